What follows belongs to an exercise in optimizing a design on an open flow for small area and a short achievable clock period; a production flow would make more cautious choices.
RTL that was checked went through simulation tests only; none was proved equivalent to the original.
Order is by start time. A run may have started before the one above it ended, and the first run may already hold edits.
Some runs may be left out. An edit can pass the tests and still lose a function that they never use.
The RTL of runs 1 to 5, 9 and 10 was laid out without a check of its function.

<file path="flow/design.v">
package PSL_pkg;
    localparam j_bit_width = 6;  
    localparam h_bit_width = 6;  
    localparam i_bit_width = 6;  
    localparam j_bram_addr_bit_width = 17;  
    localparam h_bram_addr_bit_width = 15;  
    localparam s_bram_addr_bit_width = 20;  
    localparam RNG_bit_width = 32;  
    localparam num_pbits = 50653;  
    localparam length_J_array = 26734;
    localparam length_h_array = 8442;
    localparam available_clocks = 3;
    localparam W_R_clk_ratio = 3;  
    localparam DATA_WIDTH_FMC = 30;  
    localparam DATA_WIDTH_FMCPLUS = 54;  
    localparam actual_num_pbits_sending_2_3 = 1369;  
    localparam TOTAL_NUM_PBITS_SENDING_2_3 = ((actual_num_pbits_sending_2_3 + DATA_WIDTH_FMC - 1) / DATA_WIDTH_FMC) * DATA_WIDTH_FMC;  
    localparam actual_num_pbits_receiving_3_2 = 1369;  
    localparam TOTAL_NUM_PBITS_RECEIVING_3_2 = ((actual_num_pbits_receiving_3_2 + DATA_WIDTH_FMC - 1) / DATA_WIDTH_FMC) * DATA_WIDTH_FMC;  
    localparam actual_num_pbits_sending_3_2 = 1369;  
    localparam TOTAL_NUM_PBITS_SENDING_3_2 = ((actual_num_pbits_sending_3_2 + DATA_WIDTH_FMC - 1) / DATA_WIDTH_FMC) * DATA_WIDTH_FMC;  
    localparam actual_num_pbits_receiving_2_3 = 1369;  
    localparam TOTAL_NUM_PBITS_RECEIVING_2_3 = ((actual_num_pbits_receiving_2_3 + DATA_WIDTH_FMC - 1) / DATA_WIDTH_FMC) * DATA_WIDTH_FMC;  
    localparam actual_num_pbits_sending_3_4 = 1369;  
    localparam TOTAL_NUM_PBITS_SENDING_3_4 = ((actual_num_pbits_sending_3_4 + DATA_WIDTH_FMCPLUS - 1) / DATA_WIDTH_FMCPLUS) * DATA_WIDTH_FMCPLUS;  
    localparam actual_num_pbits_receiving_4_3 = 1369;  
    localparam TOTAL_NUM_PBITS_RECEIVING_4_3 = ((actual_num_pbits_receiving_4_3 + DATA_WIDTH_FMCPLUS - 1) / DATA_WIDTH_FMCPLUS) * DATA_WIDTH_FMCPLUS;  
    localparam actual_num_pbits_sending_4_3 = 1369;  
    localparam TOTAL_NUM_PBITS_SENDING_4_3 = ((actual_num_pbits_sending_4_3 + DATA_WIDTH_FMCPLUS - 1) / DATA_WIDTH_FMCPLUS) * DATA_WIDTH_FMCPLUS;  
    localparam actual_num_pbits_receiving_3_4 = 1369;  
    localparam TOTAL_NUM_PBITS_RECEIVING_3_4 = ((actual_num_pbits_receiving_3_4 + DATA_WIDTH_FMCPLUS - 1) / DATA_WIDTH_FMCPLUS) * DATA_WIDTH_FMCPLUS;  
endpackage : PSL_pkg
`timescale 1ns / 1ps
module LFSR_n (clk, rst, en, seed_mix, LFSR_out);
  parameter RNG_bit_width=2; 
  parameter [RNG_bit_width-1:0] seed = 32'b00100001101100001100011110000001;
  input clk;
  input rst;  
  input en;   
  input [RNG_bit_width-1:0] seed_mix;  
  output [RNG_bit_width-1:0] LFSR_out;
  reg [RNG_bit_width:1] r_LFSR;
  reg  feedback;
 always @(*)
    begin
      case (RNG_bit_width)
        3: begin
          feedback = r_LFSR[3] ^~ r_LFSR[2];
        end
        4: begin
          feedback = r_LFSR[4] ^~ r_LFSR[3];
        end
        5: begin
          feedback = r_LFSR[5] ^~ r_LFSR[3];
        end
        6: begin
          feedback = r_LFSR[6] ^~ r_LFSR[5];
        end
        7: begin
          feedback = r_LFSR[7] ^~ r_LFSR[6];
        end
        8: begin
          feedback = r_LFSR[8] ^~ r_LFSR[6] ^~ r_LFSR[5] ^~ r_LFSR[4];
        end
        9: begin
          feedback = r_LFSR[9] ^~ r_LFSR[5];
        end
        10: begin
          feedback = r_LFSR[10] ^~ r_LFSR[7];
        end
        11: begin
          feedback = r_LFSR[11] ^~ r_LFSR[9];
        end
        12: begin
          feedback = r_LFSR[12] ^~ r_LFSR[6] ^~ r_LFSR[4] ^~ r_LFSR[1];
        end
        13: begin
          feedback = r_LFSR[13] ^~ r_LFSR[4] ^~ r_LFSR[3] ^~ r_LFSR[1];
        end
        14: begin
          feedback = r_LFSR[14] ^~ r_LFSR[5] ^~ r_LFSR[3] ^~ r_LFSR[1];
        end
        15: begin
          feedback = r_LFSR[15] ^~ r_LFSR[14];
        end
        16: begin
          feedback = r_LFSR[16] ^~ r_LFSR[15] ^~ r_LFSR[13] ^~ r_LFSR[4];
          end
        17: begin
          feedback = r_LFSR[17] ^~ r_LFSR[14];
        end
        18: begin
          feedback = r_LFSR[18] ^~ r_LFSR[11];
        end
        19: begin
          feedback = r_LFSR[19] ^~ r_LFSR[6] ^~ r_LFSR[2] ^~ r_LFSR[1];
        end
        20: begin
          feedback = r_LFSR[20] ^~ r_LFSR[17];
        end
        21: begin
          feedback = r_LFSR[21] ^~ r_LFSR[19];
        end
        22: begin
          feedback = r_LFSR[22] ^~ r_LFSR[21];
        end
        23: begin
          feedback = r_LFSR[23] ^~ r_LFSR[18];
        end
        24: begin
          feedback = r_LFSR[24] ^~ r_LFSR[23] ^~ r_LFSR[22] ^~ r_LFSR[17];
        end
        25: begin
          feedback = r_LFSR[25] ^~ r_LFSR[22];
        end
        26: begin
          feedback = r_LFSR[26] ^~ r_LFSR[6] ^~ r_LFSR[2] ^~ r_LFSR[1];
        end
        27: begin
          feedback = r_LFSR[27] ^~ r_LFSR[5] ^~ r_LFSR[2] ^~ r_LFSR[1];
        end
        28: begin
          feedback = r_LFSR[28] ^~ r_LFSR[25];
        end
        29: begin
          feedback = r_LFSR[29] ^~ r_LFSR[27];
        end
        30: begin
          feedback = r_LFSR[30] ^~ r_LFSR[6] ^~ r_LFSR[4] ^~ r_LFSR[1];
        end
        31: begin
          feedback = r_LFSR[31] ^~ r_LFSR[28];
        end
        32: begin
          feedback = r_LFSR[32] ^~ r_LFSR[22] ^~ r_LFSR[2] ^~ r_LFSR[1];
        end
      endcase  
    end  
    always @(posedge clk)
    begin
      if (rst) r_LFSR <= seed ^ seed_mix;
      else if (en) r_LFSR <= {r_LFSR[RNG_bit_width-1:1], feedback};
    end
  assign LFSR_out = r_LFSR[RNG_bit_width:1];
endmodule  
`timescale 1ns / 1ps
import PSL_pkg :: *;
module LUT_bias ( Iin, Out);
input  [i_bit_width-2:0] Iin;
output reg [RNG_bit_width-1:0] Out;
always @ * 
begin 
case (Iin)
5'b00000 : Out =32'b10000000000000000000000000000000;
5'b00001 : Out =32'b10111011001001101010011110101111;
5'b00010 : Out =32'b11100001011110111110101011010100;
5'b00011 : Out =32'b11110011110110111110010111100010;
5'b00100 : Out =32'b11111011011001010100000101111000;
5'b00101 : Out =32'b11111110010010010110000010011000;
5'b00110 : Out =32'b11111111010111011111010001000100;
5'b00111 : Out =32'b11111111110001000100101100011001;
5'b01000 : Out =32'b11111111111010100000010111000010;
5'b01001 : Out =32'b11111111111101111110100111001000;
5'b01010 : Out =32'b11111111111111010000011001011010;
5'b01011 : Out =32'b11111111111111101110011111001100;
5'b01100 : Out =32'b11111111111111111001100011101011;
5'b01101 : Out =32'b11111111111111111101101000010100;
5'b01110 : Out =32'b11111111111111111111001000001101;
5'b01111 : Out =32'b11111111111111111111101011011110;
5'b10000 : Out =32'b11111111111111111111111000011101;
5'b10001 : Out =32'b11111111111111111111111101001110;
5'b10010 : Out =32'b11111111111111111111111110111111;
5'b10011 : Out =32'b11111111111111111111111111101000;
5'b10100 : Out =32'b11111111111111111111111111110111;
5'b10101 : Out =32'b11111111111111111111111111111101;
5'b10110 : Out =32'b11111111111111111111111111111111;
5'b10111 : Out =32'b11111111111111111111111111111111;
5'b11000 : Out =32'b11111111111111111111111111111111;
5'b11001 : Out =32'b11111111111111111111111111111111;
5'b11010 : Out =32'b11111111111111111111111111111111;
5'b11011 : Out =32'b11111111111111111111111111111111;
5'b11100 : Out =32'b11111111111111111111111111111111;
5'b11101 : Out =32'b11111111111111111111111111111111;
5'b11110 : Out =32'b11111111111111111111111111111111;
5'b11111 : Out =32'b11111111111111111111111111111111;
endcase
end
endmodule
`timescale 1ns / 1ps
import PSL_pkg :: *;
(* use_dsp = "yes" *) module weight (s_in0, s_in1, s_in2, s_in3, s_in4, s_in5, h_n, J_n0, J_n1, J_n2, J_n3, J_n4, J_n5, Iin);
output reg[i_bit_width-1:0] Iin;
input [j_bit_width-1:0] J_n0, J_n1, J_n2, J_n3, J_n4, J_n5;
input [h_bit_width-1:0] h_n;
input s_in0, s_in1, s_in2, s_in3, s_in4, s_in5;
wire [j_bit_width-1+3:0] J_n0_temp, J_n1_temp, J_n2_temp, J_n3_temp, J_n4_temp, J_n5_temp;
wire [h_bit_width-1+3:0] h_temp;
assign J_n0_temp = {{3{J_n0[j_bit_width-1]}},J_n0};
assign J_n1_temp = {{3{J_n1[j_bit_width-1]}},J_n1};
assign J_n2_temp = {{3{J_n2[j_bit_width-1]}},J_n2};
assign J_n3_temp = {{3{J_n3[j_bit_width-1]}},J_n3};
assign J_n4_temp = {{3{J_n4[j_bit_width-1]}},J_n4};
assign J_n5_temp = {{3{J_n5[j_bit_width-1]}},J_n5};
assign h_temp =    {{3{h_n[h_bit_width-1]}},h_n};
reg  [h_bit_width-1+3:0] Iin_temp;
reg  [h_bit_width-1+3:0] nmin = 9'b111100001;  
reg  [h_bit_width-1+3:0] pmax = 9'b000011111;  
always @*  begin
Iin_temp = (s_in0 ? J_n0_temp : -J_n0_temp) + (s_in1 ? J_n1_temp : -J_n1_temp) + (s_in2 ? J_n2_temp : -J_n2_temp) + (s_in3 ? J_n3_temp : -J_n3_temp) + (s_in4 ? J_n4_temp : -J_n4_temp) + (s_in5 ? J_n5_temp : -J_n5_temp) + h_temp;
    if ($signed(Iin_temp) > $signed(pmax))
        Iin <= 6'b011111;  
    else if ($signed(Iin_temp) < $signed(nmin))
        Iin <= 6'b100001;  
    else
        Iin <= Iin_temp[i_bit_width-1:0];
end
endmodule
`timescale 1ns / 1ps
import PSL_pkg :: *;
module pbit (GE, rst, seed_mix, phase_en, clk, h_n, J_n0, J_n1, J_n2, J_n3, J_n4, J_n5, s_in0, s_in1, s_in2, s_in3, s_in4, s_in5, s_out);
parameter [RNG_bit_width-1:0] seed = 32'b00100001101100001100011110000011;
input GE;
input rst;
input [RNG_bit_width-1:0] seed_mix;  
input phase_en;  
input clk;
input [j_bit_width-1:0] J_n0, J_n1, J_n2, J_n3, J_n4, J_n5;
input [h_bit_width-1:0] h_n;
input s_in0, s_in1, s_in2, s_in3, s_in4, s_in5;
output reg s_out; 
logic [i_bit_width-1:0] Iin;
logic [i_bit_width-1:0] Iin_LUT;
logic [RNG_bit_width-1:0] LUT_out;
logic [RNG_bit_width-1:0] LFSR_out;
weight weight_i (.s_in0(s_in0), .s_in1(s_in1), .s_in2(s_in2), .s_in3(s_in3), .s_in4(s_in4), .s_in5(s_in5), .h_n(h_n), .J_n0(J_n0), .J_n1(J_n1), .J_n2(J_n2), .J_n3(J_n3), .J_n4(J_n4), .J_n5(J_n5), .Iin(Iin));
LFSR_n  #(.seed(seed), .RNG_bit_width(RNG_bit_width)) LFSR_i(.clk(clk), .rst(rst), .en(phase_en), .seed_mix(seed_mix), .LFSR_out(LFSR_out));
LUT_bias Lut_i (.Iin(Iin_LUT[i_bit_width-2:0]), .Out(LUT_out));
always @ (posedge clk) begin
    if (rst) s_out = 1'b0;
    else if (phase_en == 1'b1 && GE == 1'b1) begin
         if (Iin[i_bit_width-1]==0) begin  
               if (LUT_out == LFSR_out) s_out = 1'b0;  
               else s_out = (LUT_out > LFSR_out) ? 1'b1 : 1'b0 ;
         end
         else if (Iin[i_bit_width-1]==1) begin  
               if (LUT_out == LFSR_out) s_out = 1'b0;  
               else s_out = (LUT_out > LFSR_out) ? 1'b0 : 1'b1 ;
         end
    end
end
always@* begin
    if(Iin[i_bit_width-1]==1) Iin_LUT = -Iin;  
    else Iin_LUT = Iin;
end
endmodule
`timescale 1ns / 1ps
import PSL_pkg :: *;
module pbit_lattice (
    input  wire        clk,
    input  wire        rst,         
    input  wire        run,         
    input  wire [31:0] seed_mix,    
    input  wire        cfg_we,      
    input  wire [6:0]  cfg_addr,    
    input  wire [5:0]  cfg_wdata,   
    output wire [26:0] s            
);
localparam L = 3;
localparam N = L*L*L;
localparam [N*RNG_bit_width-1:0] SEEDS = {
        32'h55724a8a,
        32'hafa2d07c,
        32'h1121a14d,
        32'h8fde5639,
        32'h132a29cf,
        32'h27cd95a0,
        32'h26af91d1,
        32'ha71dba49,
        32'h5552da89,
        32'hdab4fcb8,
        32'h093f36eb,
        32'h8eca7365,
        32'h7965c0fe,
        32'h4d317c68,
        32'h022dd18d,
        32'h3c7ba9e3,
        32'h8be9794d,
        32'h3c95ad20,
        32'h819ed6b6,
        32'he7158a80,
        32'h21f64544,
        32'he06c85af,
        32'hbaec4ef7,
        32'h02ff349d,
        32'h4f876aa3,
        32'h9c2b9d9f,
        32'h2ae75e2e
};
reg [j_bit_width-1:0] J [0:3*N-1];
reg [h_bit_width-1:0] h [0:N-1];
reg [1:0] phase;
integer k;
always @(posedge clk) begin
    if (rst) begin
        for (k = 0; k < 3*N; k = k + 1) J[k] <= {j_bit_width{1'b0}};
        for (k = 0; k < N; k = k + 1) h[k] <= {h_bit_width{1'b0}};
    end else if (cfg_we) begin
        if (cfg_addr < 3*N) J[cfg_addr] <= cfg_wdata;
        else if (cfg_addr < 4*N) h[cfg_addr - 3*N] <= cfg_wdata;
    end
end
always @(posedge clk) begin
    if (rst) phase <= 2'd0;
    else phase <= (phase == 2'd2) ? 2'd0 : phase + 2'd1;
end
genvar x, y, z;
generate
for (z = 0; z < L; z = z + 1) begin : gz
  for (y = 0; y < L; y = y + 1) begin : gy
    for (x = 0; x < L; x = x + 1) begin : gx
      localparam integer I  = x + L*y + L*L*z;
      localparam integer XP = (x+1)%L + L*y + L*L*z;
      localparam integer XM = (x+L-1)%L + L*y + L*L*z;
      localparam integer YP = x + L*((y+1)%L) + L*L*z;
      localparam integer YM = x + L*((y+L-1)%L) + L*L*z;
      localparam integer ZP = x + L*y + L*L*((z+1)%L);
      localparam integer ZM = x + L*y + L*L*((z+L-1)%L);
      localparam integer C  = (x+y+z)%3;
      pbit #(.seed(SEEDS[I*RNG_bit_width +: RNG_bit_width])) bit_i (
          .GE(run), .rst(rst), .seed_mix(seed_mix), .phase_en(phase == C), .clk(clk), .h_n(h[I]),
          .J_n0(J[3*I+0]),  .J_n1(J[3*XM+0]),
          .J_n2(J[3*I+1]),  .J_n3(J[3*YM+1]),
          .J_n4(J[3*I+2]),  .J_n5(J[3*ZM+2]),
          .s_in0(s[XP]), .s_in1(s[XM]), .s_in2(s[YP]), .s_in3(s[YM]), .s_in4(s[ZP]), .s_in5(s[ZM]),
          .s_out(s[I]));
    end
  end
end
endgenerate
endmodule
</file>
<file path="flow/run.sh">
#!/bin/bash
# synth_recipe.tcl (not shown) runs the flow's synth.tcl, then flattens the netlist and writes it again
# the make line also repeats each setting of config.mk as NAME=value (left out here)
make -C /OpenROAD-flow-scripts/flow DESIGN_CONFIG=/design/flow/config.mk WORK_HOME=/design/flow/orfs CLKGATE_MAP_FILE= SYNTH_SCRIPT=/design/flow/synth_recipe.tcl finish
</file>
<file path="flow/config.mk">
export PLATFORM = sky130hd
export DESIGN_NAME = pbit_lattice
export DESIGN_NICKNAME = pbit_lattice
export VERILOG_FILES = /design/flow/design.v
export SDC_FILE = /design/flow/constraint.sdc
export NUM_CORES = 4
export LEC_CHECK = 0
export CAP_MARGIN = 20
export CORE_MARGIN = 2
export CORE_UTILIZATION = 40
export SLEW_MARGIN = 20
</file>
<file path="flow/constraint.sdc">
create_clock -name core_clock -period 10.0 [get_ports {clk}]
set_input_delay 2.0000 -clock core_clock [delete_from_list [all_inputs] [get_ports {clk}]]
set_output_delay 2.0000 -clock core_clock [all_outputs]
set_load 0.01 [all_outputs]
</file>
==> results of run 1 <==
-- routing by layer --
metal | vias to the layer above | routed length, um | GRT usage (%)
met2 | 6617 | 259000 | 44.1
met3 | 1029 | 69100 | 5.76
met4 | 6 | 33400 | 14.4
met1 | 65200 | 250000 | 41.7
li1 | 61000 | - | -
met5 | - | 40 | 0
-- Yosys cell counts (34+ instances only) --
| library cell | instances |
|---|---|
| o311ai_0 | 37 |
| a22oi_1 | 51 |
| nor3_1 | 500 |
| mux2i_1 | 123 |
| nand4_1 | 200 |
| nor2b_1 | 178 |
| buf_1 | 91 |
| o21a_1 | 244 |
| fa_1 | 999 |
| mux2_2 | 204 |
| xnor2_1 | 386 |
| or3_1 | 78 |
| o221ai_1 | 43 |
| nor3b_1 | 64 |
| nor4b_1 | 56 |
| a21o_1 | 366 |
| inv_1 | 2078 |
| nand3b_1 | 37 |
| or2_2 | 155 |
| nand3_1 | 161 |
| o211ai_1 | 162 |
| clkbuf_1 | 689 |
| a21oi_1 | 918 |
| o21ai_0 | 1656 |
| nor2_1 | 1258 |
| a22o_1 | 50 |
| a31oi_1 | 63 |
| ha_1 | 1407 |
| buf_2 | 70 |
| and3_1 | 83 |
| xor2_1 | 526 |
| a21boi_0 | 34 |
| a211oi_1 | 102 |
| and2_1 | 719 |
| nand2b_1 | 299 |
| o22ai_1 | 80 |
| nand2_1 | 982 |
| edfxtp_1 | 1512 |
| xnor3_1 | 57 |
-- kinds of logic after synthesis --
group | count (synthesis) | synth area share, %
adder cells (fa/ha/maj) | 2406 | 23.8
buffers and inverters | 2966 | 7.17
multiplexers | 329 | 2.25
AND/OR/NAND/NOR | 4881 | 15.5
XOR/XNOR | 984 | 6.07
AO/OA/AOI/OAI | 4204 | 16.2
flip-flops | 1541 | 29.1
-- flip-flops by register name, indices dropped and copies added (netlist names) --
name	cells
gz.gy.gx.bit_i.LFSR_i.r_LFSR	864
J	486
h	162
phase	2
gz.gy.gx.bit_i.s_out	27
-- per-stage QoR --
stage | hold slack, ps | worst slack, ps | std cells
global route | 510 | -163 | 23200
finish | 455 | 285 | 23300
floorplan | 417 | 133 | 17300
CTS | 453 | 0.433 | 23100
detailed placement | 442 | -271 | 22700
global placement | 431 | -253 | 22700
-- timing repair --
action / in CTS / in global routing
endpoints found under the setup margin: 5 / 27
gates resized for setup: 7 / 326
pin swaps: 0 / 33
gates cloned: 0 / 1
buffers inserted: 0 / 76
-- worst reg2reg max path, delay by kind of cell, from the launching register on --
kind | cells | cell delay [ps]
buffers and inverters | 8 | 1220
xor gates and xnor gates | 3 | 800
adders and majority gates | 7 | 3010
DFF | 1 | 560
AOI/OAI and AO/OA | 18 | 2950
and+or+nand+nor | 4 | 1030
-- cell type report --
class / instances / area (um2)
clock inverters: 127 / 1360
fillers: 38000 / 214000
inverters: 2083 / 7820
flip-flops and latches: 1541 / 46100
well taps: 5220 / 6530
multi-input cells: 12800 / 103000
diodes: 111 / 278
repair buffers: 1174 / 9630
clock buffers: 228 / 5030
-- worst paths after layout --
kind              slack (ps)                                       start  cells after the start                                         end
hold reg to reg          460                         phase[0]$_SDFF_PP0_                      1                         phase[0]$_SDFF_PP0_
setup reg to reg         290  gz[2].gy[0].gx[0].bit_i.s_out$_SDFFE_PP0P_                     40  gz[2].gy[0].gx[1].bit_i.s_out$_SDFFE_PP0P_
setup / recovery         290  gz[2].gy[0].gx[0].bit_i.s_out$_SDFFE_PP0P_                     40  gz[2].gy[0].gx[1].bit_i.s_out$_SDFFE_PP0P_
hold / removal           460                         phase[0]$_SDFF_PP0_                      1                         phase[0]$_SDFF_PP0_
==> run_results.csv, run 1 <==
group,metric,value,unit
outcome,outcome,"timing/DRC/antenna clean",
routing,drt-total-wl,612000,um
sta,skew,69.9,ps
floorplan,fp.coreArea,393000,um2
sta,tns,0,ps
floorplan,die_h,633,um
sta,fmax,103,MHz
cells_and_area,final_core_util,45.7,%
clocking,cts.sinks,1541,
placement,portBuffers,75,
critical_path,worstPathArrival,10500,ps
synthesis,yosys.area.top_type,"edfxtp_1",
placement,dp_hpwl,474000,um
synthesis,synth_warnings,57,
clocking,cts_buffers,194,
cells_and_area,nNetsFinal,20300,
critical_path,start_kind,"register",
synthesis,synthFlopType,"edfxtp_1",
clocking,clk_pin_slew,70,ps
routing,antenna_left,0,
critical_path,cp_slowest_stage_delay,690,ps
global_route,grt_overflow,0,
routing,wire_per_inst,26.3,um
sta,timing_hold_violations_final,0,
critical_path,cp_max_fo,24,
routing,vias,134000,
global_route,grt_max_degree,136,
cells_and_area,drive_gt1_share,12.1,%
sta,slew-limit-headroom,17.0,%
clocking,insertion_delay,930,ps
critical_path,crit_slowest_cell,"or4b_2",
floorplan,io_pins,76,
cells_and_area,fin_area,180000,um2
synthesis,synth_top_area_share,28.7,%
sta,setup_violations,0,
floorplan,die_w,633,um
synthesis,synthArstFlopShare,0,%
floorplan,num_rows,230,
critical_path,cp_common_cell,"a21o_1",
clocking,cts_hold_buf,0,
global_route,grt_usage,29.8,%
critical_path,cp-end-kind,"register",
clocking,clock_path_buffers,4,
cells_and_area,layout.cells.most_common,"inv_1",
synthesis,synth.avg_cell_area,9.14,um2
sta,worstMarginPinSlew,1250,ps
sta,slew_violations,0,
synthesis,synthCells,17300,
routing,vias_per_cell,5.75,
floorplan,initial_core_util,40.3,%
sta,period_share,97.1,%
critical_path,critical_path_class,"register to register",
placement,place_area,171000,um2
cells_and_area,final_cell_mix,"inv_1, o21ai_0, edfxtp_1, ha_1, nor2_1",
clocking,cts_tree,"yes",
routing,drc_errors,0,
synthesis,yosysUniqueCellTypes,111,
synthesis,syn_area,158000,um2
floorplan,dieArea,401000,um2
global_route,grt_pass1_wl,870000,um
clocking,clock-root-buffer,"clkbuf_16",
synthesis,ys_ff_latch,1541,
global_route,grt_pass1_vias,124000,
routing,firstDrtPassIters,6,
placement,gp_congestion,1.05,
run,drv_cap,0,
critical_path,required,10790,ps
critical_path,critPathTopFamily,"adder cells",
hold_path,min_path_type,"register to register",
synthesis,synthTopCellsByArea,"edfxtp_1, fa_1, ha_1",
sta,period_minus_slack,9710,ps
critical_path,path_buf_inv,8,
routing,drtIter0Drc,17600,
cells_and_area,area_growth,13.4,%
clocking,h-tree-depth,4,
synthesis,synth_edf_count,1512,
global_route,antenna_found_initial,88,
synthesis,ys_seq_area_share,29.1,%
Power of run 1 is not shown: default switching activity piles up to over one toggle a cycle in this logic, so the estimate is an artifact.
==> run 2: changes to the inputs <==
==> flow/design.v (replaced) <==
package PSL_pkg;
    localparam j_bit_width   = 6;   
    localparam h_bit_width   = 6;   
    localparam i_bit_width   = 6;   
    localparam RNG_bit_width = 32;  
endpackage : PSL_pkg
import PSL_pkg :: *;
module LFSR_n (r, r_next);
  input  [RNG_bit_width-1:0] r;
  output [RNG_bit_width-1:0] r_next;
  assign r_next = {r[RNG_bit_width-2:0], ~(r[31] ^ r[21] ^ r[1] ^ r[0])};
endmodule
`timescale 1ns / 1ps
import PSL_pkg :: *;
module LUT_bias ( Iin, Out);
input  [i_bit_width-2:0] Iin;
output reg [RNG_bit_width-1:0] Out;
always @ * 
begin 
case (Iin)
5'b00000 : Out =32'b10000000000000000000000000000000;
5'b00001 : Out =32'b10111011001001101010011110101111;
5'b00010 : Out =32'b11100001011110111110101011010100;
5'b00011 : Out =32'b11110011110110111110010111100010;
5'b00100 : Out =32'b11111011011001010100000101111000;
5'b00101 : Out =32'b11111110010010010110000010011000;
5'b00110 : Out =32'b11111111010111011111010001000100;
5'b00111 : Out =32'b11111111110001000100101100011001;
5'b01000 : Out =32'b11111111111010100000010111000010;
5'b01001 : Out =32'b11111111111101111110100111001000;
5'b01010 : Out =32'b11111111111111010000011001011010;
5'b01011 : Out =32'b11111111111111101110011111001100;
5'b01100 : Out =32'b11111111111111111001100011101011;
5'b01101 : Out =32'b11111111111111111101101000010100;
5'b01110 : Out =32'b11111111111111111111001000001101;
5'b01111 : Out =32'b11111111111111111111101011011110;
5'b10000 : Out =32'b11111111111111111111111000011101;
5'b10001 : Out =32'b11111111111111111111111101001110;
5'b10010 : Out =32'b11111111111111111111111110111111;
5'b10011 : Out =32'b11111111111111111111111111101000;
5'b10100 : Out =32'b11111111111111111111111111110111;
5'b10101 : Out =32'b11111111111111111111111111111101;
5'b10110 : Out =32'b11111111111111111111111111111111;
5'b10111 : Out =32'b11111111111111111111111111111111;
5'b11000 : Out =32'b11111111111111111111111111111111;
5'b11001 : Out =32'b11111111111111111111111111111111;
5'b11010 : Out =32'b11111111111111111111111111111111;
5'b11011 : Out =32'b11111111111111111111111111111111;
5'b11100 : Out =32'b11111111111111111111111111111111;
5'b11101 : Out =32'b11111111111111111111111111111111;
5'b11110 : Out =32'b11111111111111111111111111111111;
5'b11111 : Out =32'b11111111111111111111111111111111;
endcase
end
endmodule
`timescale 1ns / 1ps
import PSL_pkg :: *;
module weight (s_in0, s_in1, s_in2, s_in3, s_in4, s_in5, h_n, J_n0, J_n1, J_n2, J_n3, J_n4, J_n5, Iin);
output [i_bit_width-1:0] Iin;
input [j_bit_width-1:0] J_n0, J_n1, J_n2, J_n3, J_n4, J_n5;
input [h_bit_width-1:0] h_n;
input s_in0, s_in1, s_in2, s_in3, s_in4, s_in5;
wire signed [8:0] t0 = $signed({{3{J_n0[5]}}, J_n0} ^ {9{~s_in0}});
wire signed [8:0] t1 = $signed({{3{J_n1[5]}}, J_n1} ^ {9{~s_in1}});
wire signed [8:0] t2 = $signed({{3{J_n2[5]}}, J_n2} ^ {9{~s_in2}});
wire signed [8:0] t3 = $signed({{3{J_n3[5]}}, J_n3} ^ {9{~s_in3}});
wire signed [8:0] t4 = $signed({{3{J_n4[5]}}, J_n4} ^ {9{~s_in4}});
wire signed [8:0] t5 = $signed({{3{J_n5[5]}}, J_n5} ^ {9{~s_in5}});
wire signed [8:0] th = $signed({{3{h_n[5]}}, h_n});
wire [2:0] nneg = {2'b0, ~s_in0} + {2'b0, ~s_in1} + {2'b0, ~s_in2} + {2'b0, ~s_in3} + {2'b0, ~s_in4} + {2'b0, ~s_in5};
wire signed [8:0] I = t0 + t1 + t2 + t3 + t4 + t5 + th + $signed({6'b0, nneg});
assign Iin = (I > 9'sd31) ? 6'sd31 : (I < -9'sd31) ? -6'sd31 : I[5:0];
endmodule
`timescale 1ns / 1ps
import PSL_pkg :: *;
module pbit (h_n, J_n0, J_n1, J_n2, J_n3, J_n4, J_n5, s_in0, s_in1, s_in2, s_in3, s_in4, s_in5, r, s_new);
input [j_bit_width-1:0] J_n0, J_n1, J_n2, J_n3, J_n4, J_n5;
input [h_bit_width-1:0] h_n;
input s_in0, s_in1, s_in2, s_in3, s_in4, s_in5;
input [RNG_bit_width-1:0] r;
output s_new;
wire [i_bit_width-1:0] Iin;
wire [i_bit_width-1:0] Iin_LUT = Iin[i_bit_width-1] ? -Iin : Iin;
wire [RNG_bit_width-1:0] LUT_out;
weight weight_i (.s_in0(s_in0), .s_in1(s_in1), .s_in2(s_in2), .s_in3(s_in3), .s_in4(s_in4), .s_in5(s_in5), .h_n(h_n), .J_n0(J_n0), .J_n1(J_n1), .J_n2(J_n2), .J_n3(J_n3), .J_n4(J_n4), .J_n5(J_n5), .Iin(Iin));
LUT_bias Lut_i (.Iin(Iin_LUT[i_bit_width-2:0]), .Out(LUT_out));
assign s_new = (LUT_out == r) ? 1'b0 : (Iin[i_bit_width-1] ? (LUT_out < r) : (LUT_out > r));
endmodule
`timescale 1ns / 1ps
import PSL_pkg :: *;
module pbit_lattice (
    input  wire        clk,
    input  wire        rst,         
    input  wire        run,         
    input  wire [31:0] seed_mix,    
    input  wire        cfg_we,      
    input  wire [6:0]  cfg_addr,    
    input  wire [5:0]  cfg_wdata,   
    output wire [26:0] s            
);
localparam L = 3;
localparam N = L*L*L;
localparam [N*RNG_bit_width-1:0] SEEDS = {
        32'h55724a8a,
        32'hafa2d07c,
        32'h1121a14d,
        32'h8fde5639,
        32'h132a29cf,
        32'h27cd95a0,
        32'h26af91d1,
        32'ha71dba49,
        32'h5552da89,
        32'hdab4fcb8,
        32'h093f36eb,
        32'h8eca7365,
        32'h7965c0fe,
        32'h4d317c68,
        32'h022dd18d,
        32'h3c7ba9e3,
        32'h8be9794d,
        32'h3c95ad20,
        32'h819ed6b6,
        32'he7158a80,
        32'h21f64544,
        32'he06c85af,
        32'hbaec4ef7,
        32'h02ff349d,
        32'h4f876aa3,
        32'h9c2b9d9f,
        32'h2ae75e2e
};
reg [2:0] ph;
always @(posedge clk) begin
    if (rst) ph <= 3'b001;
    else ph <= {ph[1:0], ph[2]};
end
reg [j_bit_width-1:0]   Js [0:3*N-1];    
reg [h_bit_width-1:0]   hs [0:N-1];
reg [RNG_bit_width-1:0] rs [0:N-1];
reg [N-1:0]             ss;
wire [4*N-1:0] dec;
genvar a;
generate
for (a = 0; a < 4*N; a = a + 1) begin : gdec
    assign dec[a] = cfg_we && (cfg_addr == a);
end
endgenerate
wire [5:0] wd = rst ? 6'd0 : cfg_wdata;
genvar x, y, z, d;
generate
for (z = 0; z < L; z = z + 1) begin : gz
  for (y = 0; y < L; y = y + 1) begin : gy
    localparam integer UA  = (L - (y+z)%L) % L;
    localparam integer A   = UA + L*y + L*L*z;
    localparam integer XP  = (UA+1)%L + L*y + L*L*z;
    localparam integer XM  = (UA+L-1)%L + L*y + L*L*z;
    localparam integer YP  = UA + L*((y+1)%L) + L*L*z;
    localparam integer YM  = UA + L*((y+L-1)%L) + L*L*z;
    localparam integer ZP  = UA + L*y + L*L*((z+1)%L);
    localparam integer ZM  = UA + L*y + L*L*((z+L-1)%L);
    wire s_new;
    wire [RNG_bit_width-1:0] r_next;
    pbit unit (
        .h_n(hs[A]),
        .J_n0(Js[3*A+0]),  .J_n1(Js[3*XM+0]),
        .J_n2(Js[3*A+1]),  .J_n3(Js[3*YM+1]),
        .J_n4(Js[3*A+2]),  .J_n5(Js[3*ZM+2]),
        .s_in0(ss[XP]), .s_in1(ss[XM]), .s_in2(ss[YP]), .s_in3(ss[YM]), .s_in4(ss[ZP]), .s_in5(ss[ZM]),
        .r(rs[A]), .s_new(s_new));
    LFSR_n step (.r(rs[A]), .r_next(r_next));
    for (x = 0; x < L; x = x + 1) begin : gu
      localparam integer U   = x;
      localparam integer S   = U + L*y + L*L*z;
      localparam integer SRC = (U+1)%L + L*y + L*L*z;
      localparam integer X0  = (U+1)%L, X1 = (U+2)%L, X2 = U;
      localparam integer I0  = X0 + L*y + L*L*z, I1 = X1 + L*y + L*L*z, I2 = X2 + L*y + L*L*z;
      always @(posedge clk) begin
          if (rst) rs[S] <= SEEDS[S*RNG_bit_width +: RNG_bit_width] ^ seed_mix;
          else if (SRC == A) rs[S] <= r_next;
          else rs[S] <= rs[SRC];
      end
      always @(posedge clk) begin
          if (rst) ss[S] <= 1'b0;
          else if (SRC == A) ss[S] <= run ? s_new : ss[SRC];
          else ss[S] <= ss[SRC];
      end
      wire hld = rst | (ph[0] & dec[3*N+I0]) | (ph[1] & dec[3*N+I1]) | (ph[2] & dec[3*N+I2]);
      always @(posedge clk) hs[S] <= hld ? wd : hs[SRC];
      for (d = 0; d < 3; d = d + 1) begin : gd
        wire jld = rst | (ph[0] & dec[3*I0+d]) | (ph[1] & dec[3*I1+d]) | (ph[2] & dec[3*I2+d]);
        always @(posedge clk) Js[3*S+d] <= jld ? wd : Js[3*SRC+d];
      end
      localparam integer Q0 = x + L*y + L*L*z;
      localparam integer Q1 = (x+L-1)%L + L*y + L*L*z;
      localparam integer Q2 = (x+L-2)%L + L*y + L*L*z;
      assign s[S] = (ph[0] & ss[Q0]) | (ph[1] & ss[Q1]) | (ph[2] & ss[Q2]);
    end
  end
end
endgenerate
endmodule
==> run_results.csv, run 2 <==
group,metric,value,unit
outcome,outcome,"timing/DRC/antenna clean",
critical_path,crit_slowest_cell,"or4_1",
global_route,grt_pass1_wl,386000,um
floorplan,num_rows,162,
routing,drtIter0Drc,5883,
global_route,grt_overflow,0,
critical_path,cp_slowest_stage_delay,610,ps
critical_path,cp-end-kind,"register",
global_route,grt_max_degree,191,
clocking,cts_buffers,163,
routing,drc_errors,0,
synthesis,synthFlopType,"dfxtp_1",
synthesis,synth.avg_cell_area,8.77,um2
clocking,cts.sinks,1542,
cells_and_area,final_cell_mix,"dfxtp_1, o21ai_0, inv_1, nand2_1, ha_1",
floorplan,fp.coreArea,195000,um2
sta,slew-limit-headroom,23.6,%
global_route,grt_usage,25.8,%
floorplan,io_pins,76,
critical_path,required,10680,ps
routing,vias_per_cell,5.32,
critical_path,critPathTopFamily,"adder cells",
clocking,h-tree-depth,4,
synthesis,ys_ff_latch,1542,
synthesis,syn_area,78600,um2
cells_and_area,fillers,19000,
cells_and_area,largest_reg_flops,864,
synthesis,synth_commonest_cells,"dfxtp_1, o21ai_0, inv_1",
routing,drt-total-wl,262000,um
synthesis,yosys.area.top_type,"dfxtp_1",
clocking,clk_pin_slew,60,ps
clocking,cts_tree,"yes",
synthesis,yosysUniqueCellTypes,101,
critical_path,cp_max_fo,22,
routing,vias,62000,
routing,firstDrtPassIters,9,
synthesis,ys_seq_area_share,39.3,%
sta,skew,62.3,ps
sta,worstMarginPinSlew,1150,ps
critical_path,start_kind,"register",
routing,wl_met2,118000,um
routing,route.top_layer_used,"met5",
routing,antenna_left,0,
clocking,clock-root-buffer,"clkbuf_16",
floorplan,dieArea,200000,um2
routing,wire_per_inst,22.5,um
critical_path,path_buf_inv,6,
run,drv_cap,0,
global_route,antenna_found_initial,16,
critical_path,cp_common_cell,"fa_1",
sta,fmax,104,MHz
cells_and_area,drive_gt1_share,8.90,%
floorplan,die_w,447,um
floorplan,initial_core_util,40.3,%
clocking,clock_path_buffers,3,
synthesis,synthCells,8966,
synthesis,synth_edf_count,0,
sta,hold_slack,393,ps
routing,drt-met1-wl,116000,um
cells_and_area,layout.cells.most_common,"dfxtp_1",
sta,setup_violations,0,
synthesis,synthArstFlopShare,0,%
cells_and_area,top_regs,"rs (864), Js (486), hs (162)",
synthesis,synth_most_common_cell,"dfxtp_1",
global_route,grt_pass1_vias,59200,
sta,period_minus_slack,9640,ps
placement,dp_hpwl,195000,um
routing,wl_met3,17300,um
floorplan,die_h,447,um
synthesis,synthTopCellsByArea,"dfxtp_1, o21ai_0, fa_1",
critical_path,critical_path_class,"register to register",
placement,gp_congestion,0.989,
hold_path,min_path_type,"register to register",
clocking,insertion_delay,850,ps
sta,timing_hold_violations_final,0,
critical_path,worstPathArrival,10320,ps
cells_and_area,regMostFlops,"rs",
sta,period_share,96.4,%
synthesis,synth_top_area_share,39.3,%
cells_and_area,nNetsFinal,9749,
synthesis,synth_warnings,8,
cells_and_area,area_growth,12.5,%
placement,portBuffers,75,
clocking,cts_hold_buf,0,
sta,slew_violations,0,
==> run 2: cell types whose count changed after synthesis, sizes merged, moves of 406 or more <==
cell / change
edfxtp: -1512
and2: -709
dfxtp: +1513
inv: -771
nor3: -406
fa: -657
a21oi: -657
ha: -930
nor2: -932
==> run 2: cell type report <==
type / instances / area, um2 / area share, %
Inverter: 1312 / 4930 / 5.57
Timing Repair Buffer: 305 / 2540 / 2.87
Antenna cell: 6 / 15.0 / 0.0170
Tap cell: 2624 / 3280 / 3.71
Sequential cell: 1542 / 30900 / 34.9
Clock buffer: 226 / 4680 / 5.29
Multi-Input combinational cell: 5557 / 41000 / 46.3
Clock inverter: 70 / 1120 / 1.27
==> run 2: per-stage QoR <==
stage                     setup WS [ps]  cells  area [um2]  utilization (%)  TNS (ps)
after floorplan                     524   8966       78600                -         0
after global routing              -36.0  11600       88400             45.3     -68.4
after detailed placement           -150  11300       82300             42.2      -150
after CTS                          15.6  11600       88100             45.1         0
after global placement             -137  11300       82300             42.2      -167
final                               359  11600       88400             45.3         0
==> run 2: routing by layer <==
metal	track usage [%]	vias up
li1	-	29300
met1	35.5	30200
met2	40.9	2061
met3	3.64	411
met4	10.1	6
met5	0	-
==> run 2: kinds of logic (layout without fill, tap and decap cells) <==
family	count (synthesis)	after routing	synth area share [%]
and+or+nand+nor	1714	1714	9.96
buffers and inverters	1867	1913	9.09
adders and majority gates	819	819	16.3
other	0	6	0
xor gates and xnor gates	422	422	4.74
DFF	1542	1542	39.3
muxes	232	232	3.23
AOI/OAI and AO/OA	2370	2370	17.4
==> run 2: worst paths after layout <==
path,from,endpoint,slack (ps),depth (start not counted)
setup / recovery,ss[8]$_SDFF_PP0_,ss[6]$_SDFF_PP0_,360,35
hold / removal,Js[61][2]$_DFF_P_,Js[58][2]$_DFF_P_,390,2
hold reg to reg,Js[61][2]$_DFF_P_,Js[58][2]$_DFF_P_,390,2
setup reg to reg,ss[8]$_SDFF_PP0_,ss[6]$_SDFF_PP0_,360,35
==> run 2: repair_timing <==
item	4_1_cts	5_1_grt
pin swaps	0	5
buffers inserted	0	2
cloned	0	0
gates resized for setup	5	58
setup endpoints to repair	3	9
hold endpoints to repair	0	0
==> run 2: worst reg2reg max path: cells and delay by family (launching register included) <==
kind / cells / cell delay [ps]
AOI/OAI and AO/OA: 5 / 780
xor gates and xnor gates: 1 / 200
adders and majority gates: 11 / 4150
buffers and inverters: 6 / 530
DFF: 1 / 340
and+or+nand+nor: 12 / 3510
Power of run 2 is left out for the same reason.
==> run 3: changes to the inputs <==
==> flow/design.v (replaced) <==
package PSL_pkg;
    localparam j_bit_width   = 6;   
    localparam h_bit_width   = 6;   
    localparam i_bit_width   = 6;   
    localparam RNG_bit_width = 32;  
endpackage : PSL_pkg
import PSL_pkg :: *;
module LFSR_n (r, r_next);
  input  [RNG_bit_width-1:0] r;
  output [RNG_bit_width-1:0] r_next;
  assign r_next = {r[RNG_bit_width-2:0], ~(r[31] ^ r[21] ^ r[1] ^ r[0])};
endmodule
`timescale 1ns / 1ps
module LUT_bias (r, tp, tinf, tn, nok);
input  [31:0] r;
output [4:0]  tp;
output        tinf;
output [4:0]  tn;
output        nok;
wire [31:0] th;
assign th[0] = r[31];
assign th[1] = th[0] & r[30];
assign th[2] = th[1] & r[29];
assign th[3] = th[2] & r[28];
assign th[4] = th[3] & r[27];
assign th[5] = th[4] & r[26];
assign th[6] = th[5] & r[25];
assign th[7] = th[6] & r[24];
assign th[8] = th[7] & r[23];
assign th[9] = th[8] & r[22];
assign th[10] = th[9] & r[21];
assign th[11] = th[10] & r[20];
assign th[12] = th[11] & r[19];
assign th[13] = th[12] & r[18];
assign th[14] = th[13] & r[17];
assign th[15] = th[14] & r[16];
assign th[16] = th[15] & r[15];
assign th[17] = th[16] & r[14];
assign th[18] = th[17] & r[13];
assign th[19] = th[18] & r[12];
assign th[20] = th[19] & r[11];
assign th[21] = th[20] & r[10];
assign th[22] = th[21] & r[9];
assign th[23] = th[22] & r[8];
assign th[24] = th[23] & r[7];
assign th[25] = th[24] & r[6];
assign th[26] = th[25] & r[5];
assign th[27] = th[26] & r[4];
assign th[28] = th[27] & r[3];
assign th[29] = th[28] & r[2];
assign th[30] = th[29] & r[1];
assign th[31] = th[30] & r[0];
wire [32:0] oh;
assign oh[0] = ~r[31];
assign oh[1] = th[0] & ~r[30];
assign oh[2] = th[1] & ~r[29];
assign oh[3] = th[2] & ~r[28];
assign oh[4] = th[3] & ~r[27];
assign oh[5] = th[4] & ~r[26];
assign oh[6] = th[5] & ~r[25];
assign oh[7] = th[6] & ~r[24];
assign oh[8] = th[7] & ~r[23];
assign oh[9] = th[8] & ~r[22];
assign oh[10] = th[9] & ~r[21];
assign oh[11] = th[10] & ~r[20];
assign oh[12] = th[11] & ~r[19];
assign oh[13] = th[12] & ~r[18];
assign oh[14] = th[13] & ~r[17];
assign oh[15] = th[14] & ~r[16];
assign oh[16] = th[15] & ~r[15];
assign oh[17] = th[16] & ~r[14];
assign oh[18] = th[17] & ~r[13];
assign oh[19] = th[18] & ~r[12];
assign oh[20] = th[19] & ~r[11];
assign oh[21] = th[20] & ~r[10];
assign oh[22] = th[21] & ~r[9];
assign oh[23] = th[22] & ~r[8];
assign oh[24] = th[23] & ~r[7];
assign oh[25] = th[24] & ~r[6];
assign oh[26] = th[25] & ~r[5];
assign oh[27] = th[26] & ~r[4];
assign oh[28] = th[27] & ~r[3];
assign oh[29] = th[28] & ~r[2];
assign oh[30] = th[29] & ~r[1];
assign oh[31] = th[30] & ~r[0];
assign oh[32] = th[31];
wire [31:0] lsel;
assign lsel[0] = oh[1] | oh[10] | oh[17] | oh[20] | oh[23] | oh[25] | oh[28] | oh[30] | th[31];
assign lsel[1] = oh[1] | oh[4] | oh[11] | oh[14] | oh[17] | oh[21] | oh[24] | oh[25] | oh[28] | th[30];
assign lsel[2] = oh[1] | oh[3] | oh[8] | oh[15] | oh[18] | oh[20] | oh[21] | oh[23] | oh[24] | oh[25] | oh[28] | th[29];
assign lsel[3] = oh[1] | oh[5] | oh[7] | oh[10] | oh[12] | oh[14] | oh[15] | oh[17] | oh[20] | oh[21] | oh[23] | oh[24] | oh[25] | oh[27] | th[28];
assign lsel[4] = oh[3] | oh[5] | oh[7] | oh[10] | oh[14] | oh[18] | oh[21] | oh[23] | oh[25] | th[27];
assign lsel[5] = oh[1] | oh[4] | oh[5] | oh[17] | oh[25] | th[26];
assign lsel[6] = oh[3] | oh[4] | oh[5] | oh[8] | oh[11] | oh[12] | oh[14] | oh[15] | oh[17] | oh[21] | oh[24] | th[25];
assign lsel[7] = oh[1] | oh[3] | oh[4] | oh[7] | oh[11] | oh[12] | oh[15] | oh[17] | oh[21] | th[24];
assign lsel[8] = oh[1] | oh[4] | oh[5] | oh[10] | oh[11] | oh[12] | oh[15] | th[23];
assign lsel[9] = oh[1] | oh[3] | oh[10] | oh[14] | oh[15] | oh[18] | oh[20] | oh[21] | th[22];
assign lsel[10] = oh[1] | oh[4] | oh[8] | oh[11] | oh[14] | oh[15] | th[21];
assign lsel[11] = oh[3] | oh[10] | oh[12] | oh[17] | oh[18] | th[20];
assign lsel[12] = oh[8] | oh[17] | oh[18] | th[19];
assign lsel[13] = oh[1] | oh[3] | oh[4] | oh[7] | oh[8] | oh[12] | oh[15] | th[18];
assign lsel[14] = oh[3] | oh[4] | oh[5] | oh[7] | oh[8] | oh[10] | oh[12] | oh[15] | th[17];
assign lsel[15] = oh[1] | oh[3] | oh[4] | oh[8] | oh[12] | oh[15] | th[16];
assign lsel[16] = oh[3] | oh[4] | oh[5] | oh[7] | oh[8] | oh[12] | oh[14] | th[15];
assign lsel[17] = oh[1] | oh[3] | oh[4] | oh[11] | oh[12] | th[14];
assign lsel[18] = oh[1] | oh[5] | oh[8] | oh[10] | oh[12] | th[13];
assign lsel[19] = oh[3] | oh[4] | oh[7] | oh[8] | oh[11] | th[12];
assign lsel[20] = oh[3] | oh[4] | oh[8] | th[11];
assign lsel[21] = oh[1] | oh[3] | oh[5] | th[10];
assign lsel[22] = oh[3] | oh[4] | oh[5] | oh[7] | oh[8] | th[9];
assign lsel[23] = oh[4] | th[8];
assign lsel[24] = oh[1] | oh[3] | oh[4] | oh[5] | th[7];
assign lsel[25] = oh[1] | oh[4] | oh[5] | th[6];
assign lsel[26] = th[5];
assign lsel[27] = oh[1] | th[4];
assign lsel[28] = oh[1] | th[3];
assign lsel[29] = oh[1] | th[2];
assign lsel[30] = th[1];
assign lsel[31] = th[0];
wire [31:0] cg0 = lsel & ~r;
wire [31:0] cl0 = ~lsel & r;
wire cg1_0 = cg0[1] | (~cl0[1] & cg0[0]);
wire cl1_0 = cl0[1] | (~cg0[1] & cl0[0]);
wire cg1_1 = cg0[3] | (~cl0[3] & cg0[2]);
wire cl1_1 = cl0[3] | (~cg0[3] & cl0[2]);
wire cg1_2 = cg0[5] | (~cl0[5] & cg0[4]);
wire cl1_2 = cl0[5] | (~cg0[5] & cl0[4]);
wire cg1_3 = cg0[7] | (~cl0[7] & cg0[6]);
wire cl1_3 = cl0[7] | (~cg0[7] & cl0[6]);
wire cg1_4 = cg0[9] | (~cl0[9] & cg0[8]);
wire cl1_4 = cl0[9] | (~cg0[9] & cl0[8]);
wire cg1_5 = cg0[11] | (~cl0[11] & cg0[10]);
wire cl1_5 = cl0[11] | (~cg0[11] & cl0[10]);
wire cg1_6 = cg0[13] | (~cl0[13] & cg0[12]);
wire cl1_6 = cl0[13] | (~cg0[13] & cl0[12]);
wire cg1_7 = cg0[15] | (~cl0[15] & cg0[14]);
wire cl1_7 = cl0[15] | (~cg0[15] & cl0[14]);
wire cg1_8 = cg0[17] | (~cl0[17] & cg0[16]);
wire cl1_8 = cl0[17] | (~cg0[17] & cl0[16]);
wire cg1_9 = cg0[19] | (~cl0[19] & cg0[18]);
wire cl1_9 = cl0[19] | (~cg0[19] & cl0[18]);
wire cg1_10 = cg0[21] | (~cl0[21] & cg0[20]);
wire cl1_10 = cl0[21] | (~cg0[21] & cl0[20]);
wire cg1_11 = cg0[23] | (~cl0[23] & cg0[22]);
wire cl1_11 = cl0[23] | (~cg0[23] & cl0[22]);
wire cg1_12 = cg0[25] | (~cl0[25] & cg0[24]);
wire cl1_12 = cl0[25] | (~cg0[25] & cl0[24]);
wire cg1_13 = cg0[27] | (~cl0[27] & cg0[26]);
wire cl1_13 = cl0[27] | (~cg0[27] & cl0[26]);
wire cg1_14 = cg0[29] | (~cl0[29] & cg0[28]);
wire cl1_14 = cl0[29] | (~cg0[29] & cl0[28]);
wire cg1_15 = cg0[31] | (~cl0[31] & cg0[30]);
wire cl1_15 = cl0[31] | (~cg0[31] & cl0[30]);
wire cg2_0 = cg1_1 | (~cl1_1 & cg1_0);
wire cl2_0 = cl1_1 | (~cg1_1 & cl1_0);
wire cg2_1 = cg1_3 | (~cl1_3 & cg1_2);
wire cl2_1 = cl1_3 | (~cg1_3 & cl1_2);
wire cg2_2 = cg1_5 | (~cl1_5 & cg1_4);
wire cl2_2 = cl1_5 | (~cg1_5 & cl1_4);
wire cg2_3 = cg1_7 | (~cl1_7 & cg1_6);
wire cl2_3 = cl1_7 | (~cg1_7 & cl1_6);
wire cg2_4 = cg1_9 | (~cl1_9 & cg1_8);
wire cl2_4 = cl1_9 | (~cg1_9 & cl1_8);
wire cg2_5 = cg1_11 | (~cl1_11 & cg1_10);
wire cl2_5 = cl1_11 | (~cg1_11 & cl1_10);
wire cg2_6 = cg1_13 | (~cl1_13 & cg1_12);
wire cl2_6 = cl1_13 | (~cg1_13 & cl1_12);
wire cg2_7 = cg1_15 | (~cl1_15 & cg1_14);
wire cl2_7 = cl1_15 | (~cg1_15 & cl1_14);
wire cg3_0 = cg2_1 | (~cl2_1 & cg2_0);
wire cl3_0 = cl2_1 | (~cg2_1 & cl2_0);
wire cg3_1 = cg2_3 | (~cl2_3 & cg2_2);
wire cl3_1 = cl2_3 | (~cg2_3 & cl2_2);
wire cg3_2 = cg2_5 | (~cl2_5 & cg2_4);
wire cl3_2 = cl2_5 | (~cg2_5 & cl2_4);
wire cg3_3 = cg2_7 | (~cl2_7 & cg2_6);
wire cl3_3 = cl2_7 | (~cg2_7 & cl2_6);
wire cg4_0 = cg3_1 | (~cl3_1 & cg3_0);
wire cl4_0 = cl3_1 | (~cg3_1 & cl3_0);
wire cg4_1 = cg3_3 | (~cl3_3 & cg3_2);
wire cl4_1 = cl3_3 | (~cg3_3 & cl3_2);
wire cg5_0 = cg4_1 | (~cl4_1 & cg4_0);
wire cl5_0 = cl4_1 | (~cg4_1 & cl4_0);
wire gt = cg5_0;
wire ltc = cl5_0;
wire le = ~gt;
wire lt = ltc;
wire [5:0] mb;
assign mb[0] = oh[1] | oh[3] | oh[5] | oh[7] | oh[9] | oh[11] | oh[13] | oh[15] | oh[17] | oh[19] | oh[21] | oh[23] | oh[25] | oh[27] | oh[29] | oh[31];
assign mb[1] = oh[2] | oh[3] | oh[6] | oh[7] | oh[10] | oh[11] | oh[14] | oh[15] | oh[18] | oh[19] | oh[22] | oh[23] | oh[26] | oh[27] | oh[30] | oh[31];
assign mb[2] = oh[4] | oh[5] | oh[6] | oh[7] | oh[12] | oh[13] | oh[14] | oh[15] | oh[20] | oh[21] | oh[22] | oh[23] | oh[28] | oh[29] | oh[30] | oh[31];
assign mb[3] = oh[8] | oh[9] | oh[10] | oh[11] | oh[12] | oh[13] | oh[14] | oh[15] | oh[24] | oh[25] | oh[26] | oh[27] | oh[28] | oh[29] | oh[30] | oh[31];
assign mb[4] = oh[16] | oh[17] | oh[18] | oh[19] | oh[20] | oh[21] | oh[22] | oh[23] | oh[24] | oh[25] | oh[26] | oh[27] | oh[28] | oh[29] | oh[30] | oh[31];
assign mb[5] = oh[32];
reg [4:0] tpa, tpb, tna, tnb;
reg nka, nkb;
always @* begin
  case (mb)
    6'd0: begin tpa = 5'd0; tpb = 5'd0; tna = 5'd1; tnb = 5'd1; nka = 1'b0; nkb = 1'b0; end
    6'd1: begin tpa = 5'd2; tpb = 5'd1; tna = 5'd31; tnb = 5'd0; nka = 1'b1; nkb = 1'b0; end
    6'd2: begin tpa = 5'd2; tpb = 5'd2; tna = 5'd31; tnb = 5'd31; nka = 1'b1; nkb = 1'b1; end
    6'd3: begin tpa = 5'd3; tpb = 5'd2; tna = 5'd30; tnb = 5'd31; nka = 1'b1; nkb = 1'b1; end
    6'd4: begin tpa = 5'd4; tpb = 5'd3; tna = 5'd29; tnb = 5'd30; nka = 1'b1; nkb = 1'b1; end
    6'd5: begin tpa = 5'd5; tpb = 5'd4; tna = 5'd28; tnb = 5'd29; nka = 1'b1; nkb = 1'b1; end
    6'd6: begin tpa = 5'd5; tpb = 5'd5; tna = 5'd28; tnb = 5'd28; nka = 1'b1; nkb = 1'b1; end
    6'd7: begin tpa = 5'd6; tpb = 5'd5; tna = 5'd27; tnb = 5'd28; nka = 1'b1; nkb = 1'b1; end
    6'd8: begin tpa = 5'd7; tpb = 5'd6; tna = 5'd26; tnb = 5'd27; nka = 1'b1; nkb = 1'b1; end
    6'd9: begin tpa = 5'd7; tpb = 5'd7; tna = 5'd26; tnb = 5'd26; nka = 1'b1; nkb = 1'b1; end
    6'd10: begin tpa = 5'd8; tpb = 5'd7; tna = 5'd25; tnb = 5'd26; nka = 1'b1; nkb = 1'b1; end
    6'd11: begin tpa = 5'd9; tpb = 5'd8; tna = 5'd24; tnb = 5'd25; nka = 1'b1; nkb = 1'b1; end
    6'd12: begin tpa = 5'd10; tpb = 5'd9; tna = 5'd23; tnb = 5'd24; nka = 1'b1; nkb = 1'b1; end
    6'd13: begin tpa = 5'd10; tpb = 5'd10; tna = 5'd23; tnb = 5'd23; nka = 1'b1; nkb = 1'b1; end
    6'd14: begin tpa = 5'd11; tpb = 5'd10; tna = 5'd22; tnb = 5'd23; nka = 1'b1; nkb = 1'b1; end
    6'd15: begin tpa = 5'd12; tpb = 5'd11; tna = 5'd21; tnb = 5'd22; nka = 1'b1; nkb = 1'b1; end
    6'd16: begin tpa = 5'd12; tpb = 5'd12; tna = 5'd21; tnb = 5'd21; nka = 1'b1; nkb = 1'b1; end
    6'd17: begin tpa = 5'd13; tpb = 5'd12; tna = 5'd20; tnb = 5'd21; nka = 1'b1; nkb = 1'b1; end
    6'd18: begin tpa = 5'd14; tpb = 5'd13; tna = 5'd19; tnb = 5'd20; nka = 1'b1; nkb = 1'b1; end
    6'd19: begin tpa = 5'd14; tpb = 5'd14; tna = 5'd19; tnb = 5'd19; nka = 1'b1; nkb = 1'b1; end
    6'd20: begin tpa = 5'd15; tpb = 5'd14; tna = 5'd18; tnb = 5'd19; nka = 1'b1; nkb = 1'b1; end
    6'd21: begin tpa = 5'd16; tpb = 5'd15; tna = 5'd17; tnb = 5'd18; nka = 1'b1; nkb = 1'b1; end
    6'd22: begin tpa = 5'd16; tpb = 5'd16; tna = 5'd17; tnb = 5'd17; nka = 1'b1; nkb = 1'b1; end
    6'd23: begin tpa = 5'd17; tpb = 5'd16; tna = 5'd16; tnb = 5'd17; nka = 1'b1; nkb = 1'b1; end
    6'd24: begin tpa = 5'd18; tpb = 5'd17; tna = 5'd15; tnb = 5'd16; nka = 1'b1; nkb = 1'b1; end
    6'd25: begin tpa = 5'd19; tpb = 5'd18; tna = 5'd14; tnb = 5'd15; nka = 1'b1; nkb = 1'b1; end
    6'd26: begin tpa = 5'd19; tpb = 5'd19; tna = 5'd14; tnb = 5'd14; nka = 1'b1; nkb = 1'b1; end
    6'd27: begin tpa = 5'd20; tpb = 5'd19; tna = 5'd13; tnb = 5'd14; nka = 1'b1; nkb = 1'b1; end
    6'd28: begin tpa = 5'd21; tpb = 5'd20; tna = 5'd12; tnb = 5'd13; nka = 1'b1; nkb = 1'b1; end
    6'd29: begin tpa = 5'd21; tpb = 5'd21; tna = 5'd12; tnb = 5'd12; nka = 1'b1; nkb = 1'b1; end
    6'd30: begin tpa = 5'd22; tpb = 5'd21; tna = 5'd11; tnb = 5'd12; nka = 1'b1; nkb = 1'b1; end
    6'd31: begin tpa = 5'd22; tpb = 5'd22; tna = 5'd11; tnb = 5'd11; nka = 1'b1; nkb = 1'b1; end
    6'd32: begin tpa = 5'd0; tpb = 5'd0; tna = 5'd11; tnb = 5'd11; nka = 1'b1; nkb = 1'b1; end
    default: begin tpa = 5'd0; tpb = 5'd0; tna = 5'd0; tnb = 5'd0; nka = 1'b0; nkb = 1'b0; end
  endcase
end
assign tp = le ? tpa : tpb;
assign tinf = oh[32];
assign tn = lt ? tna : tnb;
assign nok = lt ? nka : nkb;
endmodule
`timescale 1ns / 1ps
module weight (s_in, h_n, J_n, U);
input  [5:0]  s_in;        
input  [5:0]  h_n;         
input  [35:0] J_n;         
output [8:0]  U;
wire t0_1 = ~(J_n[1] ^ s_in[0]);
wire t0_2 = ~(J_n[2] ^ s_in[0]);
wire t0_3 = ~(J_n[3] ^ s_in[0]);
wire t0_4 = ~(J_n[4] ^ s_in[0]);
wire t0_5 = J_n[5] ^ s_in[0];
wire c0 = ~(J_n[0] | s_in[0]);
wire t1_1 = ~(J_n[7] ^ s_in[1]);
wire t1_2 = ~(J_n[8] ^ s_in[1]);
wire t1_3 = ~(J_n[9] ^ s_in[1]);
wire t1_4 = ~(J_n[10] ^ s_in[1]);
wire t1_5 = J_n[11] ^ s_in[1];
wire c1 = ~(J_n[6] | s_in[1]);
wire t2_1 = ~(J_n[13] ^ s_in[2]);
wire t2_2 = ~(J_n[14] ^ s_in[2]);
wire t2_3 = ~(J_n[15] ^ s_in[2]);
wire t2_4 = ~(J_n[16] ^ s_in[2]);
wire t2_5 = J_n[17] ^ s_in[2];
wire c2 = ~(J_n[12] | s_in[2]);
wire t3_1 = ~(J_n[19] ^ s_in[3]);
wire t3_2 = ~(J_n[20] ^ s_in[3]);
wire t3_3 = ~(J_n[21] ^ s_in[3]);
wire t3_4 = ~(J_n[22] ^ s_in[3]);
wire t3_5 = J_n[23] ^ s_in[3];
wire c3 = ~(J_n[18] | s_in[3]);
wire t4_1 = ~(J_n[25] ^ s_in[4]);
wire t4_2 = ~(J_n[26] ^ s_in[4]);
wire t4_3 = ~(J_n[27] ^ s_in[4]);
wire t4_4 = ~(J_n[28] ^ s_in[4]);
wire t4_5 = J_n[29] ^ s_in[4];
wire c4 = ~(J_n[24] | s_in[4]);
wire t5_1 = ~(J_n[31] ^ s_in[5]);
wire t5_2 = ~(J_n[32] ^ s_in[5]);
wire t5_3 = ~(J_n[33] ^ s_in[5]);
wire t5_4 = ~(J_n[34] ^ s_in[5]);
wire t5_5 = J_n[35] ^ s_in[5];
wire c5 = ~(J_n[30] | s_in[5]);
wire hb5 = ~h_n[5];
wire fs1, fc1;
assign fs1 = h_n[1] ^ c0 ^ c1;
assign fc1 = (h_n[1] & c0) | (h_n[1] & c1) | (c0 & c1);
wire fs2, fc2;
assign fs2 = c2 ^ c3 ^ c4;
assign fc2 = (c2 & c3) | (c2 & c4) | (c3 & c4);
wire hs3, hc3;
assign hs3 = J_n[0] ^ J_n[6];
assign hc3 = J_n[0] & J_n[6];
wire fs4, fc4;
assign fs4 = c5 ^ t0_1 ^ t1_1;
assign fc4 = (c5 & t0_1) | (c5 & t1_1) | (t0_1 & t1_1);
wire fs5, fc5;
assign fs5 = t2_1 ^ t3_1 ^ t4_1;
assign fc5 = (t2_1 & t3_1) | (t2_1 & t4_1) | (t3_1 & t4_1);
wire fs6, fc6;
assign fs6 = h_n[2] ^ t0_2 ^ t1_2;
assign fc6 = (h_n[2] & t0_2) | (h_n[2] & t1_2) | (t0_2 & t1_2);
wire fs7, fc7;
assign fs7 = t2_2 ^ t3_2 ^ t4_2;
assign fc7 = (t2_2 & t3_2) | (t2_2 & t4_2) | (t3_2 & t4_2);
wire hs8, hc8;
assign hs8 = t5_2 ^ fc1;
assign hc8 = t5_2 & fc1;
wire fs9, fc9;
assign fs9 = h_n[3] ^ t0_3 ^ t1_3;
assign fc9 = (h_n[3] & t0_3) | (h_n[3] & t1_3) | (t0_3 & t1_3);
wire fs10, fc10;
assign fs10 = t2_3 ^ t3_3 ^ t4_3;
assign fc10 = (t2_3 & t3_3) | (t2_3 & t4_3) | (t3_3 & t4_3);
wire fs11, fc11;
assign fs11 = h_n[4] ^ t0_4 ^ t1_4;
assign fc11 = (h_n[4] & t0_4) | (h_n[4] & t1_4) | (t0_4 & t1_4);
wire hs12, hc12;
assign hs12 = t2_4 ^ t3_4;
assign hc12 = t2_4 & t3_4;
wire fs13, fc13;
assign fs13 = hb5 ^ t0_5 ^ t1_5;
assign fc13 = (hb5 & t0_5) | (hb5 & t1_5) | (t0_5 & t1_5);
wire hs14, hc14;
assign hs14 = t2_5 ^ t3_5;
assign hc14 = t2_5 & t3_5;
wire fs15, fc15;
assign fs15 = J_n[12] ^ J_n[18] ^ J_n[24];
assign fc15 = (J_n[12] & J_n[18]) | (J_n[12] & J_n[24]) | (J_n[18] & J_n[24]);
wire fs16, fc16;
assign fs16 = t5_1 ^ hc3 ^ fs1;
assign fc16 = (t5_1 & hc3) | (t5_1 & fs1) | (hc3 & fs1);
wire hs17, hc17;
assign hs17 = fs2 ^ fs4;
assign hc17 = fs2 & fs4;
wire fs18, fc18;
assign fs18 = fc2 ^ fc4 ^ fc5;
assign fc18 = (fc2 & fc4) | (fc2 & fc5) | (fc4 & fc5);
wire fs19, fc19;
assign fs19 = fs6 ^ fs7 ^ hs8;
assign fc19 = (fs6 & fs7) | (fs6 & hs8) | (fs7 & hs8);
wire fs20, fc20;
assign fs20 = t5_3 ^ fc6 ^ fc7;
assign fc20 = (t5_3 & fc6) | (t5_3 & fc7) | (fc6 & fc7);
wire fs21, fc21;
assign fs21 = fs9 ^ fs10 ^ hc8;
assign fc21 = (fs9 & fs10) | (fs9 & hc8) | (fs10 & hc8);
wire fs22, fc22;
assign fs22 = t4_4 ^ t5_4 ^ hs12;
assign fc22 = (t4_4 & t5_4) | (t4_4 & hs12) | (t5_4 & hs12);
wire fs23, fc23;
assign fs23 = fc9 ^ fc10 ^ fs11;
assign fc23 = (fc9 & fc10) | (fc9 & fs11) | (fc10 & fs11);
wire fs24, fc24;
assign fs24 = t4_5 ^ t5_5 ^ hc12;
assign fc24 = (t4_5 & t5_5) | (t4_5 & hc12) | (t5_5 & hc12);
wire fs25, fc25;
assign fs25 = hs14 ^ fc11 ^ fs13;
assign fc25 = (hs14 & fc11) | (hs14 & fs13) | (fc11 & fs13);
wire hs26, hc26;
assign hs26 = J_n[30] ^ h_n[0];
assign hc26 = J_n[30] & h_n[0];
wire fs27, fc27;
assign fs27 = fc15 ^ fs5 ^ hs17;
assign fc27 = (fc15 & fs5) | (fc15 & hs17) | (fs5 & hs17);
wire fs28, fc28;
assign fs28 = hc17 ^ fc16 ^ fs18;
assign fc28 = (hc17 & fc16) | (hc17 & fs18) | (fc16 & fs18);
wire fs29, fc29;
assign fs29 = fc18 ^ fs20 ^ fc19;
assign fc29 = (fc18 & fs20) | (fc18 & fc19) | (fs20 & fc19);
wire fs30, fc30;
assign fs30 = fs22 ^ fc20 ^ fs23;
assign fc30 = (fs22 & fc20) | (fs22 & fs23) | (fc20 & fs23);
wire fs31, fc31;
assign fs31 = fc22 ^ fs24 ^ fc23;
assign fc31 = (fc22 & fs24) | (fc22 & fc23) | (fs24 & fc23);
wire fs32, fc32;
assign fs32 = hc14 ^ fc13 ^ fc24;
assign fc32 = (hc14 & fc13) | (hc14 & fc24) | (fc13 & fc24);
wire hs33, hc33;
assign hs33 = hs26 ^ hs3;
assign hc33 = hs26 & hs3;
wire fs34, fc34;
assign fs34 = hc26 ^ fs16 ^ fs27;
assign fc34 = (hc26 & fs16) | (hc26 & fs27) | (fs16 & fs27);
wire fs35, fc35;
assign fs35 = fs19 ^ fc27 ^ fs28;
assign fc35 = (fs19 & fc27) | (fs19 & fs28) | (fc27 & fs28);
wire fs36, fc36;
assign fs36 = fs21 ^ fc28 ^ fs29;
assign fc36 = (fs21 & fc28) | (fs21 & fs29) | (fc28 & fs29);
wire fs37, fc37;
assign fs37 = fc21 ^ fs30 ^ fc29;
assign fc37 = (fc21 & fs30) | (fc21 & fc29) | (fs30 & fc29);
wire fs38, fc38;
assign fs38 = fs25 ^ fc30 ^ fs31;
assign fc38 = (fs25 & fc30) | (fs25 & fs31) | (fc30 & fs31);
wire fs39, fc39;
assign fs39 = fc25 ^ fs32 ^ fc31;
assign fc39 = (fc25 & fs32) | (fc25 & fc31) | (fs32 & fc31);
wire [8:0] ra = {1'b0, fc39, fc38, fc37, fc36, fc35, fc34, hc33, hs33};
wire [8:0] rb = {1'b0, fc32, fs39, fs38, fs37, fs36, fs35, fs34, fs15};
wire [8:0] g0 = ra & rb;
wire [8:0] x0 = ra ^ rb;
wire [8:0] p0 = x0;
wire g1_1 = g0[1] | (p0[1] & g0[0]);
wire p1_1 = p0[1] & p0[0];
wire g1_2 = g0[2] | (p0[2] & g0[1]);
wire p1_2 = p0[2] & p0[1];
wire g1_3 = g0[3] | (p0[3] & g0[2]);
wire p1_3 = p0[3] & p0[2];
wire g1_4 = g0[4] | (p0[4] & g0[3]);
wire p1_4 = p0[4] & p0[3];
wire g1_5 = g0[5] | (p0[5] & g0[4]);
wire p1_5 = p0[5] & p0[4];
wire g1_6 = g0[6] | (p0[6] & g0[5]);
wire p1_6 = p0[6] & p0[5];
wire g1_7 = g0[7] | (p0[7] & g0[6]);
wire p1_7 = p0[7] & p0[6];
wire g1_8 = g0[8] | (p0[8] & g0[7]);
wire p1_8 = p0[8] & p0[7];
wire g2_2 = g1_2 | (p1_2 & g0[0]);
wire p2_2 = p1_2 & p0[0];
wire g2_3 = g1_3 | (p1_3 & g1_1);
wire p2_3 = p1_3 & p1_1;
wire g2_4 = g1_4 | (p1_4 & g1_2);
wire p2_4 = p1_4 & p1_2;
wire g2_5 = g1_5 | (p1_5 & g1_3);
wire p2_5 = p1_5 & p1_3;
wire g2_6 = g1_6 | (p1_6 & g1_4);
wire p2_6 = p1_6 & p1_4;
wire g2_7 = g1_7 | (p1_7 & g1_5);
wire p2_7 = p1_7 & p1_5;
wire g2_8 = g1_8 | (p1_8 & g1_6);
wire p2_8 = p1_8 & p1_6;
wire g3_4 = g2_4 | (p2_4 & g0[0]);
wire p3_4 = p2_4 & p0[0];
wire g3_5 = g2_5 | (p2_5 & g1_1);
wire p3_5 = p2_5 & p1_1;
wire g3_6 = g2_6 | (p2_6 & g2_2);
wire p3_6 = p2_6 & p2_2;
wire g3_7 = g2_7 | (p2_7 & g2_3);
wire p3_7 = p2_7 & p2_3;
wire g3_8 = g2_8 | (p2_8 & g2_4);
wire p3_8 = p2_8 & p2_4;
wire g4_8 = g3_8 | (p3_8 & g0[0]);
wire p4_8 = p3_8 & p0[0];
assign U[0] = x0[0];
assign U[1] = x0[1] ^ g0[0];
assign U[2] = x0[2] ^ g1_1;
assign U[3] = x0[3] ^ g2_2;
assign U[4] = x0[4] ^ g2_3;
assign U[5] = x0[5] ^ g3_4;
assign U[6] = x0[6] ^ g3_5;
assign U[7] = x0[7] ^ g3_6;
assign U[8] = x0[8] ^ g3_7;
endmodule
`timescale 1ns / 1ps
module pbit (s_in, h_n, J_n, r, s_new);
input  [5:0]  s_in;
input  [5:0]  h_n;
input  [35:0] J_n;
input  [31:0] r;
output        s_new;
wire [8:0] U;
wire [4:0] tp, tn;
wire tinf, nok;
weight   w_i (.s_in(s_in), .h_n(h_n), .J_n(J_n), .U(U));
LUT_bias l_i (.r(r), .tp(tp), .tinf(tinf), .tn(tn), .nok(nok));
function automatic ge5(input [4:0] a, input [4:0] b);
    reg [4:0] g, e;
    reg g1, e1, g2, e2;
    begin
        g = a & ~b; e = ~a & b;    
        g1 = g[4] | (~e[4] & g[3]); e1 = e[4] | (~g[4] & e[3]);
        g2 = g[2] | (~e[2] & (g[1] | (~e[1] & g[0])));
        e2 = e[2] | (~g[2] & (e[1] | (~g[1] & e[0])));
        ge5 = g1 | (~e1 & ~e2);
    end
endfunction
wire pos = ~tinf & (U[8] | (U[7] & U[6] & U[5] & ge5(U[4:0], tp)));
wire neg = nok & ~U[8] & U[7] & U[6] & ~U[5] & ge5(U[4:0], tn);
assign s_new = pos | neg;
endmodule
`timescale 1ns / 1ps
import PSL_pkg :: *;
module pbit_lattice (
    input  wire        clk,
    input  wire        rst,         
    input  wire        run,         
    input  wire [31:0] seed_mix,    
    input  wire        cfg_we,      
    input  wire [6:0]  cfg_addr,    
    input  wire [5:0]  cfg_wdata,   
    output wire [26:0] s            
);
localparam L = 3;
localparam N = L*L*L;
localparam [N*RNG_bit_width-1:0] SEEDS = {
        32'h55724a8a,
        32'hafa2d07c,
        32'h1121a14d,
        32'h8fde5639,
        32'h132a29cf,
        32'h27cd95a0,
        32'h26af91d1,
        32'ha71dba49,
        32'h5552da89,
        32'hdab4fcb8,
        32'h093f36eb,
        32'h8eca7365,
        32'h7965c0fe,
        32'h4d317c68,
        32'h022dd18d,
        32'h3c7ba9e3,
        32'h8be9794d,
        32'h3c95ad20,
        32'h819ed6b6,
        32'he7158a80,
        32'h21f64544,
        32'he06c85af,
        32'hbaec4ef7,
        32'h02ff349d,
        32'h4f876aa3,
        32'h9c2b9d9f,
        32'h2ae75e2e
};
reg [2:0] ph;
always @(posedge clk) begin
    if (rst) ph <= 3'b001;
    else ph <= {ph[1:0], ph[2]};
end
reg [j_bit_width-1:0]   Js [0:3*N-1];    
reg [h_bit_width-1:0]   hs [0:N-1];
reg [RNG_bit_width-1:0] rs [0:N-1];
reg [N-1:0]             ss;
wire [4*N-1:0] dec;
genvar a;
generate
for (a = 0; a < 4*N; a = a + 1) begin : gdec
    assign dec[a] = cfg_we && (cfg_addr == a);
end
endgenerate
wire [5:0] wd = rst ? 6'd0 : cfg_wdata;
genvar x, y, z, d;
generate
for (z = 0; z < L; z = z + 1) begin : gz
  for (y = 0; y < L; y = y + 1) begin : gy
    localparam integer UA  = (L - (y+z)%L) % L;
    localparam integer A   = UA + L*y + L*L*z;
    localparam integer XP  = (UA+1)%L + L*y + L*L*z;
    localparam integer XM  = (UA+L-1)%L + L*y + L*L*z;
    localparam integer YP  = UA + L*((y+1)%L) + L*L*z;
    localparam integer YM  = UA + L*((y+L-1)%L) + L*L*z;
    localparam integer ZP  = UA + L*y + L*L*((z+1)%L);
    localparam integer ZM  = UA + L*y + L*L*((z+L-1)%L);
    wire s_new;
    wire [RNG_bit_width-1:0] r_next;
    pbit unit (
        .s_in({ss[ZM], ss[ZP], ss[YM], ss[YP], ss[XM], ss[XP]}),
        .h_n(hs[A]),
        .J_n({Js[3*ZM+2], Js[3*A+2], Js[3*YM+1], Js[3*A+1], Js[3*XM+0], Js[3*A+0]}),
        .r(rs[A]), .s_new(s_new));
    LFSR_n step (.r(rs[A]), .r_next(r_next));
    for (x = 0; x < L; x = x + 1) begin : gu
      localparam integer U   = x;
      localparam integer S   = U + L*y + L*L*z;
      localparam integer SRC = (U+1)%L + L*y + L*L*z;
      localparam integer X0  = (U+1)%L, X1 = (U+2)%L, X2 = U;
      localparam integer I0  = X0 + L*y + L*L*z, I1 = X1 + L*y + L*L*z, I2 = X2 + L*y + L*L*z;
      always @(posedge clk) begin
          if (rst) rs[S] <= SEEDS[S*RNG_bit_width +: RNG_bit_width] ^ seed_mix;
          else if (SRC == A) rs[S] <= r_next;
          else rs[S] <= rs[SRC];
      end
      always @(posedge clk) begin
          if (rst) ss[S] <= 1'b0;
          else if (SRC == A) ss[S] <= run ? s_new : ss[SRC];
          else ss[S] <= ss[SRC];
      end
      wire hld = rst | (ph[0] & dec[3*N+I0]) | (ph[1] & dec[3*N+I1]) | (ph[2] & dec[3*N+I2]);
      always @(posedge clk) hs[S] <= hld ? wd : hs[SRC];
      for (d = 0; d < 3; d = d + 1) begin : gd
        wire jld = rst | (ph[0] & dec[3*I0+d]) | (ph[1] & dec[3*I1+d]) | (ph[2] & dec[3*I2+d]);
        always @(posedge clk) Js[3*S+d] <= jld ? wd : Js[3*SRC+d];
      end
      localparam integer Q0 = x + L*y + L*L*z;
      localparam integer Q1 = (x+L-1)%L + L*y + L*L*z;
      localparam integer Q2 = (x+L-2)%L + L*y + L*L*z;
      assign s[S] = (ph[0] & ss[Q0]) | (ph[1] & ss[Q1]) | (ph[2] & ss[Q2]);
    end
  end
end
endgenerate
endmodule
--- a/flow/config.mk
+++ b/flow/config.mk
@@ -7,5 +7,7 @@
 export LEC_CHECK = 0
+export ABC_CLOCK_PERIOD_IN_PS = 3000
 export CAP_MARGIN = 20
 export CORE_MARGIN = 2
-export CORE_UTILIZATION = 40
+export CORE_UTILIZATION = 55
+export SETUP_SLACK_MARGIN = 5
 export SLEW_MARGIN = 20
==> run_results.csv, run 3 <==
group,metric,value,unit
outcome,outcome,"timing/DRC/antenna clean",
sta,period_minus_slack,5330,ps
sta,rsz0062_at_grt,"true",
floorplan,io_pins,76,
critical_path,r2r_start,"ss[6]$_SDFF_PP0_",
sta,slew-limit-headroom,15.3,%
placement,gp_congestion,1.05,
clocking,h-tree-depth,4,
synthesis,synthCells,10900,
sta,setup_violations,0,
clocking,clk_pin_slew,60,ps
critical_path,cp_max_fo,10,
synthesis,synthAdderAreaFrac,9.99,%
critical_path,critical_path_class,"register to register",
synthesis,synth_xor_area_share,3.40,%
critical_path,startpoint,"ss[6]$_SDFF_PP0_",
global_route,grt_pass1_wl,502000,um
cells_and_area,largest_reg_flops,864,
routing,wire_per_inst,26.1,um
floorplan,initial_core_util,55.5,%
cells_and_area,layout.cells.most_common,"o21ai_0",
synthesis,synth_top_area_share,34.5,%
routing,drc_errors,0,
synthesis,synth_commonest_cells,"o21ai_0, dfxtp_1, inv_1",
synthesis,synth-compound-area-share,24.0,%
clocking,clock-root-buffer,"clkbuf_16",
cells_and_area,final_cell_mix,"o21ai_0, dfxtp_1, inv_1, nand2_1, nor2_1",
clocking,clock_path_buffers,3,
synthesis,synth_edf_count,0,
placement,portBuffers,75,
routing,drt-total-wl,342000,um
hold_path,min_path_type,"register to register",
cells_and_area,regMostFlops,"rs",
synthesis,synth_top_family_by_area,"compound AO/OA/AOI/OAI gates",
global_route,grt_max_degree,289,
floorplan,num_rows,147,
cells_and_area,drive_gt1_share,13.4,%
floorplan,die_h,407,um
run,drv_cap,0,
routing,firstDrtPassIters,10,
synthesis,synthTopCellsByArea,"dfxtp_1, o21ai_0, fa_1",
sta,skew,53.9,ps
synthesis,yosys.area.top_type,"dfxtp_1",
clocking,insertion_delay,850,ps
global_route,antenna_found_initial,19,
synthesis,ys_seq_area_share,34.5,%
synthesis,yosysUniqueCellTypes,125,
sta,period_share,53.3,%
global_route,grt_usage,39.4,%
clocking,cts_tree,"yes",
synthesis,syn_area,89400,um2
synthesis,synth_warnings,9,
synthesis,synth.avg_cell_area,8.17,um2
sta,fmax,188,MHz
floorplan,dieArea,166000,um2
placement,dp_hpwl,240000,um
critical_path,cp-end-kind,"register",
global_route,grt_pass1_vias,78500,
routing,vias,85000,
routing,drtIter0Drc,11000,
placement,place_ws,3420,ps
critical_path,worstPathArrival,6030,ps
floorplan,fp.coreArea,161000,um2
sta,slew_violations,0,
synthesis,yosys.area_share.simple,15.5,%
sta,worstMarginPinSlew,1270,ps
critical_path,start_kind,"register",
clocking,cts_hold_buf,0,
routing,antenna_left,0,
cells_and_area,top_regs,"rs (864), Js (486), hs (162)",
clocking,cts_buffers,162,
cells_and_area,nNetsFinal,11300,
synthesis,synthFlopType,"dfxtp_1",
synthesis,ys_ff_latch,1542,
clocking,cts.sinks,1542,
synthesis,synthArstFlopShare,0,%
critical_path,required,10700,ps
sta,hold_slack,393,ps
cells_and_area,area_growth,12.4,%
sta,finalWorstSetupSlack,4670,ps
sta,tns,0,ps
sta,timing_hold_violations_final,0,
synthesis,synth_most_common_cell,"o21ai_0",
synthesis,synthMuxAreaShare,4.50,%
floorplan,die_w,407,um
routing,vias_per_cell,6.49,
hold_path,hold_path.startpoint,"rs[9][21]$_DFF_P_",
global_route,grt_overflow,0,
[run 3: cell types whose count changed after synthesis, sizes merged, moves of 108 or more]
cell	before	now
a21oi	264	477
a31oi	34	146
clkbuf	431	539
ha	477	198
inv	1308	1164
mux2	161	301
nand2	818	1001
nand3	76	265
nor2	327	523
[run 3: what timing repair did]
action,4_1_cts,5_1_grt
hold endpoints to repair,0,0
cloned,10,0
resized for setup,311,238
buffers inserted,125,30
pin swaps,132,121
setup endpoints to repair,21,13
[run 3: routing by layer]
| metal | vias up | share of wire, % | global-route usage, % |
|---|---|---|---|
| met5 | - | 0.013 | 0 |
| met4 | 8 | 7.2 | 24.9 |
| met3 | 1066 | 9.5 | 6.95 |
| met2 | 4922 | 43 | 59.5 |
| met1 | 41000 | 40 | 52.2 |
| li1 | 38000 | - | - |
[run 3: cell type report]
class / count / area [um2]
sequential: 1542 / 31000
fill: 13800 / 60400
multi-input combinational: 7539 / 53100
timing repair buffer: 379 / 3690
antenna: 9 / 22.5
inverter: 1164 / 4370
clock buffer: 223 / 4550
clock inverter: 73 / 987
tap: 2160 / 2700
[run 3: logic make-up after synthesis]
| kind of cell | Yosys count |
|---|---|
| AOI/OAI and AO/OA | 3460 |
| xor gates and xnor gates | 347 |
| adders and majority gates | 544 |
| buffers and inverters | 1860 |
| DFF | 1542 |
| muxes | 364 |
| and+or+nand+nor | 2824 |
[run 3: worst max-delay path: stages (launching register included)]
cell and delay (ps):
dfxtp_4 380, buf_12 160, nor2_1 280, fa_1 520, ha_4 290, inv_1 40
fa_1 490, inv_2 40, fa_1 510, ha_1 290, a21o_1 120, a21oi_2 70
xnor2_1 820, a22oi_1 230, a311oi_1 380, maj3_1 290, a31oi_2 130, o31ai_4 130
[run 3: final timing paths]
kind,slack [ps],cells past startpoint,end
min,390,2,rs[11][21]$_DFF_P_
max reg2reg,4670,17,ss[17]$_SDFF_PP0_
min reg2reg,390,2,rs[11][21]$_DFF_P_
max,4670,17,ss[17]$_SDFF_PP0_
[run 3: metrics by stage]
| step | util, % | area (um2) | instances |
|---|---|---|---|
| 6_report | 62.5 | 101000 | 13100 |
| 3_3_place_gp | 56.7 | 91300 | 12600 |
| 5_1_grt | 62.4 | 100000 | 13100 |
| 3_5_place_dp | 56.7 | 91300 | 12600 |
| 4_1_cts | 61.7 | 99400 | 13100 |
| 2_1_floorplan | - | 89500 | 10900 |
Power of run 3 is not shown: the default activity estimate is doubtful for this run.
==> run 4: changes to the inputs <==
==> flow/design.v (replaced) <==
package PSL_pkg;
    localparam j_bit_width   = 6;   
    localparam h_bit_width   = 6;   
    localparam i_bit_width   = 6;   
    localparam RNG_bit_width = 32;  
endpackage : PSL_pkg
`timescale 1ns / 1ps
module lfsr_bit_n (rst, q, c, d);
input rst, q, c;
output d;
assign d = ~((rst | q) & c);
endmodule
module lfsr_bit_p (nrst, q, b, d);
input nrst, q, b;
output d;
assign d = (nrst & q) | b;
endmodule
module wbit_n (ld, ldn, w, q, d);
input ld, ldn, w, q;
output d;
assign d = ~((ld | q) & (ldn | w));
endmodule
module wbit_p (ld, ldn, w, q, d);
input ld, ldn, w, q;
output d;
assign d = (ld | q) & (ldn | w);
endmodule
`timescale 1ns / 1ps
module LUT_bias (rn, base, q, hk, le, lt, tinf);
input  [31:0] rn;
output [4:0]  base;
output [5:0]  q;
output        hk, le, lt, tinf;
wire [31:0] r = ~rn;
wire [31:0] th;
assign th[0] = r[31];
assign th[1] = th[0] & r[30];
assign th[2] = th[1] & r[29];
assign th[3] = th[2] & r[28];
assign th[4] = th[3] & r[27];
assign th[5] = th[4] & r[26];
assign th[6] = th[5] & r[25];
assign th[7] = th[6] & r[24];
assign th[8] = th[7] & r[23];
assign th[9] = th[8] & r[22];
assign th[10] = th[9] & r[21];
assign th[11] = th[10] & r[20];
assign th[12] = th[11] & r[19];
assign th[13] = th[12] & r[18];
assign th[14] = th[13] & r[17];
assign th[15] = th[14] & r[16];
assign th[16] = th[15] & r[15];
assign th[17] = th[16] & r[14];
assign th[18] = th[17] & r[13];
assign th[19] = th[18] & r[12];
assign th[20] = th[19] & r[11];
assign th[21] = th[20] & r[10];
assign th[22] = th[21] & r[9];
assign th[23] = th[22] & r[8];
assign th[24] = th[23] & r[7];
assign th[25] = th[24] & r[6];
assign th[26] = th[25] & r[5];
assign th[27] = th[26] & r[4];
assign th[28] = th[27] & r[3];
assign th[29] = th[28] & r[2];
assign th[30] = th[29] & r[1];
assign th[31] = th[30] & r[0];
wire [32:0] oh;
assign oh[0] = ~r[31];
assign oh[1] = th[0] & ~r[30];
assign oh[2] = th[1] & ~r[29];
assign oh[3] = th[2] & ~r[28];
assign oh[4] = th[3] & ~r[27];
assign oh[5] = th[4] & ~r[26];
assign oh[6] = th[5] & ~r[25];
assign oh[7] = th[6] & ~r[24];
assign oh[8] = th[7] & ~r[23];
assign oh[9] = th[8] & ~r[22];
assign oh[10] = th[9] & ~r[21];
assign oh[11] = th[10] & ~r[20];
assign oh[12] = th[11] & ~r[19];
assign oh[13] = th[12] & ~r[18];
assign oh[14] = th[13] & ~r[17];
assign oh[15] = th[14] & ~r[16];
assign oh[16] = th[15] & ~r[15];
assign oh[17] = th[16] & ~r[14];
assign oh[18] = th[17] & ~r[13];
assign oh[19] = th[18] & ~r[12];
assign oh[20] = th[19] & ~r[11];
assign oh[21] = th[20] & ~r[10];
assign oh[22] = th[21] & ~r[9];
assign oh[23] = th[22] & ~r[8];
assign oh[24] = th[23] & ~r[7];
assign oh[25] = th[24] & ~r[6];
assign oh[26] = th[25] & ~r[5];
assign oh[27] = th[26] & ~r[4];
assign oh[28] = th[27] & ~r[3];
assign oh[29] = th[28] & ~r[2];
assign oh[30] = th[29] & ~r[1];
assign oh[31] = th[30] & ~r[0];
assign oh[32] = th[31];
wire [31:0] lsel;
assign lsel[0] = oh[1] | oh[10] | oh[17] | oh[20] | oh[23] | oh[25] | oh[28] | oh[30] | th[31];
assign lsel[1] = oh[1] | oh[4] | oh[11] | oh[14] | oh[17] | oh[21] | oh[24] | oh[25] | oh[28] | th[30];
assign lsel[2] = oh[1] | oh[3] | oh[8] | oh[15] | oh[18] | oh[20] | oh[21] | oh[23] | oh[24] | oh[25] | oh[28] | th[29];
assign lsel[3] = oh[1] | oh[5] | oh[7] | oh[10] | oh[12] | oh[14] | oh[15] | oh[17] | oh[20] | oh[21] | oh[23] | oh[24] | oh[25] | oh[27] | th[28];
assign lsel[4] = oh[3] | oh[5] | oh[7] | oh[10] | oh[14] | oh[18] | oh[21] | oh[23] | oh[25] | th[27];
assign lsel[5] = oh[1] | oh[4] | oh[5] | oh[17] | oh[25] | th[26];
assign lsel[6] = oh[3] | oh[4] | oh[5] | oh[8] | oh[11] | oh[12] | oh[14] | oh[15] | oh[17] | oh[21] | oh[24] | th[25];
assign lsel[7] = oh[1] | oh[3] | oh[4] | oh[7] | oh[11] | oh[12] | oh[15] | oh[17] | oh[21] | th[24];
assign lsel[8] = oh[1] | oh[4] | oh[5] | oh[10] | oh[11] | oh[12] | oh[15] | th[23];
assign lsel[9] = oh[1] | oh[3] | oh[10] | oh[14] | oh[15] | oh[18] | oh[20] | oh[21] | th[22];
assign lsel[10] = oh[1] | oh[4] | oh[8] | oh[11] | oh[14] | oh[15] | th[21];
assign lsel[11] = oh[3] | oh[10] | oh[12] | oh[17] | oh[18] | th[20];
assign lsel[12] = oh[8] | oh[17] | oh[18] | th[19];
assign lsel[13] = oh[1] | oh[3] | oh[4] | oh[7] | oh[8] | oh[12] | oh[15] | th[18];
assign lsel[14] = oh[3] | oh[4] | oh[5] | oh[7] | oh[8] | oh[10] | oh[12] | oh[15] | th[17];
assign lsel[15] = oh[1] | oh[3] | oh[4] | oh[8] | oh[12] | oh[15] | th[16];
assign lsel[16] = oh[3] | oh[4] | oh[5] | oh[7] | oh[8] | oh[12] | oh[14] | th[15];
assign lsel[17] = oh[1] | oh[3] | oh[4] | oh[11] | oh[12] | th[14];
assign lsel[18] = oh[1] | oh[5] | oh[8] | oh[10] | oh[12] | th[13];
assign lsel[19] = oh[3] | oh[4] | oh[7] | oh[8] | oh[11] | th[12];
assign lsel[20] = oh[3] | oh[4] | oh[8] | th[11];
assign lsel[21] = oh[1] | oh[3] | oh[5] | th[10];
assign lsel[22] = oh[3] | oh[4] | oh[5] | oh[7] | oh[8] | th[9];
assign lsel[23] = oh[4] | th[8];
assign lsel[24] = oh[1] | oh[3] | oh[4] | oh[5] | th[7];
assign lsel[25] = oh[1] | oh[4] | oh[5] | th[6];
assign lsel[26] = th[5];
assign lsel[27] = oh[1] | th[4];
assign lsel[28] = oh[1] | th[3];
assign lsel[29] = oh[1] | th[2];
assign lsel[30] = th[1];
assign lsel[31] = th[0];
wire [31:0] cg0, ce0;
cmp_leaf cl0 (.a(lsel[0]), .bn(rn[0]), .g(cg0[0]), .e(ce0[0]));
cmp_leaf cl1 (.a(lsel[1]), .bn(rn[1]), .g(cg0[1]), .e(ce0[1]));
cmp_leaf cl2 (.a(lsel[2]), .bn(rn[2]), .g(cg0[2]), .e(ce0[2]));
cmp_leaf cl3 (.a(lsel[3]), .bn(rn[3]), .g(cg0[3]), .e(ce0[3]));
cmp_leaf cl4 (.a(lsel[4]), .bn(rn[4]), .g(cg0[4]), .e(ce0[4]));
cmp_leaf cl5 (.a(lsel[5]), .bn(rn[5]), .g(cg0[5]), .e(ce0[5]));
cmp_leaf cl6 (.a(lsel[6]), .bn(rn[6]), .g(cg0[6]), .e(ce0[6]));
cmp_leaf cl7 (.a(lsel[7]), .bn(rn[7]), .g(cg0[7]), .e(ce0[7]));
cmp_leaf cl8 (.a(lsel[8]), .bn(rn[8]), .g(cg0[8]), .e(ce0[8]));
cmp_leaf cl9 (.a(lsel[9]), .bn(rn[9]), .g(cg0[9]), .e(ce0[9]));
cmp_leaf cl10 (.a(lsel[10]), .bn(rn[10]), .g(cg0[10]), .e(ce0[10]));
cmp_leaf cl11 (.a(lsel[11]), .bn(rn[11]), .g(cg0[11]), .e(ce0[11]));
cmp_leaf cl12 (.a(lsel[12]), .bn(rn[12]), .g(cg0[12]), .e(ce0[12]));
cmp_leaf cl13 (.a(lsel[13]), .bn(rn[13]), .g(cg0[13]), .e(ce0[13]));
cmp_leaf cl14 (.a(lsel[14]), .bn(rn[14]), .g(cg0[14]), .e(ce0[14]));
cmp_leaf cl15 (.a(lsel[15]), .bn(rn[15]), .g(cg0[15]), .e(ce0[15]));
cmp_leaf cl16 (.a(lsel[16]), .bn(rn[16]), .g(cg0[16]), .e(ce0[16]));
cmp_leaf cl17 (.a(lsel[17]), .bn(rn[17]), .g(cg0[17]), .e(ce0[17]));
cmp_leaf cl18 (.a(lsel[18]), .bn(rn[18]), .g(cg0[18]), .e(ce0[18]));
cmp_leaf cl19 (.a(lsel[19]), .bn(rn[19]), .g(cg0[19]), .e(ce0[19]));
cmp_leaf cl20 (.a(lsel[20]), .bn(rn[20]), .g(cg0[20]), .e(ce0[20]));
cmp_leaf cl21 (.a(lsel[21]), .bn(rn[21]), .g(cg0[21]), .e(ce0[21]));
cmp_leaf cl22 (.a(lsel[22]), .bn(rn[22]), .g(cg0[22]), .e(ce0[22]));
cmp_leaf cl23 (.a(lsel[23]), .bn(rn[23]), .g(cg0[23]), .e(ce0[23]));
cmp_leaf cl24 (.a(lsel[24]), .bn(rn[24]), .g(cg0[24]), .e(ce0[24]));
cmp_leaf cl25 (.a(lsel[25]), .bn(rn[25]), .g(cg0[25]), .e(ce0[25]));
cmp_leaf cl26 (.a(lsel[26]), .bn(rn[26]), .g(cg0[26]), .e(ce0[26]));
cmp_leaf cl27 (.a(lsel[27]), .bn(rn[27]), .g(cg0[27]), .e(ce0[27]));
cmp_leaf cl28 (.a(lsel[28]), .bn(rn[28]), .g(cg0[28]), .e(ce0[28]));
cmp_leaf cl29 (.a(lsel[29]), .bn(rn[29]), .g(cg0[29]), .e(ce0[29]));
cmp_leaf cl30 (.a(lsel[30]), .bn(rn[30]), .g(cg0[30]), .e(ce0[30]));
cmp_leaf cl31 (.a(lsel[31]), .bn(rn[31]), .g(cg0[31]), .e(ce0[31]));
wire c1_0g, c1_0e;
cmp_node_p nc1_0 (.gh(cg0[1]), .eh(ce0[1]), .gl(cg0[0]), .el(ce0[0]), .g(c1_0g), .e(c1_0e));
wire c1_1g, c1_1e;
cmp_node_p nc1_1 (.gh(cg0[3]), .eh(ce0[3]), .gl(cg0[2]), .el(ce0[2]), .g(c1_1g), .e(c1_1e));
wire c1_2g, c1_2e;
cmp_node_p nc1_2 (.gh(cg0[5]), .eh(ce0[5]), .gl(cg0[4]), .el(ce0[4]), .g(c1_2g), .e(c1_2e));
wire c1_3g, c1_3e;
cmp_node_p nc1_3 (.gh(cg0[7]), .eh(ce0[7]), .gl(cg0[6]), .el(ce0[6]), .g(c1_3g), .e(c1_3e));
wire c1_4g, c1_4e;
cmp_node_p nc1_4 (.gh(cg0[9]), .eh(ce0[9]), .gl(cg0[8]), .el(ce0[8]), .g(c1_4g), .e(c1_4e));
wire c1_5g, c1_5e;
cmp_node_p nc1_5 (.gh(cg0[11]), .eh(ce0[11]), .gl(cg0[10]), .el(ce0[10]), .g(c1_5g), .e(c1_5e));
wire c1_6g, c1_6e;
cmp_node_p nc1_6 (.gh(cg0[13]), .eh(ce0[13]), .gl(cg0[12]), .el(ce0[12]), .g(c1_6g), .e(c1_6e));
wire c1_7g, c1_7e;
cmp_node_p nc1_7 (.gh(cg0[15]), .eh(ce0[15]), .gl(cg0[14]), .el(ce0[14]), .g(c1_7g), .e(c1_7e));
wire c1_8g, c1_8e;
cmp_node_p nc1_8 (.gh(cg0[17]), .eh(ce0[17]), .gl(cg0[16]), .el(ce0[16]), .g(c1_8g), .e(c1_8e));
wire c1_9g, c1_9e;
cmp_node_p nc1_9 (.gh(cg0[19]), .eh(ce0[19]), .gl(cg0[18]), .el(ce0[18]), .g(c1_9g), .e(c1_9e));
wire c1_10g, c1_10e;
cmp_node_p nc1_10 (.gh(cg0[21]), .eh(ce0[21]), .gl(cg0[20]), .el(ce0[20]), .g(c1_10g), .e(c1_10e));
wire c1_11g, c1_11e;
cmp_node_p nc1_11 (.gh(cg0[23]), .eh(ce0[23]), .gl(cg0[22]), .el(ce0[22]), .g(c1_11g), .e(c1_11e));
wire c1_12g, c1_12e;
cmp_node_p nc1_12 (.gh(cg0[25]), .eh(ce0[25]), .gl(cg0[24]), .el(ce0[24]), .g(c1_12g), .e(c1_12e));
wire c1_13g, c1_13e;
cmp_node_p nc1_13 (.gh(cg0[27]), .eh(ce0[27]), .gl(cg0[26]), .el(ce0[26]), .g(c1_13g), .e(c1_13e));
wire c1_14g, c1_14e;
cmp_node_p nc1_14 (.gh(cg0[29]), .eh(ce0[29]), .gl(cg0[28]), .el(ce0[28]), .g(c1_14g), .e(c1_14e));
wire c1_15g, c1_15e;
cmp_node_p nc1_15 (.gh(cg0[31]), .eh(ce0[31]), .gl(cg0[30]), .el(ce0[30]), .g(c1_15g), .e(c1_15e));
wire c2_0g, c2_0e;
cmp_node_n nc2_0 (.gh(c1_1g), .eh(c1_1e), .gl(c1_0g), .el(c1_0e), .g(c2_0g), .e(c2_0e));
wire c2_1g, c2_1e;
cmp_node_n nc2_1 (.gh(c1_3g), .eh(c1_3e), .gl(c1_2g), .el(c1_2e), .g(c2_1g), .e(c2_1e));
wire c2_2g, c2_2e;
cmp_node_n nc2_2 (.gh(c1_5g), .eh(c1_5e), .gl(c1_4g), .el(c1_4e), .g(c2_2g), .e(c2_2e));
wire c2_3g, c2_3e;
cmp_node_n nc2_3 (.gh(c1_7g), .eh(c1_7e), .gl(c1_6g), .el(c1_6e), .g(c2_3g), .e(c2_3e));
wire c2_4g, c2_4e;
cmp_node_n nc2_4 (.gh(c1_9g), .eh(c1_9e), .gl(c1_8g), .el(c1_8e), .g(c2_4g), .e(c2_4e));
wire c2_5g, c2_5e;
cmp_node_n nc2_5 (.gh(c1_11g), .eh(c1_11e), .gl(c1_10g), .el(c1_10e), .g(c2_5g), .e(c2_5e));
wire c2_6g, c2_6e;
cmp_node_n nc2_6 (.gh(c1_13g), .eh(c1_13e), .gl(c1_12g), .el(c1_12e), .g(c2_6g), .e(c2_6e));
wire c2_7g, c2_7e;
cmp_node_n nc2_7 (.gh(c1_15g), .eh(c1_15e), .gl(c1_14g), .el(c1_14e), .g(c2_7g), .e(c2_7e));
wire c3_0g, c3_0e;
cmp_node_p nc3_0 (.gh(c2_1g), .eh(c2_1e), .gl(c2_0g), .el(c2_0e), .g(c3_0g), .e(c3_0e));
wire c3_1g, c3_1e;
cmp_node_p nc3_1 (.gh(c2_3g), .eh(c2_3e), .gl(c2_2g), .el(c2_2e), .g(c3_1g), .e(c3_1e));
wire c3_2g, c3_2e;
cmp_node_p nc3_2 (.gh(c2_5g), .eh(c2_5e), .gl(c2_4g), .el(c2_4e), .g(c3_2g), .e(c3_2e));
wire c3_3g, c3_3e;
cmp_node_p nc3_3 (.gh(c2_7g), .eh(c2_7e), .gl(c2_6g), .el(c2_6e), .g(c3_3g), .e(c3_3e));
wire c4_0g, c4_0e;
cmp_node_n nc4_0 (.gh(c3_1g), .eh(c3_1e), .gl(c3_0g), .el(c3_0e), .g(c4_0g), .e(c4_0e));
wire c4_1g, c4_1e;
cmp_node_n nc4_1 (.gh(c3_3g), .eh(c3_3e), .gl(c3_2g), .el(c3_2e), .g(c4_1g), .e(c4_1e));
wire c5_0g, c5_0e;
cmp_node_p nc5_0 (.gh(c4_1g), .eh(c4_1e), .gl(c4_0g), .el(c4_0e), .g(c5_0g), .e(c5_0e));
assign le = c5_0g;
assign lt = c5_0g & c5_0e;
assign hk = oh[1] | oh[3] | oh[4] | oh[5] | oh[7] | oh[8] | oh[10] | oh[11] | oh[12] | oh[14] | oh[15] | oh[17] | oh[18] | oh[20] | oh[21] | oh[23] | oh[24] | oh[25] | oh[27] | oh[28] | oh[30];
assign tinf = oh[32];
wire [5:0] mb;
assign mb[0] = oh[1] | oh[3] | oh[5] | oh[7] | oh[9] | oh[11] | oh[13] | oh[15] | oh[17] | oh[19] | oh[21] | oh[23] | oh[25] | oh[27] | oh[29] | oh[31];
assign mb[1] = oh[2] | oh[3] | oh[6] | oh[7] | oh[10] | oh[11] | oh[14] | oh[15] | oh[18] | oh[19] | oh[22] | oh[23] | oh[26] | oh[27] | oh[30] | oh[31];
assign mb[2] = oh[4] | oh[5] | oh[6] | oh[7] | oh[12] | oh[13] | oh[14] | oh[15] | oh[20] | oh[21] | oh[22] | oh[23] | oh[28] | oh[29] | oh[30] | oh[31];
assign mb[3] = oh[8] | oh[9] | oh[10] | oh[11] | oh[12] | oh[13] | oh[14] | oh[15] | oh[24] | oh[25] | oh[26] | oh[27] | oh[28] | oh[29] | oh[30] | oh[31];
assign mb[4] = oh[16] | oh[17] | oh[18] | oh[19] | oh[20] | oh[21] | oh[22] | oh[23] | oh[24] | oh[25] | oh[26] | oh[27] | oh[28] | oh[29] | oh[30] | oh[31];
assign mb[5] = oh[32];
t_base tb (.mb(mb), .base(base), .q(q));
endmodule
module t_base (mb, base, q);
input [5:0] mb;
output reg [4:0] base;
output reg [5:0] q;
always @* begin
  case (mb)
    6'd0: begin base = 5'd0; q = 6'd32; end
    6'd1: begin base = 5'd1; q = 6'd31; end
    6'd2: begin base = 5'd2; q = 6'd30; end
    6'd3: begin base = 5'd2; q = 6'd30; end
    6'd4: begin base = 5'd3; q = 6'd29; end
    6'd5: begin base = 5'd4; q = 6'd28; end
    6'd6: begin base = 5'd5; q = 6'd27; end
    6'd7: begin base = 5'd5; q = 6'd27; end
    6'd8: begin base = 5'd6; q = 6'd26; end
    6'd9: begin base = 5'd7; q = 6'd25; end
    6'd10: begin base = 5'd7; q = 6'd25; end
    6'd11: begin base = 5'd8; q = 6'd24; end
    6'd12: begin base = 5'd9; q = 6'd23; end
    6'd13: begin base = 5'd10; q = 6'd22; end
    6'd14: begin base = 5'd10; q = 6'd22; end
    6'd15: begin base = 5'd11; q = 6'd21; end
    6'd16: begin base = 5'd12; q = 6'd20; end
    6'd17: begin base = 5'd12; q = 6'd20; end
    6'd18: begin base = 5'd13; q = 6'd19; end
    6'd19: begin base = 5'd14; q = 6'd18; end
    6'd20: begin base = 5'd14; q = 6'd18; end
    6'd21: begin base = 5'd15; q = 6'd17; end
    6'd22: begin base = 5'd16; q = 6'd16; end
    6'd23: begin base = 5'd16; q = 6'd16; end
    6'd24: begin base = 5'd17; q = 6'd15; end
    6'd25: begin base = 5'd18; q = 6'd14; end
    6'd26: begin base = 5'd19; q = 6'd13; end
    6'd27: begin base = 5'd19; q = 6'd13; end
    6'd28: begin base = 5'd20; q = 6'd12; end
    6'd29: begin base = 5'd21; q = 6'd11; end
    6'd30: begin base = 5'd21; q = 6'd11; end
    6'd31: begin base = 5'd22; q = 6'd10; end
    6'd32: begin base = 5'd22; q = 6'd10; end
    default: begin base = 5'd0; q = 6'd32; end
  endcase
end
endmodule
module cmp_leaf (a, bn, g, e);
input a, bn;
output g, e;
assign g = a & bn;
assign e = a ^ bn;
endmodule
module cmp_node_p (gh, eh, gl, el, g, e);
input gh, eh, gl, el;
output g, e;
assign g = ~(gh | (eh & gl));
assign e = ~(eh & el);
endmodule
module cmp_node_n (gh, eh, gl, el, g, e);
input gh, eh, gl, el;
output g, e;
assign g = ~(gh & (eh | gl));
assign e = ~(eh | el);
endmodule
`timescale 1ns / 1ps
module weight (s_in, h_n, J_n, U);
input  [5:0]  s_in;        
input  [5:0]  h_n;         
input  [35:0] J_n;         
output [8:0]  U;
wire t0_1 = ~(J_n[1] ^ s_in[0]);
wire t0_2 = ~(J_n[2] ^ s_in[0]);
wire t0_3 = ~(J_n[3] ^ s_in[0]);
wire t0_4 = ~(J_n[4] ^ s_in[0]);
wire t0_5 = J_n[5] ^ s_in[0];
wire c0 = ~(J_n[0] | s_in[0]);
wire t1_1 = ~(J_n[7] ^ s_in[1]);
wire t1_2 = ~(J_n[8] ^ s_in[1]);
wire t1_3 = ~(J_n[9] ^ s_in[1]);
wire t1_4 = ~(J_n[10] ^ s_in[1]);
wire t1_5 = J_n[11] ^ s_in[1];
wire c1 = ~(J_n[6] | s_in[1]);
wire t2_1 = ~(J_n[13] ^ s_in[2]);
wire t2_2 = ~(J_n[14] ^ s_in[2]);
wire t2_3 = ~(J_n[15] ^ s_in[2]);
wire t2_4 = ~(J_n[16] ^ s_in[2]);
wire t2_5 = J_n[17] ^ s_in[2];
wire c2 = ~(J_n[12] | s_in[2]);
wire t3_1 = ~(J_n[19] ^ s_in[3]);
wire t3_2 = ~(J_n[20] ^ s_in[3]);
wire t3_3 = ~(J_n[21] ^ s_in[3]);
wire t3_4 = ~(J_n[22] ^ s_in[3]);
wire t3_5 = J_n[23] ^ s_in[3];
wire c3 = ~(J_n[18] | s_in[3]);
wire t4_1 = ~(J_n[25] ^ s_in[4]);
wire t4_2 = ~(J_n[26] ^ s_in[4]);
wire t4_3 = ~(J_n[27] ^ s_in[4]);
wire t4_4 = ~(J_n[28] ^ s_in[4]);
wire t4_5 = J_n[29] ^ s_in[4];
wire c4 = ~(J_n[24] | s_in[4]);
wire t5_1 = ~(J_n[31] ^ s_in[5]);
wire t5_2 = ~(J_n[32] ^ s_in[5]);
wire t5_3 = ~(J_n[33] ^ s_in[5]);
wire t5_4 = ~(J_n[34] ^ s_in[5]);
wire t5_5 = J_n[35] ^ s_in[5];
wire c5 = ~(J_n[30] | s_in[5]);
wire hb5 = ~h_n[5];
wire fs1, fc1;
fadd fa1 (.a(h_n[1]), .b(c0), .c(c1), .s(fs1), .co(fc1));
wire fs2, fc2;
fadd fa2 (.a(c2), .b(c3), .c(c4), .s(fs2), .co(fc2));
wire hs3, hc3;
hadd ha3 (.a(J_n[0]), .b(J_n[6]), .s(hs3), .co(hc3));
wire fs4, fc4;
fadd fa4 (.a(c5), .b(t0_1), .c(t1_1), .s(fs4), .co(fc4));
wire fs5, fc5;
fadd fa5 (.a(t2_1), .b(t3_1), .c(t4_1), .s(fs5), .co(fc5));
wire fs6, fc6;
fadd fa6 (.a(h_n[2]), .b(t0_2), .c(t1_2), .s(fs6), .co(fc6));
wire fs7, fc7;
fadd fa7 (.a(t2_2), .b(t3_2), .c(t4_2), .s(fs7), .co(fc7));
wire hs8, hc8;
hadd ha8 (.a(t5_2), .b(fc1), .s(hs8), .co(hc8));
wire fs9, fc9;
fadd fa9 (.a(h_n[3]), .b(t0_3), .c(t1_3), .s(fs9), .co(fc9));
wire fs10, fc10;
fadd fa10 (.a(t2_3), .b(t3_3), .c(t4_3), .s(fs10), .co(fc10));
wire fs11, fc11;
fadd fa11 (.a(h_n[4]), .b(t0_4), .c(t1_4), .s(fs11), .co(fc11));
wire hs12, hc12;
hadd ha12 (.a(t2_4), .b(t3_4), .s(hs12), .co(hc12));
wire fs13, fc13;
fadd fa13 (.a(hb5), .b(t0_5), .c(t1_5), .s(fs13), .co(fc13));
wire hs14, hc14;
hadd ha14 (.a(t2_5), .b(t3_5), .s(hs14), .co(hc14));
wire fs15, fc15;
fadd fa15 (.a(J_n[12]), .b(J_n[18]), .c(J_n[24]), .s(fs15), .co(fc15));
wire fs16, fc16;
fadd fa16 (.a(t5_1), .b(hc3), .c(fs1), .s(fs16), .co(fc16));
wire hs17, hc17;
hadd ha17 (.a(fs2), .b(fs4), .s(hs17), .co(hc17));
wire fs18, fc18;
fadd fa18 (.a(fc2), .b(fc4), .c(fc5), .s(fs18), .co(fc18));
wire fs19, fc19;
fadd fa19 (.a(fs6), .b(fs7), .c(hs8), .s(fs19), .co(fc19));
wire fs20, fc20;
fadd fa20 (.a(t5_3), .b(fc6), .c(fc7), .s(fs20), .co(fc20));
wire fs21, fc21;
fadd fa21 (.a(fs9), .b(fs10), .c(hc8), .s(fs21), .co(fc21));
wire fs22, fc22;
fadd fa22 (.a(t4_4), .b(t5_4), .c(hs12), .s(fs22), .co(fc22));
wire fs23, fc23;
fadd fa23 (.a(fc9), .b(fc10), .c(fs11), .s(fs23), .co(fc23));
wire fs24, fc24;
fadd fa24 (.a(t4_5), .b(t5_5), .c(hc12), .s(fs24), .co(fc24));
wire fs25, fc25;
fadd fa25 (.a(hs14), .b(fc11), .c(fs13), .s(fs25), .co(fc25));
wire hs26, hc26;
hadd ha26 (.a(J_n[30]), .b(h_n[0]), .s(hs26), .co(hc26));
wire fs27, fc27;
fadd fa27 (.a(fc15), .b(fs5), .c(hs17), .s(fs27), .co(fc27));
wire fs28, fc28;
fadd fa28 (.a(hc17), .b(fc16), .c(fs18), .s(fs28), .co(fc28));
wire fs29, fc29;
fadd fa29 (.a(fc18), .b(fs20), .c(fc19), .s(fs29), .co(fc29));
wire fs30, fc30;
fadd fa30 (.a(fs22), .b(fc20), .c(fs23), .s(fs30), .co(fc30));
wire fs31, fc31;
fadd fa31 (.a(fc22), .b(fs24), .c(fc23), .s(fs31), .co(fc31));
wire fs32, fc32;
fadd fa32 (.a(hc14), .b(fc13), .c(fc24), .s(fs32), .co(fc32));
wire hs33, hc33;
hadd ha33 (.a(hs26), .b(hs3), .s(hs33), .co(hc33));
wire fs34, fc34;
fadd fa34 (.a(hc26), .b(fs16), .c(fs27), .s(fs34), .co(fc34));
wire fs35, fc35;
fadd fa35 (.a(fs19), .b(fc27), .c(fs28), .s(fs35), .co(fc35));
wire fs36, fc36;
fadd fa36 (.a(fs21), .b(fc28), .c(fs29), .s(fs36), .co(fc36));
wire fs37, fc37;
fadd fa37 (.a(fc21), .b(fs30), .c(fc29), .s(fs37), .co(fc37));
wire fs38, fc38;
fadd fa38 (.a(fs25), .b(fc30), .c(fs31), .s(fs38), .co(fc38));
wire fs39, fc39;
fadd fa39 (.a(fc25), .b(fs32), .c(fc31), .s(fs39), .co(fc39));
wire [8:0] ra = {1'b0, fc39, fc38, fc37, fc36, fc35, fc34, hc33, hs33};
wire [8:0] rb = {1'b0, fc32, fs39, fs38, fs37, fs36, fs35, fs34, fs15};
wire [8:0] g0 = ra & rb;
wire [8:0] x0 = ra ^ rb;
wire [8:0] p0 = x0;
wire g1_1 = g0[1] | (p0[1] & g0[0]);
wire p1_1 = p0[1] & p0[0];
wire g1_2 = g0[2] | (p0[2] & g0[1]);
wire p1_2 = p0[2] & p0[1];
wire g1_3 = g0[3] | (p0[3] & g0[2]);
wire p1_3 = p0[3] & p0[2];
wire g1_4 = g0[4] | (p0[4] & g0[3]);
wire p1_4 = p0[4] & p0[3];
wire g1_5 = g0[5] | (p0[5] & g0[4]);
wire p1_5 = p0[5] & p0[4];
wire g1_6 = g0[6] | (p0[6] & g0[5]);
wire p1_6 = p0[6] & p0[5];
wire g1_7 = g0[7] | (p0[7] & g0[6]);
wire p1_7 = p0[7] & p0[6];
wire g1_8 = g0[8] | (p0[8] & g0[7]);
wire p1_8 = p0[8] & p0[7];
wire g2_2 = g1_2 | (p1_2 & g0[0]);
wire p2_2 = p1_2 & p0[0];
wire g2_3 = g1_3 | (p1_3 & g1_1);
wire p2_3 = p1_3 & p1_1;
wire g2_4 = g1_4 | (p1_4 & g1_2);
wire p2_4 = p1_4 & p1_2;
wire g2_5 = g1_5 | (p1_5 & g1_3);
wire p2_5 = p1_5 & p1_3;
wire g2_6 = g1_6 | (p1_6 & g1_4);
wire p2_6 = p1_6 & p1_4;
wire g2_7 = g1_7 | (p1_7 & g1_5);
wire p2_7 = p1_7 & p1_5;
wire g2_8 = g1_8 | (p1_8 & g1_6);
wire p2_8 = p1_8 & p1_6;
wire g3_4 = g2_4 | (p2_4 & g0[0]);
wire p3_4 = p2_4 & p0[0];
wire g3_5 = g2_5 | (p2_5 & g1_1);
wire p3_5 = p2_5 & p1_1;
wire g3_6 = g2_6 | (p2_6 & g2_2);
wire p3_6 = p2_6 & p2_2;
wire g3_7 = g2_7 | (p2_7 & g2_3);
wire p3_7 = p2_7 & p2_3;
wire g3_8 = g2_8 | (p2_8 & g2_4);
wire p3_8 = p2_8 & p2_4;
wire g4_8 = g3_8 | (p3_8 & g0[0]);
wire p4_8 = p3_8 & p0[0];
assign U[0] = x0[0];
assign U[1] = x0[1] ^ g0[0];
assign U[2] = x0[2] ^ g1_1;
assign U[3] = x0[3] ^ g2_2;
assign U[4] = x0[4] ^ g2_3;
assign U[5] = x0[5] ^ g3_4;
assign U[6] = x0[6] ^ g3_5;
assign U[7] = x0[7] ^ g3_6;
assign U[8] = x0[8] ^ g3_7;
endmodule
module fadd (a, b, c, s, co);
input a, b, c;
output s, co;
assign s = a ^ b ^ c;
assign co = (a & b) | (a & c) | (b & c);
endmodule
module hadd (a, b, s, co);
input a, b;
output s, co;
assign s = a ^ b;
assign co = a & b;
endmodule
`timescale 1ns / 1ps
module pbit (s_in, h_n, J_n, rn, s_new);
input  [5:0]  s_in;
input  [5:0]  h_n;
input  [35:0] J_n;
input  [31:0] rn;     
output        s_new;
wire [8:0] U;
wire [4:0] base;
wire [5:0] q;
wire hk, le, lt, tinf;
weight   w_i (.s_in(s_in), .h_n(h_n), .J_n(J_n), .U(U));
LUT_bias l_i (.rn(rn), .base(base), .q(q), .hk(hk), .le(le), .lt(lt), .tinf(tinf));
wire [4:0] u5 = U[4:0];
wire gtb = u5 > base;
wire eqb = u5 == base;
wire gtq = ~q[5] & (u5 > q[4:0]);
wire eqq = ~q[5] & (u5 == q[4:0]);
wire pos = ~tinf & (U[8] | (U[7] & U[6] & U[5] & (gtb | (eqb & ~(hk & le)))));
wire neg = ~U[8] & U[7] & U[6] & ~U[5] & (gtq | (eqq & hk & lt));
assign s_new = pos | neg;
endmodule
`timescale 1ns / 1ps
import PSL_pkg :: *;
module pbit_lattice (
    input  wire        clk,
    input  wire        rst,         
    input  wire        run,         
    input  wire [31:0] seed_mix,    
    input  wire        cfg_we,      
    input  wire [6:0]  cfg_addr,    
    input  wire [5:0]  cfg_wdata,   
    output wire [26:0] s            
);
localparam L = 3;
localparam N = L*L*L;
localparam [N*RNG_bit_width-1:0] SEEDS = {
        32'h55724a8a,
        32'hafa2d07c,
        32'h1121a14d,
        32'h8fde5639,
        32'h132a29cf,
        32'h27cd95a0,
        32'h26af91d1,
        32'ha71dba49,
        32'h5552da89,
        32'hdab4fcb8,
        32'h093f36eb,
        32'h8eca7365,
        32'h7965c0fe,
        32'h4d317c68,
        32'h022dd18d,
        32'h3c7ba9e3,
        32'h8be9794d,
        32'h3c95ad20,
        32'h819ed6b6,
        32'he7158a80,
        32'h21f64544,
        32'he06c85af,
        32'hbaec4ef7,
        32'h02ff349d,
        32'h4f876aa3,
        32'h9c2b9d9f,
        32'h2ae75e2e
};
reg [2:0] ph;
always @(posedge clk) begin
    if (rst) ph <= 3'b001;
    else ph <= {ph[1:0], ph[2]};
end
reg [j_bit_width-1:0]   Js [0:3*N-1];    
reg [h_bit_width-1:0]   hs [0:N-1];
reg [RNG_bit_width-1:0] rs [0:N-1];
reg [N-1:0]             ss;
wire [4*N-1:0] dec;
genvar a;
generate
for (a = 0; a < 4*N; a = a + 1) begin : gdec
    assign dec[a] = cfg_we && (cfg_addr == a);
end
endgenerate
wire [5:0] wd0 = rst ? 6'd0 : cfg_wdata;
wire [5:0] wd1 = ~wd0;
wire nrst = ~rst;
wire [31:0] rmix1 = {32{rst}} & seed_mix;
wire [31:0] rmix0 = {32{rst}} & ~seed_mix;
wire [31:0] rmixn1 = ~rmix1;    
wire [31:0] rmixn0 = ~rmix0;    
genvar x, y, z, d, b;
generate
for (z = 0; z < L; z = z + 1) begin : gz
  for (y = 0; y < L; y = y + 1) begin : gy
    localparam integer UA  = (L - (y+z)%L) % L;
    localparam integer A   = UA + L*y + L*L*z;
    localparam integer XP  = (UA+1)%L + L*y + L*L*z;
    localparam integer XM  = (UA+L-1)%L + L*y + L*L*z;
    localparam integer YP  = UA + L*((y+1)%L) + L*L*z;
    localparam integer YM  = UA + L*((y+L-1)%L) + L*L*z;
    localparam integer ZP  = UA + L*y + L*L*((z+1)%L);
    localparam integer ZM  = UA + L*y + L*L*((z+L-1)%L);
    wire s_new;
    wire [RNG_bit_width-1:0] r_next;
    pbit unit (
        .s_in({ss[ZM], ss[ZP], ss[YM], ss[YP], ss[XM], ss[XP]}),
        .h_n(hs[A]),
        .J_n({Js[3*ZM+2], Js[3*A+2], Js[3*YM+1], Js[3*A+1], Js[3*XM+0], Js[3*A+0]}),
        .rn(rs[A]), .s_new(s_new));
    wire [RNG_bit_width-1:0] r_a = ~rs[A];
    assign r_next = {r_a[RNG_bit_width-2:0], ~(r_a[31] ^ r_a[21] ^ r_a[1] ^ r_a[0])};
    for (x = 0; x < L; x = x + 1) begin : gu
      localparam integer U   = x;
      localparam integer S   = U + L*y + L*L*z;
      localparam integer SRC = (U+1)%L + L*y + L*L*z;
      localparam integer X0  = (U+1)%L, X1 = (U+2)%L, X2 = U;
      localparam integer I0  = X0 + L*y + L*L*z, I1 = X1 + L*y + L*L*z, I2 = X2 + L*y + L*L*z;
      localparam POL  = (U == (UA+1)%L);
      localparam PSRC = (((U+1)%L) == (UA+1)%L);
      localparam INV  = POL ^ PSRC;
      localparam LPOL  = !POL;
      localparam LPSRC = !PSRC;
      localparam LINV  = LPOL ^ LPSRC;
      localparam [RNG_bit_width-1:0] SEED = SEEDS[S*RNG_bit_width +: RNG_bit_width];
      wire [RNG_bit_width-1:0] rq = (SRC == A) ? (r_next ^ {RNG_bit_width{LPSRC}}) : rs[SRC];
      wire [RNG_bit_width-1:0] rd;
      for (b = 0; b < RNG_bit_width; b = b + 1) begin : gb
        if (LINV) begin : n
          lfsr_bit_n g (.rst(rst), .q(rq[b]), .c((SEED[b] ^ LPOL) ? rmixn0[b] : rmixn1[b]), .d(rd[b]));
        end else begin : p
          lfsr_bit_p g (.nrst(nrst), .q(rq[b]), .b((SEED[b] ^ LPOL) ? rmix0[b] : rmix1[b]), .d(rd[b]));
        end
      end
      always @(posedge clk) rs[S] <= rd;
      always @(posedge clk) begin
          if (rst) ss[S] <= 1'b0;
          else if (SRC == A) ss[S] <= run ? s_new : ss[SRC];
          else ss[S] <= ss[SRC];
      end
      wire hld = rst | (ph[0] & dec[3*N+I0]) | (ph[1] & dec[3*N+I1]) | (ph[2] & dec[3*N+I2]);
      wire [h_bit_width-1:0] hd;
      for (b = 0; b < h_bit_width; b = b + 1) begin : ghb
        if (INV) begin : n
          wbit_n g (.ld(hld), .ldn(~hld), .w(POL ? wd0[b] : wd1[b]), .q(hs[SRC][b]), .d(hd[b]));
        end else begin : p
          wbit_p g (.ld(hld), .ldn(~hld), .w(POL ? wd1[b] : wd0[b]), .q(hs[SRC][b]), .d(hd[b]));
        end
      end
      always @(posedge clk) hs[S] <= hd;
      for (d = 0; d < 3; d = d + 1) begin : gd
        wire jld = rst | (ph[0] & dec[3*I0+d]) | (ph[1] & dec[3*I1+d]) | (ph[2] & dec[3*I2+d]);
        wire [j_bit_width-1:0] jd;
        for (b = 0; b < j_bit_width; b = b + 1) begin : gjb
          if (INV) begin : n
            wbit_n g (.ld(jld), .ldn(~jld), .w(POL ? wd0[b] : wd1[b]), .q(Js[3*SRC+d][b]), .d(jd[b]));
          end else begin : p
            wbit_p g (.ld(jld), .ldn(~jld), .w(POL ? wd1[b] : wd0[b]), .q(Js[3*SRC+d][b]), .d(jd[b]));
          end
        end
        always @(posedge clk) Js[3*S+d] <= jd;
      end
      localparam integer Q0 = x + L*y + L*L*z;
      localparam integer Q1 = (x+L-1)%L + L*y + L*L*z;
      localparam integer Q2 = (x+L-2)%L + L*y + L*L*z;
      assign s[S] = (ph[0] & ss[Q0]) | (ph[1] & ss[Q1]) | (ph[2] & ss[Q2]);
    end
  end
end
endgenerate
endmodule
--- a/flow/config.mk
+++ b/flow/config.mk
@@ -7,3 +7,3 @@
 export LEC_CHECK = 0
-export ABC_CLOCK_PERIOD_IN_PS = 3000
+export ABC_CLOCK_PERIOD_IN_PS = 4000
 export CAP_MARGIN = 20
@@ -13 +13,3 @@
 export SLEW_MARGIN = 20
+export SYNTH_HIERARCHICAL = 1
+export SYNTH_MINIMUM_KEEP_SIZE = 0
==> run_results.csv, run 4 <==
group,metric,value,unit
outcome,outcome,"timing/DRC/antenna clean",
synthesis,synth.avg_cell_area,9.49,um2
clocking,cts.sinks,1542,
floorplan,initial_core_util,55.4,%
routing,wire_per_inst,28.7,um
global_route,grt_overflow,0,
cells_and_area,largest_reg_flops,864,
critical_path,crit_slowest_cell,"fa_1",
sta,slew_violations,0,
routing,vias,74400,
sta,timing_hold_violations_final,0,
routing,vias_per_cell,6.71,
cells_and_area,fin_area,95600,um2
clocking,cts_hold_buf,0,
sta,tns,0,ps
sta,period_minus_slack,5070,ps
routing,drtIter0Drc,8925,
critical_path,cp_max_fo,6,
synthesis,ys_seq_area_share,37.1,%
routing,antenna_left,0,
placement,place_area,85800,um2
synthesis,yosysUniqueCellTypes,92,
routing,firstDrtPassIters,12,
cells_and_area,final_cell_mix,"dfxtp_1, o21ai_1, nor2_1, ha_1, o22ai_1",
critical_path,critical_path_class,"register to register",
critical_path,cp-end-kind,"register",
sta,rsz0062_at_grt,"true",
synthesis,synth_commonest_cells,"dfxtp_1, o21ai_1, ha_1",
hold_path,min_path_type,"register to register",
critical_path,r2r_end,"ss[17]$_SDFF_PP0_",
clocking,cts_tree,"yes",
clocking,clock_path_buffers,3,
placement,placedCellCount,10600,
critical_path,worstPathArrival,5750,ps
clocking,cts_buffers,159,
synthesis,synthCells,8766,
sta,skew,39.0,ps
synthesis,synth_top_area_share,37.1,%
critical_path,cp_slowest_stage_delay,510,ps
cells_and_area,regMostFlops,"rs",
sta,setup_violations,0,
floorplan,die_h,393,um
synthesis,yosys.area.top_type,"dfxtp_1",
sta,fmax,197,MHz
floorplan,dieArea,154000,um2
hold_path,hold_path_end,"rs[13][23]$_DFF_P_",
placement,gp_congestion,1.05,
synthesis,synth_most_common_cell,"dfxtp_1",
clocking,insertion_delay,830,ps
placement,portBuffers,75,
routing,drc_errors,0,
routing,drt-total-wl,319000,um
clocking,clk_pin_slew,70,ps
placement,dp_hpwl,225000,um
cells_and_area,layout.cells.non_filler,11100,
critical_path,crit_chain,"buf_12, nor2_1, fa_1, ha_1, fa_2, fa_1, fa_1, ha_4, inv_2, o21bai_1, xor2_1, buf_4, ha_1, or4_1, a21oi_2, nor4_2, a221o_1, mux2i_1, nor2_1",
synthesis,synth_edf_count,0,
floorplan,io_pins,76,
critical_path,start_kind,"register",
cells_and_area,layout.cells.most_common,"dfxtp_1",
synthesis,ys_ff_latch,1542,
run,drv_cap,0,
cells_and_area,drive_gt1_share,15.8,%
clocking,clock-root-buffer,"clkbuf_16",
global_route,grt_usage,39.1,%
cells_and_area,nNetsFinal,9870,
global_route,grt_max_degree,154,
critical_path,required,10680,ps
floorplan,num_rows,142,
sta,slew-limit-headroom,17.6,%
critical_path,r2r_start,"ss[16]$_SDFF_PP0_",
global_route,antenna_found_initial,11,
floorplan,fp.coreArea,150000,um2
clocking,h-tree-depth,4,
sta,worstMarginPinSlew,1240,ps
cells_and_area,area_growth,14.9,%
critical_path,rrSetupSlack,4930,ps
synthesis,syn_area,83200,um2
critical_path,cp_common_cell,"fa_1",
synthesis,synthTopCellsByArea,"dfxtp_1, ha_1, fa_1",
global_route,grt_pass1_wl,452000,um
synthesis,synthArstFlopShare,0,%
synthesis,synthFlopType,"dfxtp_1",
global_route,grt_pass1_vias,70100,
cells_and_area,top_regs,"rs (864), Js (486), hs (162)",
floorplan,die_w,393,um
synthesis,synth_warnings,14,
hold_path,min_path_cells,1,
sta,period_share,50.7,%
hold_path,hold_path.startpoint,"rs[14][23]$_DFF_P_",
critical_path,ff2ff_path_depth,19,
==> run 4: cell count changes in the layout (fill, tap and decap cells not counted), moves of 212 or more <==
cell     previous run  this run
mux2_2            299        13
o21ai_0          1554       188
o22a_1              7       219
o22ai_1            76       460
o21ai_1            58       589
ha_1              180       544
a21o_1             88       379
inv_1            1143       338
nand2_1           987       453
==> run 4: final cells by class <==
| cell class | count | area [um2] |
|---|---|---|
| diodes | 5 | 12.5 |
| well taps | 2016 | 2520 |
| flip-flops and latches | 1542 | 31100 |
| multi-input cells | 6561 | 51500 |
| repair buffers | 320 | 3350 |
| inverters | 364 | 1390 |
| clock buffers | 213 | 4480 |
| clock inverters | 77 | 1200 |
| fillers | 12500 | 54500 |
==> run 4: worst max-delay path, delay by kind of cell, from the launching register on <==
family / cells / cell delay (ps)
buffers and inverters: 3 / 380
multiplexers: 1 / 140
flip-flops: 1 / 420
adder cells (fa/ha/maj): 7 / 2580
AND/OR/NAND/NOR: 4 / 700
XOR/XNOR: 1 / 100
AO/OA/AOI/OAI: 3 / 580
==> run 4: kinds of logic (layout without fill, tap and decap cells) <==
kind of cell	after synthesis	count (layout)	synth area share, %
AO/OA/AOI/OAI	3095	3095	25.3
XOR/XNOR	333	333	3.50
adder cells (fa/ha/maj)	873	873	15.8
buffers and inverters	678	974	3.57
flip-flops	1542	1542	37.1
multiplexers	42	42	0.690
other	0	5	0
AND/OR/NAND/NOR	2203	2218	14.0
==> run 4: layer usage <==
metal  vias up  track usage (%)  wire, um  part of all wire (%)
met5         -                0       177                 0.056
met4        14             16.4     16300                   5.1
li1      33000                -         -                     -
met3       845             11.1     37400                    12
met2      4289             58.0    135000                    42
met1     36300             53.2    129000                    41
==> run 4: how the worst max path moves through the flow <==
stage / start / end / slack, ps
after detailed placement: ss[22]$_SDFF_PP0_ / ss[12]$_SDFF_PP0_ / 4440
after global placement: ss[22]$_SDFF_PP0_ / ss[12]$_SDFF_PP0_ / 4380
after CTS: ss[2]$_SDFF_PP0_ / ss[2]$_SDFF_PP0_ / 4990
after floorplan: rst / Js[12][0]$_DFF_P_ / 5000
final: ss[16]$_SDFF_PP0_ / ss[17]$_SDFF_PP0_ / 4930
after global routing: rs[13][31]$_DFF_P_ / ss[12]$_SDFF_PP0_ / 4780
==> run 4: per-stage QoR <==
stage | hold WS, ps | worst slack, ps | util, %
after floorplan | 389 | 5000 | -
after global placement | 394 | 4380 | 57.1
after detailed placement | 397 | 4440 | 57.1
after CTS | 386 | 4990 | 61.8
after global routing | 398 | 4780 | 63.7
final | 385 | 4930 | 63.7
==> run 4: per-module statistics from Yosys (local to each module, per instance), a selection <==
| module | flip-flops and latches | times used | area (um2) |
|---|---|---|---|
| pbit_lattice | 1542 | 1 | 35500 |
| pbit | 0 | 9 | 302 |
| cmp_node_p | 0 | 189 | 12.5 |
| LUT_bias | 0 | 9 | 1290 |
| wbit_n | 0 | 432 | 6.26 |
| t_base | 0 | 9 | 473 |
| lfsr_bit_n | 0 | 576 | 5.00 |
| fadd | 0 | 288 | 20.0 |
| cmp_leaf | 0 | 288 | 12.5 |
| weight | 0 | 9 | 643 |
| cmp_node_n | 0 | 90 | 12.5 |
| lfsr_bit_p | 0 | 288 | 7.51 |
| hadd | 0 | 63 | 12.5 |
==> run 4: repair_timing <==
action / CTS / global route
pin swaps: 17 / 101
cloned: 12 / 22
gates resized for setup: 223 / 358
buffers inserted: 34 / 87
endpoints found under the setup margin: 9 / 9
Power of run 4 is not shown: the default activity estimate is doubtful for this run.
==> run 5: changes to the inputs <==
--- a/flow/design.v
+++ b/flow/design.v
@@ -28,6 +28,6 @@
 `timescale 1ns / 1ps
-module LUT_bias (rn, base, q, hk, le, lt, tinf);
+module LUT_bias (rn, base, p31, hk, le, lt, tinf);
 input  [31:0] rn;
 output [4:0]  base;
-output [5:0]  q;
+output [5:0]  p31;
 output        hk, le, lt, tinf;
@@ -135,96 +135,159 @@
 wire [31:0] cg0, ce0;
-cmp_leaf cl0 (.a(lsel[0]), .bn(rn[0]), .g(cg0[0]), .e(ce0[0]));
-cmp_leaf cl1 (.a(lsel[1]), .bn(rn[1]), .g(cg0[1]), .e(ce0[1]));
-cmp_leaf cl2 (.a(lsel[2]), .bn(rn[2]), .g(cg0[2]), .e(ce0[2]));
-cmp_leaf cl3 (.a(lsel[3]), .bn(rn[3]), .g(cg0[3]), .e(ce0[3]));
-cmp_leaf cl4 (.a(lsel[4]), .bn(rn[4]), .g(cg0[4]), .e(ce0[4]));
-cmp_leaf cl5 (.a(lsel[5]), .bn(rn[5]), .g(cg0[5]), .e(ce0[5]));
-cmp_leaf cl6 (.a(lsel[6]), .bn(rn[6]), .g(cg0[6]), .e(ce0[6]));
-cmp_leaf cl7 (.a(lsel[7]), .bn(rn[7]), .g(cg0[7]), .e(ce0[7]));
-cmp_leaf cl8 (.a(lsel[8]), .bn(rn[8]), .g(cg0[8]), .e(ce0[8]));
-cmp_leaf cl9 (.a(lsel[9]), .bn(rn[9]), .g(cg0[9]), .e(ce0[9]));
-cmp_leaf cl10 (.a(lsel[10]), .bn(rn[10]), .g(cg0[10]), .e(ce0[10]));
-cmp_leaf cl11 (.a(lsel[11]), .bn(rn[11]), .g(cg0[11]), .e(ce0[11]));
-cmp_leaf cl12 (.a(lsel[12]), .bn(rn[12]), .g(cg0[12]), .e(ce0[12]));
-cmp_leaf cl13 (.a(lsel[13]), .bn(rn[13]), .g(cg0[13]), .e(ce0[13]));
-cmp_leaf cl14 (.a(lsel[14]), .bn(rn[14]), .g(cg0[14]), .e(ce0[14]));
-cmp_leaf cl15 (.a(lsel[15]), .bn(rn[15]), .g(cg0[15]), .e(ce0[15]));
-cmp_leaf cl16 (.a(lsel[16]), .bn(rn[16]), .g(cg0[16]), .e(ce0[16]));
-cmp_leaf cl17 (.a(lsel[17]), .bn(rn[17]), .g(cg0[17]), .e(ce0[17]));
-cmp_leaf cl18 (.a(lsel[18]), .bn(rn[18]), .g(cg0[18]), .e(ce0[18]));
-cmp_leaf cl19 (.a(lsel[19]), .bn(rn[19]), .g(cg0[19]), .e(ce0[19]));
-cmp_leaf cl20 (.a(lsel[20]), .bn(rn[20]), .g(cg0[20]), .e(ce0[20]));
-cmp_leaf cl21 (.a(lsel[21]), .bn(rn[21]), .g(cg0[21]), .e(ce0[21]));
-cmp_leaf cl22 (.a(lsel[22]), .bn(rn[22]), .g(cg0[22]), .e(ce0[22]));
-cmp_leaf cl23 (.a(lsel[23]), .bn(rn[23]), .g(cg0[23]), .e(ce0[23]));
-cmp_leaf cl24 (.a(lsel[24]), .bn(rn[24]), .g(cg0[24]), .e(ce0[24]));
-cmp_leaf cl25 (.a(lsel[25]), .bn(rn[25]), .g(cg0[25]), .e(ce0[25]));
-cmp_leaf cl26 (.a(lsel[26]), .bn(rn[26]), .g(cg0[26]), .e(ce0[26]));
-cmp_leaf cl27 (.a(lsel[27]), .bn(rn[27]), .g(cg0[27]), .e(ce0[27]));
-cmp_leaf cl28 (.a(lsel[28]), .bn(rn[28]), .g(cg0[28]), .e(ce0[28]));
-cmp_leaf cl29 (.a(lsel[29]), .bn(rn[29]), .g(cg0[29]), .e(ce0[29]));
-cmp_leaf cl30 (.a(lsel[30]), .bn(rn[30]), .g(cg0[30]), .e(ce0[30]));
-cmp_leaf cl31 (.a(lsel[31]), .bn(rn[31]), .g(cg0[31]), .e(ce0[31]));
+assign cg0[0] = lsel[0] & rn[0];
+assign ce0[0] = lsel[0] ^ rn[0];
+assign cg0[1] = lsel[1] & rn[1];
+assign ce0[1] = lsel[1] ^ rn[1];
+assign cg0[2] = lsel[2] & rn[2];
+assign ce0[2] = lsel[2] ^ rn[2];
+assign cg0[3] = lsel[3] & rn[3];
+assign ce0[3] = lsel[3] ^ rn[3];
+assign cg0[4] = lsel[4] & rn[4];
+assign ce0[4] = lsel[4] ^ rn[4];
+assign cg0[5] = lsel[5] & rn[5];
+assign ce0[5] = lsel[5] ^ rn[5];
+assign cg0[6] = lsel[6] & rn[6];
+assign ce0[6] = lsel[6] ^ rn[6];
+assign cg0[7] = lsel[7] & rn[7];
+assign ce0[7] = lsel[7] ^ rn[7];
+assign cg0[8] = lsel[8] & rn[8];
+assign ce0[8] = lsel[8] ^ rn[8];
+assign cg0[9] = lsel[9] & rn[9];
+assign ce0[9] = lsel[9] ^ rn[9];
+assign cg0[10] = lsel[10] & rn[10];
+assign ce0[10] = lsel[10] ^ rn[10];
+assign cg0[11] = lsel[11] & rn[11];
+assign ce0[11] = lsel[11] ^ rn[11];
+assign cg0[12] = lsel[12] & rn[12];
+assign ce0[12] = lsel[12] ^ rn[12];
+assign cg0[13] = lsel[13] & rn[13];
+assign ce0[13] = lsel[13] ^ rn[13];
+assign cg0[14] = lsel[14] & rn[14];
+assign ce0[14] = lsel[14] ^ rn[14];
+assign cg0[15] = lsel[15] & rn[15];
+assign ce0[15] = lsel[15] ^ rn[15];
+assign cg0[16] = lsel[16] & rn[16];
+assign ce0[16] = lsel[16] ^ rn[16];
+assign cg0[17] = lsel[17] & rn[17];
+assign ce0[17] = lsel[17] ^ rn[17];
+assign cg0[18] = lsel[18] & rn[18];
+assign ce0[18] = lsel[18] ^ rn[18];
+assign cg0[19] = lsel[19] & rn[19];
+assign ce0[19] = lsel[19] ^ rn[19];
+assign cg0[20] = lsel[20] & rn[20];
+assign ce0[20] = lsel[20] ^ rn[20];
+assign cg0[21] = lsel[21] & rn[21];
+assign ce0[21] = lsel[21] ^ rn[21];
+assign cg0[22] = lsel[22] & rn[22];
+assign ce0[22] = lsel[22] ^ rn[22];
+assign cg0[23] = lsel[23] & rn[23];
+assign ce0[23] = lsel[23] ^ rn[23];
+assign cg0[24] = lsel[24] & rn[24];
+assign ce0[24] = lsel[24] ^ rn[24];
+assign cg0[25] = lsel[25] & rn[25];
+assign ce0[25] = lsel[25] ^ rn[25];
+assign cg0[26] = lsel[26] & rn[26];
+assign ce0[26] = lsel[26] ^ rn[26];
+assign cg0[27] = lsel[27] & rn[27];
+assign ce0[27] = lsel[27] ^ rn[27];
+assign cg0[28] = lsel[28] & rn[28];
+assign ce0[28] = lsel[28] ^ rn[28];
+assign cg0[29] = lsel[29] & rn[29];
+assign ce0[29] = lsel[29] ^ rn[29];
+assign cg0[30] = lsel[30] & rn[30];
+assign ce0[30] = lsel[30] ^ rn[30];
+assign cg0[31] = lsel[31] & rn[31];
+assign ce0[31] = lsel[31] ^ rn[31];
 wire c1_0g, c1_0e;
-cmp_node_p nc1_0 (.gh(cg0[1]), .eh(ce0[1]), .gl(cg0[0]), .el(ce0[0]), .g(c1_0g), .e(c1_0e));
+assign c1_0g = ~(cg0[1] | (ce0[1] & cg0[0]));
+assign c1_0e = ~(ce0[1] & ce0[0]);
 wire c1_1g, c1_1e;
-cmp_node_p nc1_1 (.gh(cg0[3]), .eh(ce0[3]), .gl(cg0[2]), .el(ce0[2]), .g(c1_1g), .e(c1_1e));
+assign c1_1g = ~(cg0[3] | (ce0[3] & cg0[2]));
+assign c1_1e = ~(ce0[3] & ce0[2]);
 wire c1_2g, c1_2e;
-cmp_node_p nc1_2 (.gh(cg0[5]), .eh(ce0[5]), .gl(cg0[4]), .el(ce0[4]), .g(c1_2g), .e(c1_2e));
+assign c1_2g = ~(cg0[5] | (ce0[5] & cg0[4]));
+assign c1_2e = ~(ce0[5] & ce0[4]);
 wire c1_3g, c1_3e;
-cmp_node_p nc1_3 (.gh(cg0[7]), .eh(ce0[7]), .gl(cg0[6]), .el(ce0[6]), .g(c1_3g), .e(c1_3e));
+assign c1_3g = ~(cg0[7] | (ce0[7] & cg0[6]));
+assign c1_3e = ~(ce0[7] & ce0[6]);
 wire c1_4g, c1_4e;
-cmp_node_p nc1_4 (.gh(cg0[9]), .eh(ce0[9]), .gl(cg0[8]), .el(ce0[8]), .g(c1_4g), .e(c1_4e));
+assign c1_4g = ~(cg0[9] | (ce0[9] & cg0[8]));
+assign c1_4e = ~(ce0[9] & ce0[8]);
 wire c1_5g, c1_5e;
-cmp_node_p nc1_5 (.gh(cg0[11]), .eh(ce0[11]), .gl(cg0[10]), .el(ce0[10]), .g(c1_5g), .e(c1_5e));
+assign c1_5g = ~(cg0[11] | (ce0[11] & cg0[10]));
+assign c1_5e = ~(ce0[11] & ce0[10]);
 wire c1_6g, c1_6e;
-cmp_node_p nc1_6 (.gh(cg0[13]), .eh(ce0[13]), .gl(cg0[12]), .el(ce0[12]), .g(c1_6g), .e(c1_6e));
+assign c1_6g = ~(cg0[13] | (ce0[13] & cg0[12]));
+assign c1_6e = ~(ce0[13] & ce0[12]);
 wire c1_7g, c1_7e;
-cmp_node_p nc1_7 (.gh(cg0[15]), .eh(ce0[15]), .gl(cg0[14]), .el(ce0[14]), .g(c1_7g), .e(c1_7e));
+assign c1_7g = ~(cg0[15] | (ce0[15] & cg0[14]));
+assign c1_7e = ~(ce0[15] & ce0[14]);
 wire c1_8g, c1_8e;
-cmp_node_p nc1_8 (.gh(cg0[17]), .eh(ce0[17]), .gl(cg0[16]), .el(ce0[16]), .g(c1_8g), .e(c1_8e));
+assign c1_8g = ~(cg0[17] | (ce0[17] & cg0[16]));
+assign c1_8e = ~(ce0[17] & ce0[16]);
 wire c1_9g, c1_9e;
-cmp_node_p nc1_9 (.gh(cg0[19]), .eh(ce0[19]), .gl(cg0[18]), .el(ce0[18]), .g(c1_9g), .e(c1_9e));
+assign c1_9g = ~(cg0[19] | (ce0[19] & cg0[18]));
+assign c1_9e = ~(ce0[19] & ce0[18]);
 wire c1_10g, c1_10e;
-cmp_node_p nc1_10 (.gh(cg0[21]), .eh(ce0[21]), .gl(cg0[20]), .el(ce0[20]), .g(c1_10g), .e(c1_10e));
+assign c1_10g = ~(cg0[21] | (ce0[21] & cg0[20]));
+assign c1_10e = ~(ce0[21] & ce0[20]);
 wire c1_11g, c1_11e;
-cmp_node_p nc1_11 (.gh(cg0[23]), .eh(ce0[23]), .gl(cg0[22]), .el(ce0[22]), .g(c1_11g), .e(c1_11e));
+assign c1_11g = ~(cg0[23] | (ce0[23] & cg0[22]));
+assign c1_11e = ~(ce0[23] & ce0[22]);
 wire c1_12g, c1_12e;
-cmp_node_p nc1_12 (.gh(cg0[25]), .eh(ce0[25]), .gl(cg0[24]), .el(ce0[24]), .g(c1_12g), .e(c1_12e));
+assign c1_12g = ~(cg0[25] | (ce0[25] & cg0[24]));
+assign c1_12e = ~(ce0[25] & ce0[24]);
 wire c1_13g, c1_13e;
-cmp_node_p nc1_13 (.gh(cg0[27]), .eh(ce0[27]), .gl(cg0[26]), .el(ce0[26]), .g(c1_13g), .e(c1_13e));
+assign c1_13g = ~(cg0[27] | (ce0[27] & cg0[26]));
+assign c1_13e = ~(ce0[27] & ce0[26]);
 wire c1_14g, c1_14e;
-cmp_node_p nc1_14 (.gh(cg0[29]), .eh(ce0[29]), .gl(cg0[28]), .el(ce0[28]), .g(c1_14g), .e(c1_14e));
+assign c1_14g = ~(cg0[29] | (ce0[29] & cg0[28]));
+assign c1_14e = ~(ce0[29] & ce0[28]);
 wire c1_15g, c1_15e;
-cmp_node_p nc1_15 (.gh(cg0[31]), .eh(ce0[31]), .gl(cg0[30]), .el(ce0[30]), .g(c1_15g), .e(c1_15e));
+assign c1_15g = ~(cg0[31] | (ce0[31] & cg0[30]));
+assign c1_15e = ~(ce0[31] & ce0[30]);
 wire c2_0g, c2_0e;
-cmp_node_n nc2_0 (.gh(c1_1g), .eh(c1_1e), .gl(c1_0g), .el(c1_0e), .g(c2_0g), .e(c2_0e));
+assign c2_0g = ~(c1_1g & (c1_1e | c1_0g));
+assign c2_0e = ~(c1_1e | c1_0e);
 wire c2_1g, c2_1e;
-cmp_node_n nc2_1 (.gh(c1_3g), .eh(c1_3e), .gl(c1_2g), .el(c1_2e), .g(c2_1g), .e(c2_1e));
+assign c2_1g = ~(c1_3g & (c1_3e | c1_2g));
+assign c2_1e = ~(c1_3e | c1_2e);
 wire c2_2g, c2_2e;
-cmp_node_n nc2_2 (.gh(c1_5g), .eh(c1_5e), .gl(c1_4g), .el(c1_4e), .g(c2_2g), .e(c2_2e));
+assign c2_2g = ~(c1_5g & (c1_5e | c1_4g));
+assign c2_2e = ~(c1_5e | c1_4e);
 wire c2_3g, c2_3e;
-cmp_node_n nc2_3 (.gh(c1_7g), .eh(c1_7e), .gl(c1_6g), .el(c1_6e), .g(c2_3g), .e(c2_3e));
+assign c2_3g = ~(c1_7g & (c1_7e | c1_6g));
+assign c2_3e = ~(c1_7e | c1_6e);
 wire c2_4g, c2_4e;
-cmp_node_n nc2_4 (.gh(c1_9g), .eh(c1_9e), .gl(c1_8g), .el(c1_8e), .g(c2_4g), .e(c2_4e));
+assign c2_4g = ~(c1_9g & (c1_9e | c1_8g));
+assign c2_4e = ~(c1_9e | c1_8e);
 wire c2_5g, c2_5e;
-cmp_node_n nc2_5 (.gh(c1_11g), .eh(c1_11e), .gl(c1_10g), .el(c1_10e), .g(c2_5g), .e(c2_5e));
+assign c2_5g = ~(c1_11g & (c1_11e | c1_10g));
+assign c2_5e = ~(c1_11e | c1_10e);
 wire c2_6g, c2_6e;
-cmp_node_n nc2_6 (.gh(c1_13g), .eh(c1_13e), .gl(c1_12g), .el(c1_12e), .g(c2_6g), .e(c2_6e));
+assign c2_6g = ~(c1_13g & (c1_13e | c1_12g));
+assign c2_6e = ~(c1_13e | c1_12e);
 wire c2_7g, c2_7e;
-cmp_node_n nc2_7 (.gh(c1_15g), .eh(c1_15e), .gl(c1_14g), .el(c1_14e), .g(c2_7g), .e(c2_7e));
+assign c2_7g = ~(c1_15g & (c1_15e | c1_14g));
+assign c2_7e = ~(c1_15e | c1_14e);
 wire c3_0g, c3_0e;
-cmp_node_p nc3_0 (.gh(c2_1g), .eh(c2_1e), .gl(c2_0g), .el(c2_0e), .g(c3_0g), .e(c3_0e));
+assign c3_0g = ~(c2_1g | (c2_1e & c2_0g));
+assign c3_0e = ~(c2_1e & c2_0e);
 wire c3_1g, c3_1e;
-cmp_node_p nc3_1 (.gh(c2_3g), .eh(c2_3e), .gl(c2_2g), .el(c2_2e), .g(c3_1g), .e(c3_1e));
+assign c3_1g = ~(c2_3g | (c2_3e & c2_2g));
+assign c3_1e = ~(c2_3e & c2_2e);
 wire c3_2g, c3_2e;
-cmp_node_p nc3_2 (.gh(c2_5g), .eh(c2_5e), .gl(c2_4g), .el(c2_4e), .g(c3_2g), .e(c3_2e));
+assign c3_2g = ~(c2_5g | (c2_5e & c2_4g));
+assign c3_2e = ~(c2_5e & c2_4e);
 wire c3_3g, c3_3e;
-cmp_node_p nc3_3 (.gh(c2_7g), .eh(c2_7e), .gl(c2_6g), .el(c2_6e), .g(c3_3g), .e(c3_3e));
+assign c3_3g = ~(c2_7g | (c2_7e & c2_6g));
+assign c3_3e = ~(c2_7e & c2_6e);
 wire c4_0g, c4_0e;
-cmp_node_n nc4_0 (.gh(c3_1g), .eh(c3_1e), .gl(c3_0g), .el(c3_0e), .g(c4_0g), .e(c4_0e));
+assign c4_0g = ~(c3_1g & (c3_1e | c3_0g));
+assign c4_0e = ~(c3_1e | c3_0e);
 wire c4_1g, c4_1e;
-cmp_node_n nc4_1 (.gh(c3_3g), .eh(c3_3e), .gl(c3_2g), .el(c3_2e), .g(c4_1g), .e(c4_1e));
+assign c4_1g = ~(c3_3g & (c3_3e | c3_2g));
+assign c4_1e = ~(c3_3e | c3_2e);
 wire c5_0g, c5_0e;
-cmp_node_p nc5_0 (.gh(c4_1g), .eh(c4_1e), .gl(c4_0g), .el(c4_0e), .g(c5_0g), .e(c5_0e));
+assign c5_0g = ~(c4_1g | (c4_1e & c4_0g));
+assign c5_0e = ~(c4_1e & c4_0e);
 assign le = c5_0g;
@@ -233,53 +296,13 @@
 assign tinf = oh[32];
-wire [5:0] mb;
-assign mb[0] = oh[1] | oh[3] | oh[5] | oh[7] | oh[9] | oh[11] | oh[13] | oh[15] | oh[17] | oh[19] | oh[21] | oh[23] | oh[25] | oh[27] | oh[29] | oh[31];
-assign mb[1] = oh[2] | oh[3] | oh[6] | oh[7] | oh[10] | oh[11] | oh[14] | oh[15] | oh[18] | oh[19] | oh[22] | oh[23] | oh[26] | oh[27] | oh[30] | oh[31];
-assign mb[2] = oh[4] | oh[5] | oh[6] | oh[7] | oh[12] | oh[13] | oh[14] | oh[15] | oh[20] | oh[21] | oh[22] | oh[23] | oh[28] | oh[29] | oh[30] | oh[31];
-assign mb[3] = oh[8] | oh[9] | oh[10] | oh[11] | oh[12] | oh[13] | oh[14] | oh[15] | oh[24] | oh[25] | oh[26] | oh[27] | oh[28] | oh[29] | oh[30] | oh[31];
-assign mb[4] = oh[16] | oh[17] | oh[18] | oh[19] | oh[20] | oh[21] | oh[22] | oh[23] | oh[24] | oh[25] | oh[26] | oh[27] | oh[28] | oh[29] | oh[30] | oh[31];
-assign mb[5] = oh[32];
-t_base tb (.mb(mb), .base(base), .q(q));
-endmodule
-module t_base (mb, base, q);
-input [5:0] mb;
-output reg [4:0] base;
-output reg [5:0] q;
-always @* begin
-  case (mb)
-    6'd0: begin base = 5'd0; q = 6'd32; end
-    6'd1: begin base = 5'd1; q = 6'd31; end
-    6'd2: begin base = 5'd2; q = 6'd30; end
-    6'd3: begin base = 5'd2; q = 6'd30; end
-    6'd4: begin base = 5'd3; q = 6'd29; end
-    6'd5: begin base = 5'd4; q = 6'd28; end
-    6'd6: begin base = 5'd5; q = 6'd27; end
-    6'd7: begin base = 5'd5; q = 6'd27; end
-    6'd8: begin base = 5'd6; q = 6'd26; end
-    6'd9: begin base = 5'd7; q = 6'd25; end
-    6'd10: begin base = 5'd7; q = 6'd25; end
-    6'd11: begin base = 5'd8; q = 6'd24; end
-    6'd12: begin base = 5'd9; q = 6'd23; end
-    6'd13: begin base = 5'd10; q = 6'd22; end
-    6'd14: begin base = 5'd10; q = 6'd22; end
-    6'd15: begin base = 5'd11; q = 6'd21; end
-    6'd16: begin base = 5'd12; q = 6'd20; end
-    6'd17: begin base = 5'd12; q = 6'd20; end
-    6'd18: begin base = 5'd13; q = 6'd19; end
-    6'd19: begin base = 5'd14; q = 6'd18; end
-    6'd20: begin base = 5'd14; q = 6'd18; end
-    6'd21: begin base = 5'd15; q = 6'd17; end
-    6'd22: begin base = 5'd16; q = 6'd16; end
-    6'd23: begin base = 5'd16; q = 6'd16; end
-    6'd24: begin base = 5'd17; q = 6'd15; end
-    6'd25: begin base = 5'd18; q = 6'd14; end
-    6'd26: begin base = 5'd19; q = 6'd13; end
-    6'd27: begin base = 5'd19; q = 6'd13; end
-    6'd28: begin base = 5'd20; q = 6'd12; end
-    6'd29: begin base = 5'd21; q = 6'd11; end
-    6'd30: begin base = 5'd21; q = 6'd11; end
-    6'd31: begin base = 5'd22; q = 6'd10; end
-    6'd32: begin base = 5'd22; q = 6'd10; end
-    default: begin base = 5'd0; q = 6'd32; end
-  endcase
-end
+assign base[0] = (th[0] & ~th[1]) | (th[3] & ~th[4]) | (th[5] & ~th[7]) | (th[8] & ~th[10]) | (th[11] & ~th[12]) | (th[14] & ~th[15]) | (th[17] & ~th[18]) | (th[20] & ~th[21]) | (th[23] & ~th[24]) | (th[25] & ~th[27]) | (th[28] & ~th[30]);
+assign base[1] = (th[1] & ~th[4]) | (th[7] & ~th[10]) | (th[12] & ~th[15]) | (th[18] & ~th[21]) | (th[24] & ~th[27]) | (th[30]);
+assign base[2] = (th[4] & ~th[10]) | (th[15] & ~th[21]) | (th[27]);
+assign base[3] = (th[10] & ~th[21]);
+assign base[4] = (th[21]);
+assign p31[0] = (~th[0]) | (th[1] & ~th[3]) | (th[4] & ~th[5]) | (th[7] & ~th[8]) | (th[10] & ~th[11]) | (th[12] & ~th[14]) | (th[15] & ~th[17]) | (th[18] & ~th[20]) | (th[21] & ~th[23]) | (th[24] & ~th[25]) | (th[27] & ~th[28]) | (th[30]);
+assign p31[1] = (~th[0]) | (th[3] & ~th[5]) | (th[8] & ~th[11]) | (th[14] & ~th[17]) | (th[20] & ~th[23]) | (th[25] & ~th[28]);
+assign p31[2] = (~th[0]) | (th[5] & ~th[11]) | (th[17] & ~th[23]) | (th[28]);
+assign p31[3] = (~th[0]) | (th[11] & ~th[23]);
+assign p31[4] = (~th[0]) | (th[23]);
+assign p31[5] = (th[0]);
 endmodule
@@ -304,7 +327,29 @@
 `timescale 1ns / 1ps
-module weight (s_in, h_n, J_n, U);
-input  [5:0]  s_in;        
-input  [5:0]  h_n;         
-input  [35:0] J_n;         
-output [8:0]  U;
+module fadd (a, b, c, s, co);
+input a, b, c;
+output s, co;
+assign s = a ^ b ^ c;
+assign co = (a & b) | (a & c) | (b & c);
+endmodule
+module hadd (a, b, s, co);
+input a, b;
+output s, co;
+assign s = a ^ b;
+assign co = a & b;
+endmodule
+`timescale 1ns / 1ps
+module pbit (s_in, h_n, J_n, rn, s_new);
+input  [5:0]  s_in;
+input  [5:0]  h_n;
+input  [35:0] J_n;
+input  [31:0] rn;     
+output        s_new;
+wire [4:0] base;
+wire [5:0] p31;
+wire hk, le, lt, tinf;
+LUT_bias l_i (.rn(rn), .base(base), .p31(p31), .hk(hk), .le(le), .lt(lt), .tinf(tinf));
+wire c1n = ~(hk & le);
+wire th_c2 = hk & lt;
+wire co1, co2, co3;
+wire [8:0] ra, rb;
 wire t0_1 = ~(J_n[1] ^ s_in[0]);
@@ -314,3 +359,3 @@
 wire t0_5 = J_n[5] ^ s_in[0];
-wire c0 = ~(J_n[0] | s_in[0]);
+wire ci0 = ~(J_n[0] | s_in[0]);
 wire t1_1 = ~(J_n[7] ^ s_in[1]);
@@ -320,3 +365,3 @@
 wire t1_5 = J_n[11] ^ s_in[1];
-wire c1 = ~(J_n[6] | s_in[1]);
+wire ci1 = ~(J_n[6] | s_in[1]);
 wire t2_1 = ~(J_n[13] ^ s_in[2]);
@@ -326,3 +371,3 @@
 wire t2_5 = J_n[17] ^ s_in[2];
-wire c2 = ~(J_n[12] | s_in[2]);
+wire ci2 = ~(J_n[12] | s_in[2]);
 wire t3_1 = ~(J_n[19] ^ s_in[3]);
@@ -332,3 +377,3 @@
 wire t3_5 = J_n[23] ^ s_in[3];
-wire c3 = ~(J_n[18] | s_in[3]);
+wire ci3 = ~(J_n[18] | s_in[3]);
 wire t4_1 = ~(J_n[25] ^ s_in[4]);
@@ -338,3 +383,3 @@
 wire t4_5 = J_n[29] ^ s_in[4];
-wire c4 = ~(J_n[24] | s_in[4]);
+wire ci4 = ~(J_n[24] | s_in[4]);
 wire t5_1 = ~(J_n[31] ^ s_in[5]);
@@ -344,8 +389,8 @@
 wire t5_5 = J_n[35] ^ s_in[5];
-wire c5 = ~(J_n[30] | s_in[5]);
+wire ci5 = ~(J_n[30] | s_in[5]);
 wire hb5 = ~h_n[5];
 wire fs1, fc1;
-fadd fa1 (.a(h_n[1]), .b(c0), .c(c1), .s(fs1), .co(fc1));
+fadd fa1 (.a(h_n[1]), .b(ci0), .c(ci1), .s(fs1), .co(fc1));
 wire fs2, fc2;
-fadd fa2 (.a(c2), .b(c3), .c(c4), .s(fs2), .co(fc2));
+fadd fa2 (.a(ci2), .b(ci3), .c(ci4), .s(fs2), .co(fc2));
 wire hs3, hc3;
@@ -353,3 +398,3 @@
 wire fs4, fc4;
-fadd fa4 (.a(c5), .b(t0_1), .c(t1_1), .s(fs4), .co(fc4));
+fadd fa4 (.a(ci5), .b(t0_1), .c(t1_1), .s(fs4), .co(fc4));
 wire fs5, fc5;
@@ -424,92 +469,131 @@
 fadd fa39 (.a(fc25), .b(fs32), .c(fc31), .s(fs39), .co(fc39));
-wire [8:0] ra = {1'b0, fc39, fc38, fc37, fc36, fc35, fc34, hc33, hs33};
-wire [8:0] rb = {1'b0, fc32, fs39, fs38, fs37, fs36, fs35, fs34, fs15};
-wire [8:0] g0 = ra & rb;
-wire [8:0] x0 = ra ^ rb;
-wire [8:0] p0 = x0;
-wire g1_1 = g0[1] | (p0[1] & g0[0]);
-wire p1_1 = p0[1] & p0[0];
-wire g1_2 = g0[2] | (p0[2] & g0[1]);
-wire p1_2 = p0[2] & p0[1];
-wire g1_3 = g0[3] | (p0[3] & g0[2]);
-wire p1_3 = p0[3] & p0[2];
-wire g1_4 = g0[4] | (p0[4] & g0[3]);
-wire p1_4 = p0[4] & p0[3];
-wire g1_5 = g0[5] | (p0[5] & g0[4]);
-wire p1_5 = p0[5] & p0[4];
-wire g1_6 = g0[6] | (p0[6] & g0[5]);
-wire p1_6 = p0[6] & p0[5];
-wire g1_7 = g0[7] | (p0[7] & g0[6]);
-wire p1_7 = p0[7] & p0[6];
-wire g1_8 = g0[8] | (p0[8] & g0[7]);
-wire p1_8 = p0[8] & p0[7];
-wire g2_2 = g1_2 | (p1_2 & g0[0]);
-wire p2_2 = p1_2 & p0[0];
-wire g2_3 = g1_3 | (p1_3 & g1_1);
-wire p2_3 = p1_3 & p1_1;
-wire g2_4 = g1_4 | (p1_4 & g1_2);
-wire p2_4 = p1_4 & p1_2;
-wire g2_5 = g1_5 | (p1_5 & g1_3);
-wire p2_5 = p1_5 & p1_3;
-wire g2_6 = g1_6 | (p1_6 & g1_4);
-wire p2_6 = p1_6 & p1_4;
-wire g2_7 = g1_7 | (p1_7 & g1_5);
-wire p2_7 = p1_7 & p1_5;
-wire g2_8 = g1_8 | (p1_8 & g1_6);
-wire p2_8 = p1_8 & p1_6;
-wire g3_4 = g2_4 | (p2_4 & g0[0]);
-wire p3_4 = p2_4 & p0[0];
-wire g3_5 = g2_5 | (p2_5 & g1_1);
-wire p3_5 = p2_5 & p1_1;
-wire g3_6 = g2_6 | (p2_6 & g2_2);
-wire p3_6 = p2_6 & p2_2;
-wire g3_7 = g2_7 | (p2_7 & g2_3);
-wire p3_7 = p2_7 & p2_3;
-wire g3_8 = g2_8 | (p2_8 & g2_4);
-wire p3_8 = p2_8 & p2_4;
-wire g4_8 = g3_8 | (p3_8 & g0[0]);
-wire p4_8 = p3_8 & p0[0];
-assign U[0] = x0[0];
-assign U[1] = x0[1] ^ g0[0];
-assign U[2] = x0[2] ^ g1_1;
-assign U[3] = x0[3] ^ g2_2;
-assign U[4] = x0[4] ^ g2_3;
-assign U[5] = x0[5] ^ g3_4;
-assign U[6] = x0[6] ^ g3_5;
-assign U[7] = x0[7] ^ g3_6;
-assign U[8] = x0[8] ^ g3_7;
+assign ra = {1'b0, fc39, fc38, fc37, fc36, fc35, fc34, hc33, hs33};
+assign rb = {1'b0, fc32, fs39, fs38, fs37, fs36, fs35, fs34, fs15};
+wire [4:0] nbase = ~base;
+geq_t g1 (.a(ra[7:0]), .b(rb[7:0]), .k(nbase), .cin(c1n), .co(co1));
+geq_n g2 (.a(ra[7:0]), .b(rb[7:0]), .k(p31), .cin(th_c2), .co(co2));
+geq_z g3 (.a(ra[7:0]), .b(rb[7:0]), .cin(1'b0), .co(co3));
+assign s_new = (~tinf & co1) | (co2 & ~co3);
 endmodule
-module fadd (a, b, c, s, co);
-input a, b, c;
-output s, co;
-assign s = a ^ b ^ c;
-assign co = (a & b) | (a & c) | (b & c);
+module geq_t (a, b, k, cin, co);
+input [7:0] a, b;
+input [4:0] k;
+input cin;
+output co;
+wire [7:0] s, c;
+assign s[0] = a[0] ^ b[0] ^ k[0];
+assign c[0] = (a[0] & b[0]) | (a[0] & k[0]) | (b[0] & k[0]);
+assign s[1] = a[1] ^ b[1] ^ k[1];
+assign c[1] = (a[1] & b[1]) | (a[1] & k[1]) | (b[1] & k[1]);
+assign s[2] = a[2] ^ b[2] ^ k[2];
+assign c[2] = (a[2] & b[2]) | (a[2] & k[2]) | (b[2] & k[2]);
+assign s[3] = a[3] ^ b[3] ^ k[3];
+assign c[3] = (a[3] & b[3]) | (a[3] & k[3]) | (b[3] & k[3]);
+assign s[4] = a[4] ^ b[4] ^ k[4];
+assign c[4] = (a[4] & b[4]) | (a[4] & k[4]) | (b[4] & k[4]);
+assign s[5] = a[5] ^ b[5];
+assign c[5] = a[5] & b[5];
+assign s[6] = a[6] ^ b[6];
+assign c[6] = a[6] & b[6];
+assign s[7] = a[7] ^ b[7];
+assign c[7] = a[7] & b[7];
+wire [7:0] y = {c[6:0], cin};
+wire [7:0] g0 = s & y;
+wire [7:0] p0 = s | y;
+wire gg1 = g0[1] | (p0[1] & g0[0]);
+wire pp1 = p0[1] & p0[0];
+wire gg2 = g0[3] | (p0[3] & g0[2]);
+wire pp2 = p0[3] & p0[2];
+wire gg3 = g0[5] | (p0[5] & g0[4]);
+wire pp3 = p0[5] & p0[4];
+wire gg4 = g0[7] | (p0[7] & g0[6]);
+wire pp4 = p0[7] & p0[6];
+wire gg5 = gg2 | (pp2 & gg1);
+wire pp5 = pp2 & pp1;
+wire gg6 = gg4 | (pp4 & gg3);
+wire pp6 = pp4 & pp3;
+wire gg7 = gg6 | (pp6 & gg5);
+wire pp7 = pp6 & pp5;
+assign co = c[7] | gg7;
 endmodule
-module hadd (a, b, s, co);
-input a, b;
-output s, co;
-assign s = a ^ b;
-assign co = a & b;
+module geq_n (a, b, k, cin, co);
+input [7:0] a, b;
+input [5:0] k;
+input cin;
+output co;
+wire [7:0] s, c;
+assign s[0] = a[0] ^ b[0] ^ k[0];
+assign c[0] = (a[0] & b[0]) | (a[0] & k[0]) | (b[0] & k[0]);
+assign s[1] = a[1] ^ b[1] ^ k[1];
+assign c[1] = (a[1] & b[1]) | (a[1] & k[1]) | (b[1] & k[1]);
+assign s[2] = a[2] ^ b[2] ^ k[2];
+assign c[2] = (a[2] & b[2]) | (a[2] & k[2]) | (b[2] & k[2]);
+assign s[3] = a[3] ^ b[3] ^ k[3];
+assign c[3] = (a[3] & b[3]) | (a[3] & k[3]) | (b[3] & k[3]);
+assign s[4] = a[4] ^ b[4] ^ k[4];
+assign c[4] = (a[4] & b[4]) | (a[4] & k[4]) | (b[4] & k[4]);
+assign s[5] = a[5] ^ b[5] ^ k[5];
+assign c[5] = (a[5] & b[5]) | (a[5] & k[5]) | (b[5] & k[5]);
+assign s[6] = a[6] ^ b[6];
+assign c[6] = a[6] & b[6];
+assign s[7] = a[7] ^ b[7];
+assign c[7] = a[7] & b[7];
+wire [7:0] y = {c[6:0], cin};
+wire [7:0] g0 = s & y;
+wire [7:0] p0 = s | y;
+wire gg1 = g0[1] | (p0[1] & g0[0]);
+wire pp1 = p0[1] & p0[0];
+wire gg2 = g0[3] | (p0[3] & g0[2]);
+wire pp2 = p0[3] & p0[2];
+wire gg3 = g0[5] | (p0[5] & g0[4]);
+wire pp3 = p0[5] & p0[4];
+wire gg4 = g0[7] | (p0[7] & g0[6]);
+wire pp4 = p0[7] & p0[6];
+wire gg5 = gg2 | (pp2 & gg1);
+wire pp5 = pp2 & pp1;
+wire gg6 = gg4 | (pp4 & gg3);
+wire pp6 = pp4 & pp3;
+wire gg7 = gg6 | (pp6 & gg5);
+wire pp7 = pp6 & pp5;
+assign co = c[7] | gg7;
 endmodule
-`timescale 1ns / 1ps
-module pbit (s_in, h_n, J_n, rn, s_new);
-input  [5:0]  s_in;
-input  [5:0]  h_n;
-input  [35:0] J_n;
-input  [31:0] rn;     
-output        s_new;
-wire [8:0] U;
-wire [4:0] base;
-wire [5:0] q;
-wire hk, le, lt, tinf;
-weight   w_i (.s_in(s_in), .h_n(h_n), .J_n(J_n), .U(U));
-LUT_bias l_i (.rn(rn), .base(base), .q(q), .hk(hk), .le(le), .lt(lt), .tinf(tinf));
-wire [4:0] u5 = U[4:0];
-wire gtb = u5 > base;
-wire eqb = u5 == base;
-wire gtq = ~q[5] & (u5 > q[4:0]);
-wire eqq = ~q[5] & (u5 == q[4:0]);
-wire pos = ~tinf & (U[8] | (U[7] & U[6] & U[5] & (gtb | (eqb & ~(hk & le)))));
-wire neg = ~U[8] & U[7] & U[6] & ~U[5] & (gtq | (eqq & hk & lt));
-assign s_new = pos | neg;
+module geq_z (a, b, cin, co);
+input [7:0] a, b;
+input cin;
+output co;
+wire [7:0] s, c;
+assign s[0] = a[0] ^ b[0];
+assign c[0] = a[0] & b[0];
+assign s[1] = a[1] ^ b[1];
+assign c[1] = a[1] & b[1];
+assign s[2] = a[2] ^ b[2];
+assign c[2] = a[2] & b[2];
+assign s[3] = a[3] ^ b[3];
+assign c[3] = a[3] & b[3];
+assign s[4] = a[4] ^ b[4];
+assign c[4] = a[4] & b[4];
+assign s[5] = ~(a[5] ^ b[5]);
+assign c[5] = a[5] | b[5];
+assign s[6] = a[6] ^ b[6];
+assign c[6] = a[6] & b[6];
+assign s[7] = a[7] ^ b[7];
+assign c[7] = a[7] & b[7];
+wire [7:0] y = {c[6:0], cin};
+wire [7:0] g0 = s & y;
+wire [7:0] p0 = s | y;
+wire gg1 = g0[1] | (p0[1] & g0[0]);
+wire pp1 = p0[1] & p0[0];
+wire gg2 = g0[3] | (p0[3] & g0[2]);
+wire pp2 = p0[3] & p0[2];
+wire gg3 = g0[5] | (p0[5] & g0[4]);
+wire pp3 = p0[5] & p0[4];
+wire gg4 = g0[7] | (p0[7] & g0[6]);
+wire pp4 = p0[7] & p0[6];
+wire gg5 = gg2 | (pp2 & gg1);
+wire pp5 = pp2 & pp1;
+wire gg6 = gg4 | (pp4 & gg3);
+wire pp6 = pp4 & pp3;
+wire gg7 = gg6 | (pp6 & gg5);
+wire pp7 = pp6 & pp5;
+assign co = c[7] | gg7;
 endmodule
--- a/flow/config.mk
+++ b/flow/config.mk
@@ -7,3 +7,2 @@
 export LEC_CHECK = 0
-export ABC_CLOCK_PERIOD_IN_PS = 4000
 export CAP_MARGIN = 20
@@ -11,2 +10,4 @@
 export CORE_UTILIZATION = 55
+export CTS_CLUSTER_DIAMETER = 100
+export CTS_CLUSTER_SIZE = 30
 export SETUP_SLACK_MARGIN = 5
==> run_results.csv, run 5 <==
group,metric,value,unit
cells_and_area,final_core_util,58.7,%
critical_path,cp_slowest_stage_delay,620,ps
synthesis,synthTopCellsByArea,"dfxtp_1, fa_1, ha_1",
critical_path,cp-end-kind,"register",
floorplan,die_w,386,um
cells_and_area,nNetsFinal,9142,
synthesis,synth_warnings,13,
floorplan,io_pins,76,
synthesis,synth.avg_cell_area,9.75,um2
clocking,h-tree-depth,2,
placement,gp_congestion,1.04,
global_route,grt_pass1_vias,64800,
run,drv_cap,0,
sta,worstMarginPinSlew,1250,ps
clocking,clk_pin_slew,110,ps
synthesis,syn_area,80300,um2
floorplan,initial_core_util,55.3,%
cells_and_area,layout.cells.non_filler,10200,
clocking,clock_path_buffers,3,
cells_and_area,top_regs,"rs (864), Js (486), hs (162)",
hold_path,min_path_type,"register to register",
sta,fmax,203,MHz
placement,portBuffers,75,
sta,skew,41.6,ps
synthesis,synth_edf_count,0,
global_route,grt_pass1_wl,445000,um
global_route,grt_max_degree,201,
global_route,grt_overflow,0,
critical_path,required,10680,ps
routing,drt-total-wl,311000,um
sta,setup_violations,0,
routing,firstDrtPassIters,8,
clocking,insertion_delay,750,ps
clocking,cts_hold_buf,0,
critical_path,critPathTopFamily,"adder cells",
critical_path,cp_max_fo,22,
clocking,cts.sinks,1542,
critical_path,crit_chain,"buf_8, xnor2_1, fa_1, fa_1, fa_1, fa_1, ha_1, a21oi_1, o221ai_1, a31oi_1, o22ai_1, a211o_1, o22ai_1, mux2i_1, nor2_1",
floorplan,num_rows,140,
critical_path,cp_common_cell,"fa_1",
sta,timing_hold_violations_final,0,
synthesis,yosys.area.top_type,"dfxtp_1",
placement,placedCellCount,10100,
routing,antenna_left,0,
synthesis,synth_top_area_share,38.5,%
clocking,cts_buffers,61,
critical_path,worstPathArrival,5600,ps
sta,slew-limit-headroom,15.6,%
clocking,cts_tree,"yes",
critical_path,path_buf_inv,1,
critical_path,start_kind,"register",
floorplan,die_h,386,um
routing,vias_per_cell,6.75,
global_route,antenna_found_initial,6,
sta,period_share,49.2,%
cells_and_area,regMostFlops,"rs",
routing,wire_per_inst,30.5,um
cells_and_area,area_growth,6.12,%
sta,rsz0062_at_grt,"true",
synthesis,ys_ff_latch,1542,
placement,dp_hpwl,235000,um
outcome,outcome,"timing/DRC/antenna clean",
critical_path,crit_slowest_cell,"fa_1",
routing,vias,68800,
sta,tns,0,ps
sta,slew_violations,0,
cells_and_area,drive_gt1_share,5.98,%
routing,drtIter0Drc,8620,
floorplan,fp.coreArea,145000,um2
synthesis,yosysUniqueCellTypes,92,
synthesis,synth_commonest_cells,"dfxtp_1, o21ai_1, o22ai_1",
synthesis,synth_most_common_cell,"dfxtp_1",
synthesis,synthFlopType,"dfxtp_1",
critical_path,critical_path_class,"register to register",
cells_and_area,layout.cells.most_common,"dfxtp_1",
synthesis,ys_seq_area_share,38.5,%
cells_and_area,largest_reg_flops,864,
synthesis,synthCells,8235,
floorplan,dieArea,149000,um2
global_route,grt_usage,40.6,%
synthesis,synthArstFlopShare,0,%
clocking,clock-root-buffer,"clkbuf_16",
routing,drc_errors,0,
cells_and_area,final_cell_mix,"dfxtp_1, o21ai_1, o22ai_1, nor2_1, ha_1",
sta,period_minus_slack,4920,ps
-- run 5: through the flow --
stage | setup slack (ps) | cell area, um2 | hold slack (ps)
5_1_grt | 4930 | 85200 | 410
3_5_place_dp | 4600 | 83000 | 397
6_report | 5080 | 85200 | 396
2_1_floorplan | 5000 | 80300 | 389
3_3_place_gp | 4600 | 82900 | 394
4_1_cts | 4980 | 84800 | 398
-- run 5: layer usage --
metal | GRT usage [%] | wire [um]
met2 | 61.6 | 134000
met5 | 0 | 0
met4 | 23.6 | 22500
met3 | 5.89 | 29300
met1 | 55.1 | 125000
-- run 5: layout make-up --
class | instances | area, um2
repair buffers | 209 | 1930
clock inverters | 13 | 220
inverters | 445 | 1700
well taps | 1917 | 2400
multi-input cells | 6006 | 46500
diodes | 1 | 2.50
flip-flops and latches | 1542 | 30900
clock buffers | 64 | 1580
fillers | 12700 | 60000
-- run 5: worst paths after layout --
check | from | slack, ps | depth (start not counted) | endpoint
worst min-delay path | rs[8][5]$_DFF_P_ | 400 | 1 | rs[7][5]$_DFF_P_
worst max-delay path | ss[20]$_SDFF_PP0_ | 5080 | 15 | ss[10]$_SDFF_PP0_
worst max register to register | ss[20]$_SDFF_PP0_ | 5080 | 15 | ss[10]$_SDFF_PP0_
worst min register to register | rs[8][5]$_DFF_P_ | 400 | 1 | rs[7][5]$_DFF_P_
-- run 5: kinds of logic (layout without fill, tap and decap cells) --
kind of cell | Yosys count | count (layout) | share of synthesized area (%)
other cells | 9 | 19 | 0.0421
mux | 15 | 15 | 0.224
simple gates | 1933 | 1933 | 13.2
compound gates | 2897 | 2897 | 23.6
flops | 1542 | 1542 | 38.5
fa+ha+maj | 846 | 846 | 16.8
xor+xnor | 297 | 297 | 3.75
buf+inv | 696 | 731 | 3.99
-- run 5: what timing repair did --
| item | in CTS | in global routing |
|---|---|---|
| pin swaps | 0 | 5 |
| gates resized for setup | 12 | 63 |
| setup buffers | 0 | 12 |
| endpoints found under the hold margin | 0 | 0 |
| setup endpoints to repair | 6 | 9 |
-- run 5: Yosys stat by module, one instance, submodules excluded, excerpt --
| module | times used | flip-flops and latches | cell area [um2] |
|---|---|---|---|
| geq_t | 9 | 0 | 288 |
| pbit | 9 | 0 | 448 |
| pbit_lattice | 1 | 1542 | 35500 |
| wbit_n | 432 | 0 | 6.26 |
| geq_z | 9 | 0 | 215 |
| LUT_bias | 9 | 0 | 1910 |
-- run 5: worst register-to-register path, delay by kind of cell (launching register included) --
family | cells | cell delay [ps]
XOR/XNOR | 1 | 600
adder cells (fa/ha/maj) | 5 | 2400
buffers and inverters | 1 | 200
multiplexers | 1 | 100
AO/OA/AOI/OAI | 6 | 1140
AND/OR/NAND/NOR | 1 | 90
flip-flops | 1 | 330
Power of run 5 is not shown: the default activity estimate is doubtful for this run.
==> run 6: changes to the inputs <==
--- a/flow/design.v
+++ b/flow/design.v
@@ -12,6 +12,6 @@
 endmodule
-module lfsr_bit_p (nrst, q, b, d);
-input nrst, q, b;
+module lfsr_bit_p (rst, q, c, d);
+input rst, q, c;
 output d;
-assign d = (nrst & q) | b;
+assign d = (rst | q) & c;
 endmodule
@@ -195,6 +195,4 @@
 assign ce0[29] = lsel[29] ^ rn[29];
-assign cg0[30] = lsel[30] & rn[30];
-assign ce0[30] = lsel[30] ^ rn[30];
-assign cg0[31] = lsel[31] & rn[31];
-assign ce0[31] = lsel[31] ^ rn[31];
+assign cg0[31:30] = 2'b00;
+assign ce0[31:30] = 2'b11;
 wire c1_0g, c1_0e;
@@ -340,3 +338,3 @@
 `timescale 1ns / 1ps
-module pbit (s_in, h_n, J_n, rn, s_new);
+module pbit (s_in, h_n, J_n, rn, en, keep, sq, d0, d1, d2);
 input  [5:0]  s_in;
@@ -345,3 +343,4 @@
 input  [31:0] rn;     
-output        s_new;
+input         en, keep, sq;
+output        d0, d1, d2;
 wire [4:0] base;
@@ -475,3 +474,7 @@
 geq_z g3 (.a(ra[7:0]), .b(rb[7:0]), .cin(1'b0), .co(co3));
-assign s_new = (~tinf & co1) | (co2 & ~co3);
+wire s_new = (~tinf & co1) | (co2 & ~co3);
+wire d = (en & s_new) | (keep & sq);
+assign d0 = d;
+assign d1 = d;
+assign d2 = d;
 endmodule
@@ -650,3 +653,3 @@
 reg [RNG_bit_width-1:0] rs [0:N-1];
-reg [N-1:0]             ss;
+reg [N-1:0]             ss0, ss1, ss2;
 wire [4*N-1:0] dec;
@@ -660,7 +663,6 @@
 wire [5:0] wd1 = ~wd0;
-wire nrst = ~rst;
-wire [31:0] rmix1 = {32{rst}} & seed_mix;
-wire [31:0] rmix0 = {32{rst}} & ~seed_mix;
-wire [31:0] rmixn1 = ~rmix1;    
-wire [31:0] rmixn0 = ~rmix0;    
+wire [31:0] rmixn1 = ~({32{rst}} & seed_mix);    
+wire [31:0] rmixn0 = ~({32{rst}} & ~seed_mix);   
+wire s_en   = run & ~rst;
+wire s_keep = ~run & ~rst;
 genvar x, y, z, d, b;
@@ -677,9 +679,9 @@
     localparam integer ZM  = UA + L*y + L*L*((z+L-1)%L);
-    wire s_new;
+    wire s_d0, s_d1, s_d2;     
     wire [RNG_bit_width-1:0] r_next;
     pbit unit (
-        .s_in({ss[ZM], ss[ZP], ss[YM], ss[YP], ss[XM], ss[XP]}),
+        .s_in({ss2[ZM], ss2[ZP], ss1[YM], ss1[YP], ss0[XM], ss0[XP]}),
         .h_n(hs[A]),
         .J_n({Js[3*ZM+2], Js[3*A+2], Js[3*YM+1], Js[3*A+1], Js[3*XM+0], Js[3*A+0]}),
-        .rn(rs[A]), .s_new(s_new));
+        .rn(rs[A]), .en(s_en), .keep(s_keep), .sq(ss0[A]), .d0(s_d0), .d1(s_d1), .d2(s_d2));
     wire [RNG_bit_width-1:0] r_a = ~rs[A];
@@ -705,3 +707,3 @@
         end else begin : p
-          lfsr_bit_p g (.nrst(nrst), .q(rq[b]), .b((SEED[b] ^ LPOL) ? rmix0[b] : rmix1[b]), .d(rd[b]));
+          lfsr_bit_p g (.rst(rst), .q(rq[b]), .c((SEED[b] ^ LPOL) ? rmixn1[b] : rmixn0[b]), .d(rd[b]));
         end
@@ -709,6 +711,16 @@
       always @(posedge clk) rs[S] <= rd;
-      always @(posedge clk) begin
-          if (rst) ss[S] <= 1'b0;
-          else if (SRC == A) ss[S] <= run ? s_new : ss[SRC];
-          else ss[S] <= ss[SRC];
+      if (SRC == A) begin : sa
+        always @(posedge clk) begin
+          ss0[S] <= s_d0;
+          ss1[S] <= s_d1;
+          ss2[S] <= s_d2;
+        end
+      end else if (S == A) begin : sc
+        always @(posedge clk) ss0[S] <= rst ? 1'b0 : ss0[SRC];
+      end else begin : sb
+        always @(posedge clk) begin
+          ss0[S] <= rst ? 1'b0 : ss0[SRC];
+          ss1[S] <= rst ? 1'b0 : ss1[SRC];
+          ss2[S] <= rst ? 1'b0 : ss2[SRC];
+        end
       end
@@ -739,3 +751,3 @@
       localparam integer Q2 = (x+L-2)%L + L*y + L*L*z;
-      assign s[S] = (ph[0] & ss[Q0]) | (ph[1] & ss[Q1]) | (ph[2] & ss[Q2]);
+      assign s[S] = (ph[0] & ss0[Q0]) | (ph[1] & ss0[Q1]) | (ph[2] & ss0[Q2]);
     end
==> run_results.csv, run 6 <==
group,metric,value,unit
clocking,cts_hold_buf,0,
hold_path,min_path_type,"register to register",
global_route,grt_pass1_wl,428000,um
sta,tns,0,ps
critical_path,cp_max_fo,16,
clocking,cts.sinks,1578,
routing,wire_per_inst,29.1,um
cells_and_area,fillers,12600,
synthesis,ys_seq_area_share,39.5,%
critical_path,start_kind,"register",
critical_path,rrSetupSlack,5110,ps
synthesis,yosys.area.top_type,"dfxtp_1",
cells_and_area,regMostFlops,"rs",
routing,firstDrtPassIters,9,
floorplan,initial_core_util,55.6,%
synthesis,synth_most_common_cell,"dfxtp_1",
global_route,grt_pass1_vias,64200,
cells_and_area,largest_reg_flops,864,
synthesis,synthCells,8131,
critical_path,worstPathArrival,5510,ps
floorplan,die_w,385,um
synthesis,synthArstFlopShare,0,%
synthesis,synth.avg_cell_area,9.83,um2
synthesis,synth_top_area_share,39.5,%
sta,timing_hold_violations_final,0,
placement,portBuffers,75,
clocking,insertion_delay,730,ps
synthesis,ys_ff_latch,1578,
sta,slew-limit-headroom,12.9,%
global_route,grt_max_degree,189,
cells_and_area,nNetsFinal,9050,
clocking,cts_buffers,70,
floorplan,fp.coreArea,144000,um2
synthesis,syn_area,79900,um2
routing,drt-total-wl,294000,um
cells_and_area,drive_gt1_share,7.36,%
sta,setup_violations,0,
cells_and_area,regArea,31600,um2
sta,worstMarginPinSlew,1290,ps
floorplan,die_h,385,um
clocking,clock_path_buffers,3,
sta,period_share,48.9,%
global_route,antenna_found_initial,5,
cells_and_area,layout.cells.most_common,"dfxtp_1",
synthesis,synth_edf_count,0,
sta,period_minus_slack,4890,ps
synthesis,synthFlopType,"dfxtp_1",
clocking,clk_pin_slew,120,ps
clocking,clock-root-buffer,"clkbuf_16",
global_route,grt_overflow,0,
clocking,h-tree-depth,3,
cells_and_area,final_cell_mix,"dfxtp_1, o21ai_1, nor2_1, o22ai_1, ha_1",
synthesis,synth_commonest_cells,"dfxtp_1, o21ai_1, nor2_1",
run,drv_cap,0,
routing,antenna_left,0,
sta,fmax,205,MHz
floorplan,num_rows,139,
global_route,grt_usage,38.8,%
floorplan,dieArea,148000,um2
routing,vias_per_cell,6.66,
synthesis,yosysUniqueCellTypes,102,
critical_path,required,10620,ps
cells_and_area,area_growth,6.78,%
placement,dp_hpwl,222000,um
sta,skew,42.4,ps
synthesis,synth_warnings,13,
cells_and_area,top_regs,"rs (864), Js (486), hs (162)",
sta,slew_violations,0,
floorplan,io_pins,76,
routing,drtIter0Drc,7750,
routing,vias,67400,
cells_and_area,multi_input_area,46000,um2
critical_path,critical_path_class,"register to register",
sta,rsz0062_at_grt,"true",
synthesis,synthTopCellsByArea,"dfxtp_1, fa_1, ha_1",
placement,gp_congestion,1.05,
critical_path,cp-end-kind,"register",
clocking,cts_tree,"yes",
routing,drc_errors,0,
outcome,outcome,"timing/DRC/antenna clean",
[run 6: worst paths after layout]
| path | startpoint | to | depth (start not counted) |
|---|---|---|---|
| setup / recovery | rs[19][26]$_DFF_P_ | ss0[18]$_DFF_P_ | 19 |
| hold / removal | hs[16][1]$_DFF_P_ | hs[15][1]$_DFF_P_ | 1 |
| setup reg to reg | rs[19][26]$_DFF_P_ | ss0[18]$_DFF_P_ | 19 |
| hold reg to reg | hs[16][1]$_DFF_P_ | hs[15][1]$_DFF_P_ | 1 |
[run 6: critical path: stages, from the launching register on]
cell and delay [ps]:
dfxtp_2 440, or4_4 630, nor4_4 470, nand4b_1 290, nor2_1 290, or3_1 170
ha_1 250, a211oi_1 260, o211ai_1 130, o211ai_1 260, a211oi_1 120, nor3_1 320
nand2_2 200, o211ai_1 140, a21oi_1 60, o221ai_1 210, nand3_1 90, inv_1 70
o22ai_2 90, a22o_2 260
[run 6: cells by family (layout without fill, tap and decap cells)]
group | after synthesis | in the layout | share of synthesized area (%)
other cells | 9 | 21 | 0.0423
mux | 2 | 2 | 0.0282
buf+inv | 614 | 682 | 3.60
fa+ha+maj | 837 | 837 | 16.7
compound gates | 2827 | 2827 | 23.2
xor+xnor | 297 | 297 | 3.76
flops | 1578 | 1578 | 39.5
simple gates | 1967 | 1967 | 13.2
[run 6: area by class of cell]
type	count	share of cell area, %
inverter	413	1.82
clock buffer	73	2.12
antenna	3	0.00880
tap	1903	2.79
sequential	1578	37.1
multi-input combinational	5948	53.9
timing repair buffer	171	1.82
clock inverter	25	0.478
[run 6: modules after synthesis (local to each module, per instance)]
module        times used  flip-flops and latches  cell area (um2)
geq_n                  9                       0              305
lfsr_bit_n           576                       0             5.00
wbit_n               432                       0             6.26
pbit                   9                       0              473
fadd                 288                       0             20.0
pbit_lattice           1                    1578            36000
geq_t                  9                       0              288
LUT_bias               9                       0             1800
geq_z                  9                       0              215
wbit_p               216                       0             8.76
lfsr_bit_p           288                       0             7.51
hadd                  63                       0             12.5
[run 6: through the flow]
stage	std cells	instance area (um2)	hold slack, ps	worst slack, ps	utilization (%)
global route	10100	85300	398	4950	59.3
global placement	9990	82400	394	4420	57.3
finish	10100	85300	389	5110	59.3
floorplan	8140	79900	389	5150	-
CTS	10100	84700	385	5000	58.9
detailed placement	9991	82400	397	4230	57.3
[run 6: what timing repair did]
action | CTS | global route
endpoints found under the setup margin | 21 | 72
resized for setup | 21 | 119
pin swaps | 1 | 21
setup buffers | 0 | 19
[run 6: per-layer routing]
metal | global-route usage [%] | wire [um] | part of all wire (%) | vias to the layer above
met3 | 6.15 | 24400 | 8.3 | 753
li1 | - | - | - | 30100
met5 | 0 | 16 | 0.0054 | -
met4 | 24.0 | 22200 | 7.6 | 2
met1 | 51.4 | 120000 | 41 | 33300
met2 | 59.7 | 128000 | 44 | 3255
Power of run 6 is not shown: the default activity estimate is doubtful for this run.
==> run 7: changes to the inputs <==
--- a/flow/config.mk
+++ b/flow/config.mk
@@ -9,5 +9,5 @@
 export CORE_MARGIN = 2
-export CORE_UTILIZATION = 55
-export CTS_CLUSTER_DIAMETER = 100
-export CTS_CLUSTER_SIZE = 30
+export CORE_UTILIZATION = 65
+export CTS_CLUSTER_DIAMETER = 80
+export CTS_CLUSTER_SIZE = 24
 export SETUP_SLACK_MARGIN = 5
==> run_results.csv, run 7 <==
group,metric,value,unit
critical_path,path_buf_inv,3,
placement,place_ws,4340,ps
floorplan,die_w,355,um
floorplan,die_h,355,um
synthesis,ys_seq_area_share,39.5,%
clocking,cts.sinks,1578,
synthesis,synth_commonest_cells,"dfxtp_1, o21ai_1, nor2_1",
routing,firstDrtPassIters,11,
synthesis,yosysUniqueCellTypes,102,
clocking,cts_buffers,84,
clocking,cts_hold_buf,0,
global_route,grt_pass1_wl,431000,um
clocking,insertion_delay,740,ps
cells_and_area,drive_gt1_share,7.19,%
critical_path,crit_chain,"buf_6, a222oi_1, inv_1, clkdlybuf4s50_1",
cells_and_area,multi_input_area,45900,um2
cells_and_area,layout.cells.most_common,"dfxtp_1",
critical_path,cp_max_fo,43,
routing,drtIter0Drc,9874,
global_route,grt_usage,45.9,%
synthesis,synth_edf_count,0,
sta,rsz0062_at_grt,"true",
synthesis,synth_top_area_share,39.5,%
clocking,cts_tree,"yes",
synthesis,synthTopCellsByArea,"dfxtp_1, fa_1, ha_1",
floorplan,io_pins,76,
synthesis,synth.avg_cell_area,9.83,um2
clocking,h-tree-depth,3,
cells_and_area,final_cell_mix,"dfxtp_1, o21ai_1, nor2_1, o22ai_1, ha_1",
routing,drt-total-wl,295000,um
critical_path,required,8000,ps
routing,vias_per_cell,7.03,
cells_and_area,fin_area,85200,um2
sta,worstMarginPinSlew,1260,ps
hold_path,min_path_type,"register to register",
placement,gp_congestion,1.09,
sta,setup_violations,0,
cells_and_area,regArea,31600,um2
floorplan,dieArea,126000,um2
sta,period_minus_slack,5010,ps
outcome,outcome,"timing/DRC/antenna clean",
cells_and_area,regMostFlops,"rs",
sta,tns,0,ps
placement,dp_hpwl,215000,um
sta,fmax,200,MHz
sta,timing_hold_violations_final,0,
clocking,clk_pin_slew,90,ps
sta,finalWorstSetupSlack,4990,ps
critical_path,start_kind,"register",
routing,vias,69200,
critical_path,cp_slowest_stage_delay,980,ps
critical_path,critical_path_class,"register to primary output",
floorplan,fp.coreArea,122000,um2
floorplan,initial_core_util,65.6,%
floorplan,num_rows,128,
clocking,clock-root-buffer,"clkbuf_16",
routing,wire_per_inst,30.0,um
synthesis,synthArstFlopShare,0,%
global_route,grt_overflow,0,
global_route,grt_pass1_vias,66300,
global_route,grt_max_degree,205,
synthesis,synthFlopType,"dfxtp_1",
run,drv_cap,0,
cells_and_area,nNetsFinal,9058,
critical_path,worstPathArrival,3010,ps
global_route,antenna_found_initial,10,
critical_path,crit_slowest_cell,"a222oi_1",
cells_and_area,area_growth,6.58,%
placement,portBuffers,75,
synthesis,synthCells,8131,
sta,slew-limit-headroom,15.9,%
routing,antenna_left,0,
synthesis,synth_most_common_cell,"dfxtp_1",
synthesis,syn_area,79900,um2
synthesis,synth_warnings,13,
placement,place_area,82100,um2
synthesis,yosys.area.top_type,"dfxtp_1",
synthesis,ys_ff_latch,1578,
cells_and_area,fillers,9380,
routing,drc_errors,0,
sta,skew,35.7,ps
clocking,clock_path_buffers,3,
sta,period_share,50.1,%
critical_path,cp-end-kind,"primary output",
cells_and_area,top_regs,"rs (864), Js (486), hs (162)",
cells_and_area,largest_reg_flops,864,
critical_path,critPathTopFamily,"compound AO/OA/AOI/OAI gates",
sta,slew_violations,0,
## run 7: cell types whose count changed in the layout (fill, tap and decap cells not counted), moves of 5 or more
cell	change
nor4_1	+6
buf_4	-6
dfxtp_1	+6
dfxtp_2	-5
clkbuf_16	+17
nor4_2	-5
## run 7: layout make-up
cell class              count  area share [%]
well taps                1625            2.39
flip-flops and latches   1578            37.2
multi-input cells        5948            53.9
clock inverters            17           0.313
inverters                 413            1.82
clock buffers              94            2.65
repair buffers            165            1.74
diodes                      6          0.0176
## run 7: layer usage
| metal | GRT usage (%) | wire, um | vias to the layer above |
|---|---|---|---|
| met1 | 60.3 | 112000 | 33500 |
| met3 | 15.2 | 40500 | 1037 |
| met5 | 0 | 63 | - |
| met4 | 31.2 | 24400 | 8 |
| li1 | - | - | 30100 |
| met2 | 63.9 | 118000 | 4621 |
## run 7: worst reg2reg max path, cell delays in order (launching register included)
cell and delay [ps]:
dfxtp_2 560, nor2_1 120, fa_1 480, ha_1 330
fa_1 380, fa_1 470, fa_1 730, ha_1 360
a211oi_1 280, nor2_1 90, a31oi_1 170, o22ai_1 120
a211o_1 340, o22ai_2 270, a22o_2 230
## run 7: path summary, 6_finish.rpt
path / startpoint / end / slack (ps) / cells after the start
max reg2reg: ss0[10]$_DFF_P_ / ss0[10]$_DFF_P_ / 5020 / 14
min reg2reg: rs[25][2]$_DFF_P_ / rs[24][2]$_DFF_P_ / 390 / 1
max: ph[2]$_SDFF_PP0_ / s[22] / 4990 / 4
min: rs[25][2]$_DFF_P_ / rs[24][2]$_DFF_P_ / 390 / 1
## run 7: kinds of logic (layout without fill, tap and decap cells)
family | Yosys count | count (layout) | share of synthesized area (%)
other | 9 | 24 | 0.0423
xor gates and xnor gates | 297 | 297 | 3.76
muxes | 2 | 2 | 0.0282
DFF | 1578 | 1578 | 39.5
buffers and inverters | 614 | 689 | 3.60
AOI/OAI and AO/OA | 2827 | 2827 | 23.2
adders and majority gates | 837 | 837 | 16.7
and+or+nand+nor | 1967 | 1967 | 13.2
## run 7: Yosys stat by module (local to each module, per instance), excerpt
| module | cell area (um2) | copies in the design | flops+latches |
|---|---|---|---|
| wbit_n | 6.26 | 432 | 0 |
| LUT_bias | 1800 | 9 | 0 |
| hadd | 12.5 | 63 | 0 |
| wbit_p | 8.76 | 216 | 0 |
| geq_n | 305 | 9 | 0 |
| fadd | 20.0 | 288 | 0 |
## run 7: through the flow
step	hold WS, ps	util [%]	std cells
floorplan	389	-	8140
global placement	393	67.3	9709
detailed placement	397	67.3	9710
CTS	392	69.5	9822
global route	410	69.9	9842
finish	389	69.9	9846
## run 7: timing repair
item	4_1_cts	5_1_grt
pin swaps	2	16
gates resized for setup	24	93
setup endpoints to repair	25	52
cloned	0	0
setup buffers	1	16
Power of run 7 is not shown: default switching activity piles up to over one toggle a cycle in this logic, so the estimate is an artifact.
==> run 8: changes to the inputs <==
--- a/flow/design.v
+++ b/flow/design.v
@@ -502,3 +502,3 @@
 assign c[7] = a[7] & b[7];
-wire [7:0] y = {c[6:0], cin};
+wire [7:0] y = {c[6:0], 1'b0};
 wire [7:0] g0 = s & y;
@@ -519,3 +519,3 @@
 wire pp7 = pp6 & pp5;
-assign co = c[7] | gg7;
+assign co = c[7] | gg7 | (pp7 & cin);
 endmodule
@@ -543,3 +543,3 @@
 assign c[7] = a[7] & b[7];
-wire [7:0] y = {c[6:0], cin};
+wire [7:0] y = {c[6:0], 1'b0};
 wire [7:0] g0 = s & y;
@@ -560,3 +560,3 @@
 wire pp7 = pp6 & pp5;
-assign co = c[7] | gg7;
+assign co = c[7] | gg7 | (pp7 & cin);
 endmodule
@@ -583,3 +583,3 @@
 assign c[7] = a[7] & b[7];
-wire [7:0] y = {c[6:0], cin};
+wire [7:0] y = {c[6:0], 1'b0};
 wire [7:0] g0 = s & y;
@@ -600,3 +600,3 @@
 wire pp7 = pp6 & pp5;
-assign co = c[7] | gg7;
+assign co = c[7] | gg7 | (pp7 & cin);
 endmodule
--- a/flow/config.mk
+++ b/flow/config.mk
@@ -9,3 +9,3 @@
 export CORE_MARGIN = 2
-export CORE_UTILIZATION = 65
+export CORE_UTILIZATION = 55
 export CTS_CLUSTER_DIAMETER = 80
==> run_results.csv, run 8 <==
group,metric,value,unit
synthesis,yosysUniqueCellTypes,107,
synthesis,synthArstFlopShare,0,%
clocking,clk_pin_slew,90,ps
placement,portBuffers,75,
sta,skew,58.8,ps
sta,tns,0,ps
cells_and_area,fillers,12600,
synthesis,synth_top_area_share,39.2,%
cells_and_area,multi_input_area,46200,um2
sta,slew-limit-headroom,13.5,%
clocking,cts_tree,"yes",
sta,period_share,50.2,%
synthesis,ys_seq_area_share,39.2,%
cells_and_area,area_growth,7.46,%
cells_and_area,regArea,31700,um2
global_route,grt_pass1_vias,65000,
synthesis,synth_edf_count,0,
cells_and_area,drive_gt1_share,7.98,%
cells_and_area,layout.cells.most_common,"dfxtp_1",
global_route,grt_max_degree,175,
synthesis,yosys.area.top_type,"dfxtp_1",
synthesis,synth.avg_cell_area,9.76,um2
floorplan,num_rows,140,
critical_path,required,10600,ps
clocking,clock_path_buffers,3,
floorplan,die_w,387,um
synthesis,synthCells,8257,
critical_path,r2r_start,"rs[19][24]$_DFF_P_",
critical_path,start_kind,"primary input",
cells_and_area,nNetsFinal,9181,
synthesis,ys_ff_latch,1578,
global_route,grt_overflow,0,
routing,vias_per_cell,6.66,
global_route,antenna_found_initial,7,
critical_path,cp-end-kind,"register",
clocking,h-tree-depth,3,
run,drv_cap,0,
synthesis,synth_most_common_cell,"dfxtp_1",
routing,wire_per_inst,29.1,um
synthesis,syn_area,80600,um2
global_route,grt_pass1_wl,436000,um
outcome,outcome,"timing/DRC/antenna clean",
routing,drtIter0Drc,8043,
hold_path,min_path_type,"register to register",
floorplan,dieArea,150000,um2
clocking,insertion_delay,760,ps
sta,setup_violations,0,
critical_path,worstPathArrival,5620,ps
floorplan,initial_core_util,55.3,%
placement,gp_congestion,1.06,
critical_path,cp_max_fo,28,
sta,worstMarginPinSlew,1300,ps
hold_path,hold_path.startpoint,"rs[25][15]$_DFF_P_",
sta,timing_hold_violations_final,0,
global_route,grt_usage,38.8,%
synthesis,synth_warnings,13,
clocking,cts_buffers,87,
routing,firstDrtPassIters,9,
sta,slew_violations,0,
critical_path,startpoint,"cfg_addr[2]",
cells_and_area,largest_reg_flops,864,
sta,period_minus_slack,5020,ps
synthesis,synthFlopType,"dfxtp_1",
routing,vias,68400,
synthesis,synth_commonest_cells,"dfxtp_1, o21ai_1, nor2_1",
cells_and_area,top_regs,"rs (864), Js (486), hs (162)",
routing,drt-total-wl,299000,um
routing,drc_errors,0,
clocking,cts.sinks,1578,
floorplan,die_h,387,um
cells_and_area,final_cell_mix,"dfxtp_1, o21ai_1, inv_1, nor2_1, o22ai_1",
sta,fmax,199,MHz
critical_path,critical_path_class,"primary input to register",
floorplan,fp.coreArea,146000,um2
cells_and_area,regMostFlops,"rs",
clocking,cts_hold_buf,0,
placement,dp_hpwl,221000,um
sta,rsz0062_at_grt,"true",
floorplan,io_pins,76,
routing,antenna_left,0,
clocking,clock-root-buffer,"clkbuf_16",
synthesis,synthTopCellsByArea,"dfxtp_1, fa_1, ha_1",
[run 8: final cells by class]
type,instances,area share [%]
Multi-Input combinational cell,5930,53.4
Sequential cell,1578,36.6
Tap cell,1917,2.77
Clock buffer,95,2.60
Inverter,548,2.38
Timing Repair Buffer,168,1.69
Clock inverter,29,0.607
Antenna cell,5,0.0145
[run 8: repair_timing]
action,4_1_cts,5_1_grt
gates resized for setup,49,127
setup buffers,3,30
pin swaps,5,21
endpoints found under the setup margin,27,51
[run 8: path summary, 6_finish.rpt]
check	depth (start not counted)	endpoint	slack [ps]
max	6	Js[70][3]$_DFF_P_	4980
min	1	rs[24][15]$_DFF_P_	380
max reg2reg	19	ss1[18]$_DFF_P_	5110
min reg2reg	1	rs[24][15]$_DFF_P_	380
[run 8: cells by family (layout without fill, tap and decap cells)]
group | count (synthesis) | after routing | synth area share [%]
buf+inv | 749 | 840 | 4.20
compound gates | 2899 | 2899 | 23.6
flops | 1578 | 1578 | 39.2
simple gates | 1886 | 1886 | 12.6
fa+ha+maj | 837 | 837 | 16.6
other cells | 9 | 14 | 0.0419
mux | 2 | 2 | 0.0280
xor+xnor | 297 | 297 | 3.73
[run 8: per-module statistics from Yosys, one instance, submodules excluded, excerpt]
module	flops+latches	cell area, um2	copies in the design	cells inside
geq_t	0	305	9	42
hadd	0	12.5	63	1
fadd	0	20.0	288	1
LUT_bias	0	1800	9	281
wbit_p	0	8.76	216	1
lfsr_bit_p	0	7.51	288	1
wbit_n	0	6.26	432	1
pbit_lattice	1578	36000	1	2308
pbit	0	473	9	57
geq_z	0	243	9	31
[run 8: worst max-delay path: stages]
cell	delay, ps
clkdlybuf4s50_1	1110
or3_1	710
o22ai_2	340
nor3_1	840
nor2_1	300
o22a_1	290
[run 8: metrics by stage]
step	utilization [%]	worst slack, ps	std cells	area, um2	hold slack (ps)
final	59.5	4980	10300	86600	383
after global routing	59.5	4970	10300	86600	399
after CTS	59.0	5000	10200	85900	393
after detailed placement	56.9	4160	10100	82900	397
after global placement	56.9	4240	10100	82900	394
after floorplan	-	5150	8257	80600	389
[run 8: routing by layer]
metal / up-vias / global-route usage (%) / routed length [um]
met3: 755 / 10.4 / 32200
li1: 30400 / - / -
met5: - / 0 / 27
met2: 3584 / 56.7 / 125000
met4: 4 / 19.5 / 18300
met1: 33600 / 53.0 / 124000
Power of run 8 is left out for the same reason.
==> run 9: changes to the inputs <==
--- a/flow/design.v
+++ b/flow/design.v
@@ -338,3 +338,3 @@
 `timescale 1ns / 1ps
-module pbit (s_in, h_n, J_n, rn, en, keep, sq, d0, d1, d2);
+module pbit (s_in, h_n, J_n, nbase, p31, c1n, th_c2, tinf, first, r31n, en, keep, sq, d0, d1, d2);
 input  [5:0]  s_in;
@@ -342,11 +342,7 @@
 input  [35:0] J_n;
-input  [31:0] rn;     
+input  [4:0]  nbase;
+input  [5:0]  p31;
+input         c1n, th_c2, tinf, first, r31n;
 input         en, keep, sq;
 output        d0, d1, d2;
-wire [4:0] base;
-wire [5:0] p31;
-wire hk, le, lt, tinf;
-LUT_bias l_i (.rn(rn), .base(base), .p31(p31), .hk(hk), .le(le), .lt(lt), .tinf(tinf));
-wire c1n = ~(hk & le);
-wire th_c2 = hk & lt;
 wire co1, co2, co3;
@@ -470,3 +466,2 @@
 assign rb = {1'b0, fc32, fs39, fs38, fs37, fs36, fs35, fs34, fs15};
-wire [4:0] nbase = ~base;
 geq_t g1 (.a(ra[7:0]), .b(rb[7:0]), .k(nbase), .cin(c1n), .co(co1));
@@ -474,3 +469,3 @@
 geq_z g3 (.a(ra[7:0]), .b(rb[7:0]), .cin(1'b0), .co(co3));
-wire s_new = (~tinf & co1) | (co2 & ~co3);
+wire s_new = first ? r31n : ((~tinf & co1) | (co2 & ~co3));
 wire d = (en & s_new) | (keep & sq);
@@ -650,2 +645,4 @@
 end
+reg first;
+always @(posedge clk) first <= rst;
 reg [j_bit_width-1:0]   Js [0:3*N-1];    
@@ -681,2 +678,17 @@
     wire [RNG_bit_width-1:0] r_next;
+    localparam integer NX = (UA+1)%L + L*y + L*L*z;
+    wire [4:0] t_base;
+    wire [5:0] t_p31;
+    wire t_hk, t_le, t_lt, t_tinf;
+    LUT_bias lut (.rn(rs[NX]), .base(t_base), .p31(t_p31), .hk(t_hk), .le(t_le), .lt(t_lt), .tinf(t_tinf));
+    reg [4:0] q_nbase;
+    reg [5:0] q_p31;
+    reg q_c1n, q_c2, q_tinf;
+    always @(posedge clk) begin
+        q_nbase <= ~t_base;
+        q_p31   <= t_p31;
+        q_c1n   <= ~(t_hk & t_le);
+        q_c2    <= t_hk & t_lt;
+        q_tinf  <= t_tinf;
+    end
     pbit unit (
@@ -685,4 +697,6 @@
         .J_n({Js[3*ZM+2], Js[3*A+2], Js[3*YM+1], Js[3*A+1], Js[3*XM+0], Js[3*A+0]}),
-        .rn(rs[A]), .en(s_en), .keep(s_keep), .sq(ss0[A]), .d0(s_d0), .d1(s_d1), .d2(s_d2));
-    wire [RNG_bit_width-1:0] r_a = ~rs[A];
+        .nbase(q_nbase), .p31(q_p31), .c1n(q_c1n), .th_c2(q_c2), .tinf(q_tinf),
+        .first(first), .r31n(~rs[A][31]),
+        .en(s_en), .keep(s_keep), .sq(ss0[A]), .d0(s_d0), .d1(s_d1), .d2(s_d2));
+    wire [RNG_bit_width-1:0] r_a = rs[A];
     assign r_next = {r_a[RNG_bit_width-2:0], ~(r_a[31] ^ r_a[21] ^ r_a[1] ^ r_a[0])};
@@ -697,4 +711,4 @@
       localparam INV  = POL ^ PSRC;
-      localparam LPOL  = !POL;
-      localparam LPSRC = !PSRC;
+      localparam LPOL  = POL;
+      localparam LPSRC = PSRC;
       localparam LINV  = LPOL ^ LPSRC;
==> run_results.csv, run 9 <==
group,metric,value,unit
clocking,clock_path_buffers,3,
synthesis,synthTopCellsByArea,"dfxtp_1, fa_1, ha_1",
global_route,grt_max_degree,236,
critical_path,cp_max_fo,7,
placement,dp_hpwl,228000,um
critical_path,critical_path_class,"register to register",
cells_and_area,multi_input_area,45900,um2
sta,slew_violations,0,
synthesis,synth_warnings,13,
floorplan,initial_core_util,55.5,%
clocking,clock-root-buffer,"clkbuf_16",
synthesis,syn_area,83200,um2
placement,gp_congestion,1.02,
hold_path,min_path_type,"register to register",
critical_path,required,10590,ps
floorplan,dieArea,154000,um2
cells_and_area,nNetsFinal,9298,
synthesis,ys_seq_area_share,41.0,%
sta,slew-limit-headroom,11.5,%
critical_path,cp-end-kind,"register",
cells_and_area,layout.cells.most_common,"dfxtp_1",
synthesis,ys_ff_latch,1705,
sta,finalWorstSetupSlack,5040,ps
routing,drc_errors,0,
critical_path,critical_path.endpoint,"ss1[10]$_DFF_P_",
synthesis,synth-compound-area-share,24.2,%
synthesis,yosys.area.top_type,"dfxtp_1",
synthesis,synthCells,8399,
run,drv_cap,0,
global_route,grt_pass1_vias,66100,
cells_and_area,drive_gt1_share,5.83,%
global_route,grt_overflow,0,
sta,timing_hold_violations_final,0,
routing,drtIter0Drc,8740,
synthesis,synthFlopType,"dfxtp_1",
global_route,grt_pass1_wl,447000,um
sta,fmax,202,MHz
floorplan,die_h,393,um
synthesis,synthArstFlopShare,0,%
synthesis,synth.avg_cell_area,9.90,um2
global_route,antenna_found_initial,16,
floorplan,fp.coreArea,150000,um2
placement,place_ws,4640,ps
cells_and_area,final_cell_mix,"dfxtp_1, o21ai_1, inv_1, nor2_1, o22ai_1",
critical_path,ff2ff_path_depth,12,
clocking,cts_tree,"yes",
synthesis,synth_most_common_cell,"dfxtp_1",
placement,portBuffers,75,
sta,period_minus_slack,4960,ps
routing,vias,69700,
floorplan,io_pins,76,
critical_path,worstPathArrival,5560,ps
synthesis,synth_top_area_share,41.0,%
routing,wire_per_inst,29.1,um
synthesis,synthAdderAreaFrac,16.0,%
global_route,grt_usage,39.1,%
cells_and_area,regArea,34200,um2
clocking,insertion_delay,750,ps
critical_path,rrSetupSlack,5040,ps
critical_path,startpoint,"ss2[2]$_DFF_P_",
synthesis,synth_top_family_by_area,"compound AO/OA/AOI/OAI gates",
sta,worstMarginPinSlew,1330,ps
clocking,cts.sinks,1705,
cells_and_area,fillers,13100,
synthesis,synthMuxAreaShare,0.0481,%
synthesis,synth_edf_count,0,
sta,rsz0062_at_grt,"false",
synthesis,yosysUniqueCellTypes,102,
critical_path,start_kind,"register",
cells_and_area,largest_reg_flops,864,
routing,drt-total-wl,305000,um
cells_and_area,regMostFlops,"rs",
outcome,outcome,"timing/DRC/antenna clean",
clocking,cts_buffers,94,
sta,tns,0,ps
cells_and_area,top_regs,"rs (864), Js (486), hs (162)",
synthesis,yosys.area_share.simple,11.5,%
routing,firstDrtPassIters,9,
clocking,cts_setup_buffers,0,
clocking,h-tree-depth,3,
cells_and_area,area_growth,7.17,%
sta,setup_violations,0,
sta,skew,32.0,ps
synthesis,synth_xor_area_share,3.13,%
synthesis,synth_commonest_cells,"dfxtp_1, o21ai_1, inv_1",
floorplan,num_rows,142,
sta,period_share,49.6,%
critical_path,r2r_end,"ss1[10]$_DFF_P_",
clocking,clk_pin_slew,90,ps
floorplan,die_w,393,um
critical_path,r2r_start,"ss2[2]$_DFF_P_",
routing,antenna_left,0,
routing,vias_per_cell,6.64,
run 9: cell types whose count changed after synthesis, sizes merged, moves of 15 or more:
| cell | change |
|---|---|
| dfxtp | +127 |
| nand2 | -51 |
| a221o | +34 |
| nor2 | -31 |
| a221oi | +29 |
| nand3 | -26 |
| a31oi | -17 |
| o21ai | +16 |
| o31a | +16 |
| buf | +15 |
| clkbuf | +15 |
run 9: cell type report:
| type | instances | area share [%] |
|---|---|---|
| Inverter | 548 | 2.31 |
| Clock inverter | 32 | 0.571 |
| Antenna cell | 7 | 0.0197 |
| Sequential cell | 1705 | 38.3 |
| Clock buffer | 104 | 2.81 |
| Multi-Input combinational cell | 5915 | 51.5 |
| Tap cell | 2016 | 2.83 |
| Timing Repair Buffer | 166 | 1.64 |
run 9: what timing repair did:
action	in CTS	in global routing
endpoints found under the setup margin	16	21
hold buffers	0	0
gates resized for setup	11	23
cloned	0	0
run 9: modules after synthesis, one instance, submodules excluded, excerpt:
module / cells inside / copies in the design
wbit_p: 1 / 216
geq_t: 42 / 9
lfsr_bit_p: 1 / 288
geq_n: 43 / 9
pbit_lattice: 2486 / 1
wbit_n: 1 / 432
hadd: 1 / 63
lfsr_bit_n: 1 / 576
run 9: how the worst min path moves through the flow:
stage                       startpoint            endpoint  slack, ps  cells past startpoint
finish              rs[18][19]$_DFF_P_  rs[20][19]$_DFF_P_        400                      1
global route        rs[12][31]$_DFF_P_  rs[14][31]$_DFF_P_        400                      1
CTS                 rs[18][19]$_DFF_P_  rs[20][19]$_DFF_P_        380                      1
detailed placement  rs[17][29]$_DFF_P_  rs[16][29]$_DFF_P_        400                      1
global placement     rs[2][24]$_DFF_P_   rs[1][24]$_DFF_P_        390                      1
floorplan            rs[12][0]$_DFF_P_   rs[14][0]$_DFF_P_        390                      1
run 9: critical path, stage by stage, from the launching register on:
cell	delay, ps
dfxtp_1	670
xor2_1	510
fa_1	590
fa_1	530
fa_1	590
inv_1	80
fa_1	520
o211a_1	270
a2111oi_2	270
a211o_1	180
a21o_1	90
a221oi_2	70
o21ai_1	410
run 9: stage by stage:
stage	util (%)	instances	hold slack, ps	area (um2)
6_report	59.4	10500	398	89100
5_1_grt	59.4	10500	401	89100
4_1_cts	59.4	10500	383	89000
3_5_place_dp	57.3	10300	397	86000
3_3_place_gp	57.3	10300	394	85900
2_1_floorplan	-	8399	389	83200
run 9: layer usage:
| layer | global-route usage (%) | share of wire (%) |
|---|---|---|
| met4 | 21.4 | 6.5 |
| met2 | 57.4 | 42 |
| met3 | 8.44 | 10 |
| met1 | 53.6 | 41 |
| met5 | 0 | 0.029 |
run 9: kinds of logic after synthesis:
logic type	count (synthesis)
compound gates	3012
buf+inv	779
flops	1705
simple gates	1756
other cells	9
mux	4
xor+xnor	297
fa+ha+maj	837
Power of run 9 is not shown: the default activity estimate is doubtful for this run.
==> run 10: changes to the inputs <==
==> flow/flow/run.sh (new file) <==
#!/bin/bash
# The standard layout (standard.sh, unchanged synthesis and steps),
# with timing repair aimed at a 4 ns period: setup slack margin 6 ns against
# the design's 10 ns clock. All of make's output goes to standard.log.
set -euo pipefail
bash standard.sh SETUP_SLACK_MARGIN=6 finish > standard.log 2>&1
==> flow/standard.sh (new file) <==
#!/bin/bash
# synth_recipe.tcl (not shown) runs the flow's synth.tcl, then flattens the netlist and writes it again
# the make line also repeats each setting of config.mk as NAME=value (left out here)
make -C /OpenROAD-flow-scripts/flow DESIGN_CONFIG=/design/flow/config.mk WORK_HOME=/design/flow/orfs CLKGATE_MAP_FILE= SYNTH_SCRIPT=/design/flow/synth_recipe.tcl "${@:-finish}"
--- a/flow/config.mk
+++ b/flow/config.mk
@@ -12,3 +12,2 @@
 export CTS_CLUSTER_SIZE = 24
-export SETUP_SLACK_MARGIN = 5
 export SLEW_MARGIN = 20
removed: flow/run.sh
==> run_results.csv, run 10 <==
group,metric,value,unit
critical_path,worstPathArrival,5260,ps
placement,portBuffers,75,
routing,drtIter0Drc,8070,
synthesis,synth_top_area_share,41.0,%
synthesis,synthFlopType,"dfxtp_1",
global_route,grt_pass1_wl,462000,um
floorplan,io_pins,76,
sta,skew,56.2,ps
outcome,outcome,"timing/DRC/antenna clean",
clocking,clk_pin_slew,100,ps
sta,worstMarginPinSlew,1210,ps
run,drv_cap,0,
hold_path,hold_path.startpoint,"Js[66][4]$_DFF_P_",
hold_path,min_path_type,"register to register",
cells_and_area,final_cell_mix,"dfxtp_1, o21ai_1, inv_1, o22ai_1, nor2_1",
sta,period_minus_slack,4630,ps
global_route,grt_overflow,0,
synthesis,syn_area,83200,um2
cells_and_area,top_regs,"rs (864), Js (486), hs (162)",
synthesis,synth_edf_count,0,
global_route,antenna_found_initial,27,
clocking,cts.sinks,1705,
synthesis,synth_top_family_by_area,"compound AO/OA/AOI/OAI gates",
sta,period_share,46.3,%
floorplan,dieArea,154000,um2
synthesis,synthAdderAreaFrac,16.0,%
routing,antenna_left,0,
routing,vias_per_cell,6.69,
critical_path,critical_path_class,"register to register",
routing,firstDrtPassIters,10,
synthesis,synthMuxAreaShare,0.0481,%
cells_and_area,regArea,34300,um2
cells_and_area,fillers,12800,
floorplan,num_rows,142,
sta,slew-limit-headroom,19.5,%
critical_path,cp-end-kind,"register",
synthesis,synth_warnings,13,
sta,rsz0062_at_grt,"true",
routing,drc_errors,0,
synthesis,yosys.area_share.simple,11.5,%
critical_path,r2r_start,"ss0[14]$_SDFF_PP0_",
global_route,grt_pass1_vias,68000,
clocking,insertion_delay,770,ps
critical_path,startpoint,"ss0[14]$_SDFF_PP0_",
sta,timing_hold_violations_final,0,
global_route,grt_usage,40.7,%
cells_and_area,drive_gt1_share,11.2,%
routing,wire_per_inst,30.1,um
cells_and_area,largest_reg_flops,864,
critical_path,cp_max_fo,5,
clocking,clock-root-buffer,"clkbuf_16",
clocking,cts_buffers,100,
cells_and_area,multi_input_area,47300,um2
cells_and_area,nNetsFinal,9412,
floorplan,fp.coreArea,150000,um2
synthesis,synthArstFlopShare,0,%
cells_and_area,final_core_util,61.5,%
cells_and_area,area_growth,10.9,%
synthesis,synthCells,8399,
synthesis,synth_commonest_cells,"dfxtp_1, o21ai_1, inv_1",
sta,fmax,216,MHz
sta,slew_violations,0,
synthesis,ys_seq_area_share,41.0,%
sta,setup_violations,0,
routing,drt-total-wl,320000,um
clocking,clock_path_buffers,3,
synthesis,synth_most_common_cell,"dfxtp_1",
routing,vias,71100,
floorplan,die_h,393,um
synthesis,synth_xor_area_share,3.13,%
synthesis,synth.avg_cell_area,9.90,um2
global_route,grt_max_degree,176,
synthesis,synthTopCellsByArea,"dfxtp_1, fa_1, ha_1",
placement,gp_congestion,1.02,
synthesis,yosysUniqueCellTypes,102,
cells_and_area,layout.cells.most_common,"dfxtp_1",
placement,dp_hpwl,234000,um
sta,tns,0,ps
synthesis,yosys.area.top_type,"dfxtp_1",
floorplan,initial_core_util,55.5,%
synthesis,synth-compound-area-share,24.2,%
critical_path,required,10630,ps
synthesis,ys_ff_latch,1705,
clocking,h-tree-depth,3,
clocking,cts_tree,"yes",
floorplan,die_w,393,um
cells_and_area,regMostFlops,"rs",
critical_path,start_kind,"register",
-- run 10: cell counts after synthesis --
No cell type changed its count.
-- run 10: critical path, cell delays in order, from the launching register on --
cell      delay (ps)
dfxtp_4          400
buf_6            130
buf_4            140
xnor2_2          140
fa_2             460
fa_1             480
fa_1             540
fa_2             620
inv_1             80
fa_1             550
a31oi_1          100
nor2_1           130
a21oi_1           60
a21o_1           190
a221oi_2         300
o21ai_2          170
-- run 10: stage by stage --
stage	hold slack [ps]	instance area, um2	setup slack (ps)	instances
after floorplan	389	83500	5800	8399
after global placement	394	86200	4600	10400
after detailed placement	397	86300	4560	10400
after CTS	377	91000	5420	10600
after global routing	409	92200	5260	10600
final	389	92200	5370	10600
-- run 10: routing by layer --
metal | GRT usage [%] | share of wire [%] | up-vias
met3 | 11.3 | 11 | 877
li1 | - | - | 31300
met4 | 23.2 | 7.0 | 12
met1 | 53.8 | 40 | 35000
met2 | 59.7 | 42 | 3906
met5 | 0 | 0.019 | -
-- run 10: final cells by class --
cell class,count,share of cell area (%)
multi-input combinational,5915,51.3
sequential,1705,37.2
clock buffer,107,2.82
timing repair buffer,273,2.76
tap,2016,2.74
inverter,548,2.25
clock inverter,47,0.895
antenna,6,0.0163
timing repair inverter,1,0.00814
-- run 10: worst paths after layout --
check                           cells after the start  slack [ps]                end
worst min-delay path                                1         390  Js[63][4]$_DFF_P_
worst max register to register                     15        5370    ss1[12]$_DFF_P_
worst max-delay path                               15        5370    ss1[12]$_DFF_P_
worst min register to register                      1         390  Js[63][4]$_DFF_P_
-- run 10: Yosys stat by module, one instance, submodules excluded, excerpt --
module        times used  flops+latches  cells inside  cell area, um2
pbit_lattice           1           1705          2486           39400
LUT_bias               9              0           281            1800
pbit                   9              0            53             393
geq_t                  9              0            42             305
geq_z                  9              0            31             243
fadd                 288              0             1            20.0
hadd                  63              0             1            12.5
wbit_p               216              0             1            8.76
lfsr_bit_p           288              0             1            7.51
wbit_n               432              0             1            6.26
lfsr_bit_n           576              0             1            5.00
-- run 10: cell families after synthesis --
logic type,count (synthesis)
AO/OA/AOI/OAI,3012
AND/OR/NAND/NOR,1756
flip-flops,1705
adder cells (fa/ha/maj),837
buffers and inverters,779
XOR/XNOR,297
other,9
multiplexers,4
-- run 10: repair_timing --
item	4_1_cts	5_1_grt
setup buffers	59	36
pin swaps	56	102
gates cloned	6	1
endpoints found under the setup margin	801	717
hold buffers	0	0
gates resized for setup	319	233
endpoints found under the hold margin	0	0
Power of run 10 is not shown: the default activity estimate is doubtful for this run.
==> run 11: changes to the inputs <==
--- a/flow/design.v
+++ b/flow/design.v
@@ -28,6 +28,5 @@
 `timescale 1ns / 1ps
-module LUT_bias (rn, base, p31, hk, le, lt, tinf);
+module LUT_bias (rn, base, hk, le, lt, tinf);
 input  [31:0] rn;
 output [4:0]  base;
-output [5:0]  p31;
 output        hk, le, lt, tinf;
@@ -299,8 +298,2 @@
 assign base[4] = (th[21]);
-assign p31[0] = (~th[0]) | (th[1] & ~th[3]) | (th[4] & ~th[5]) | (th[7] & ~th[8]) | (th[10] & ~th[11]) | (th[12] & ~th[14]) | (th[15] & ~th[17]) | (th[18] & ~th[20]) | (th[21] & ~th[23]) | (th[24] & ~th[25]) | (th[27] & ~th[28]) | (th[30]);
-assign p31[1] = (~th[0]) | (th[3] & ~th[5]) | (th[8] & ~th[11]) | (th[14] & ~th[17]) | (th[20] & ~th[23]) | (th[25] & ~th[28]);
-assign p31[2] = (~th[0]) | (th[5] & ~th[11]) | (th[17] & ~th[23]) | (th[28]);
-assign p31[3] = (~th[0]) | (th[11] & ~th[23]);
-assign p31[4] = (~th[0]) | (th[23]);
-assign p31[5] = (th[0]);
 endmodule
@@ -328,4 +321,6 @@
 output s, co;
-assign s = a ^ b ^ c;
-assign co = (a & b) | (a & c) | (b & c);
+wire t;
+xor_c x1 (.a(a), .b(b), .y(t));
+xor_c x2 (.a(t), .b(c), .y(s));
+maj_c m1 (.a(a), .b(b), .c(c), .y(co));
 endmodule
@@ -334,7 +329,22 @@
 output s, co;
-assign s = a ^ b;
-assign co = a & b;
+xor_c x1 (.a(a), .b(b), .y(s));
+and_c n1 (.a(a), .b(b), .y(co));
+endmodule
+module xor_c (a, b, y);
+input a, b;
+output y;
+assign y = a ^ b;
+endmodule
+module maj_c (a, b, c, y);
+input a, b, c;
+output y;
+assign y = (a & b) | (a & c) | (b & c);
+endmodule
+module and_c (a, b, y);
+input a, b;
+output y;
+assign y = a & b;
 endmodule
 `timescale 1ns / 1ps
-module pbit (s_in, h_n, J_n, nbase, p31, c1n, th_c2, tinf, first, r31n, en, keep, sq, d0, d1, d2);
+module pbit (s_in, h_n, J_n, base, c1n, th_c2, tinf, first, r31n, en, keep, sq, d0, d1, d2);
 input  [5:0]  s_in;
@@ -342,4 +352,3 @@
 input  [35:0] J_n;
-input  [4:0]  nbase;
-input  [5:0]  p31;
+input  [4:0]  base;
 input         c1n, th_c2, tinf, first, r31n;
@@ -348,2 +357,4 @@
 wire co1, co2, co3;
+wire [4:0] nbase = ~base;
+wire [5:0] p31 = {1'b0, base} + 6'd31;
 wire [8:0] ra, rb;
@@ -680,11 +691,8 @@
     wire [4:0] t_base;
-    wire [5:0] t_p31;
     wire t_hk, t_le, t_lt, t_tinf;
-    LUT_bias lut (.rn(rs[NX]), .base(t_base), .p31(t_p31), .hk(t_hk), .le(t_le), .lt(t_lt), .tinf(t_tinf));
-    reg [4:0] q_nbase;
-    reg [5:0] q_p31;
+    LUT_bias lut (.rn(rs[NX]), .base(t_base), .hk(t_hk), .le(t_le), .lt(t_lt), .tinf(t_tinf));
+    reg [4:0] q_base;
     reg q_c1n, q_c2, q_tinf;
     always @(posedge clk) begin
-        q_nbase <= ~t_base;
-        q_p31   <= t_p31;
+        q_base  <= t_base;
         q_c1n   <= ~(t_hk & t_le);
@@ -697,3 +705,3 @@
         .J_n({Js[3*ZM+2], Js[3*A+2], Js[3*YM+1], Js[3*A+1], Js[3*XM+0], Js[3*A+0]}),
-        .nbase(q_nbase), .p31(q_p31), .c1n(q_c1n), .th_c2(q_c2), .tinf(q_tinf),
+        .base(q_base), .c1n(q_c1n), .th_c2(q_c2), .tinf(q_tinf),
         .first(first), .r31n(~rs[A][31]),
==> flow/run.sh (new file) <==
#!/bin/bash
# synth_recipe.tcl (not shown) runs the flow's synth.tcl, then flattens the netlist and writes it again
# the make line also repeats each setting of config.mk as NAME=value (left out here)
make -C /OpenROAD-flow-scripts/flow DESIGN_CONFIG=/design/flow/config.mk WORK_HOME=/design/flow/orfs CLKGATE_MAP_FILE= SYNTH_SCRIPT=/design/flow/synth_recipe.tcl finish
--- a/flow/config.mk
+++ b/flow/config.mk
@@ -12,2 +12,3 @@
 export CTS_CLUSTER_SIZE = 24
+export SETUP_SLACK_MARGIN = 5
 export SLEW_MARGIN = 20
removed: flow/flow/run.sh
removed: flow/standard.sh
==> run_results.csv, run 11 <==
group,metric,value,unit
outcome,outcome,"timing/DRC/antenna clean",
sta,fmax,196,MHz
cells_and_area,largest_reg_flops,864,
critical_path,critPathTopFamily,"buffers and inverters",
global_route,antenna_found_initial,16,
sta,worstMarginPinSlew,1250,ps
critical_path,required,10610,ps
critical_path,cp-end-kind,"register",
cells_and_area,regMostFlops,"rs",
floorplan,io_pins,76,
synthesis,synthCells,8959,
floorplan,die_h,397,um
cells_and_area,regArea,33100,um2
cells_and_area,area_growth,6.88,%
sta,slew-limit-headroom,16.7,%
global_route,grt_overflow,0,
clocking,cts_buffers,93,
synthesis,synthTopCellsByArea,"dfxtp_1, xor2_1, ha_1",
clocking,cts.sinks,1651,
critical_path,cp_slowest_stage_delay,920,ps
routing,vias_per_cell,6.52,
cells_and_area,multi_input_area,48600,um2
synthesis,ys_seq_area_share,39.0,%
hold_path,hold_path.startpoint,"rs[18][6]$_DFF_P_",
sta,rsz0062_at_grt,"false",
floorplan,num_rows,144,
sta,skew,45.1,ps
routing,wire_per_inst,27.1,um
clocking,clock_path_buffers,3,
synthesis,synth_most_common_cell,"dfxtp_1",
routing,firstDrtPassIters,8,
synthesis,ys_ff_latch,1651,
clocking,insertion_delay,740,ps
synthesis,synthFlopType,"dfxtp_1",
cells_and_area,nNetsFinal,9514,
sta,timing_hold_violations_final,0,
global_route,grt_usage,36.9,%
cells_and_area,final_cell_mix,"dfxtp_1, xor2_1, o21ai_1, inv_1, o22ai_1",
placement,dp_hpwl,222000,um
synthesis,synth_warnings,13,
critical_path,cp_max_fo,81,
hold_path,hold_path_end,"rs[20][6]$_DFF_P_",
critical_path,worstPathArrival,5710,ps
cells_and_area,layout.cells.most_common,"dfxtp_1",
sta,slew_violations,0,
cells_and_area,final_core_util,59.0,%
sta,tns,0,ps
hold_path,min_path_type,"register to register",
synthesis,synthArstFlopShare,0,%
placement,gp_congestion,1.04,
synthesis,yosysUniqueCellTypes,106,
synthesis,synth_commonest_cells,"dfxtp_1, xor2_1, o21ai_1",
global_route,grt_pass1_vias,68700,
sta,period_minus_slack,5100,ps
cells_and_area,top_regs,"rs (864), Js (486), hs (162)",
routing,antenna_left,0,
floorplan,fp.coreArea,154000,um2
synthesis,synth.avg_cell_area,9.46,um2
synthesis,synth_edf_count,0,
floorplan,initial_core_util,55.2,%
routing,drtIter0Drc,8176,
critical_path,crit_slowest_cell,"clkinv_1",
critical_path,cp_common_cell,"buf_4",
clocking,cts_tree,"yes",
synthesis,yosys.area.top_type,"dfxtp_1",
critical_path,ff2ff_path_depth,14,
synthesis,syn_area,84800,um2
global_route,grt_max_degree,238,
routing,vias,72200,
clocking,clock-root-buffer,"clkbuf_16",
floorplan,dieArea,157000,um2
routing,drt-total-wl,300000,um
cells_and_area,drive_gt1_share,8.49,%
hold_path,min_path_cells,1,
sta,setup_violations,0,
critical_path,critical_path_class,"primary input to register",
global_route,grt_pass1_wl,442000,um
critical_path,r2r_end,"ss1[12]$_DFF_P_",
placement,portBuffers,75,
routing,drc_errors,0,
critical_path,rrSetupSlack,5190,ps
critical_path,start_kind,"primary input",
clocking,clk_pin_slew,90,ps
cells_and_area,fillers,13700,
critical_path,crit_chain,"buf_8, clkinv_1, nand2_2, buf_4, inv_2, buf_4, o22a_1",
synthesis,synth_top_area_share,39.0,%
critical_path,r2r_start,"ss2[22]$_SDFF_PP0_",
critical_path,path_buf_inv,5,
sta,period_share,51.0,%
clocking,h-tree-depth,3,
run,drv_cap,0,
floorplan,die_w,397,um
[run 11: cell types whose count changed after synthesis, moves of 63 or more]
cell / previous run / this run
xor2_1: 54 / 702
maj3_2: 9 / 324
fa_1: 387 / 99
o21ai_0: 363 / 267
buf_2: 41 / 132
and2_1: 41 / 104
[run 11: how the worst max path moves through the flow]
stage | startpoint | end | slack [ps] | depth (start not counted)
finish | rst | Js[32][5]$_DFF_P_ | 4900 | 7
CTS | ss0[14]$_SDFF_PP0_ | ss1[12]$_DFF_P_ | 5020 | 15
global route | ph[0]$_SDFF_PP1_ | s[11] | 5010 | 4
global placement | cfg_addr[0] | Js[72][3]$_DFF_P_ | 4390 | 6
detailed placement | rst | Js[0][0]$_DFF_P_ | 4250 | 7
floorplan | rst | Js[10][0]$_DFF_P_ | 5260 | 6
[run 11: kinds of logic after synthesis]
kind of cell,count (synthesis),share of synthesized area (%)
multiplexers,9,0.122
buffers and inverters,780,3.84
XOR/XNOR,963,9.95
adder cells (fa/ha/maj),810,12.3
AO/OA/AOI/OAI,2909,22.8
other,9,0.0398
AND/OR/NAND/NOR,1828,11.9
flip-flops,1651,39.0
[run 11: area by class of cell]
cell class | instances | area share [%]
multi-input cells | 6528 | 53.6
flip-flops and latches | 1651 | 36.5
well taps | 2044 | 2.82
clock buffers | 97 | 2.63
inverters | 550 | 2.28
repair buffers | 164 | 1.64
clock inverters | 34 | 0.526
diodes | 6 | 0.0166
[run 11: routing by layer]
metal	wire [um]	part of all wire [%]	GRT usage [%]	up-vias
li1	-	-	-	33000
met1	124000	41	48.4	35400
met2	132000	44	58.1	3164
met3	23700	7.9	6.34	738
met4	19200	6.4	20.0	6
met5	36	0.012	0	-
[run 11: modules after synthesis (local to each module, per instance), a selection]
module        cells inside  copies in the design
LUT_bias               269                     9
and_c                    1                    63
geq_n                   43                     9
geq_t                   38                     9
geq_z                   31                     9
lfsr_bit_n               1                   576
pbit_lattice          2434                     1
wbit_n                   1                   432
xor_c                    1                   639
[run 11: per-stage QoR]
stage	instance area, um2	hold WS [ps]	instances	worst slack, ps
2_1_floorplan	84800	389	8959	5260
3_3_place_gp	87600	394	10900	4390
3_5_place_dp	87700	397	10900	4250
4_1_cts	90600	393	11100	5020
5_1_grt	90600	413	11100	5010
6_report	90600	406	11100	4900
[run 11: repair_timing]
item,4_1_cts,5_1_grt
hold buffers,0,0
setup buffers,0,0
gates resized for setup,3,9
endpoints found under the setup margin,9,63
pin swaps,0,1
Power of run 11 is not shown: the default activity estimate is doubtful for this run.
==> run 12: changes to the inputs <==
==> flow/flow/run.sh (new file) <==
#!/bin/bash
# The standard layout (standard.sh, unchanged synthesis and steps),
# with timing repair aimed at a 3.5 ns period: setup slack margin 6.5 ns
# against the design's 10 ns clock. All of make's output goes to
# standard.log.
set -euo pipefail
bash standard.sh SETUP_SLACK_MARGIN=6.5 finish > standard.log 2>&1
==> flow/standard.sh (new file) <==
#!/bin/bash
# synth_recipe.tcl (not shown) runs the flow's synth.tcl, then flattens the netlist and writes it again
# the make line also repeats each setting of config.mk as NAME=value (left out here)
make -C /OpenROAD-flow-scripts/flow DESIGN_CONFIG=/design/flow/config.mk WORK_HOME=/design/flow/orfs CLKGATE_MAP_FILE= SYNTH_SCRIPT=/design/flow/synth_recipe.tcl "${@:-finish}"
--- a/flow/config.mk
+++ b/flow/config.mk
@@ -12,3 +12,2 @@
 export CTS_CLUSTER_SIZE = 24
-export SETUP_SLACK_MARGIN = 5
 export SLEW_MARGIN = 20
removed: flow/run.sh
==> run_results.csv, run 12 <==
group,metric,value,unit
synthesis,ys_seq_area_share,39.0,%
clocking,insertion_delay,760,ps
synthesis,synth_warnings,13,
sta,skew,38.2,ps
clocking,cts.sinks,1651,
cells_and_area,final_cell_mix,"dfxtp_1, xor2_1, o21ai_1, inv_1, o22ai_1",
outcome,outcome,"timing/DRC/antenna clean",
floorplan,fp.coreArea,154000,um2
floorplan,initial_core_util,55.2,%
critical_path,crit_slowest_cell,"dfxtp_4",
critical_path,crit_chain,"xnor2_2, xor2_1, xor2_1, xor2_1, xor2_1, xor2_1, inv_1, fa_1, maj3_2, maj3_2, maj3_2, o21ai_4, a221oi_4, o21ai_4",
sta,rsz0062_at_grt,"true",
critical_path,start_kind,"register",
routing,firstDrtPassIters,8,
critical_path,cp_max_fo,7,
critical_path,critical_path_class,"register to register",
floorplan,dieArea,157000,um2
global_route,grt_pass1_vias,71400,
floorplan,num_rows,144,
floorplan,die_h,397,um
placement,portBuffers,75,
sta,fmax,234,MHz
floorplan,io_pins,76,
critical_path,cp_common_cell,"xor2_1",
synthesis,ys_ff_latch,1651,
routing,drtIter0Drc,8683,
synthesis,synth_commonest_cells,"dfxtp_1, xor2_1, o21ai_1",
routing,vias,75900,
critical_path,path_buf_inv,1,
routing,vias_per_cell,6.61,
routing,antenna_left,0,
synthesis,synthFlopType,"dfxtp_1",
floorplan,die_w,397,um
critical_path,required,10610,ps
critical_path,cp-end-kind,"register",
synthesis,synth_edf_count,0,
routing,drc_errors,0,
cells_and_area,area_growth,17.8,%
global_route,grt_usage,39.9,%
placement,placedCellCount,10900,
critical_path,cp_slowest_stage_delay,530,ps
clocking,cts_hold_buf,0,
cells_and_area,regMostFlops,"rs",
clocking,clock-root-buffer,"clkbuf_16",
clocking,clock_path_buffers,3,
cells_and_area,largest_reg_flops,864,
critical_path,critPathTopFamily,"adder cells",
synthesis,synth_top_area_share,39.0,%
sta,period_share,42.7,%
run,drv_cap,0,
cells_and_area,fillers,12700,
hold_path,min_path_type,"register to register",
sta,slew_violations,0,
global_route,grt_overflow,0,
critical_path,r2r_start,"ss1[23]$_DFF_P_",
sta,tns,0,ps
global_route,antenna_found_initial,7,
global_route,grt_max_degree,192,
synthesis,yosys.area.top_type,"dfxtp_1",
cells_and_area,diodes,0,
critical_path,startpoint,"ss1[23]$_DFF_P_",
sta,period_minus_slack,4270,ps
cells_and_area,nNetsFinal,9917,
synthesis,synthArstFlopShare,0,%
cells_and_area,layout.cells.non_filler,11500,
critical_path,worstPathArrival,4890,ps
hold_path,hold_path.startpoint,"rs[23][23]$_DFF_P_",
cells_and_area,final_core_util,65.1,%
cells_and_area,layout.cells.most_common,"dfxtp_1",
sta,finalWorstSetupSlack,5730,ps
synthesis,synth.avg_cell_area,9.46,um2
sta,setup_violations,0,
synthesis,yosysUniqueCellTypes,106,
synthesis,synthCells,8959,
synthesis,synth_most_common_cell,"dfxtp_1",
routing,wire_per_inst,28.7,um
cells_and_area,top_regs,"rs (864), Js (486), hs (162)",
synthesis,synthTopCellsByArea,"dfxtp_1, xor2_1, ha_1",
clocking,clk_pin_slew,90,ps
cells_and_area,drive_gt1_share,20.5,%
routing,drt-total-wl,329000,um
sta,timing_hold_violations_final,0,
global_route,grt_pass1_wl,473000,um
clocking,cts_tree,"yes",
sta,slew-limit-headroom,23.6,%
synthesis,syn_area,84800,um2
sta,worstMarginPinSlew,1150,ps
placement,place_ws,4680,ps
placement,dp_hpwl,229000,um
clocking,cts_buffers,97,
clocking,h-tree-depth,3,
placement,gp_congestion,1.04,
[run 12: cell count changes in the layout (fill, tap and decap cells not counted), sizes merged, moves of 2 or more]
| cell | previous run | this run |
|---|---|---|
| clkdlybuf4s50 | 73 | 40 |
| nand2b | 65 | 68 |
| clkinvlp | 2 | 15 |
| bufbuf | 0 | 5 |
| diode | 6 | 0 |
| dlymetal6s2s | 0 | 3 |
| buf | 91 | 485 |
| nor3 | 203 | 205 |
| nand2 | 336 | 342 |
| clkbuf | 97 | 119 |
| inv | 562 | 555 |
| bufinv | 0 | 3 |
| nand4 | 129 | 131 |
[run 12: final cells by class]
| type | instances | area (um2) | share of cell area [%] |
|---|---|---|---|
| Inverter | 550 | 2100 | 2.11 |
| Tap cell | 2044 | 2560 | 2.56 |
| Timing Repair Buffer | 547 | 5230 | 5.23 |
| Clock inverter | 43 | 653 | 0.654 |
| Multi-Input combinational cell | 6543 | 53400 | 53.4 |
| Clock buffer | 106 | 2540 | 2.55 |
| Sequential cell | 1651 | 33400 | 33.5 |
| Timing Repair inverter | 1 | 7.51 | 0.00752 |
[run 12: timing repair]
| item | CTS | global route |
|---|---|---|
| pin swaps | 153 | 213 |
| setup endpoints to repair | 1585 | 698 |
| gates resized for setup | 689 | 494 |
| setup buffers | 184 | 182 |
| cloned | 21 | 17 |
[run 12: modules after synthesis (local to each module, per instance), excerpt]
module      times used  cells inside
lfsr_bit_p         288             1
LUT_bias             9           269
geq_z                9            31
wbit_p             216             1
wbit_n             432             1
geq_n                9            43
pbit                 9            66
geq_t                9            38
lfsr_bit_n         576             1
[run 12: cells by family (layout without fill, tap and decap cells)]
family	after synthesis	in the layout	share of synthesized area (%)
simple gates	1828	1843	11.9
buf+inv	780	1247	3.84
mux	9	9	0.122
other cells	9	9	0.0398
xor+xnor	963	963	9.95
flops	1651	1651	39.0
compound gates	2909	2909	22.8
fa+ha+maj	810	810	12.3
[run 12: metrics by stage]
step           hold slack, ps  instance area, um2
2_1_floorplan             389               85500
5_1_grt                   393               99900
6_report                  381               99900
3_5_place_dp              397               88200
4_1_cts                   384               95900
3_3_place_gp              394               88200
[run 12: worst paths after layout]
check                                     endpoint  slack, ps  cells past startpoint
worst min-delay path            rs[22][23]$_DFF_P_        380                      1
worst max register to register     ss0[25]$_DFF_P_       5730                     14
worst max-delay path               ss0[25]$_DFF_P_       5730                     14
worst min register to register  rs[22][23]$_DFF_P_        380                      1
[run 12: worst register-to-register path, stage by stage (launching register included)]
cell	delay [ps]
dfxtp_4	530
xnor2_2	200
xor2_1	200
xor2_1	250
xor2_1	220
xor2_1	270
xor2_1	290
inv_1	90
fa_1	460
maj3_2	310
maj3_2	320
maj3_2	340
o21ai_4	160
a221oi_4	130
o21ai_4	370
[run 12: routing by layer]
layer | up-vias | global-route usage, % | part of all wire (%)
met2 | 3994 | 61.0 | 43
met3 | 992 | 8.30 | 9.6
met4 | 6 | 23.3 | 7.3
met5 | - | 0.123 | 0.013
met1 | 37100 | 52.2 | 40
li1 | 33800 | - | -
Power of run 12 is not shown: the default activity estimate is doubtful for this run.
==> run 13: changes to the inputs <==
==> flow/design.v: back to that of run 8 <==
==> flow/flow/run.sh (replaced) <==
#!/bin/bash
# The standard layout (standard.sh, unchanged synthesis and steps),
# with timing repair aimed at a 4 ns period: setup slack margin 6 ns against
# the design's 10 ns clock. All of make's output goes to standard.log.
set -euo pipefail
bash standard.sh SETUP_SLACK_MARGIN=6 finish > standard.log 2>&1
==> run_results.csv, run 13 <==
group,metric,value,unit
outcome,outcome,"timing/DRC/antenna clean",
critical_path,path_buf_inv,5,
critical_path,critical_path_class,"register to register",
critical_path,crit_chain,"or4_4, or4_4, and4bb_4, buf_6, buf_4, buf_4, nor4_1, or4_1, inv_1, fa_1, maj3_1, a21oi_1, a21o_1, inv_2, o22ai_4, a22o_4",
sta,rsz0062_at_grt,"true",
synthesis,synth_commonest_cells,"dfxtp_1, o21ai_1, nor2_1",
cells_and_area,regArea,32200,um2
clocking,clk_pin_slew,90,ps
synthesis,synth_edf_count,0,
floorplan,die_h,387,um
cells_and_area,largest_reg_flops,864,
global_route,grt_usage,39.6,%
floorplan,fp.coreArea,146000,um2
sta,timing_hold_violations_final,0,
global_route,grt_overflow,0,
cells_and_area,drive_gt1_share,16.5,%
synthesis,synthTopCellsByArea,"dfxtp_1, fa_1, ha_1",
sta,period_minus_slack,4520,ps
synthesis,synthFlopType,"dfxtp_1",
sta,slew_violations,0,
routing,wire_per_inst,29.1,um
sta,fmax,221,MHz
floorplan,io_pins,76,
floorplan,initial_core_util,55.3,%
floorplan,num_rows,140,
sta,skew,40.6,ps
critical_path,critPathTopFamily,"simple AND/OR/NAND/NOR gates",
global_route,grt_pass1_vias,67700,
critical_path,crit_slowest_cell,"or4_1",
synthesis,syn_area,80600,um2
floorplan,dieArea,150000,um2
cells_and_area,final_cell_mix,"dfxtp_1, o21ai_1, inv_1, nor2_1, o22ai_1",
global_route,grt_pass1_wl,445000,um
cells_and_area,top_regs,"rs (864), Js (486), hs (162)",
critical_path,cp_slowest_stage_delay,610,ps
placement,portBuffers,75,
synthesis,ys_ff_latch,1578,
routing,vias_per_cell,6.66,
routing,drt-total-wl,306000,um
clocking,clock-root-buffer,"clkbuf_16",
sta,period_share,45.2,%
clocking,clock_path_buffers,3,
cells_and_area,regMostFlops,"rs",
synthesis,yosys.area.top_type,"dfxtp_1",
clocking,h-tree-depth,3,
cells_and_area,nNetsFinal,9434,
cells_and_area,multi_input_area,48200,um2
clocking,cts_buffers,84,
critical_path,cp_max_fo,6,
synthesis,synth_top_area_share,39.2,%
synthesis,synth.avg_cell_area,9.76,um2
routing,vias,70100,
synthesis,synth_warnings,13,
sta,tns,0,ps
routing,drc_errors,0,
critical_path,start_kind,"register",
cells_and_area,layout.cells.most_common,"dfxtp_1",
critical_path,worstPathArrival,5190,ps
cells_and_area,fillers,12200,
synthesis,synthCells,8257,
clocking,cts_tree,"yes",
run,drv_cap,0,
sta,setup_violations,0,
synthesis,synth_most_common_cell,"dfxtp_1",
synthesis,synthArstFlopShare,0,%
sta,worstMarginPinSlew,1400,ps
routing,firstDrtPassIters,9,
critical_path,required,10670,ps
cells_and_area,area_growth,12.9,%
sta,slew-limit-headroom,5.91,%
clocking,cts_hold_buf,0,
synthesis,yosysUniqueCellTypes,107,
clocking,insertion_delay,730,ps
placement,gp_congestion,1.08,
global_route,grt_max_degree,206,
routing,drtIter0Drc,8142,
routing,antenna_left,0,
global_route,antenna_found_initial,13,
clocking,cts.sinks,1578,
placement,dp_hpwl,221000,um
critical_path,cp-end-kind,"register",
floorplan,die_w,387,um
hold_path,min_path_type,"register to register",
synthesis,ys_seq_area_share,39.2,%
run 13: kinds of logic after synthesis:
family,count (synthesis),synth area share [%]
simple gates,1886,12.6
fa+ha+maj,837,16.6
mux,2,0.0280
compound gates,2899,23.6
flops,1578,39.2
buf+inv,749,4.20
other cells,9,0.0419
xor+xnor,297,3.73
run 13: what timing repair did:
| action | 4_1_cts | 5_1_grt |
|---|---|---|
| setup endpoints to repair | 916 | 874 |
| pin swaps | 180 | 138 |
| gates resized for setup | 715 | 251 |
| cloned | 3 | 2 |
| buffers inserted | 200 | 79 |
run 13: layout make-up:
| class | instances | share of cell area (%) |
|---|---|---|
| Tap cell | 1917 | 2.64 |
| Antenna cell | 4 | 0.0110 |
| Timing Repair Buffer | 422 | 3.92 |
| Sequential cell | 1578 | 35.4 |
| Multi-Input combinational cell | 5930 | 53.0 |
| Timing Repair inverter | 2 | 0.0138 |
| Inverter | 548 | 2.29 |
| Clock buffer | 90 | 2.36 |
| Clock inverter | 31 | 0.411 |
run 13: per-module statistics from Yosys (local to each module, per instance):
module        flops+latches  cells inside  copies in the design
hadd                      0             1                    63
pbit_lattice           1578          2308                     1
LUT_bias                  0           281                     9
geq_n                     0            43                     9
wbit_p                    0             1                   216
lfsr_bit_n                0             1                   576
pbit                      0            57                     9
wbit_n                    0             1                   432
geq_t                     0            42                     9
geq_z                     0            31                     9
lfsr_bit_p                0             1                   288
fadd                      0             1                   288
run 13: per-stage QoR:
stage | util, % | cell area, um2 | hold slack [ps] | std cells | setup WS (ps)
after global routing | 62.5 | 90900 | 398 | 10500 | 5370
after floorplan | - | 80900 | 389 | 8257 | 5790
final | 62.5 | 91000 | 375 | 10500 | 5480
after detailed placement | 57.2 | 83300 | 397 | 10100 | 4230
after global placement | 57.2 | 83200 | 394 | 10100 | 4400
after CTS | 61.4 | 89400 | 381 | 10400 | 5560
run 13: final timing paths:
kind | slack, ps | endpoint | cells past startpoint | from
min reg2reg | 380 | rs[11][23]$_DFF_P_ | 1 | rs[9][23]$_DFF_P_
min | 380 | rs[11][23]$_DFF_P_ | 1 | rs[9][23]$_DFF_P_
max | 5480 | ss0[6]$_DFF_P_ | 16 | rs[7][24]$_DFF_P_
max reg2reg | 5480 | ss0[6]$_DFF_P_ | 16 | rs[7][24]$_DFF_P_
run 13: worst register-to-register path, cell delays in order, from the launching register on:
cell	delay (ps)
dfxtp_4	380
or4_4	600
or4_4	520
and4bb_4	430
buf_6	120
buf_4	90
buf_4	120
nor4_1	50
or4_1	610
inv_1	160
fa_1	430
maj3_1	340
a21oi_1	160
a21o_1	140
inv_2	40
o22ai_4	140
a22o_4	150
run 13: routing by layer:
metal | track usage, % | vias to the layer above | wire length, um
li1 | - | 30900 | -
met1 | 53.6 | 34700 | 124000
met2 | 59.6 | 3756 | 132000
met3 | 9.62 | 724 | 33000
met4 | 18.5 | 6 | 16800
met5 | 0 | - | 45
Power of run 13 is left out: the tool's default activity adds up to more than one toggle a clock period on the data nets, which glitch-free logic cannot reach.
==> run 14: changes to the inputs <==
==> flow/design.v: back to that of run 11 <==
==> flow/flow/run.sh (replaced) <==
#!/bin/bash
# The standard layout (standard.sh, unchanged synthesis and steps),
# with timing repair aimed at a 3.5 ns period: setup slack margin 6.5 ns
# against the design's 10 ns clock. All of make's output goes to
# standard.log.
set -euo pipefail
bash standard.sh SETUP_SLACK_MARGIN=6.5 finish > standard.log 2>&1
--- a/flow/config.mk
+++ b/flow/config.mk
@@ -15 +15,2 @@
 export SYNTH_MINIMUM_KEEP_SIZE = 0
+export TNS_END_PERCENT = 10
==> run_results.csv, run 14 <==
group,metric,value,unit
critical_path,r2r_start,"ss2[12]$_DFF_P_",
cells_and_area,area_growth,15.1,%
synthesis,yosys.area.top_type,"dfxtp_1",
run,drv_cap,0,
synthesis,yosysUniqueCellTypes,106,
floorplan,fp.coreArea,154000,um2
synthesis,synth_edf_count,0,
critical_path,crit_slowest_cell,"fa_1",
global_route,grt_pass1_wl,457000,um
hold_path,min_path_type,"register to register",
critical_path,rrSetupSlack,5730,ps
synthesis,ys_ff_latch,1651,
cells_and_area,drive_gt1_share,18.2,%
sta,rsz0062_at_grt,"true",
cells_and_area,fin_area,97600,um2
sta,skew,46.9,ps
clocking,h-tree-depth,3,
sta,period_minus_slack,4270,ps
clocking,clk_pin_slew,90,ps
synthesis,synth.avg_cell_area,9.46,um2
floorplan,die_h,397,um
routing,antenna_left,0,
placement,gp_congestion,0.992,
routing,vias_per_cell,6.55,
clocking,cts_buffers,91,
floorplan,initial_core_util,55.2,%
synthesis,synth_warnings,13,
cells_and_area,largest_reg_flops,864,
sta,setup_violations,0,
clocking,cts_hold_buf,0,
critical_path,r2r_end,"ss0[23]$_DFF_P_",
critical_path,cp_common_cell,"xor2_1",
sta,tns,0,ps
critical_path,required,10570,ps
global_route,antenna_found_initial,7,
synthesis,synth_top_area_share,39.0,%
placement,place_area,88100,um2
synthesis,synthFlopType,"dfxtp_1",
cells_and_area,nNetsFinal,9827,
floorplan,num_rows,144,
clocking,clock_path_buffers,3,
routing,firstDrtPassIters,7,
cells_and_area,layout.cells.most_common,"dfxtp_1",
critical_path,cp_max_fo,7,
synthesis,synth_commonest_cells,"dfxtp_1, xor2_1, o21ai_1",
routing,vias,74600,
global_route,grt_max_degree,133,
cells_and_area,regMostFlops,"rs",
synthesis,synthArstFlopShare,0,%
routing,drtIter0Drc,8354,
floorplan,io_pins,76,
sta,fmax,234,MHz
critical_path,cp-end-kind,"register",
sta,period_share,42.7,%
synthesis,ys_seq_area_share,39.0,%
sta,slew-limit-headroom,22.9,%
hold_path,hold_path_end,"rs[16][11]$_DFF_P_",
sta,slew_violations,0,
critical_path,ff2ff_path_depth,15,
routing,drt-total-wl,318000,um
clocking,cts_tree,"yes",
sta,worstMarginPinSlew,1140,ps
global_route,grt_pass1_vias,70400,
cells_and_area,final_core_util,63.6,%
routing,wire_per_inst,27.9,um
clocking,insertion_delay,760,ps
routing,drc_errors,0,
synthesis,synthTopCellsByArea,"dfxtp_1, xor2_1, ha_1",
hold_path,min_path_cells,1,
cells_and_area,final_cell_mix,"dfxtp_1, xor2_1, o21ai_1, inv_1, o22ai_1",
critical_path,critical_path_class,"register to register",
critical_path,worstPathArrival,4840,ps
synthesis,syn_area,84800,um2
global_route,grt_usage,38.4,%
floorplan,dieArea,157000,um2
global_route,grt_overflow,0,
hold_path,hold_path.startpoint,"rs[17][11]$_DFF_P_",
outcome,outcome,"timing/DRC/antenna clean",
floorplan,die_w,397,um
placement,portBuffers,75,
clocking,cts.sinks,1651,
cells_and_area,top_regs,"rs (864), Js (486), hs (162)",
critical_path,start_kind,"register",
sta,timing_hold_violations_final,0,
critical_path,cp_slowest_stage_delay,540,ps
clocking,clock-root-buffer,"clkbuf_16",
placement,dp_hpwl,231000,um
synthesis,synth_most_common_cell,"dfxtp_1",
synthesis,synthCells,8959,
critical_path,crit_chain,"xnor2_2, xor2_1, xor2_2, xor2_2, xor2_1, xor2_1, xor2_1, inv_1, fa_1, o211a_1, a2111oi_2, a211o_1, a21o_1, a221oi_4, o21ai_4",
## run 14: cell type report
| type | instances | area, um2 |
|---|---|---|
| Antenna cell | 1 | 2.50 |
| Sequential cell | 1651 | 33400 |
| Inverter | 550 | 2100 |
| Clock inverter | 34 | 551 |
| Timing Repair Buffer | 474 | 4340 |
| Fill cell | 12900 | 55900 |
| Tap cell | 2044 | 2560 |
| Timing Repair inverter | 1 | 5.00 |
| Multi-Input combinational cell | 6532 | 52200 |
| Clock buffer | 97 | 2340 |
## run 14: worst max-delay path: cells and delay by family, from the launching register on
family / cells / cell delay [ps]
XOR/XNOR: 7 / 1810
buffers and inverters: 1 / 110
adder cells (fa/ha/maj): 1 / 540
AO/OA/AOI/OAI: 6 / 1170
flip-flops: 1 / 430
## run 14: cells by family (layout without fill, tap and decap cells)
family,after synthesis,in the layout,synth area share (%)
AO/OA/AOI/OAI,2909,2909,22.8
AND/OR/NAND/NOR,1828,1832,11.9
flip-flops,1651,1651,39.0
XOR/XNOR,963,963,9.95
adder cells (fa/ha/maj),810,810,12.3
buffers and inverters,780,1156,3.84
other,9,10,0.0398
multiplexers,9,9,0.122
## run 14: per-module statistics from Yosys (local to each module, per instance), a selection
module	flops+latches	copies in the design
and_c	0	63
geq_t	0	9
geq_z	0	9
lfsr_bit_p	0	288
pbit	0	9
wbit_n	0	432
xor_c	0	639
## run 14: timing repair
action / in CTS / in global routing
hold endpoints to repair: 0 / 0
gates cloned: 6 / 13
gates resized for setup: 292 / 639
setup buffers: 61 / 222
endpoints found under the setup margin: 1448 / 1138
pin swaps: 57 / 257
## run 14: how the worst max path moves through the flow
stage	from	end	slack, ps
after floorplan	ss0[17]$_DFF_P_	ss1[17]$_DFF_P_	6240
after global placement	cfg_addr[3]	Js[19][0]$_DFF_P_	4310
after detailed placement	rst	rs[12][20]$_DFF_P_	4280
after CTS	ss0[1]$_SDFF_PP0_	ss2[2]$_DFF_P_	5800
after global routing	ss2[3]$_SDFF_PP0_	ss0[23]$_DFF_P_	5620
final	ss2[12]$_DFF_P_	ss0[23]$_DFF_P_	5730
## run 14: metrics by stage
step | std cells | setup slack, ps | hold WS (ps)
floorplan | 8959 | 6240 | 389
global placement | 10900 | 4310 | 394
detailed placement | 10900 | 4280 | 397
CTS | 11100 | 5800 | 400
global route | 11400 | 5620 | 409
finish | 11400 | 5730 | 398
## run 14: per-layer routing
layer	GRT usage [%]	up-vias	part of all wire [%]	wire length, um
met5	0	-	0.0079	25
met4	20.9	4	6.7	21300
met3	6.64	907	8.7	27800
met2	62.1	3764	45	144000
met1	48.9	36400	39	125000
li1	-	33600	-	-
Power of run 14 is not shown: the default activity estimate is doubtful for this run.
==> run 15: changes to the inputs <==
==> flow/design.v: back to that of run 8 <==
==> flow/flow/run.sh (replaced) <==
#!/bin/bash
# The standard layout (standard.sh, unchanged synthesis and steps),
# with timing repair aimed at a 4 ns period: setup slack margin 6 ns against
# the design's 10 ns clock. All of make's output goes to standard.log.
set -euo pipefail
bash standard.sh SETUP_SLACK_MARGIN=6 finish > standard.log 2>&1
==> run_results.csv, run 15 <==
group,metric,value,unit
sta,worstMarginPinSlew,1280,ps
critical_path,start_kind,"register",
sta,period_share,46.0,%
synthesis,synthCells,8257,
floorplan,die_h,387,um
critical_path,cp-end-kind,"register",
sta,finalWorstSetupSlack,5400,ps
critical_path,rrSetupSlack,5400,ps
outcome,outcome,"timing/DRC/antenna clean",
critical_path,path_buf_inv,4,
cells_and_area,nNetsFinal,9350,
clocking,cts_hold_buf,0,
clocking,cts_tree,"yes",
critical_path,ff2ff_path_depth,21,
clocking,cts_buffers,88,
routing,drt-total-wl,302000,um
critical_path,critPathTopFamily,"simple AND/OR/NAND/NOR gates",
synthesis,synth_commonest_cells,"dfxtp_1, o21ai_1, nor2_1",
global_route,grt_pass1_wl,440000,um
global_route,grt_max_degree,239,
cells_and_area,drive_gt1_share,14.1,%
global_route,grt_overflow,0,
placement,portBuffers,75,
cells_and_area,layout.cells.most_common,"dfxtp_1",
hold_path,min_path_cells,1,
placement,place_ws,4210,ps
global_route,grt_usage,39.1,%
routing,vias,69600,
routing,antenna_left,0,
critical_path,required,10610,ps
cells_and_area,largest_reg_flops,864,
clocking,clock-root-buffer,"clkbuf_16",
floorplan,num_rows,140,
synthesis,yosysUniqueCellTypes,107,
synthesis,synthArstFlopShare,0,%
hold_path,min_path_type,"register to register",
sta,slew_violations,0,
routing,drc_errors,0,
critical_path,cp_max_fo,6,
floorplan,io_pins,76,
routing,firstDrtPassIters,9,
synthesis,ys_ff_latch,1578,
synthesis,synthFlopType,"dfxtp_1",
synthesis,yosys.area.top_type,"dfxtp_1",
synthesis,syn_area,80600,um2
sta,timing_hold_violations_final,0,
critical_path,critical_path_class,"register to register",
global_route,grt_pass1_vias,66100,
synthesis,synth_top_area_share,39.2,%
sta,tns,0,ps
floorplan,fp.coreArea,146000,um2
placement,gp_congestion,1.03,
cells_and_area,regMostFlops,"rs",
sta,rsz0062_at_grt,"true",
sta,slew-limit-headroom,13.8,%
hold_path,hold_path_end,"rs[26][20]$_DFF_P_",
critical_path,r2r_end,"ss0[2]$_DFF_P_",
cells_and_area,final_cell_mix,"dfxtp_1, o21ai_1, inv_1, nor2_1, o22ai_1",
clocking,insertion_delay,730,ps
clocking,clk_pin_slew,90,ps
sta,period_minus_slack,4600,ps
synthesis,synth_edf_count,0,
clocking,clock_path_buffers,3,
cells_and_area,area_growth,11.5,%
global_route,antenna_found_initial,7,
critical_path,crit_slowest_cell,"or4_4",
sta,fmax,217,MHz
floorplan,initial_core_util,55.3,%
critical_path,r2r_start,"rs[0][26]$_DFF_P_",
clocking,cts.sinks,1578,
floorplan,dieArea,150000,um2
routing,drtIter0Drc,8523,
critical_path,cp_common_cell,"o211ai_1",
synthesis,synthTopCellsByArea,"dfxtp_1, fa_1, ha_1",
synthesis,synth_most_common_cell,"dfxtp_1",
hold_path,hold_path.startpoint,"rs[24][20]$_DFF_P_",
clocking,h-tree-depth,3,
routing,vias_per_cell,6.67,
sta,setup_violations,0,
critical_path,crit_chain,"or4_4, nor4_4, nand4b_1, buf_4, o21bai_4, o211ai_1, ha_1, nand4_1, o211ai_1, o211ai_1, buf_4, a211oi_1, nor3_1, nand2_1, inv_1, o22ai_1, a22o_1, a21o_1, inv_2, o22ai_4, a22o_2",
routing,wire_per_inst,29.0,um
sta,hold_slack,381,ps
critical_path,worstPathArrival,5210,ps
critical_path,cp_slowest_stage_delay,590,ps
placement,dp_hpwl,218000,um
synthesis,synth_warnings,13,
floorplan,die_w,387,um
cells_and_area,top_regs,"rs (864), Js (486), hs (162)",
sta,skew,29.8,ps
synthesis,ys_seq_area_share,39.2,%
run,drv_cap,0,
synthesis,synth.avg_cell_area,9.76,um2
[run 15: what timing repair did]
item                       4_1_cts  5_1_grt
resized for setup              514      189
pin swaps                      144      142
setup buffers                  141       50
cloned                           3        2
setup endpoints to repair     1037      873
[run 15: cell type report]
cell class	instances	area, um2
Antenna cell	2	5.00
Clock buffer	96	2320
Clock inverter	29	513
Fill cell	12400	55700
Inverter	548	2080
Multi-Input combinational cell	5932	47600
Sequential cell	1578	32100
Tap cell	1917	2400
Timing Repair Buffer	333	2870
Timing Repair inverter	1	7.51
[run 15: worst max path at each step]
stage                       start                 to  slack [ps]  cells after the start
2_1_floorplan     ss0[17]$_DFF_P_    ss1[17]$_DFF_P_        5780                     16
3_3_place_gp               cfg_we  Js[40][3]$_DFF_P_        4220                      6
3_5_place_dp          cfg_addr[2]  Js[32][2]$_DFF_P_        4210                      6
4_1_cts         rs[0][25]$_DFF_P_     ss0[2]$_DFF_P_        5490                     21
5_1_grt        rs[13][24]$_DFF_P_    ss1[12]$_DFF_P_        5180                     19
6_report        rs[0][26]$_DFF_P_     ss0[2]$_DFF_P_        5400                     21
[run 15: per-module statistics from Yosys, one instance, submodules excluded, a selection]
| module | copies in the design | area, um2 |
|---|---|---|
| geq_n | 9 | 333 |
| wbit_n | 432 | 6.26 |
| pbit | 9 | 473 |
| lfsr_bit_n | 576 | 5.00 |
| geq_z | 9 | 243 |
| LUT_bias | 9 | 1800 |
[run 15: metrics by stage]
step           utilization [%]  cells  area, um2
2_1_floorplan                -   8257      80800
3_3_place_gp              57.1  10100      83100
3_5_place_dp              57.1  10100      83100
5_1_grt                   61.7  10400      89800
4_1_cts                   60.9  10400      88600
6_report                  61.7  10400      89800
[run 15: routing by layer]
metal | up-vias | track usage, % | share of wire [%]
li1 | 30700 | - | -
met1 | 34400 | 53.2 | 41
met2 | 3797 | 59.2 | 43
met3 | 686 | 8.76 | 11
met4 | 0 | 18.0 | 5.4
met5 | - | 0 | 0
[run 15: worst register-to-register path, delay by kind of cell (launching register included)]
kind	cells	cell delay (ps)
buf+inv	4	550
flops	1	350
simple gates	6	1790
compound gates	10	1510
fa+ha+maj	1	280
[run 15: cell families (layout without fill, tap and decap cells)]
group / after synthesis / after routing / share of synthesized area [%]
AOI/OAI and AO/OA: 2899 / 2899 / 23.6
adders and majority gates: 837 / 837 / 16.6
DFF: 1578 / 1578 / 39.2
and+or+nand+nor: 1886 / 1888 / 12.6
xor gates and xnor gates: 297 / 297 / 3.73
muxes: 2 / 2 / 0.0280
other: 9 / 11 / 0.0419
buffers and inverters: 749 / 1007 / 4.20
Power of run 15 is not shown: default switching activity piles up to over one toggle a cycle in this logic, so the estimate is an artifact.
==> run 16: changes to the inputs <==
--- a/flow/design.v
+++ b/flow/design.v
@@ -502,3 +502,3 @@
 assign c[7] = a[7] & b[7];
-wire [7:0] y = {c[6:0], 1'b0};
+wire [7:0] y = {c[6:0], cin};
 wire [7:0] g0 = s & y;
@@ -519,3 +519,3 @@
 wire pp7 = pp6 & pp5;
-assign co = c[7] | gg7 | (pp7 & cin);
+assign co = c[7] | gg7;
 endmodule
@@ -543,3 +543,3 @@
 assign c[7] = a[7] & b[7];
-wire [7:0] y = {c[6:0], 1'b0};
+wire [7:0] y = {c[6:0], cin};
 wire [7:0] g0 = s & y;
@@ -560,3 +560,3 @@
 wire pp7 = pp6 & pp5;
-assign co = c[7] | gg7 | (pp7 & cin);
+assign co = c[7] | gg7;
 endmodule
@@ -583,3 +583,3 @@
 assign c[7] = a[7] & b[7];
-wire [7:0] y = {c[6:0], 1'b0};
+wire [7:0] y = {c[6:0], cin};
 wire [7:0] g0 = s & y;
@@ -600,3 +600,3 @@
 wire pp7 = pp6 & pp5;
-assign co = c[7] | gg7 | (pp7 & cin);
+assign co = c[7] | gg7;
 endmodule
==> run_results.csv, run 16 <==
group,metric,value,unit
cells_and_area,layout.cells.most_common,"dfxtp_1",
synthesis,synth_warnings,13,
placement,portBuffers,75,
critical_path,crit_slowest_cell,"or4_4",
synthesis,synth_top_area_share,39.5,%
cells_and_area,drive_gt1_share,15.3,%
sta,slew-limit-headroom,18.4,%
synthesis,synth.avg_cell_area,9.83,um2
global_route,grt_max_degree,175,
synthesis,synth-compound-area-share,23.2,%
floorplan,die_h,385,um
cells_and_area,largest_reg_flops,864,
critical_path,cp_common_cell,"o211ai_1",
routing,drt-total-wl,304000,um
routing,drtIter0Drc,8048,
critical_path,cp_slowest_stage_delay,580,ps
synthesis,yosys.area_share.simple,13.2,%
placement,gp_congestion,1.05,
critical_path,required,10620,ps
sta,fmax,222,MHz
synthesis,yosys.area.top_type,"dfxtp_1",
sta,period_minus_slack,4500,ps
cells_and_area,area_growth,12.3,%
synthesis,synthCells,8131,
sta,period_share,45.0,%
placement,dp_hpwl,223000,um
floorplan,num_rows,139,
cells_and_area,nNetsFinal,9242,
placement,place_ws,4080,ps
sta,worstMarginPinSlew,1210,ps
routing,drc_errors,0,
sta,tns,0,ps
synthesis,synthTopCellsByArea,"dfxtp_1, fa_1, ha_1",
routing,firstDrtPassIters,8,
critical_path,worstPathArrival,5120,ps
synthesis,synth_most_common_cell,"dfxtp_1",
critical_path,crit_chain,"buf_8, or4_4, or4_4, and4bb_4, nand2b_1, or4b_2, ha_1, nand4_1, o211ai_1, o211ai_1, a211oi_1, nor3_1, nand2_1, o211ai_1, a21oi_1, o221ai_1, nand3_1, inv_1, o22ai_2, a22o_2",
clocking,clk_pin_slew,90,ps
sta,setup_violations,0,
synthesis,synth_edf_count,0,
sta,hold_slack,381,ps
global_route,grt_overflow,0,
global_route,antenna_found_initial,8,
synthesis,synthFlopType,"dfxtp_1",
synthesis,synth_commonest_cells,"dfxtp_1, o21ai_1, nor2_1",
global_route,grt_pass1_vias,66100,
synthesis,syn_area,79900,um2
routing,vias,68900,
routing,vias_per_cell,6.68,
synthesis,synthAdderAreaFrac,16.7,%
floorplan,die_w,385,um
hold_path,min_path_type,"register to register",
critical_path,path_buf_inv,2,
critical_path,critical_path_class,"register to register",
cells_and_area,top_regs,"rs (864), Js (486), hs (162)",
clocking,clock-root-buffer,"clkbuf_16",
sta,finalWorstSetupSlack,5500,ps
critical_path,critPathTopFamily,"simple AND/OR/NAND/NOR gates",
sta,skew,57.1,ps
global_route,grt_pass1_wl,440000,um
synthesis,yosysUniqueCellTypes,102,
synthesis,synth_xor_area_share,3.76,%
clocking,h-tree-depth,3,
routing,wire_per_inst,29.4,um
cells_and_area,final_core_util,62.4,%
sta,slew_violations,0,
synthesis,synth_top_family_by_area,"compound AO/OA/AOI/OAI gates",
floorplan,fp.coreArea,144000,um2
cells_and_area,final_cell_mix,"dfxtp_1, o21ai_1, nor2_1, o22ai_1, ha_1",
sta,timing_hold_violations_final,0,
run,drv_cap,0,
clocking,cts.sinks,1578,
clocking,cts_tree,"yes",
critical_path,rrSetupSlack,5500,ps
synthesis,synthMuxAreaShare,0.0282,%
sta,rsz0062_at_grt,"true",
synthesis,ys_seq_area_share,39.5,%
floorplan,io_pins,76,
clocking,insertion_delay,740,ps
clocking,clock_path_buffers,3,
floorplan,initial_core_util,55.6,%
cells_and_area,regMostFlops,"rs",
synthesis,synthArstFlopShare,0,%
critical_path,cp_max_fo,8,
outcome,outcome,"timing/DRC/antenna clean",
floorplan,dieArea,148000,um2
routing,antenna_left,0,
critical_path,start_kind,"register",
clocking,cts_buffers,88,
synthesis,ys_ff_latch,1578,
critical_path,cp-end-kind,"register",
global_route,grt_usage,40.0,%
-- run 16: stage by stage --
stage	cells	instance area [um2]
final	10300	89700
after global routing	10300	89700
after CTS	10300	88700
after detailed placement	9988	83000
after global placement	9987	83000
after floorplan	8140	80600
-- run 16: worst register-to-register path, delay by kind of cell (launching register included) --
family | cells | cell delay, ps
AOI/OAI and AO/OA | 8 | 1230
and+or+nand+nor | 9 | 2400
DFF | 1 | 330
buffers and inverters | 2 | 210
adders and majority gates | 1 | 220
-- run 16: metal layers --
layer  global-route usage [%]  share of wire (%)
met1                     53.0                 40
met2                     61.5                 44
met3                     6.89                8.9
met4                     24.0                7.2
met5                        0              0.011
-- run 16: kinds of logic (layout without fill, tap and decap cells) --
kind of cell	Yosys count	in the layout
xor gates and xnor gates	297	297
muxes	2	2
adders and majority gates	837	837
and+or+nand+nor	1967	1967
other	9	25
AOI/OAI and AO/OA	2827	2827
DFF	1578	1578
buffers and inverters	614	884
-- run 16: area by class of cell --
| class | count | area (um2) |
|---|---|---|
| fill | 11900 | 54100 |
| inverter | 413 | 1570 |
| clock inverter | 32 | 573 |
| timing repair buffer | 343 | 3000 |
| antenna | 7 | 17.5 |
| timing repair inverter | 2 | 10.0 |
| multi-input combinational | 5948 | 47800 |
| tap | 1903 | 2380 |
| sequential | 1578 | 32100 |
| clock buffer | 94 | 2300 |
-- run 16: modules after synthesis (local to each module, per instance), excerpt --
module        area [um2]  flops+latches  cells inside
geq_t                288              0            35
pbit                 473              0            57
hadd                12.5              0             1
lfsr_bit_p          7.51              0             1
wbit_p              8.76              0             1
fadd                20.0              0             1
pbit_lattice       36000           1578          2308
geq_z                215              0            29
-- run 16: final timing paths --
| path | from | to | cells past startpoint |
|---|---|---|---|
| hold / removal | rs[25][13]$_DFF_P_ | rs[24][13]$_DFF_P_ | 1 |
| setup / recovery | rs[13][11]$_DFF_P_ | ss1[12]$_DFF_P_ | 20 |
| setup reg to reg | rs[13][11]$_DFF_P_ | ss1[12]$_DFF_P_ | 20 |
| hold reg to reg | rs[25][13]$_DFF_P_ | rs[24][13]$_DFF_P_ | 1 |
-- run 16: what timing repair did --
action	4_1_cts	5_1_grt
pin swaps	160	128
gates resized for setup	584	141
buffers inserted	140	52
endpoints found under the setup margin	968	837
gates cloned	5	1
hold buffers	0	0
Power of run 16 is not shown: the default activity estimate is doubtful for this run.
==> run 17: changes to the inputs <==
==> flow/flow/run.sh (replaced) <==
#!/bin/bash
# The standard layout (standard.sh, unchanged synthesis and steps),
# with timing repair aimed at a 3.7 ns period: setup slack margin 6.3 ns against
# the design's 10 ns clock. All of make's output goes to standard.log.
set -euo pipefail
bash standard.sh SETUP_SLACK_MARGIN=6.3 finish > standard.log 2>&1
==> run_results.csv, run 17 <==
group,metric,value,unit
outcome,outcome,"timing/DRC/antenna clean",
cells_and_area,fillers,11900,
synthesis,synth_most_common_cell,"dfxtp_1",
routing,drtIter0Drc,8440,
synthesis,synthArstFlopShare,0,%
cells_and_area,fin_area,91000,um2
clocking,clock-root-buffer,"clkbuf_16",
critical_path,critical_path_class,"register to register",
sta,timing_hold_violations_final,0,
placement,portBuffers,75,
floorplan,dieArea,148000,um2
clocking,insertion_delay,740,ps
routing,vias_per_cell,6.69,
floorplan,fp.coreArea,144000,um2
routing,drt-total-wl,307000,um
cells_and_area,final_cell_mix,"dfxtp_1, o21ai_1, nor2_1, o22ai_1, ha_1",
cells_and_area,top_regs,"rs (864), Js (486), hs (162)",
sta,rsz0062_at_grt,"true",
routing,antenna_left,0,
routing,firstDrtPassIters,6,
critical_path,cp_slowest_stage_delay,540,ps
cells_and_area,layout.cells.most_common,"dfxtp_1",
clocking,cts_tree,"yes",
floorplan,num_rows,139,
global_route,grt_overflow,0,
critical_path,worstPathArrival,5290,ps
synthesis,yosysUniqueCellTypes,102,
critical_path,cp_common_cell,"o211ai_1",
sta,period_minus_slack,4600,ps
routing,wire_per_inst,29.5,um
synthesis,synth_commonest_cells,"dfxtp_1, o21ai_1, nor2_1",
clocking,cts.sinks,1578,
routing,drc_errors,0,
global_route,grt_pass1_wl,442000,um
cells_and_area,nNetsFinal,9351,
sta,worstMarginPinSlew,1280,ps
cells_and_area,largest_reg_flops,864,
critical_path,cp-end-kind,"register",
sta,period_share,46.0,%
clocking,cts_hold_buf,0,
hold_path,min_path_cells,1,
synthesis,synth_warnings,13,
sta,skew,31.3,ps
placement,dp_hpwl,219000,um
critical_path,start_kind,"register",
global_route,grt_usage,40.2,%
clocking,clk_pin_slew,100,ps
synthesis,synth_edf_count,0,
cells_and_area,regMostFlops,"rs",
cells_and_area,area_growth,13.9,%
synthesis,ys_ff_latch,1578,
placement,place_area,83100,um2
routing,vias,69700,
placement,gp_congestion,1.08,
synthesis,synthFlopType,"dfxtp_1",
sta,tns,0,ps
floorplan,initial_core_util,55.6,%
critical_path,cp_max_fo,4,
synthesis,synth_top_area_share,39.5,%
hold_path,min_path_type,"register to register",
sta,fmax,217,MHz
synthesis,syn_area,79900,um2
critical_path,ff2ff_path_depth,20,
global_route,grt_max_degree,206,
sta,slew-limit-headroom,13.9,%
floorplan,die_h,385,um
global_route,grt_pass1_vias,66100,
synthesis,yosys.area.top_type,"dfxtp_1",
clocking,cts_buffers,89,
synthesis,synthCells,8131,
floorplan,die_w,385,um
clocking,h-tree-depth,3,
critical_path,crit_slowest_cell,"or4_4",
critical_path,crit_chain,"or4_4, or4_4, and4bb_4, nand2_2, or4b_4, ha_4, a21oi_2, o211ai_1, o211ai_1, buf_4, nand4_1, a21oi_2, and2_4, o211ai_1, a21oi_1, o221ai_1, nand3_1, inv_1, o22ai_2, a22o_2",
sta,hold_slack,370,ps
global_route,antenna_found_initial,10,
synthesis,synth.avg_cell_area,9.83,um2
synthesis,ys_seq_area_share,39.5,%
sta,setup_violations,0,
sta,slew_violations,0,
clocking,clock_path_buffers,3,
critical_path,required,10680,ps
floorplan,io_pins,76,
cells_and_area,drive_gt1_share,17.0,%
synthesis,synthTopCellsByArea,"dfxtp_1, fa_1, ha_1",
run,drv_cap,0,
-- run 17: cell counts after synthesis --
No cell type changed its count.
-- run 17: path summary, 6_finish.rpt --
kind	slack [ps]	start	endpoint
worst max-delay path	5400	rs[15][12]$_DFF_P_	ss2[17]$_DFF_P_
worst min-delay path	370	rs[8][26]$_DFF_P_	rs[7][26]$_DFF_P_
worst max register to register	5400	rs[15][12]$_DFF_P_	ss2[17]$_DFF_P_
worst min register to register	370	rs[8][26]$_DFF_P_	rs[7][26]$_DFF_P_
-- run 17: area by class of cell --
type | count | area, um2 | area share (%)
Antenna cell | 5 | 12.5 | 0.0137
Clock buffer | 94 | 2280 | 2.50
Clock inverter | 28 | 484 | 0.532
Inverter | 413 | 1570 | 1.73
Multi-Input combinational cell | 5951 | 48200 | 52.9
Sequential cell | 1578 | 32200 | 35.4
Tap cell | 1903 | 2380 | 2.62
Timing Repair Buffer | 449 | 3920 | 4.30
Timing Repair inverter | 1 | 7.51 | 0.00825
-- run 17: kinds of logic (layout without fill, tap and decap cells) --
kind of cell | count (synthesis) | in the layout | synth area share [%]
AND/OR/NAND/NOR | 1967 | 1970 | 13.2
buffers and inverters | 614 | 985 | 3.60
XOR/XNOR | 297 | 297 | 3.76
multiplexers | 2 | 2 | 0.0282
other | 9 | 23 | 0.0423
adder cells (fa/ha/maj) | 837 | 837 | 16.7
AO/OA/AOI/OAI | 2827 | 2827 | 23.2
flip-flops | 1578 | 1578 | 39.5
-- run 17: timing repair --
action,CTS,global route
endpoints found under the setup margin,1361,1332
setup buffers,217,67
gates cloned,9,2
resized for setup,739,174
pin swaps,182,108
-- run 17: through the flow --
| step | std cells | utilization [%] | worst slack, ps |
|---|---|---|---|
| 4_1_cts | 10300 | 62.4 | 5560 |
| 5_1_grt | 10400 | 63.3 | 5300 |
| 2_1_floorplan | 8140 | - | 5960 |
| 3_5_place_dp | 9999 | 57.8 | 4120 |
| 3_3_place_gp | 9997 | 57.8 | 4240 |
| 6_report | 10400 | 63.3 | 5400 |
-- run 17: Yosys stat by module (local to each module, per instance) --
module        cell area (um2)  copies in the design
LUT_bias                 1800                     9
pbit_lattice            36000                     1
lfsr_bit_p               7.51                   288
pbit                      473                     9
wbit_n                   6.26                   432
geq_z                     215                     9
fadd                     20.0                   288
geq_n                     305                     9
geq_t                     288                     9
lfsr_bit_n               5.00                   576
hadd                     12.5                    63
wbit_p                   8.76                   216
-- run 17: metal layers --
layer,vias to the layer above,track usage (%),routed length (um)
li1,30700,-,-
met1,34200,53.5,124000
met2,3836,60.0,130000
met3,951,7.83,29700
met4,8,25.7,23700
met5,-,0,69
-- run 17: worst max-delay path, delay by kind of cell (launching register included) --
kind	cells	cell delay, ps
adders and majority gates	1	200
AOI/OAI and AO/OA	9	1540
buffers and inverters	2	220
DFF	1	370
and+or+nand+nor	8	2190
Power of run 17 is not shown: the default activity estimate is doubtful for this run.
==> run 18: changes to the inputs <==
==> flow/flow/run.sh (replaced) <==
#!/bin/bash
# The standard layout (standard.sh, unchanged synthesis and steps),
# with timing repair aimed at a 4 ns period: setup slack margin 6 ns against
# the design's 10 ns clock. All of make's output goes to standard.log.
set -euo pipefail
bash standard.sh SETUP_SLACK_MARGIN=6 finish > standard.log 2>&1
--- a/flow/config.mk
+++ b/flow/config.mk
@@ -12,2 +12,3 @@
 export CTS_CLUSTER_SIZE = 24
+export PLACE_DENSITY = 0.7
 export SLEW_MARGIN = 20
==> run_results.csv, run 18 <==
group,metric,value,unit
synthesis,synthTopCellsByArea,"dfxtp_1, fa_1, ha_1",
routing,vias_per_cell,6.67,
floorplan,fp.coreArea,144000,um2
floorplan,die_w,385,um
critical_path,critical_path_class,"register to register",
synthesis,ys_ff_latch,1578,
placement,portBuffers,75,
synthesis,synth_edf_count,0,
sta,period_minus_slack,4500,ps
sta,fmax,222,MHz
cells_and_area,nNetsFinal,9302,
synthesis,yosys.area.top_type,"dfxtp_1",
synthesis,synth_commonest_cells,"dfxtp_1, o21ai_1, nor2_1",
cells_and_area,area_growth,13.3,%
routing,drtIter0Drc,8341,
sta,rsz0062_at_grt,"true",
routing,vias,69200,
sta,period_share,45.0,%
clocking,clock_path_buffers,3,
global_route,grt_usage,40.3,%
cells_and_area,top_regs,"rs (864), Js (486), hs (162)",
clocking,cts.sinks,1578,
sta,timing_hold_violations_final,0,
hold_path,min_path_type,"register to register",
placement,dp_hpwl,225000,um
global_route,grt_pass1_wl,443000,um
critical_path,cp_max_fo,8,
routing,drt-total-wl,307000,um
placement,place_area,83100,um2
sta,setup_violations,0,
routing,firstDrtPassIters,9,
cells_and_area,fillers,11900,
critical_path,path_buf_inv,2,
cells_and_area,fin_area,90500,um2
clocking,cts_buffers,89,
critical_path,start_kind,"register",
synthesis,syn_area,79900,um2
critical_path,required,10700,ps
synthesis,synthFlopType,"dfxtp_1",
clocking,clock-root-buffer,"clkbuf_16",
sta,skew,44.5,ps
global_route,grt_pass1_vias,66400,
clocking,cts_tree,"yes",
outcome,outcome,"timing/DRC/antenna clean",
sta,worstMarginPinSlew,1250,ps
clocking,h-tree-depth,3,
global_route,grt_max_degree,256,
sta,slew-limit-headroom,15.8,%
clocking,insertion_delay,760,ps
synthesis,ys_seq_area_share,39.5,%
critical_path,cp_slowest_stage_delay,520,ps
critical_path,rrSetupSlack,5500,ps
cells_and_area,largest_reg_flops,864,
clocking,clk_pin_slew,90,ps
synthesis,synthCells,8131,
routing,antenna_left,0,
critical_path,crit_slowest_cell,"or4_4",
sta,slew_violations,0,
global_route,grt_overflow,0,
floorplan,io_pins,76,
synthesis,synth.avg_cell_area,9.83,um2
floorplan,die_h,385,um
critical_path,cp-end-kind,"register",
routing,wire_per_inst,29.6,um
routing,drc_errors,0,
synthesis,synthArstFlopShare,0,%
synthesis,synth_warnings,13,
critical_path,cp_common_cell,"o211ai_1",
critical_path,worstPathArrival,5200,ps
run,drv_cap,0,
synthesis,synth_most_common_cell,"dfxtp_1",
floorplan,initial_core_util,55.6,%
floorplan,num_rows,139,
critical_path,crit_chain,"or4_4, or4_4, and4bb_4, buf_6, nand4b_1, ha_1, nand4_1, o211ai_1, o211ai_1, nand4_1, a21oi_2, and2_4, o211ai_1, a21oi_1, o221ai_1, nand3_1, inv_2, o22ai_4, a22o_2",
critical_path,critPathTopFamily,"simple AND/OR/NAND/NOR gates",
synthesis,yosysUniqueCellTypes,102,
synthesis,synth_top_area_share,39.5,%
cells_and_area,regMostFlops,"rs",
floorplan,dieArea,148000,um2
cells_and_area,final_cell_mix,"dfxtp_1, o21ai_1, nor2_1, o22ai_1, ha_1",
cells_and_area,layout.cells.most_common,"dfxtp_1",
global_route,antenna_found_initial,3,
cells_and_area,drive_gt1_share,16.4,%
placement,gp_congestion,1.06,
sta,tns,0,ps
run 18: cell counts after synthesis:
Identical to the previous run, type by type.
run 18: area by class of cell:
type | count | area, um2 | share of cell area (%)
tap | 1903 | 2380 | 2.63
clock buffer | 95 | 2300 | 2.54
inverter | 413 | 1570 | 1.74
antenna | 3 | 7.51 | 0.00829
multi-input combinational | 5948 | 48200 | 53.2
sequential | 1578 | 32200 | 35.6
clock inverter | 37 | 566 | 0.625
timing repair buffer | 404 | 3370 | 3.72
run 18: worst paths after layout:
kind | startpoint | to | cells past startpoint
worst min register to register | rs[22][18]$_DFF_P_ | rs[21][18]$_DFF_P_ | 1
worst min-delay path | rs[22][18]$_DFF_P_ | rs[21][18]$_DFF_P_ | 1
worst max-delay path | rs[15][11]$_DFF_P_ | ss2[17]$_DFF_P_ | 19
worst max register to register | rs[15][11]$_DFF_P_ | ss2[17]$_DFF_P_ | 19
run 18: cell families after synthesis:
| family | share of synthesized area, % |
|---|---|
| other cells | 0.0423 |
| xor+xnor | 3.76 |
| mux | 0.0282 |
| compound gates | 23.2 |
| buf+inv | 3.60 |
| simple gates | 13.2 |
| fa+ha+maj | 16.7 |
| flops | 39.5 |
run 18: worst reg2reg max path, delay by kind of cell (launching register included):
kind	cells	cell delay, ps
DFF	1	390
and+or+nand+nor	8	2300
adders and majority gates	1	260
AOI/OAI and AO/OA	8	1320
buffers and inverters	2	170
run 18: what timing repair did:
| item | 4_1_cts | 5_1_grt |
|---|---|---|
| buffers inserted | 185 | 59 |
| gates cloned | 0 | 4 |
| hold buffers | 0 | 0 |
| setup endpoints to repair | 867 | 788 |
| resized for setup | 620 | 171 |
| pin swaps | 187 | 63 |
run 18: Yosys stat by module, one instance, submodules excluded:
module        times used  cells inside  area, um2
geq_n                  9            38        305
pbit                   9            57        473
hadd                  63             1       12.5
LUT_bias               9           281       1800
lfsr_bit_p           288             1       7.51
lfsr_bit_n           576             1       5.00
geq_z                  9            29        215
pbit_lattice           1          2308      36000
geq_t                  9            35        288
wbit_n               432             1       6.26
fadd                 288             1       20.0
wbit_p               216             1       8.76
run 18: through the flow:
step | hold slack, ps | worst slack [ps] | util (%) | std cells
after floorplan | 389 | 5960 | - | 8140
after global placement | 394 | 4550 | 57.8 | 9994
after detailed placement | 397 | 4450 | 57.8 | 9997
after CTS | 379 | 5550 | 62.1 | 10300
after global routing | 394 | 5340 | 62.9 | 10400
final | 382 | 5500 | 63.0 | 10400
run 18: layer usage:
layer / global-route usage (%) / routed length [um] / vias to the layer above / share of wire (%)
li1: - / - / 30600 / -
met1: 53.1 / 123000 / 34000 / 40
met2: 60.0 / 131000 / 3658 / 43
met3: 7.89 / 28200 / 895 / 9.2
met4: 26.7 / 25100 / 2 / 8.2
met5: 0 / 7 / - / 0.0023
Power of run 18 is not shown: the default activity estimate is doubtful for this run.

static timing again, ports no longer ideal:
Ports are ideal in the flow. The routed layouts listed here were re-timed in OpenROAD.
Step 1 sets driving cells, clkbuf_16 on the clock port and buf_2 on the other inputs (assumed; they add their load-dependent delay and slew).
Step 2 also shifts input and output timing later by t, the mid clock arrival at the registers, as if the neighbouring blocks saw the same clock.
Three values: no drivers, after step 1, after step 2; two values: the first two.
run | shift t [ns] | setup WS [ns] | cell pins on the clock port's net
run 1 | 1.014 | 0.285 / 0.285 / 0.285 | 1
run 2 | 0.913 | 0.359 / 0.359 / 0.359 | 1
run 3 | 0.915 | 4.672 / 4.672 / 4.480 | 1
run 4 | 0.894 | 4.931 / 4.931 / 4.324 | 1
run 5 | 0.818 | 5.081 / 5.081 / 4.481 | 1
run 6 | 0.800 | 5.114 / 5.114 / 4.463 | 1
run 7 | 0.811 | 4.988 / 4.902 / 4.249 | 1
run 8 | 0.817 | 4.985 / 4.991 / 4.229 | 1
run 9 | 0.823 | 5.038 / 4.977 / 4.364 | 1
run 10 | 0.835 | 5.371 / 5.371 / 5.042 | 1
run 11 | 0.799 | 4.901 / 4.929 / 4.130 | 1
run 12 | 0.820 | 5.726 / 5.702 / 5.596 | 1
run 13 | 0.793 | 5.479 / 5.479 / 5.086 | 1
run 14 | 0.832 | 5.728 / 5.656 / 5.135 | 1
run 15 | 0.798 | 5.401 / 5.401 / 4.965 | 1
run 16 | 0.797 | 5.504 / 5.504 / 4.986 | 1
run 17 | 0.822 | 5.399 / 5.399 / 5.069 | 1
run 18 | 0.830 | 5.501 / 5.501 / 4.886 | 1
After both steps every run listed still meets setup and hold. For run 11, which loses most, drivers alone change the setup slack by +0.028 ns; drivers and shift together by -0.771 ns.
